Context: an optimization exercise on an open-source flow, tuned for small area and a short achievable clock period. The choices shown serve that exercise and are no tape-out recipe.
Function was checked by simulation only, so behaviour that the tests miss may differ from the original.
The runs stand in the order in which they began. Some may have run side by side, so a run need not build on the results above it, and the first need not be the original design.
Some runs may be left out. An edit can pass the tests and still lose a function that they never use.

--- design/flow/constraint.sdc ---
create_clock -name core_clock -period 9.0 [get_ports {clk}]
set_input_delay 1.8000 -clock core_clock [delete_from_list [all_inputs] [get_ports {clk}]]
set_output_delay 1.8000 -clock core_clock [all_outputs]
set_load 0.01 [all_outputs]
--- design/flow/run.sh ---
#!/bin/bash
# synth_recipe.tcl (not shown) runs the flow's synth.tcl, then flattens the netlist and writes it again
# the make line also repeats each setting of config.mk as NAME=value (left out here)
make -C /OpenROAD-flow-scripts/flow DESIGN_CONFIG=/design/flow/config.mk WORK_HOME=/design/flow/orfs CLKGATE_MAP_FILE= SYNTH_SCRIPT=/design/flow/synth_recipe.tcl finish
--- design/flow/config.mk ---
export PLATFORM = sky130hd
export DESIGN_NAME = binary_lif_neuron
export DESIGN_NICKNAME = binary_lif_neuron
export VERILOG_FILES = /design/flow/design.v
export SDC_FILE = /design/flow/constraint.sdc
export NUM_CORES = 4
export LEC_CHECK = 0
export CAP_MARGIN = 20
export CORE_MARGIN = 2
export CORE_UTILIZATION = 40
export SLEW_MARGIN = 20
--- design/flow/design.v ---
`timescale 1ns / 1ps
module binary_lif_neuron #(
    parameter POTENTIAL_WIDTH = 16,  
    parameter FRACTION_BITS = 8      
) (
    input wire clk,
    input wire reset,
    input wire I,                    
    input wire [FRACTION_BITS-1:0] lambda_val_scaled,  
    input wire [POTENTIAL_WIDTH-1:0] theta_val_scaled,   
    input wire [POTENTIAL_WIDTH-1:0] reset_val_scaled,   
    output reg S                      
);
    reg [POTENTIAL_WIDTH-1:0] P;
    always @(posedge clk or posedge reset) begin
        if (reset) begin
            P <= 0;
            S <= 0;
        end else begin
            reg [POTENTIAL_WIDTH + FRACTION_BITS - 1:0] P_mul_result;
            reg [POTENTIAL_WIDTH-1:0] P_current_cycle_calc;  
            P_mul_result = P * lambda_val_scaled;
            P_current_cycle_calc = P_mul_result >>> FRACTION_BITS;
            P_current_cycle_calc = P_current_cycle_calc + (I ? (1 << FRACTION_BITS) : 0);
            if (P_current_cycle_calc >= theta_val_scaled) begin
                S <= 1;              
                P <= reset_val_scaled;  
            end else begin
                S <= 0;              
                P <= P_current_cycle_calc;  
            end
        end
    end
endmodule
==> results of run 1 <==
-- cell type report --
type | count | area, um^2
fillers | 1284 | 6397
clock inverters | 1 | 7.507
clock buffers | 3 | 75.07
inverters | 120 | 450.4
flip-flops and latches | 17 | 425.4
well taps | 172 | 215.2
multi-input cells | 437 | 4273
repair buffers | 97 | 827.0
-- layer usage --
| layer | global-route usage | up-vias | routed length (um) |
|---|---|---|---|
| li1 | - | 2031 | - |
| met1 | 0.2834 | 2037 | 6166 |
| met2 | 0.3302 | 76 | 6102 |
| met3 | 0.01303 | 10 | 399 |
| met4 | 0.02410 | 0 | 80 |
| met5 | 0 | - | 0 |
-- cell families (layout without fill, tap and decap cells) --
family,after synthesis,in the layout
AO/OA/AOI/OAI,65,65
XOR/XNOR,21,21
adder cells (fa/ha/maj),142,142
buffers and inverters,136,221
flip-flops,17,17
multiplexers,16,16
AND/OR/NAND/NOR,193,193
-- repair_timing --
| action | 4_1_cts | 5_1_grt |
|---|---|---|
| gates resized for setup | 7 | 15 |
| pin swaps | 0 | 1 |
| endpoints found under the setup margin | 12 | 15 |
-- worst max path at each step --
stage / cells past startpoint / end / slack [ps]
2_1_floorplan: 31 / P[10] / 350
3_3_place_gp: 32 / P[15] / -270
3_5_place_dp: 33 / P[15] / -370
4_1_cts: 33 / P[15] / 130
5_1_grt: 32 / P[11] / 30
6_report: 32 / P[11] / 430
-- synth_stat cells (2+ instances only) --
cell        n  area share
a211oi_1    3      0.0043
a21o_1     11       0.016
a21oi_1    20       0.019
a221oi_1    3      0.0050
and2_1     86        0.10
and3_1      2      0.0024
buf_6       2      0.0043
clkbuf_1   12      0.0086
dfrtp_1    17       0.081
fa_1       83        0.32
ha_1       59        0.14
inv_1     120       0.086
mux2_2     13       0.028
mux2_4      2      0.0058
nand2_1    57       0.041
nand3_1     4      0.0038
nand4_1     7      0.0084
nor2_1     14       0.010
nor2b_1     2      0.0024
nor3_1      6      0.0058
nor4_1      3      0.0036
o21a_1      3      0.0043
o21ai_0     9      0.0086
xnor2_1    12       0.020
xor2_1      9       0.015
-- sequential cells by signal, summed over array words and instances, names as in the netlist --
name	count
P	16
S	1
-- stage by stage --
step           utilization  setup TNS, ps  area (um^2)  hold WS, ps
2_1_floorplan            -              0         5223         1158
3_3_place_gp        0.4898          -2730         6206         1402
3_5_place_dp        0.4898          -4069         6206         1429
4_1_cts             0.4962              0         6287         1450
5_1_grt             0.4951              0         6274         1535
6_report            0.4951              0         6274         1430
-- critical path, delay by kind of cell --
kind	cells	cell delay [ps]
xor gates and xnor gates	2	280
muxes	2	620
buffers and inverters	5	550
and+or+nand+nor	5	730
AOI/OAI and AO/OA	10	1730
adders and majority gates	8	2970
==> impl_summary.txt, run 1 <==
----------------------------------------------------
[Run status]
  Status ... complete, no violations

[Global routing]
  Number of antenna violations at the first check in global routing ... 0
  First-pass GRT wire length ... 22,520 um
  Pin count of the biggest net entering global routing ... 18
  Vias in the first global route ... 4,650
  Total overflow reported by the global router ... 0
  Tot GR Track Use ... 0.1957

[Synthesis]
  Combinational family with the most area after synthesis ... adder cells
  Synthesized area divided by synthesized cell count ... 8.852 um^2
  Sequential fraction of the synthesis area ... 0.08146
  Simple-Gate Fraction of Synth Area ... 0.2000
  Share of async-settable or async-resettable flops after synthesis ... 1.000
  Mapped Nets ... 775
  Most used DFF post-synth ... dfrtp_1
  Fraction of the mapped netlist area in compound gates ... 0.08649
  Adder and majority cell fraction of the synthesized area ... 0.4595
  Netlist cell types ... 56
  Mux cell area share after synthesis ... 0.03570
  Synth Warn # ... 1
  Xor and xnor area share after synthesis ... 0.03522
  Cell count after synthesis ... 590
  Number of synthesized flops with an enable pin ... 0
  Flip-flop and latch count after synthesis ... 17
  Mapped cell area ... 5223 um^2

[Clock tree]
  Level count of the clock H-tree ... 1
  Maximum root-to-sink buffer count ... 2
  Later-pin clock latency in the skew report ... 250 ps
  Post-CTS setup buffer count ... 0
  CTS tree ... built
  Count of hold-fix buffers inserted at cts ... 0
  Clock Root Buffer ... clkbuf_16
  Sinks on Clock Net ... 17
  TritonCTS buffer count ... 3
  Clock edge transition at the registers on the reported setup and hold paths ... 50 ps

[Critical path]
  Worst Setup End Kind ... flip-flop
  Worst reg-to-reg setup slack ... 1600 ps
  End of the worst register-to-register path ... P[11]
  CP Data Required Time ... 9130 ps
  Max incr delay on CP ... 560 ps
  Data arrival time at the worst-slack endpoint ... 8700 ps
  Cell with the largest stage delay on the worst path ... fa_1
  Worst-path maximum fanout ... 10
  Kind of critical path ... input port to flip-flop
  Register-to-Register Path Depth ... 31
  Start of the worst register-to-register path ... P[1]
  Category of the worst setup path launch point ... input port
  Critical Path Start ... lambda_val_scaled[4]

[Timing]
  Final hold viol count ... 0
  FMAX ... 116.7 MHz
  Smallest setup slack after layout ... 431.7 ps
  Worst Tran Pin Value ... 687.0 ps
  Slew Viols, Final ... 0
  RSZ-0062 raised after global routing ... false
  Worst Skew ... 1.692 ps
  Min Tclk post-route ... 8568 ps
  Setup violation total in the final timing report ... 0
  Max-slew headroom at the worst pin ... 0.5415
  Post-route clock period utilization ... 0.9520

[Routing]
  Post-route ant nets ... 0
  Detailed-route wire length ... 12,750 um
  Number of iterations in the first detailed-routing pass ... 4
  Via count normalized by instance count ... 4.904
  DRC viols ... 0
  Routed wirelength normalized by instance count ... 15.05 um
  Total number of vias ... 4,154
  Number of design-rule violations left by the first detailed-router iteration ... 148

[Cells and area]
  Share of layout cells above drive strength 1 ... 0.1333
  Number of nets in the layout ... 861
  Most frequent standard cell in the layout excluding fill and tap cells ... inv_1
  Antenna diodes ... 0
  Top library cells by usage in the layout, fill and taps aside ... 120 x inv_1, 86 x and2_1, 83 x fa_1, 59 x ha_1, 57 x nand2_1
  Layout-stage area growth over the synthesis result ... 20.12%
  Non-filler cells in the finished layout ... 847

[Floorplan]
  Die height ... 118.3 um
  Number of top-level design ports ... 44
  Effective utilization at floorplan ... 0.4122
  Overall die area ... 13,990 um^2
  Width of the die ... 118.3 um
  Number of standard-cell rows in the floorplan ... 41
  Core box area ... 12,670 um^2

[Worst hold path]
  Hold path start ... P[15]
  Number of instances on the worst hold path ... 7
  Class of the most critical hold timing path ... flip-flop to flip-flop
  Hold-critical path endpoint ... P[15]

[Placement]
  Setup Slack @ Placement ... -370.5 ps
  Number of cells after detailed placement ... 843
  Placed wire-length estimate ... 11,240 um
  Port Buf Inserts ... 43
  Placer's final routability congestion estimate ... 0.8817

[Flow run]
  # Max-Cap Violations ... 0

----------------------------------------------------
Power of run 1 is not shown: default switching activity piles up to over one toggle a cycle in this logic, so the estimate is an artifact.
==> inputs of run 2 (changes only) <==
==> design/flow/design.v (replaced) <==
`timescale 1ns / 1ps
module binary_lif_neuron #(
    parameter POTENTIAL_WIDTH = 16,
    parameter FRACTION_BITS = 8
) (
    input wire clk,
    input wire reset,
    input wire I,
    input wire [FRACTION_BITS-1:0] lambda_val_scaled,
    input wire [POTENTIAL_WIDTH-1:0] theta_val_scaled,
    input wire [POTENTIAL_WIDTH-1:0] reset_val_scaled,
    output reg S
);
    reg [15:0] P;
    wire x1;
    wire w3;
    wire x5;
    wire w7;
    wire x9;
    wire w11;
    wire x13;
    wire w15;
    wire x17;
    wire w19;
    wire x21;
    wire w23;
    wire x25;
    wire w27;
    wire x29;
    wire w31;
    wire x33;
    wire w35;
    wire x37;
    wire w39;
    wire x41;
    wire w43;
    wire x45;
    wire w47;
    wire x49;
    wire w51;
    wire x53;
    wire w55;
    wire x57;
    wire w59;
    wire w61;
    wire w63;
    wire w65;
    wire w67;
    wire w69;
    wire w71;
    wire w73;
    wire w75;
    wire w77;
    wire w79;
    wire w81;
    wire w83;
    wire w85;
    wire w87;
    wire w89;
    wire w91;
    wire w93;
    wire w95;
    wire w97;
    wire w99;
    wire w101;
    wire w103;
    wire w105;
    wire w107;
    wire w109;
    wire w111;
    wire w113;
    wire w115;
    wire w117;
    wire w119;
    wire w121;
    wire w123;
    wire w125;
    wire w127;
    wire w129;
    wire w131;
    wire w133;
    wire w135;
    wire w137;
    wire w139;
    wire w141;
    wire w143;
    wire w145;
    wire w147;
    wire w149;
    wire w151;
    wire w153;
    wire w155;
    wire w157;
    wire x159;
    wire x161;
    wire x163;
    wire x165;
    wire x167;
    wire x169;
    wire x171;
    wire x173;
    wire x175;
    wire x177;
    wire x179;
    wire x181;
    wire x183;
    wire x185;
    wire x187;
    wire pp189;
    wire pp190;
    wire pp192;
    wire pp194;
    wire pp196;
    wire pp198;
    wire pp200;
    wire pp202;
    wire pp204;
    wire pp206;
    wire pp208;
    wire pp210;
    wire pp212;
    wire pp214;
    wire pp216;
    wire pp218;
    wire pp220;
    wire pp221;
    wire pp222;
    wire pp223;
    wire pp225;
    wire pp227;
    wire pp229;
    wire pp231;
    wire pp233;
    wire pp235;
    wire pp237;
    wire pp239;
    wire pp241;
    wire pp243;
    wire pp245;
    wire pp247;
    wire pp249;
    wire pp251;
    wire pp253;
    wire pp254;
    wire pp255;
    wire pp256;
    wire pp258;
    wire pp260;
    wire pp262;
    wire pp264;
    wire pp266;
    wire pp268;
    wire pp270;
    wire pp272;
    wire pp274;
    wire pp276;
    wire pp278;
    wire pp280;
    wire pp282;
    wire pp284;
    wire pp286;
    wire pp287;
    wire pp288;
    wire pp289;
    wire pp291;
    wire pp293;
    wire pp295;
    wire pp297;
    wire pp299;
    wire pp301;
    wire pp303;
    wire pp305;
    wire pp307;
    wire pp309;
    wire pp311;
    wire pp313;
    wire pp315;
    wire pp317;
    wire pp319;
    wire pp320;
    wire x321;
    wire w323;
    wire s325;
    wire c326;
    wire s328;
    wire c329;
    wire s331;
    wire c332;
    wire s334;
    wire c335;
    wire s337;
    wire c338;
    wire s340;
    wire c341;
    wire s343;
    wire c344;
    wire s346;
    wire c347;
    wire s349;
    wire c350;
    wire s352;
    wire c353;
    wire s355;
    wire c356;
    wire x358;
    wire w360;
    wire x362;
    wire w364;
    wire x366;
    wire w368;
    wire s370;
    wire c371;
    wire s373;
    wire c374;
    wire i376;
    wire s378;
    wire c379;
    wire s381;
    wire c382;
    wire s384;
    wire c385;
    wire s387;
    wire c388;
    wire s390;
    wire c391;
    wire s393;
    wire c394;
    wire s396;
    wire c397;
    wire s399;
    wire c400;
    wire s402;
    wire c403;
    wire s405;
    wire c406;
    wire s408;
    wire c409;
    wire s411;
    wire c412;
    wire i414;
    wire s416;
    wire c417;
    wire i419;
    wire s421;
    wire c422;
    wire x424;
    wire w426;
    wire x428;
    wire w430;
    wire x432;
    wire w434;
    wire x436;
    wire w438;
    wire x440;
    wire w442;
    wire x444;
    wire w446;
    wire x448;
    wire w450;
    wire w452;
    wire w454;
    wire w456;
    wire w458;
    wire w460;
    wire w462;
    wire w464;
    wire x466;
    wire w468;
    wire x470;
    wire w472;
    wire x474;
    wire w476;
    wire x478;
    wire w480;
    wire x482;
    wire w484;
    wire x486;
    wire w488;
    wire x490;
    wire w492;
    wire x494;
    wire w496;
    wire x498;
    wire w500;
    wire x502;
    wire w504;
    wire x506;
    wire w508;
    wire x510;
    wire w512;
    wire x514;
    wire w516;
    wire x518;
    wire w520;
    wire x522;
    wire w524;
    wire w526;
    wire w528;
    wire w530;
    wire w532;
    wire w534;
    wire w536;
    wire w538;
    wire w540;
    wire w542;
    wire w544;
    wire w546;
    wire w548;
    wire w550;
    wire w552;
    wire w554;
    wire w556;
    wire w558;
    wire w560;
    wire w562;
    wire w564;
    wire w566;
    wire w568;
    wire w570;
    wire w572;
    wire w574;
    wire w576;
    wire w578;
    wire w580;
    wire w582;
    wire w584;
    wire w586;
    wire w588;
    wire w590;
    wire w592;
    wire w594;
    wire w596;
    wire w598;
    wire w600;
    wire w602;
    wire w604;
    wire w606;
    wire w608;
    wire w610;
    wire w612;
    wire w614;
    wire w616;
    wire w618;
    wire w620;
    wire w622;
    wire w624;
    wire x626;
    wire x628;
    wire x630;
    wire x632;
    wire x634;
    wire x636;
    wire x638;
    wire x640;
    wire x642;
    wire x644;
    wire x646;
    wire x648;
    wire x650;
    wire x652;
    wire x654;
    wire x656;
    wire s658;
    wire c659;
    wire s661;
    wire c662;
    wire s664;
    wire c665;
    wire s667;
    wire c668;
    wire s670;
    wire c671;
    wire s673;
    wire c674;
    wire s676;
    wire c677;
    wire s679;
    wire c680;
    wire s682;
    wire c683;
    wire s685;
    wire c686;
    wire s688;
    wire c689;
    wire s691;
    wire c692;
    wire s694;
    wire c695;
    wire s697;
    wire c698;
    wire i700;
    wire s702;
    wire c703;
    wire x705;
    wire w707;
    wire i709;
    wire fg711;
    wire fp712;
    wire fg715;
    wire fp716;
    wire fg719;
    wire fp720;
    wire fg723;
    wire fp724;
    wire fg727;
    wire fp728;
    wire fg731;
    wire fp732;
    wire fg735;
    wire fp736;
    wire fg739;
    wire fp740;
    wire fg743;
    wire fp744;
    wire fg747;
    wire fp748;
    wire fg751;
    wire fp752;
    wire fg755;
    wire fp756;
    wire fg759;
    wire fp760;
    wire fg763;
    wire fp764;
    wire fg767;
    wire fp768;
    wire fg771;
    wire fp772;
    wire i775;
    wire i777;
    wire fz779;
    wire w781;
    wire w783;
    wire w785;
    wire w787;
    wire w789;
    wire w791;
    wire w793;
    wire w795;
    wire w797;
    wire w799;
    wire w801;
    wire w803;
    wire w805;
    wire w807;
    wire w809;
    wire w811;
    wire w813;
    wire w815;
    wire w817;
    wire w819;
    wire w821;
    wire w823;
    wire w825;
    wire w827;
    wire w829;
    wire w831;
    wire i833;
    wire i835;
    lif_xor2 u2 (.a(P[1]), .b(P[0]), .y(x1));
    lif_g0 u4 (.i0(P[1]), .i1(P[0]), .y(w3));
    lif_xor2 u6 (.a(P[2]), .b(P[1]), .y(x5));
    lif_g0 u8 (.i0(P[2]), .i1(P[1]), .y(w7));
    lif_xor2 u10 (.a(P[3]), .b(P[2]), .y(x9));
    lif_g0 u12 (.i0(P[3]), .i1(P[2]), .y(w11));
    lif_xor2 u14 (.a(P[4]), .b(P[3]), .y(x13));
    lif_g0 u16 (.i0(P[4]), .i1(P[3]), .y(w15));
    lif_xor2 u18 (.a(P[5]), .b(P[4]), .y(x17));
    lif_g0 u20 (.i0(P[5]), .i1(P[4]), .y(w19));
    lif_xor2 u22 (.a(P[6]), .b(P[5]), .y(x21));
    lif_g0 u24 (.i0(P[6]), .i1(P[5]), .y(w23));
    lif_xor2 u26 (.a(P[7]), .b(P[6]), .y(x25));
    lif_g0 u28 (.i0(P[7]), .i1(P[6]), .y(w27));
    lif_xor2 u30 (.a(P[8]), .b(P[7]), .y(x29));
    lif_g0 u32 (.i0(P[8]), .i1(P[7]), .y(w31));
    lif_xor2 u34 (.a(P[9]), .b(P[8]), .y(x33));
    lif_g0 u36 (.i0(P[9]), .i1(P[8]), .y(w35));
    lif_xor2 u38 (.a(P[10]), .b(P[9]), .y(x37));
    lif_g0 u40 (.i0(P[10]), .i1(P[9]), .y(w39));
    lif_xor2 u42 (.a(P[11]), .b(P[10]), .y(x41));
    lif_g0 u44 (.i0(P[11]), .i1(P[10]), .y(w43));
    lif_xor2 u46 (.a(P[12]), .b(P[11]), .y(x45));
    lif_g0 u48 (.i0(P[12]), .i1(P[11]), .y(w47));
    lif_xor2 u50 (.a(P[13]), .b(P[12]), .y(x49));
    lif_g0 u52 (.i0(P[13]), .i1(P[12]), .y(w51));
    lif_xor2 u54 (.a(P[14]), .b(P[13]), .y(x53));
    lif_g0 u56 (.i0(P[14]), .i1(P[13]), .y(w55));
    lif_xor2 u58 (.a(P[15]), .b(P[14]), .y(x57));
    lif_g0 u60 (.i0(P[15]), .i1(P[14]), .y(w59));
    lif_g1 u62 (.i0(w7), .i1(x5), .i2(w3), .y(w61));
    lif_g1 u64 (.i0(w15), .i1(x13), .i2(w11), .y(w63));
    lif_g0 u66 (.i0(x13), .i1(x9), .y(w65));
    lif_g1 u68 (.i0(w23), .i1(x21), .i2(w19), .y(w67));
    lif_g0 u70 (.i0(x21), .i1(x17), .y(w69));
    lif_g1 u72 (.i0(w31), .i1(x29), .i2(w27), .y(w71));
    lif_g0 u74 (.i0(x29), .i1(x25), .y(w73));
    lif_g1 u76 (.i0(w39), .i1(x37), .i2(w35), .y(w75));
    lif_g0 u78 (.i0(x37), .i1(x33), .y(w77));
    lif_g1 u80 (.i0(w47), .i1(x45), .i2(w43), .y(w79));
    lif_g0 u82 (.i0(x45), .i1(x41), .y(w81));
    lif_g1 u84 (.i0(w55), .i1(x53), .i2(w51), .y(w83));
    lif_g0 u86 (.i0(x53), .i1(x49), .y(w85));
    lif_g2 u88 (.i0(1'b0), .i1(P[15]), .i2(w59), .y(w87));
    lif_g0 u90 (.i0(P[15]), .i1(x57), .y(w89));
    lif_g3 u92 (.i0(w11), .i1(x9), .i2(w61), .y(w91));
    lif_g4 u94 (.i0(w63), .i1(w65), .i2(w61), .y(w93));
    lif_g3 u96 (.i0(w27), .i1(x25), .i2(w67), .y(w95));
    lif_g5 u98 (.i0(x25), .i1(w69), .y(w97));
    lif_g4 u100 (.i0(w71), .i1(w73), .i2(w67), .y(w99));
    lif_g6 u102 (.i0(w73), .i1(w69), .y(w101));
    lif_g3 u104 (.i0(w43), .i1(x41), .i2(w75), .y(w103));
    lif_g5 u106 (.i0(x41), .i1(w77), .y(w105));
    lif_g4 u108 (.i0(w79), .i1(w81), .i2(w75), .y(w107));
    lif_g6 u110 (.i0(w81), .i1(w77), .y(w109));
    lif_g3 u112 (.i0(w59), .i1(x57), .i2(w83), .y(w111));
    lif_g5 u114 (.i0(x57), .i1(w85), .y(w113));
    lif_g7 u116 (.i0(w87), .i1(w89), .i2(w83), .y(w115));
    lif_g6 u118 (.i0(w89), .i1(w85), .y(w117));
    lif_g1 u120 (.i0(w19), .i1(x17), .i2(w93), .y(w119));
    lif_g8 u122 (.i0(w67), .i1(w69), .i2(w93), .y(w121));
    lif_g9 u124 (.i0(w95), .i1(w97), .i2(w93), .y(w123));
    lif_g1 u126 (.i0(w99), .i1(w101), .i2(w93), .y(w125));
    lif_g1 u128 (.i0(w51), .i1(x49), .i2(w107), .y(w127));
    lif_g0 u130 (.i0(x49), .i1(w109), .y(w129));
    lif_g8 u132 (.i0(w83), .i1(w85), .i2(w107), .y(w131));
    lif_g10 u134 (.i0(w85), .i1(w109), .y(w133));
    lif_g9 u136 (.i0(w111), .i1(w113), .i2(w107), .y(w135));
    lif_g10 u138 (.i0(w113), .i1(w109), .y(w137));
    lif_g2 u140 (.i0(w115), .i1(w117), .i2(w107), .y(w139));
    lif_g0 u142 (.i0(w117), .i1(w109), .y(w141));
    lif_g3 u144 (.i0(w35), .i1(x33), .i2(w125), .y(w143));
    lif_g4 u146 (.i0(w75), .i1(w77), .i2(w125), .y(w145));
    lif_g7 u148 (.i0(w103), .i1(w105), .i2(w125), .y(w147));
    lif_g3 u150 (.i0(w107), .i1(w109), .i2(w125), .y(w149));
    lif_g4 u152 (.i0(w127), .i1(w129), .i2(w125), .y(w151));
    lif_g4 u154 (.i0(w131), .i1(w133), .i2(w125), .y(w153));
    lif_g4 u156 (.i0(w135), .i1(w137), .i2(w125), .y(w155));
    lif_g7 u158 (.i0(w139), .i1(w141), .i2(w125), .y(w157));
    lif_xnor2 u160 (.a(x5), .b(w3), .y(x159));
    lif_xor2 u162 (.a(x9), .b(w61), .y(x161));
    lif_xnor2 u164 (.a(x13), .b(w91), .y(x163));
    lif_xnor2 u166 (.a(x17), .b(w93), .y(x165));
    lif_xor2 u168 (.a(x21), .b(w119), .y(x167));
    lif_xor2 u170 (.a(x25), .b(w121), .y(x169));
    lif_xor2 u172 (.a(x29), .b(w123), .y(x171));
    lif_xor2 u174 (.a(x33), .b(w125), .y(x173));
    lif_xnor2 u176 (.a(x37), .b(w143), .y(x175));
    lif_xnor2 u178 (.a(x41), .b(w145), .y(x177));
    lif_xor2 u180 (.a(x45), .b(w147), .y(x179));
    lif_xnor2 u182 (.a(x49), .b(w149), .y(x181));
    lif_xnor2 u184 (.a(x53), .b(w151), .y(x183));
    lif_xnor2 u186 (.a(x57), .b(w153), .y(x185));
    lif_xnor2 u188 (.a(P[15]), .b(w155), .y(x187));
    wire [17:0] P3 = {w157, x187, x185, x183, x181, x179, x177, x175, x173, x171, x169, x167, x165, x163, x161, x159, x1, P[0]};
    wire [17:0] P1 = {2'b00, P};
    wire [17:0] P2 = {1'b0, P, 1'b0};
    wire s0_0 = ~lambda_val_scaled[0] & ~lambda_val_scaled[1];
    wire s1_0 =  lambda_val_scaled[0] & ~lambda_val_scaled[1];
    wire s2_0 = ~lambda_val_scaled[0] &  lambda_val_scaled[1];
    wire s3_0 =  lambda_val_scaled[0] &  lambda_val_scaled[1];
    assign pp189 = ~((P1[0] & s1_0) | (P3[0] & s3_0));
    lif_sel u191 (.a(P1[1]), .b(P2[1]), .c(P3[1]), .sa(s1_0), .sb(s2_0), .sc(s3_0), .yn(pp190));
    lif_sel u193 (.a(P1[2]), .b(P2[2]), .c(P3[2]), .sa(s1_0), .sb(s2_0), .sc(s3_0), .yn(pp192));
    lif_sel u195 (.a(P1[3]), .b(P2[3]), .c(P3[3]), .sa(s1_0), .sb(s2_0), .sc(s3_0), .yn(pp194));
    lif_sel u197 (.a(P1[4]), .b(P2[4]), .c(P3[4]), .sa(s1_0), .sb(s2_0), .sc(s3_0), .yn(pp196));
    lif_sel u199 (.a(P1[5]), .b(P2[5]), .c(P3[5]), .sa(s1_0), .sb(s2_0), .sc(s3_0), .yn(pp198));
    lif_sel u201 (.a(P1[6]), .b(P2[6]), .c(P3[6]), .sa(s1_0), .sb(s2_0), .sc(s3_0), .yn(pp200));
    lif_sel u203 (.a(P1[7]), .b(P2[7]), .c(P3[7]), .sa(s1_0), .sb(s2_0), .sc(s3_0), .yn(pp202));
    lif_sel u205 (.a(P1[8]), .b(P2[8]), .c(P3[8]), .sa(s1_0), .sb(s2_0), .sc(s3_0), .yn(pp204));
    lif_sel u207 (.a(P1[9]), .b(P2[9]), .c(P3[9]), .sa(s1_0), .sb(s2_0), .sc(s3_0), .yn(pp206));
    lif_sel u209 (.a(P1[10]), .b(P2[10]), .c(P3[10]), .sa(s1_0), .sb(s2_0), .sc(s3_0), .yn(pp208));
    lif_sel u211 (.a(P1[11]), .b(P2[11]), .c(P3[11]), .sa(s1_0), .sb(s2_0), .sc(s3_0), .yn(pp210));
    lif_sel u213 (.a(P1[12]), .b(P2[12]), .c(P3[12]), .sa(s1_0), .sb(s2_0), .sc(s3_0), .yn(pp212));
    lif_sel u215 (.a(P1[13]), .b(P2[13]), .c(P3[13]), .sa(s1_0), .sb(s2_0), .sc(s3_0), .yn(pp214));
    lif_sel u217 (.a(P1[14]), .b(P2[14]), .c(P3[14]), .sa(s1_0), .sb(s2_0), .sc(s3_0), .yn(pp216));
    lif_sel u219 (.a(P1[15]), .b(P2[15]), .c(P3[15]), .sa(s1_0), .sb(s2_0), .sc(s3_0), .yn(pp218));
    assign pp220 = ~((I & (s0_0 | s1_0)) | (s2_0 & (P2[16] ^ I)) | (s3_0 & (P3[16] ^ I)));
    assign pp221 = ~((s2_0 & (P2[16] & I)) | (s3_0 & (P3[17] ^ (P3[16] & I))));
    wire s0_1 = ~lambda_val_scaled[2] & ~lambda_val_scaled[3];
    wire s1_1 =  lambda_val_scaled[2] & ~lambda_val_scaled[3];
    wire s2_1 = ~lambda_val_scaled[2] &  lambda_val_scaled[3];
    wire s3_1 =  lambda_val_scaled[2] &  lambda_val_scaled[3];
    assign pp222 = ~((P1[0] & s1_1) | (P3[0] & s3_1));
    lif_sel u224 (.a(P1[1]), .b(P2[1]), .c(P3[1]), .sa(s1_1), .sb(s2_1), .sc(s3_1), .yn(pp223));
    lif_sel u226 (.a(P1[2]), .b(P2[2]), .c(P3[2]), .sa(s1_1), .sb(s2_1), .sc(s3_1), .yn(pp225));
    lif_sel u228 (.a(P1[3]), .b(P2[3]), .c(P3[3]), .sa(s1_1), .sb(s2_1), .sc(s3_1), .yn(pp227));
    lif_sel u230 (.a(P1[4]), .b(P2[4]), .c(P3[4]), .sa(s1_1), .sb(s2_1), .sc(s3_1), .yn(pp229));
    lif_sel u232 (.a(P1[5]), .b(P2[5]), .c(P3[5]), .sa(s1_1), .sb(s2_1), .sc(s3_1), .yn(pp231));
    lif_sel u234 (.a(P1[6]), .b(P2[6]), .c(P3[6]), .sa(s1_1), .sb(s2_1), .sc(s3_1), .yn(pp233));
    lif_sel u236 (.a(P1[7]), .b(P2[7]), .c(P3[7]), .sa(s1_1), .sb(s2_1), .sc(s3_1), .yn(pp235));
    lif_sel u238 (.a(P1[8]), .b(P2[8]), .c(P3[8]), .sa(s1_1), .sb(s2_1), .sc(s3_1), .yn(pp237));
    lif_sel u240 (.a(P1[9]), .b(P2[9]), .c(P3[9]), .sa(s1_1), .sb(s2_1), .sc(s3_1), .yn(pp239));
    lif_sel u242 (.a(P1[10]), .b(P2[10]), .c(P3[10]), .sa(s1_1), .sb(s2_1), .sc(s3_1), .yn(pp241));
    lif_sel u244 (.a(P1[11]), .b(P2[11]), .c(P3[11]), .sa(s1_1), .sb(s2_1), .sc(s3_1), .yn(pp243));
    lif_sel u246 (.a(P1[12]), .b(P2[12]), .c(P3[12]), .sa(s1_1), .sb(s2_1), .sc(s3_1), .yn(pp245));
    lif_sel u248 (.a(P1[13]), .b(P2[13]), .c(P3[13]), .sa(s1_1), .sb(s2_1), .sc(s3_1), .yn(pp247));
    lif_sel u250 (.a(P1[14]), .b(P2[14]), .c(P3[14]), .sa(s1_1), .sb(s2_1), .sc(s3_1), .yn(pp249));
    lif_sel u252 (.a(P1[15]), .b(P2[15]), .c(P3[15]), .sa(s1_1), .sb(s2_1), .sc(s3_1), .yn(pp251));
    assign pp253 = ~((P2[16] & s2_1) | (P3[16] & s3_1));
    assign pp254 = ~((P3[17] & s3_1));
    wire s0_2 = ~lambda_val_scaled[4] & ~lambda_val_scaled[5];
    wire s1_2 =  lambda_val_scaled[4] & ~lambda_val_scaled[5];
    wire s2_2 = ~lambda_val_scaled[4] &  lambda_val_scaled[5];
    wire s3_2 =  lambda_val_scaled[4] &  lambda_val_scaled[5];
    assign pp255 = ~((P1[0] & s1_2) | (P3[0] & s3_2));
    lif_sel u257 (.a(P1[1]), .b(P2[1]), .c(P3[1]), .sa(s1_2), .sb(s2_2), .sc(s3_2), .yn(pp256));
    lif_sel u259 (.a(P1[2]), .b(P2[2]), .c(P3[2]), .sa(s1_2), .sb(s2_2), .sc(s3_2), .yn(pp258));
    lif_sel u261 (.a(P1[3]), .b(P2[3]), .c(P3[3]), .sa(s1_2), .sb(s2_2), .sc(s3_2), .yn(pp260));
    lif_sel u263 (.a(P1[4]), .b(P2[4]), .c(P3[4]), .sa(s1_2), .sb(s2_2), .sc(s3_2), .yn(pp262));
    lif_sel u265 (.a(P1[5]), .b(P2[5]), .c(P3[5]), .sa(s1_2), .sb(s2_2), .sc(s3_2), .yn(pp264));
    lif_sel u267 (.a(P1[6]), .b(P2[6]), .c(P3[6]), .sa(s1_2), .sb(s2_2), .sc(s3_2), .yn(pp266));
    lif_sel u269 (.a(P1[7]), .b(P2[7]), .c(P3[7]), .sa(s1_2), .sb(s2_2), .sc(s3_2), .yn(pp268));
    lif_sel u271 (.a(P1[8]), .b(P2[8]), .c(P3[8]), .sa(s1_2), .sb(s2_2), .sc(s3_2), .yn(pp270));
    lif_sel u273 (.a(P1[9]), .b(P2[9]), .c(P3[9]), .sa(s1_2), .sb(s2_2), .sc(s3_2), .yn(pp272));
    lif_sel u275 (.a(P1[10]), .b(P2[10]), .c(P3[10]), .sa(s1_2), .sb(s2_2), .sc(s3_2), .yn(pp274));
    lif_sel u277 (.a(P1[11]), .b(P2[11]), .c(P3[11]), .sa(s1_2), .sb(s2_2), .sc(s3_2), .yn(pp276));
    lif_sel u279 (.a(P1[12]), .b(P2[12]), .c(P3[12]), .sa(s1_2), .sb(s2_2), .sc(s3_2), .yn(pp278));
    lif_sel u281 (.a(P1[13]), .b(P2[13]), .c(P3[13]), .sa(s1_2), .sb(s2_2), .sc(s3_2), .yn(pp280));
    lif_sel u283 (.a(P1[14]), .b(P2[14]), .c(P3[14]), .sa(s1_2), .sb(s2_2), .sc(s3_2), .yn(pp282));
    lif_sel u285 (.a(P1[15]), .b(P2[15]), .c(P3[15]), .sa(s1_2), .sb(s2_2), .sc(s3_2), .yn(pp284));
    assign pp286 = ~((P2[16] & s2_2) | (P3[16] & s3_2));
    assign pp287 = ~((P3[17] & s3_2));
    wire s0_3 = ~lambda_val_scaled[6] & ~lambda_val_scaled[7];
    wire s1_3 =  lambda_val_scaled[6] & ~lambda_val_scaled[7];
    wire s2_3 = ~lambda_val_scaled[6] &  lambda_val_scaled[7];
    wire s3_3 =  lambda_val_scaled[6] &  lambda_val_scaled[7];
    assign pp288 = ~((P1[0] & s1_3) | (P3[0] & s3_3));
    lif_sel u290 (.a(P1[1]), .b(P2[1]), .c(P3[1]), .sa(s1_3), .sb(s2_3), .sc(s3_3), .yn(pp289));
    lif_sel u292 (.a(P1[2]), .b(P2[2]), .c(P3[2]), .sa(s1_3), .sb(s2_3), .sc(s3_3), .yn(pp291));
    lif_sel u294 (.a(P1[3]), .b(P2[3]), .c(P3[3]), .sa(s1_3), .sb(s2_3), .sc(s3_3), .yn(pp293));
    lif_sel u296 (.a(P1[4]), .b(P2[4]), .c(P3[4]), .sa(s1_3), .sb(s2_3), .sc(s3_3), .yn(pp295));
    lif_sel u298 (.a(P1[5]), .b(P2[5]), .c(P3[5]), .sa(s1_3), .sb(s2_3), .sc(s3_3), .yn(pp297));
    lif_sel u300 (.a(P1[6]), .b(P2[6]), .c(P3[6]), .sa(s1_3), .sb(s2_3), .sc(s3_3), .yn(pp299));
    lif_sel u302 (.a(P1[7]), .b(P2[7]), .c(P3[7]), .sa(s1_3), .sb(s2_3), .sc(s3_3), .yn(pp301));
    lif_sel u304 (.a(P1[8]), .b(P2[8]), .c(P3[8]), .sa(s1_3), .sb(s2_3), .sc(s3_3), .yn(pp303));
    lif_sel u306 (.a(P1[9]), .b(P2[9]), .c(P3[9]), .sa(s1_3), .sb(s2_3), .sc(s3_3), .yn(pp305));
    lif_sel u308 (.a(P1[10]), .b(P2[10]), .c(P3[10]), .sa(s1_3), .sb(s2_3), .sc(s3_3), .yn(pp307));
    lif_sel u310 (.a(P1[11]), .b(P2[11]), .c(P3[11]), .sa(s1_3), .sb(s2_3), .sc(s3_3), .yn(pp309));
    lif_sel u312 (.a(P1[12]), .b(P2[12]), .c(P3[12]), .sa(s1_3), .sb(s2_3), .sc(s3_3), .yn(pp311));
    lif_sel u314 (.a(P1[13]), .b(P2[13]), .c(P3[13]), .sa(s1_3), .sb(s2_3), .sc(s3_3), .yn(pp313));
    lif_sel u316 (.a(P1[14]), .b(P2[14]), .c(P3[14]), .sa(s1_3), .sb(s2_3), .sc(s3_3), .yn(pp315));
    lif_sel u318 (.a(P1[15]), .b(P2[15]), .c(P3[15]), .sa(s1_3), .sb(s2_3), .sc(s3_3), .yn(pp317));
    assign pp319 = ~((P2[16] & s2_3) | (P3[16] & s3_3));
    assign pp320 = ~((P3[17] & s3_3));
    lif_xnor2 u322 (.a(pp200), .b(pp229), .y(x321));
    lif_g6 u324 (.i0(pp200), .i1(pp229), .y(w323));
    lif_fa u327 (.a(pp202), .b(pp231), .c(pp260), .s(s325), .co(c326));
    lif_fa u330 (.a(pp204), .b(pp233), .c(pp262), .s(s328), .co(c329));
    lif_fa u333 (.a(pp206), .b(pp235), .c(pp264), .s(s331), .co(c332));
    lif_fa u336 (.a(pp208), .b(pp237), .c(pp266), .s(s334), .co(c335));
    lif_fa u339 (.a(pp210), .b(pp239), .c(pp268), .s(s337), .co(c338));
    lif_fa u342 (.a(pp212), .b(pp241), .c(pp270), .s(s340), .co(c341));
    lif_fa u345 (.a(pp214), .b(pp243), .c(pp272), .s(s343), .co(c344));
    lif_fa u348 (.a(pp216), .b(pp245), .c(pp274), .s(s346), .co(c347));
    lif_fa u351 (.a(pp218), .b(pp247), .c(pp276), .s(s349), .co(c350));
    lif_fa u354 (.a(pp220), .b(pp249), .c(pp278), .s(s352), .co(c353));
    lif_fa u357 (.a(pp221), .b(pp251), .c(pp280), .s(s355), .co(c356));
    lif_xnor2 u359 (.a(pp253), .b(pp282), .y(x358));
    lif_g6 u361 (.i0(pp253), .i1(pp282), .y(w360));
    lif_xnor2 u363 (.a(pp254), .b(pp284), .y(x362));
    lif_g6 u365 (.i0(pp254), .i1(pp284), .y(w364));
    lif_xnor2 u367 (.a(pp196), .b(pp225), .y(x366));
    lif_g6 u369 (.i0(pp196), .i1(pp225), .y(w368));
    lif_fa u372 (.a(pp198), .b(pp227), .c(pp256), .s(s370), .co(c371));
    lif_fa u375 (.a(pp258), .b(pp288), .c(x321), .s(s373), .co(c374));
    lif_inv u377 (.a(w323), .y(i376));
    lif_fa u380 (.a(pp289), .b(s325), .c(i376), .s(s378), .co(c379));
    lif_fa u383 (.a(pp291), .b(s328), .c(c326), .s(s381), .co(c382));
    lif_fa u386 (.a(pp293), .b(s331), .c(c329), .s(s384), .co(c385));
    lif_fa u389 (.a(pp295), .b(s334), .c(c332), .s(s387), .co(c388));
    lif_fa u392 (.a(pp297), .b(s337), .c(c335), .s(s390), .co(c391));
    lif_fa u395 (.a(pp299), .b(s340), .c(c338), .s(s393), .co(c394));
    lif_fa u398 (.a(pp301), .b(s343), .c(c341), .s(s396), .co(c397));
    lif_fa u401 (.a(pp303), .b(s346), .c(c344), .s(s399), .co(c400));
    lif_fa u404 (.a(pp305), .b(s349), .c(c347), .s(s402), .co(c403));
    lif_fa u407 (.a(pp307), .b(s352), .c(c350), .s(s405), .co(c406));
    lif_fa u410 (.a(pp309), .b(s355), .c(c353), .s(s408), .co(c409));
    lif_fa u413 (.a(pp311), .b(x358), .c(c356), .s(s411), .co(c412));
    lif_inv u415 (.a(w360), .y(i414));
    lif_fa u418 (.a(pp313), .b(x362), .c(i414), .s(s416), .co(c417));
    lif_inv u420 (.a(w364), .y(i419));
    lif_fa u423 (.a(pp286), .b(pp315), .c(i419), .s(s421), .co(c422));
    lif_xnor2 u425 (.a(pp287), .b(pp317), .y(x424));
    lif_g6 u427 (.i0(pp287), .i1(pp317), .y(w426));
    lif_xor2 u429 (.a(pp192), .b(pp222), .y(x428));
    lif_g6 u431 (.i0(pp192), .i1(pp222), .y(w430));
    lif_xor2 u433 (.a(pp194), .b(pp223), .y(x432));
    lif_g6 u435 (.i0(pp194), .i1(pp223), .y(w434));
    lif_xor2 u437 (.a(pp255), .b(x366), .y(x436));
    lif_g6 u439 (.i0(pp255), .i1(x366), .y(w438));
    lif_xnor2 u441 (.a(s370), .b(w368), .y(x440));
    lif_g10 u443 (.i0(s370), .i1(w368), .y(w442));
    lif_xor2 u445 (.a(s373), .b(c371), .y(x444));
    lif_g6 u447 (.i0(s373), .i1(c371), .y(w446));
    lif_xor2 u449 (.a(s378), .b(c374), .y(x448));
    lif_g6 u451 (.i0(s378), .i1(c374), .y(w450));
    lif_g11 u453 (.i0(w434), .i1(x432), .i2(w430), .y(w452));
    lif_g3 u455 (.i0(w442), .i1(x440), .i2(w438), .y(w454));
    lif_g0 u457 (.i0(x440), .i1(x436), .y(w456));
    lif_g11 u459 (.i0(w450), .i1(x448), .i2(w446), .y(w458));
    lif_g0 u461 (.i0(x448), .i1(x444), .y(w460));
    lif_g9 u463 (.i0(w454), .i1(w456), .i2(w452), .y(w462));
    lif_g7 u465 (.i0(w458), .i1(w460), .i2(w462), .y(w464));
    lif_xor2 u467 (.a(s381), .b(c379), .y(x466));
    lif_g6 u469 (.i0(s381), .i1(c379), .y(w468));
    lif_xor2 u471 (.a(s384), .b(c382), .y(x470));
    lif_g6 u473 (.i0(s384), .i1(c382), .y(w472));
    lif_xor2 u475 (.a(s387), .b(c385), .y(x474));
    lif_g6 u477 (.i0(s387), .i1(c385), .y(w476));
    lif_xor2 u479 (.a(s390), .b(c388), .y(x478));
    lif_g6 u481 (.i0(s390), .i1(c388), .y(w480));
    lif_xor2 u483 (.a(s393), .b(c391), .y(x482));
    lif_g6 u485 (.i0(s393), .i1(c391), .y(w484));
    lif_xor2 u487 (.a(s396), .b(c394), .y(x486));
    lif_g6 u489 (.i0(s396), .i1(c394), .y(w488));
    lif_xor2 u491 (.a(s399), .b(c397), .y(x490));
    lif_g6 u493 (.i0(s399), .i1(c397), .y(w492));
    lif_xor2 u495 (.a(s402), .b(c400), .y(x494));
    lif_g6 u497 (.i0(s402), .i1(c400), .y(w496));
    lif_xor2 u499 (.a(s405), .b(c403), .y(x498));
    lif_g6 u501 (.i0(s405), .i1(c403), .y(w500));
    lif_xor2 u503 (.a(s408), .b(c406), .y(x502));
    lif_g6 u505 (.i0(s408), .i1(c406), .y(w504));
    lif_xor2 u507 (.a(s411), .b(c409), .y(x506));
    lif_g6 u509 (.i0(s411), .i1(c409), .y(w508));
    lif_xor2 u511 (.a(s416), .b(c412), .y(x510));
    lif_g6 u513 (.i0(s416), .i1(c412), .y(w512));
    lif_xor2 u515 (.a(s421), .b(c417), .y(x514));
    lif_g6 u517 (.i0(s421), .i1(c417), .y(w516));
    lif_xor2 u519 (.a(x424), .b(c422), .y(x518));
    lif_g6 u521 (.i0(x424), .i1(c422), .y(w520));
    lif_xnor2 u523 (.a(pp319), .b(w426), .y(x522));
    lif_g10 u525 (.i0(pp319), .i1(w426), .y(w524));
    lif_g11 u527 (.i0(w468), .i1(x466), .i2(w464), .y(w526));
    lif_g2 u529 (.i0(w472), .i1(x470), .i2(w526), .y(w528));
    lif_g11 u531 (.i0(w480), .i1(x478), .i2(w476), .y(w530));
    lif_g0 u533 (.i0(x478), .i1(x474), .y(w532));
    lif_g11 u535 (.i0(w488), .i1(x486), .i2(w484), .y(w534));
    lif_g0 u537 (.i0(x486), .i1(x482), .y(w536));
    lif_g11 u539 (.i0(w496), .i1(x494), .i2(w492), .y(w538));
    lif_g0 u541 (.i0(x494), .i1(x490), .y(w540));
    lif_g11 u543 (.i0(w504), .i1(x502), .i2(w500), .y(w542));
    lif_g0 u545 (.i0(x502), .i1(x498), .y(w544));
    lif_g11 u547 (.i0(w512), .i1(x510), .i2(w508), .y(w546));
    lif_g0 u549 (.i0(x510), .i1(x506), .y(w548));
    lif_g11 u551 (.i0(w520), .i1(x518), .i2(w516), .y(w550));
    lif_g0 u553 (.i0(x518), .i1(x514), .y(w552));
    lif_g8 u555 (.i0(1'b0), .i1(pp320), .i2(w524), .y(w554));
    lif_g10 u557 (.i0(pp320), .i1(x522), .y(w556));
    lif_g2 u559 (.i0(w476), .i1(x474), .i2(w528), .y(w558));
    lif_g9 u561 (.i0(w530), .i1(w532), .i2(w528), .y(w560));
    lif_g2 u563 (.i0(w492), .i1(x490), .i2(w534), .y(w562));
    lif_g5 u565 (.i0(x490), .i1(w536), .y(w564));
    lif_g9 u567 (.i0(w538), .i1(w540), .i2(w534), .y(w566));
    lif_g6 u569 (.i0(w540), .i1(w536), .y(w568));
    lif_g2 u571 (.i0(w508), .i1(x506), .i2(w542), .y(w570));
    lif_g5 u573 (.i0(x506), .i1(w544), .y(w572));
    lif_g9 u575 (.i0(w546), .i1(w548), .i2(w542), .y(w574));
    lif_g6 u577 (.i0(w548), .i1(w544), .y(w576));
    lif_g1 u579 (.i0(w524), .i1(x522), .i2(w550), .y(w578));
    lif_g5 u581 (.i0(x522), .i1(w552), .y(w580));
    lif_g8 u583 (.i0(w554), .i1(w556), .i2(w550), .y(w582));
    lif_g6 u585 (.i0(w556), .i1(w552), .y(w584));
    lif_g11 u587 (.i0(w484), .i1(x482), .i2(w560), .y(w586));
    lif_g7 u589 (.i0(w534), .i1(w536), .i2(w560), .y(w588));
    lif_g7 u591 (.i0(w562), .i1(w564), .i2(w560), .y(w590));
    lif_g11 u593 (.i0(w566), .i1(w568), .i2(w560), .y(w592));
    lif_g11 u595 (.i0(w516), .i1(x514), .i2(w574), .y(w594));
    lif_g0 u597 (.i0(x514), .i1(w576), .y(w596));
    lif_g7 u599 (.i0(w550), .i1(w552), .i2(w574), .y(w598));
    lif_g10 u601 (.i0(w552), .i1(w576), .y(w600));
    lif_g4 u603 (.i0(w578), .i1(w580), .i2(w574), .y(w602));
    lif_g10 u605 (.i0(w580), .i1(w576), .y(w604));
    lif_g11 u607 (.i0(w582), .i1(w584), .i2(w574), .y(w606));
    lif_g0 u609 (.i0(w584), .i1(w576), .y(w608));
    lif_g2 u611 (.i0(w500), .i1(x498), .i2(w592), .y(w610));
    lif_g9 u613 (.i0(w542), .i1(w544), .i2(w592), .y(w612));
    lif_g9 u615 (.i0(w570), .i1(w572), .i2(w592), .y(w614));
    lif_g2 u617 (.i0(w574), .i1(w576), .i2(w592), .y(w616));
    lif_g9 u619 (.i0(w594), .i1(w596), .i2(w592), .y(w618));
    lif_g8 u621 (.i0(w598), .i1(w600), .i2(w592), .y(w620));
    lif_g9 u623 (.i0(w602), .i1(w604), .i2(w592), .y(w622));
    lif_g9 u625 (.i0(w606), .i1(w608), .i2(w592), .y(w624));
    lif_xor2 u627 (.a(x466), .b(w464), .y(x626));
    lif_xnor2 u629 (.a(x470), .b(w526), .y(x628));
    lif_xnor2 u631 (.a(x474), .b(w528), .y(x630));
    lif_xnor2 u633 (.a(x478), .b(w558), .y(x632));
    lif_xor2 u635 (.a(x482), .b(w560), .y(x634));
    lif_xnor2 u637 (.a(x486), .b(w586), .y(x636));
    lif_xor2 u639 (.a(x490), .b(w588), .y(x638));
    lif_xor2 u641 (.a(x494), .b(w590), .y(x640));
    lif_xnor2 u643 (.a(x498), .b(w592), .y(x642));
    lif_xnor2 u645 (.a(x502), .b(w610), .y(x644));
    lif_xor2 u647 (.a(x506), .b(w612), .y(x646));
    lif_xor2 u649 (.a(x510), .b(w614), .y(x648));
    lif_xnor2 u651 (.a(x514), .b(w616), .y(x650));
    lif_xor2 u653 (.a(x518), .b(w618), .y(x652));
    lif_xor2 u655 (.a(x522), .b(w620), .y(x654));
    lif_xnor2 u657 (.a(pp320), .b(w622), .y(x656));
    wire [15:0] Pc = {x656, x654, x652, x650, x648, x646, x644, x642, x640, x638, x636, x634, x632, x630, x628, x626};
    lif_fa u660 (.a(s381), .b(c379), .c(theta_val_scaled[0]), .s(s658), .co(c659));
    lif_fa u663 (.a(s384), .b(c382), .c(theta_val_scaled[1]), .s(s661), .co(c662));
    lif_fa u666 (.a(s387), .b(c385), .c(theta_val_scaled[2]), .s(s664), .co(c665));
    lif_fa u669 (.a(s390), .b(c388), .c(theta_val_scaled[3]), .s(s667), .co(c668));
    lif_fa u672 (.a(s393), .b(c391), .c(theta_val_scaled[4]), .s(s670), .co(c671));
    lif_fa u675 (.a(s396), .b(c394), .c(theta_val_scaled[5]), .s(s673), .co(c674));
    lif_fa u678 (.a(s399), .b(c397), .c(theta_val_scaled[6]), .s(s676), .co(c677));
    lif_fa u681 (.a(s402), .b(c400), .c(theta_val_scaled[7]), .s(s679), .co(c680));
    lif_fa u684 (.a(s405), .b(c403), .c(theta_val_scaled[8]), .s(s682), .co(c683));
    lif_fa u687 (.a(s408), .b(c406), .c(theta_val_scaled[9]), .s(s685), .co(c686));
    lif_fa u690 (.a(s411), .b(c409), .c(theta_val_scaled[10]), .s(s688), .co(c689));
    lif_fa u693 (.a(s416), .b(c412), .c(theta_val_scaled[11]), .s(s691), .co(c692));
    lif_fa u696 (.a(s421), .b(c417), .c(theta_val_scaled[12]), .s(s694), .co(c695));
    lif_fa u699 (.a(x424), .b(c422), .c(theta_val_scaled[13]), .s(s697), .co(c698));
    lif_inv u701 (.a(w426), .y(i700));
    lif_fa u704 (.a(pp319), .b(i700), .c(theta_val_scaled[14]), .s(s702), .co(c703));
    lif_xnor2 u706 (.a(pp320), .b(theta_val_scaled[15]), .y(x705));
    lif_g6 u708 (.i0(pp320), .i1(theta_val_scaled[15]), .y(w707));
    lif_inv u710 (.a(w464), .y(i709));
    lif_nor2 u713 (.a(s658), .b(i709), .y(fg711));
    lif_nand2 u714 (.a(s658), .b(i709), .y(fp712));
    lif_nor2 u717 (.a(s661), .b(c659), .y(fg715));
    lif_nand2 u718 (.a(s661), .b(c659), .y(fp716));
    lif_nor2 u721 (.a(s664), .b(c662), .y(fg719));
    lif_nand2 u722 (.a(s664), .b(c662), .y(fp720));
    lif_nor2 u725 (.a(s667), .b(c665), .y(fg723));
    lif_nand2 u726 (.a(s667), .b(c665), .y(fp724));
    lif_nor2 u729 (.a(s670), .b(c668), .y(fg727));
    lif_nand2 u730 (.a(s670), .b(c668), .y(fp728));
    lif_nor2 u733 (.a(s673), .b(c671), .y(fg731));
    lif_nand2 u734 (.a(s673), .b(c671), .y(fp732));
    lif_nor2 u737 (.a(s676), .b(c674), .y(fg735));
    lif_nand2 u738 (.a(s676), .b(c674), .y(fp736));
    lif_nor2 u741 (.a(s679), .b(c677), .y(fg739));
    lif_nand2 u742 (.a(s679), .b(c677), .y(fp740));
    lif_nor2 u745 (.a(s682), .b(c680), .y(fg743));
    lif_nand2 u746 (.a(s682), .b(c680), .y(fp744));
    lif_nor2 u749 (.a(s685), .b(c683), .y(fg747));
    lif_nand2 u750 (.a(s685), .b(c683), .y(fp748));
    lif_nor2 u753 (.a(s688), .b(c686), .y(fg751));
    lif_nand2 u754 (.a(s688), .b(c686), .y(fp752));
    lif_nor2 u757 (.a(s691), .b(c689), .y(fg755));
    lif_nand2 u758 (.a(s691), .b(c689), .y(fp756));
    lif_nor2 u761 (.a(s694), .b(c692), .y(fg759));
    lif_nand2 u762 (.a(s694), .b(c692), .y(fp760));
    lif_nor2 u765 (.a(s697), .b(c695), .y(fg763));
    lif_nand2 u766 (.a(s697), .b(c695), .y(fp764));
    lif_nor2 u769 (.a(s702), .b(c698), .y(fg767));
    lif_nand2 u770 (.a(s702), .b(c698), .y(fp768));
    lif_nor2 u773 (.a(x705), .b(c703), .y(fg771));
    lif_nand2 u774 (.a(x705), .b(c703), .y(fp772));
    lif_inv u776 (.a(fg711), .y(i775));
    lif_inv u778 (.a(fp712), .y(i777));
    lif_nand2 u780 (.a(i775), .b(i777), .y(fz779));
    lif_g11 u782 (.i0(fg715), .i1(fp716), .i2(fz779), .y(w781));
    lif_g11 u784 (.i0(fg723), .i1(fp724), .i2(fg719), .y(w783));
    lif_g0 u786 (.i0(fp724), .i1(fp720), .y(w785));
    lif_g11 u788 (.i0(fg731), .i1(fp732), .i2(fg727), .y(w787));
    lif_g0 u790 (.i0(fp732), .i1(fp728), .y(w789));
    lif_g11 u792 (.i0(fg739), .i1(fp740), .i2(fg735), .y(w791));
    lif_g0 u794 (.i0(fp740), .i1(fp736), .y(w793));
    lif_g11 u796 (.i0(fg747), .i1(fp748), .i2(fg743), .y(w795));
    lif_g0 u798 (.i0(fp748), .i1(fp744), .y(w797));
    lif_g11 u800 (.i0(fg755), .i1(fp756), .i2(fg751), .y(w799));
    lif_g0 u802 (.i0(fp756), .i1(fp752), .y(w801));
    lif_g11 u804 (.i0(fg763), .i1(fp764), .i2(fg759), .y(w803));
    lif_g0 u806 (.i0(fp764), .i1(fp760), .y(w805));
    lif_g11 u808 (.i0(fg771), .i1(fp772), .i2(fg767), .y(w807));
    lif_g0 u810 (.i0(fp772), .i1(fp768), .y(w809));
    lif_g9 u812 (.i0(w783), .i1(w785), .i2(w781), .y(w811));
    lif_g9 u814 (.i0(w791), .i1(w793), .i2(w787), .y(w813));
    lif_g6 u816 (.i0(w793), .i1(w789), .y(w815));
    lif_g9 u818 (.i0(w799), .i1(w801), .i2(w795), .y(w817));
    lif_g6 u820 (.i0(w801), .i1(w797), .y(w819));
    lif_g9 u822 (.i0(w807), .i1(w809), .i2(w803), .y(w821));
    lif_g6 u824 (.i0(w809), .i1(w805), .y(w823));
    lif_g11 u826 (.i0(w813), .i1(w815), .i2(w811), .y(w825));
    lif_g11 u828 (.i0(w821), .i1(w823), .i2(w817), .y(w827));
    lif_g0 u830 (.i0(w823), .i1(w819), .y(w829));
    lif_g9 u832 (.i0(w827), .i1(w829), .i2(w825), .y(w831));
    lif_inv u834 (.a(w831), .y(i833));
    lif_inv u836 (.a(w707), .y(i835));
    wire spike = ~(i833 & i835);
    always @(posedge clk or posedge reset) begin
        if (reset) begin
            P <= 16'd0;
            S <= 1'b0;
        end else begin
            S <= spike;
            P <= spike ? reset_val_scaled : Pc;
        end
    end
endmodule
module lif_fa (input wire a, input wire b, input wire c, output wire s, output wire co);
    assign s = a ^ b ^ c;
    assign co = (a & b) | (a & c) | (b & c);
endmodule
module lif_ha (input wire a, input wire b, output wire s, output wire co);
    assign s = a ^ b;
    assign co = a & b;
endmodule
module lif_inv (input wire a, output wire y);
    assign y = ~a;
endmodule
module lif_aoi21 (input wire a, input wire b, input wire c, output wire y);
    assign y = ~(a | (b & c));
endmodule
module lif_oai21 (input wire a, input wire b, input wire c, output wire y);
    assign y = ~(a & (b | c));
endmodule
module lif_nand2 (input wire a, input wire b, output wire y);
    assign y = ~(a & b);
endmodule
module lif_nor2 (input wire a, input wire b, output wire y);
    assign y = ~(a | b);
endmodule
module lif_or2 (input wire a, input wire b, output wire y);
    assign y = a | b;
endmodule
module lif_xor2 (input wire a, input wire b, output wire y);
    assign y = a ^ b;
endmodule
module lif_xnor2 (input wire a, input wire b, output wire y);
    assign y = ~(a ^ b);
endmodule
module lif_geq (input wire a, input wire b, output wire g, output wire p);
    assign g = a & ~b;
    assign p = a | ~b;
endmodule
module lif_sel (input wire a, input wire b, input wire c, input wire sa, input wire sb,
                input wire sc, output wire yn);
    assign yn = ~((a & sa) | (b & sb) | (c & sc));
endmodule
module lif_g0 (input wire i0, input wire i1, output wire y);
    assign y = ~((i0 & i1));
endmodule
module lif_g1 (input wire i0, input wire i1, input wire i2, output wire y);
    assign y = (~i0 | (i1 & ~i2));
endmodule
module lif_g2 (input wire i0, input wire i1, input wire i2, output wire y);
    assign y = ~((i0 | (i1 & ~i2)));
endmodule
module lif_g3 (input wire i0, input wire i1, input wire i2, output wire y);
    assign y = ~((~i0 | (i1 & i2)));
endmodule
module lif_g4 (input wire i0, input wire i1, input wire i2, output wire y);
    assign y = ~((i0 | (~i1 & i2)));
endmodule
module lif_g5 (input wire i0, input wire i1, output wire y);
    assign y = ~((i0 & ~i1));
endmodule
module lif_g6 (input wire i0, input wire i1, output wire y);
    assign y = (~i0 & ~i1);
endmodule
module lif_g7 (input wire i0, input wire i1, input wire i2, output wire y);
    assign y = (~i0 | (~i1 & i2));
endmodule
module lif_g8 (input wire i0, input wire i1, input wire i2, output wire y);
    assign y = (i0 | (~i1 & ~i2));
endmodule
module lif_g9 (input wire i0, input wire i1, input wire i2, output wire y);
    assign y = (~i0 | (~i1 & ~i2));
endmodule
module lif_g10 (input wire i0, input wire i1, output wire y);
    assign y = ~((~i0 & i1));
endmodule
module lif_g11 (input wire i0, input wire i1, input wire i2, output wire y);
    assign y = ~((i0 | (i1 & i2)));
endmodule
--- a/design/flow/config.mk
+++ b/design/flow/config.mk
@@ -9,3 +9,4 @@
 export CORE_MARGIN = 2
 export CORE_UTILIZATION = 40
 export SLEW_MARGIN = 20
+export SYNTH_HIERARCHICAL = 1
==> impl_summary.txt, run 2 <==
----------------------------------------------------
[Synthesis]
  Cell count after synthesis ... 484
  Largest area contributor in the netlist ... fa_1
  Flip-flop and latch count after synthesis ... 17
  Number of synthesized flops with an enable pin ... 0
  Most used DFF post-synth ... dfrtp_1
  Mapped cell area ... 4255 um^2
  Synthesized area divided by synthesized cell count ... 8.792 um^2
  Netlist cell types ... 25
  Top post-synthesis cells by count ... 67 x nand2_1, 59 x a222oi_1, 49 x nor2_1, 47 x xor2_1, 44 x inv_1
  Mapped Nets ... 571
  Share of the synthesized area in the top cell type ... 0.1976
  Ranking of synthesized cells by area ... fa_1 20%, a222oi_1 14%, dfrtp_1 10%
  Synth Warn # ... 7
  Cell with the most instances after synthesis ... nand2_1
  Sequential fraction of the synthesis area ... 0.09997
  Share of async-settable or async-resettable flops after synthesis ... 1.000

[Cells and area]
  Layout-stage area growth over the synthesis result ... 14.97%
  Largest regs ... P x16, S x1
  Antenna diodes ... 0
  Register bank with the most flops ... P
  Filler Cell Count ... 1,011
  Most frequent standard cell in the layout excluding fill and tap cells ... nand2_1
  Max FFs per register ... 16
  Share of layout cells above drive strength 1 ... 0.1736
  Number of nets in the layout ... 618
  Top library cells by usage in the layout, fill and taps aside ... 67 x nand2_1, 59 x a222oi_1, 49 x nor2_1, 47 x xor2_1, 44 x inv_1

[Flow run]
  # Max-Cap Violations ... 0

[Routing]
  Number of iterations in the first detailed-routing pass ... 14
  Via count normalized by instance count ... 5.839
  DRC viols ... 0
  Routed wirelength normalized by instance count ... 17.20 um
  Detailed-route wire length ... 11,460 um
  Number of design-rule violations left by the first detailed-router iteration ... 525
  Total number of vias ... 3,889
  Post-route ant nets ... 0

[Clock tree]
  Clock Root Buffer ... clkbuf_8
  Clock edge transition at the registers on the reported setup and hold paths ... 90 ps
  Number of gates resized after CTS ... 0
  Sinks on Clock Net ... 17
  Count of hold-fix buffers inserted at cts ... 0
  Later-pin clock latency in the skew report ... 270 ps
  Maximum root-to-sink buffer count ... 2
  CTS tree ... built
  Post-CTS setup buffer count ... 0
  Level count of the clock H-tree ... 1
  TritonCTS buffer count ... 3

[Critical path]
  Kind of critical path ... input port to flip-flop
  Cell with the largest stage delay on the worst path ... nor2b_1
  Endpoint of the worst setup timing path ... P[15]
  End of the worst register-to-register path ... P[15]
  Worst-path maximum fanout ... 17
  Critical Path Start ... lambda_val_scaled[2]
  Cell-by-cell listing of the critical path ... clkdlybuf4s50_1 -> nor2b_1 -> a222oi_1 -> fa_1 -> fa_1 -> xor2_1 -> nand2_1 -> o21ai_2 -> inv_1 -> nor2_1 -> inv_1 -> nand2_1 -> a21oi_2 -> o21ai_1 -> a21oi_2 -> o21ai_1 -> inv_1 -> nand2_4 -> mux2_2
  Start of the worst register-to-register path ... P[2]
  Category of the worst setup path launch point ... input port
  Dominant delay contributor by cell family on the critical path ... simple AND/OR/NAND/NOR gates
  Worst reg-to-reg setup slack ... 2860 ps
  Data arrival time at the worst-slack endpoint ... 6900 ps
  CP Data Required Time ... 9150 ps
  Worst path buffer plus inverter count ... 4
  Cell seen most often among critical-path stages ... inv_1
  Max incr delay on CP ... 900 ps
  Register-to-Register Path Depth ... 21
  Worst path depth ... 19
  Worst Setup End Kind ... flip-flop

[Global routing]
  Global-route met2 utilization ... 0.3463
  Vias in the first global route ... 3,965
  Number of antenna violations at the first check in global routing ... 0
  Met3 Use GR ... 0.02006
  Total overflow reported by the global router ... 0
  Fraction of met1 tracks used by global routing ... 0.2987
  Pin count of the biggest net entering global routing ... 18
  First-pass GRT wire length ... 19,620 um
  GRT Max-Usage Layer ... met2
  Tot GR Track Use ... 0.2109

[Timing]
  Post-route clock period utilization ... 0.7499
  Worst Tran Pin Value ... 1134 ps
  Slew Viols, Final ... 0
  Min Tclk post-route ... 6749 ps
  Setup TNS ... 0 ps
  Max-slew headroom at the worst pin ... 0.2422
  Worst Skew ... 10.76 ps
  FMAX ... 148.2 MHz
  Final hold viol count ... 0
  Smallest setup slack after layout ... 2251 ps
  Setup violation total in the final timing report ... 0
  RSZ-0062 raised after global routing ... false

[Placement]
  Port Buf Inserts ... 43
  Placer's final routability congestion estimate ... 0.8245
  Placed wire-length estimate ... 8812 um
  Setup Slack @ Placement ... 2026 ps

[Floorplan]
  Effective utilization at floorplan ... 0.4122
  Number of standard-cell rows in the floorplan ... 37
  Number of top-level design ports ... 44
  Overall die area ... 11,480 um^2
  Die height ... 107.1 um
  Core box area ... 10,320 um^2
  Width of the die ... 107.1 um

[Worst hold path]
  Class of the most critical hold timing path ... flip-flop to flip-flop

[Run status]
  Status ... complete, no violations

----------------------------------------------------
run 2: worst min path at each step:
| stage | startpoint | end | slack, ps | cells after the start |
|---|---|---|---|---|
| after detailed placement | P[0] | P[0] | 1310 | 8 |
| after global placement | P[0] | P[0] | 1290 | 8 |
| after floorplan | P[0] | P[0] | 1120 | 8 |
| final | P[0] | P[0] | 1360 | 8 |
| after CTS | P[0] | P[0] | 1340 | 8 |
| after global routing | P[0] | P[0] | 1430 | 8 |
run 2: layout make-up:
| cell class | instances | area (um^2) | share of cell area |
|---|---|---|---|
| multi-input combinational | 422 | 3655 | 0.7471 |
| timing repair buffer | 43 | 430.4 | 0.08798 |
| sequential | 17 | 425.4 | 0.08696 |
| tap | 136 | 170.2 | 0.03478 |
| inverter | 44 | 165.2 | 0.03376 |
| clock buffer | 3 | 41.29 | 0.008440 |
| clock inverter | 1 | 5.005 | 0.001023 |
run 2: routing by layer:
metal	vias up	wire length (um)
met2	145	5587
met1	1879	5018
met3	17	667
li1	1848	-
met4	0	183
met5	-	0
run 2: tightest hold or removal path: stages, from the launching register on:
cell	delay (ps)
dfrtp_1	500
nand2_1	150
xor2_1	70
nand2_1	50
o21ai_1	60
inv_1	70
o21ai_2	90
xor2_1	170
mux2_2	160
run 2: kinds of logic after synthesis:
logic type               after synthesis  share of synthesized area
AO/OA/AOI/OAI                        142                     0.2984
XOR/XNOR                              73                     0.1502
adder cells (fa/ha/maj)               44                     0.2035
buffers and inverters                 45                    0.04352
flip-flops                            17                    0.09997
multiplexers                          21                    0.06322
other                                  1                  0.0008812
AND/OR/NAND/NOR                      141                     0.1403
run 2: modules after synthesis (local to each module, per instance), excerpt:
module     cells  flops+latches  times used
lif_g8         1              0           3
lif_inv        1              0           9
lif_sel        1              0          59
lif_g5         1              0           6
lif_g7         2              0           7
lif_g6         1              0          33
lif_g4         2              0           8
lif_g1         2              0          11
lif_g2         2              0           8
lif_nand2      1              0          17
lif_g0         1              0          41
lif_xor2       1              0          47
run 2: through the flow:
stage,cells,area (um^2),hold slack (ps),utilization
after floorplan,484,4255,1119,-
after global placement,662,4836,1294,0.4684
after detailed placement,662,4838,1311,0.4687
after CTS,666,4885,1343,0.4732
after global routing,666,4892,1432,0.4739
final,666,4892,1362,0.4739
Power of run 2 is left out for the same reason.
==> inputs of run 3 (changes only) <==
--- a/design/flow/config.mk
+++ b/design/flow/config.mk
@@ -7,6 +7,7 @@
 export LEC_CHECK = 0
 export CAP_MARGIN = 20
 export CORE_MARGIN = 2
-export CORE_UTILIZATION = 40
+export CORE_UTILIZATION = 30
+export SETUP_SLACK_MARGIN = 2.5
 export SLEW_MARGIN = 20
 export SYNTH_HIERARCHICAL = 1
==> impl_summary.txt, run 3 <==
----------------------------------------------------
[Run status]
  Status ... complete, no violations

[Floorplan]
  Number of standard-cell rows in the floorplan ... 43
  Effective utilization at floorplan ... 0.3066
  Overall die area ... 15,150 um^2
  Number of top-level design ports ... 44
  Width of the die ... 123.1 um
  Core box area ... 13,880 um^2
  Die height ... 123.1 um

[Timing]
  Max-slew headroom at the worst pin ... 0.4956
  Worst Tran Pin Value ... 753.2 ps
  Final hold viol count ... 0
  RSZ-0062 raised after global routing ... false
  Setup violation total in the final timing report ... 0
  Post-route clock period utilization ... 0.6910
  Worst Skew ... 7.422 ps
  FMAX ... 160.8 MHz
  Setup TNS ... 0 ps
  Min Tclk post-route ... 6219 ps
  Slew Viols, Final ... 0

[Synthesis]
  Mapped cell area ... 4255 um^2
  Top post-synthesis cells by count ... 67 x nand2_1, 59 x a222oi_1, 49 x nor2_1, 47 x xor2_1, 44 x inv_1
  Sequential fraction of the synthesis area ... 0.09997
  Most used DFF post-synth ... dfrtp_1
  Flip-flop and latch count after synthesis ... 17
  Share of the synthesized area in the top cell type ... 0.1976
  Cell with the most instances after synthesis ... nand2_1
  Number of synthesized flops with an enable pin ... 0
  Largest area contributor in the netlist ... fa_1
  Netlist cell types ... 25
  Share of async-settable or async-resettable flops after synthesis ... 1.000
  Mapped Nets ... 571
  Synthesized area divided by synthesized cell count ... 8.792 um^2
  Cell count after synthesis ... 484
  Synth Warn # ... 7
  Ranking of synthesized cells by area ... fa_1 20%, a222oi_1 14%, dfrtp_1 10%

[Clock tree]
  Clock edge transition at the registers on the reported setup and hold paths ... 60 ps
  Post-CTS setup buffer count ... 0
  Maximum root-to-sink buffer count ... 2
  Level count of the clock H-tree ... 1
  CTS tree ... built
  TritonCTS buffer count ... 3
  Later-pin clock latency in the skew report ... 260 ps
  Sinks on Clock Net ... 17
  Clock Root Buffer ... clkbuf_16

[Flow run]
  # Max-Cap Violations ... 0

[Routing]
  Number of design-rule violations left by the first detailed-router iteration ... 564
  Total number of vias ... 3,979
  Number of iterations in the first detailed-routing pass ... 9
  Post-route ant nets ... 0
  Via count normalized by instance count ... 5.604
  Detailed-route wire length ... 12,310 um
  DRC viols ... 0
  Routed wirelength normalized by instance count ... 17.34 um

[Critical path]
  Kind of critical path ... input port to flip-flop
  Worst Setup End Kind ... flip-flop
  CP Data Required Time ... 9140 ps
  Worst-path maximum fanout ... 17
  Data arrival time at the worst-slack endpoint ... 6360 ps
  Category of the worst setup path launch point ... input port

[Cells and area]
  Most frequent standard cell in the layout excluding fill and tap cells ... nand2_1
  Filler Cell Count ... 1,421
  Top library cells by usage in the layout, fill and taps aside ... 67 x nand2_1, 59 x a222oi_1, 49 x nor2_1, 47 x xor2_1, 44 x inv_1
  Core Util, Final ... 0.3617
  Non-filler cells in the finished layout ... 710
  Layout-stage area growth over the synthesis result ... 17.99%
  Number of nets in the layout ... 618
  Antenna diodes ... 0
  Share of layout cells above drive strength 1 ... 0.1849
  Largest regs ... P x16, S x1
  Max FFs per register ... 16
  Register bank with the most flops ... P

[Placement]
  Port Buf Inserts ... 43
  Placed wire-length estimate ... 9531 um
  Placer's final routability congestion estimate ... 0.8518
  Number of cells after detailed placement ... 706

[Global routing]
  Vias in the first global route ... 4,095
  Tot GR Track Use ... 0.1677
  Number of antenna violations at the first check in global routing ... 0
  Total overflow reported by the global router ... 0
  First-pass GRT wire length ... 20,350 um
  Pin count of the biggest net entering global routing ... 18

[Worst hold path]
  Class of the most critical hold timing path ... flip-flop to flip-flop

----------------------------------------------------
==> run 3: path summary, 6_finish.rpt <==
path	from	end	slack, ps	cells past startpoint
max in group asynchronous	reset	P[15]	6600	2
min reg2reg	P[0]	P[0]	1360	8
min in group asynchronous	reset	P[5]	1950	2
max	lambda_val_scaled[4]	P[0]	2780	19
max reg2reg	P[6]	P[0]	3040	21
min	P[0]	P[0]	1360	8
==> run 3: cell families (layout without fill, tap and decap cells) <==
group,after synthesis,in the layout,synth area share
DFF,17,17,0.09997
muxes,21,21,0.06322
other,1,1,0.0008812
adders and majority gates,44,44,0.2035
buffers and inverters,45,91,0.04352
xor gates and xnor gates,73,73,0.1502
AOI/OAI and AO/OA,142,142,0.2984
and+or+nand+nor,141,141,0.1403
==> run 3: critical path, stage by stage <==
cell	delay, ps
clkdlybuf4s50_1	550
nor2b_2	630
a222oi_1	260
fa_1	510
fa_1	560
xor2_1	240
nand2_1	110
o21ai_2	220
inv_1	90
nor2_1	100
inv_1	40
nand2_1	70
a21oi_2	50
o21ai_1	210
a21oi_2	100
o21ai_1	130
inv_1	80
nand2_4	240
mux2_2	380
==> run 3: metal layers <==
metal / routed length (um) / track usage / share of wire / vias to the layer above
met5: 0 / 0 / 0 / -
met4: 224 / 0.04759 / 0.018 / 0
met3: 776 / 0.01661 / 0.063 / 25
met2: 6026 / 0.2907 / 0.49 / 169
met1: 5283 / 0.2218 / 0.43 / 1937
li1: - / - / - / 1848
==> run 3: Yosys stat by module (local to each module, per instance), excerpt <==
module | copies in the design | flip-flops and latches | cell area [um^2]
lif_inv | 9 | 0 | 3.754
lif_g4 | 8 | 0 | 12.51
lif_g3 | 7 | 0 | 11.26
lif_fa | 42 | 0 | 20.02
lif_g8 | 3 | 0 | 7.507
lif_sel | 59 | 0 | 10.01
lif_nand2 | 17 | 0 | 3.754
lif_g7 | 7 | 0 | 12.51
lif_g2 | 8 | 0 | 12.51
lif_g1 | 11 | 0 | 12.51
lif_xor2 | 47 | 0 | 8.758
lif_xnor2 | 25 | 0 | 8.758
==> run 3: what timing repair did <==
item | in CTS | in global routing
endpoints found under the setup margin | 12 | 16
pin swaps | 0 | 1
resized for setup | 3 | 9
hold buffers | 0 | 0
==> run 3: layout make-up <==
cell class / count / area [um^2] / share of cell area
Clock buffer: 3 / 75.07 / 0.01495
Clock inverter: 1 / 5.005 / 0.0009968
Inverter: 44 / 165.2 / 0.03289
Multi-Input combinational cell: 422 / 3695 / 0.7359
Sequential cell: 17 / 425.4 / 0.08472
Tap cell: 180 / 225.2 / 0.04485
Timing Repair Buffer: 43 / 430.4 / 0.08572
==> run 3: stage by stage <==
stage | hold slack (ps) | cell area, um^2 | setup slack, ps
finish | 1361 | 5021 | 2781
detailed placement | 1325 | 4893 | 2175
CTS | 1350 | 4981 | 2515
floorplan | 1119 | 4255 | 3484
global placement | 1319 | 4891 | 2286
global route | 1429 | 5021 | 2511
Power of run 3 is left out for the same reason.
==> inputs of run 4 (changes only) <==
--- a/design/flow/config.mk
+++ b/design/flow/config.mk
@@ -7,7 +7,7 @@
 export LEC_CHECK = 0
 export CAP_MARGIN = 20
 export CORE_MARGIN = 2
-export CORE_UTILIZATION = 30
-export SETUP_SLACK_MARGIN = 2.5
+export CORE_UTILIZATION = 40
+export SETUP_SLACK_MARGIN = 3.0
 export SLEW_MARGIN = 20
 export SYNTH_HIERARCHICAL = 1
==> impl_summary.txt, run 4 <==
----------------------------------------------------
[Synthesis]
  Share of async-settable or async-resettable flops after synthesis ... 1.000
  Share of the synthesized area in the top cell type ... 0.1976
  Synth Warn # ... 7
  Most used DFF post-synth ... dfrtp_1
  Fraction of the mapped netlist area in compound gates ... 0.2984
  Adder and majority cell fraction of the synthesized area ... 0.2035
  Mapped cell area ... 4255 um^2
  Ranking of synthesized cells by area ... fa_1 20%, a222oi_1 14%, dfrtp_1 10%
  Synthesized area divided by synthesized cell count ... 8.792 um^2
  Largest area contributor in the netlist ... fa_1
  Xor and xnor area share after synthesis ... 0.1502
  Simple-Gate Fraction of Synth Area ... 0.1403
  Sequential fraction of the synthesis area ... 0.09997
  Mapped Nets ... 571
  Flip-flop and latch count after synthesis ... 17
  Combinational family with the most area after synthesis ... compound AO/OA/AOI/OAI gates
  Number of synthesized flops with an enable pin ... 0
  Top post-synthesis cells by count ... 67 x nand2_1, 59 x a222oi_1, 49 x nor2_1, 47 x xor2_1, 44 x inv_1
  Cell count after synthesis ... 484
  Mux cell area share after synthesis ... 0.06322
  Cell with the most instances after synthesis ... nand2_1
  Netlist cell types ... 25

[Critical path]
  Register-to-Register Path Depth ... 21
  Worst reg-to-reg setup slack ... 3280 ps
  Data arrival time at the worst-slack endpoint ... 5930 ps
  Critical Path Start ... I
  Worst-path maximum fanout ... 8
  Category of the worst setup path launch point ... input port
  Start of the worst register-to-register path ... P[2]
  CP Data Required Time ... 9150 ps
  Kind of critical path ... input port to flip-flop
  Endpoint of the worst setup timing path ... P[10]
  Worst Setup End Kind ... flip-flop
  End of the worst register-to-register path ... P[10]

[Timing]
  Worst Skew ... 9.706 ps
  Max-slew headroom at the worst pin ... 0.4942
  Setup TNS ... 0 ps
  Post-route clock period utilization ... 0.6420
  RSZ-0062 raised after global routing ... true
  Min Tclk post-route ... 5778 ps
  FMAX ... 173.1 MHz
  Final hold viol count ... 0
  Slew Viols, Final ... 0
  Worst Tran Pin Value ... 757.8 ps
  Setup violation total in the final timing report ... 0

[Worst hold path]
  Class of the most critical hold timing path ... flip-flop to flip-flop

[Cells and area]
  Top library cells by usage in the layout, fill and taps aside ... 67 x nand2_1, 59 x a222oi_1, 49 x nor2_1, 45 x xor2_1, 43 x inv_1
  Max FFs per register ... 16
  Register bank with the most flops ... P
  Most frequent standard cell in the layout excluding fill and tap cells ... nand2_1
  Layout-stage area growth over the synthesis result ... 21.93%
  Largest regs ... P x16, S x1
  Share of layout cells above drive strength 1 ... 0.2482
  Antenna diodes ... 0
  Number of nets in the layout ... 640
  Core Util, Final ... 0.5026
  Non-filler cells in the finished layout ... 688
  Filler Cell Count ... 993

[Clock tree]
  Maximum root-to-sink buffer count ... 2
  Later-pin clock latency in the skew report ... 270 ps
  Clock Root Buffer ... clkbuf_8
  TritonCTS buffer count ... 3
  Clock edge transition at the registers on the reported setup and hold paths ... 90 ps
  CTS tree ... built
  Count of hold-fix buffers inserted at cts ... 0
  Level count of the clock H-tree ... 1
  Sinks on Clock Net ... 17

[Placement]
  Port Buf Inserts ... 43
  Number of cells after detailed placement ... 662
  Placer's final routability congestion estimate ... 0.8245
  Placed wire-length estimate ... 8812 um

[Global routing]
  First-pass GRT wire length ... 20,270 um
  Total overflow reported by the global router ... 0
  Tot GR Track Use ... 0.2185
  Pin count of the biggest net entering global routing ... 18
  Vias in the first global route ... 4,032
  Number of antenna violations at the first check in global routing ... 0

[Routing]
  DRC viols ... 0
  Number of iterations in the first detailed-routing pass ... 12
  Total number of vias ... 4,002
  Via count normalized by instance count ... 5.817
  Detailed-route wire length ... 12,080 um
  Post-route ant nets ... 0
  Number of design-rule violations left by the first detailed-router iteration ... 691
  Routed wirelength normalized by instance count ... 17.55 um

[Floorplan]
  Number of standard-cell rows in the floorplan ... 37
  Number of top-level design ports ... 44
  Effective utilization at floorplan ... 0.4122
  Core box area ... 10,320 um^2
  Width of the die ... 107.1 um
  Die height ... 107.1 um
  Overall die area ... 11,480 um^2

[Run status]
  Status ... complete, no violations

[Flow run]
  # Max-Cap Violations ... 0

----------------------------------------------------
[run 4: what timing repair did]
item / CTS / global route
setup endpoints to repair: 17 / 16
cloned: 1 / 0
resized for setup: 26 / 20
setup buffers: 12 / 9
pin swaps: 6 / 7
[run 4: worst max-delay path: stages]
cell and delay [ps]:
clkdlybuf4s50_1 470, ha_1 320, mux2_2 260, mux2i_1 320
fa_1 500, fa_1 580, fa_1 590, nor2_1 50
a21oi_2 120, o21ai_1 90, a21oi_2 110, o21ai_1 80
inv_2 150, nand2_4 150, mux2_4 330
[run 4: area by class of cell]
| type | instances | area, um^2 | area share |
|---|---|---|---|
| sequential | 17 | 437.9 | 0.08440 |
| clock buffer | 3 | 41.29 | 0.007958 |
| clock inverter | 1 | 5.005 | 0.0009646 |
| timing repair buffer | 64 | 591.8 | 0.1141 |
| tap | 136 | 170.2 | 0.03279 |
| inverter | 44 | 165.2 | 0.03183 |
| multi-input combinational | 423 | 3777 | 0.7280 |
[run 4: worst min path at each step]
stage | from | end | slack [ps] | cells after the start
after floorplan | P[0] | P[0] | 1120 | 8
after global placement | P[0] | P[0] | 1290 | 8
after detailed placement | P[0] | P[0] | 1310 | 8
after CTS | P[0] | P[0] | 1350 | 8
after global routing | P[0] | P[0] | 1450 | 8
final | P[0] | P[0] | 1380 | 8
[run 4: metrics by stage]
step | setup WS (ps) | hold slack, ps | cell area [um^2]
detailed placement | 2026 | 1311 | 4838
global placement | 2191 | 1294 | 4836
floorplan | 3484 | 1119 | 4255
finish | 3222 | 1376 | 5189
CTS | 3002 | 1346 | 5061
global route | 2975 | 1448 | 5189
[run 4: cell families (layout without fill, tap and decap cells)]
family          Yosys count  count (layout)
xor+xnor                 73              73
simple gates            141             142
other cells               1               1
mux                      21              21
compound gates          142             142
buf+inv                  45             112
fa+ha+maj                44              44
flops                    17              17
[run 4: per-module statistics from Yosys (local to each module, per instance), a selection]
module,cell area [um^2],flops+latches
lif_fa,20.02,0
lif_g1,12.51,0
lif_g11,8.758,0
lif_g2,12.51,0
lif_g3,11.26,0
lif_g4,12.51,0
lif_g5,6.256,0
lif_g6,3.754,0
lif_g7,12.51,0
lif_g9,5.005,0
lif_inv,3.754,0
lif_xnor2,8.758,0
[run 4: routing by layer]
metal	track usage	wire length, um	vias up
li1	-	-	1894
met1	0.3109	5273	1931
met2	0.3590	5890	163
met3	0.01702	746	14
met4	0.05473	165	0
met5	0	0	-
Power of run 4 is left out for the same reason.
==> inputs of run 5 (changes only) <==
==> design/flow/design.v (replaced) <==
`timescale 1ns / 1ps
module binary_lif_neuron #(
    parameter POTENTIAL_WIDTH = 16,
    parameter FRACTION_BITS = 8
) (
    input wire clk,
    input wire reset,
    input wire I,
    input wire [FRACTION_BITS-1:0] lambda_val_scaled,
    input wire [POTENTIAL_WIDTH-1:0] theta_val_scaled,
    input wire [POTENTIAL_WIDTH-1:0] reset_val_scaled,
    output reg S
);
    reg [15:0] P;
    wire x1;
    wire w3;
    wire x5;
    wire w7;
    wire x9;
    wire w11;
    wire x13;
    wire w15;
    wire x17;
    wire w19;
    wire x21;
    wire w23;
    wire x25;
    wire w27;
    wire x29;
    wire w31;
    wire x33;
    wire w35;
    wire x37;
    wire w39;
    wire x41;
    wire w43;
    wire x45;
    wire w47;
    wire x49;
    wire w51;
    wire x53;
    wire w55;
    wire x57;
    wire w59;
    wire i61;
    wire w63;
    wire i65;
    wire w67;
    wire w69;
    wire i71;
    wire w73;
    wire w75;
    wire i77;
    wire w79;
    wire w81;
    wire i83;
    wire w85;
    wire w87;
    wire i89;
    wire w91;
    wire w93;
    wire i95;
    wire w97;
    wire w99;
    wire i101;
    wire w103;
    wire w105;
    wire i107;
    wire w109;
    wire w111;
    wire i113;
    wire w115;
    wire w117;
    wire w119;
    wire w121;
    wire i123;
    wire w125;
    wire w127;
    wire w129;
    wire w131;
    wire i133;
    wire w135;
    wire w137;
    wire w139;
    wire w141;
    wire w143;
    wire i145;
    wire w147;
    wire w149;
    wire w151;
    wire w153;
    wire w155;
    wire i157;
    wire w159;
    wire w161;
    wire w163;
    wire w165;
    wire w167;
    wire w169;
    wire i171;
    wire w173;
    wire w175;
    wire w177;
    wire w179;
    wire w181;
    wire w183;
    wire w185;
    wire w187;
    wire x189;
    wire x191;
    wire x193;
    wire x195;
    wire x197;
    wire x199;
    wire x201;
    wire x203;
    wire x205;
    wire x207;
    wire x209;
    wire x211;
    wire x213;
    wire x215;
    wire x217;
    wire pp219;
    wire pp220;
    wire pp222;
    wire pp224;
    wire pp226;
    wire pp228;
    wire pp230;
    wire pp232;
    wire pp234;
    wire pp236;
    wire pp238;
    wire pp240;
    wire pp242;
    wire pp244;
    wire pp246;
    wire pp248;
    wire pp250;
    wire pp251;
    wire pp252;
    wire pp253;
    wire pp255;
    wire pp257;
    wire pp259;
    wire pp261;
    wire pp263;
    wire pp265;
    wire pp267;
    wire pp269;
    wire pp271;
    wire pp273;
    wire pp275;
    wire pp277;
    wire pp279;
    wire pp281;
    wire pp283;
    wire pp284;
    wire pp285;
    wire pp286;
    wire pp288;
    wire pp290;
    wire pp292;
    wire pp294;
    wire pp296;
    wire pp298;
    wire pp300;
    wire pp302;
    wire pp304;
    wire pp306;
    wire pp308;
    wire pp310;
    wire pp312;
    wire pp314;
    wire pp316;
    wire pp317;
    wire pp318;
    wire pp319;
    wire pp321;
    wire pp323;
    wire pp325;
    wire pp327;
    wire pp329;
    wire pp331;
    wire pp333;
    wire pp335;
    wire pp337;
    wire pp339;
    wire pp341;
    wire pp343;
    wire pp345;
    wire pp347;
    wire pp349;
    wire pp350;
    wire x351;
    wire w353;
    wire s355;
    wire c356;
    wire s358;
    wire c359;
    wire s361;
    wire c362;
    wire s364;
    wire c365;
    wire s367;
    wire c368;
    wire s370;
    wire c371;
    wire s373;
    wire c374;
    wire s376;
    wire c377;
    wire s379;
    wire c380;
    wire s382;
    wire c383;
    wire s385;
    wire c386;
    wire x388;
    wire w390;
    wire x392;
    wire w394;
    wire x396;
    wire w398;
    wire s400;
    wire c401;
    wire s403;
    wire c404;
    wire i406;
    wire s408;
    wire c409;
    wire s411;
    wire c412;
    wire s414;
    wire c415;
    wire s417;
    wire c418;
    wire s420;
    wire c421;
    wire s423;
    wire c424;
    wire s426;
    wire c427;
    wire s429;
    wire c430;
    wire s432;
    wire c433;
    wire s435;
    wire c436;
    wire s438;
    wire c439;
    wire s441;
    wire c442;
    wire i444;
    wire s446;
    wire c447;
    wire i449;
    wire s451;
    wire c452;
    wire x454;
    wire w456;
    wire x458;
    wire w460;
    wire x462;
    wire w464;
    wire x466;
    wire w468;
    wire x470;
    wire w472;
    wire x474;
    wire w476;
    wire x478;
    wire w480;
    wire w482;
    wire w484;
    wire w486;
    wire w488;
    wire w490;
    wire w492;
    wire i494;
    wire w496;
    wire x498;
    wire w500;
    wire x502;
    wire w504;
    wire x506;
    wire w508;
    wire x510;
    wire w512;
    wire x514;
    wire w516;
    wire x518;
    wire w520;
    wire x522;
    wire w524;
    wire x526;
    wire w528;
    wire x530;
    wire w532;
    wire x534;
    wire w536;
    wire x538;
    wire w540;
    wire x542;
    wire w544;
    wire x546;
    wire w548;
    wire x550;
    wire w552;
    wire x554;
    wire w556;
    wire w558;
    wire i560;
    wire w562;
    wire w564;
    wire w566;
    wire w568;
    wire w570;
    wire w572;
    wire w574;
    wire w576;
    wire w578;
    wire w580;
    wire w582;
    wire w584;
    wire w586;
    wire w588;
    wire w590;
    wire i592;
    wire w594;
    wire w596;
    wire i598;
    wire w600;
    wire w602;
    wire w604;
    wire w606;
    wire i608;
    wire w610;
    wire w612;
    wire w614;
    wire w616;
    wire i618;
    wire w620;
    wire w622;
    wire w624;
    wire w626;
    wire w628;
    wire i630;
    wire w632;
    wire w634;
    wire w636;
    wire w638;
    wire w640;
    wire i642;
    wire w644;
    wire w646;
    wire w648;
    wire w650;
    wire w652;
    wire w654;
    wire i656;
    wire w658;
    wire w660;
    wire w662;
    wire w664;
    wire w666;
    wire w668;
    wire w670;
    wire w672;
    wire x674;
    wire x676;
    wire x678;
    wire x680;
    wire x682;
    wire x684;
    wire x686;
    wire x688;
    wire x690;
    wire x692;
    wire x694;
    wire x696;
    wire x698;
    wire x700;
    wire x702;
    wire x704;
    wire s706;
    wire c707;
    wire s709;
    wire c710;
    wire s712;
    wire c713;
    wire s715;
    wire c716;
    wire s718;
    wire c719;
    wire s721;
    wire c722;
    wire s724;
    wire c725;
    wire s727;
    wire c728;
    wire s730;
    wire c731;
    wire s733;
    wire c734;
    wire s736;
    wire c737;
    wire s739;
    wire c740;
    wire s742;
    wire c743;
    wire s745;
    wire c746;
    wire i748;
    wire s750;
    wire c751;
    wire x753;
    wire w755;
    wire i757;
    wire fg759;
    wire fp760;
    wire fg763;
    wire fp764;
    wire fg767;
    wire fp768;
    wire fg771;
    wire fp772;
    wire fg775;
    wire fp776;
    wire fg779;
    wire fp780;
    wire fg783;
    wire fp784;
    wire fg787;
    wire fp788;
    wire fg791;
    wire fp792;
    wire fg795;
    wire fp796;
    wire fg799;
    wire fp800;
    wire fg803;
    wire fp804;
    wire fg807;
    wire fp808;
    wire fg811;
    wire fp812;
    wire fg815;
    wire fp816;
    wire fg819;
    wire fp820;
    wire i823;
    wire i825;
    wire fz827;
    wire w829;
    wire w831;
    wire w833;
    wire w835;
    wire w837;
    wire w839;
    wire w841;
    wire w843;
    wire w845;
    wire w847;
    wire w849;
    wire w851;
    wire w853;
    wire w855;
    wire w857;
    wire w859;
    wire w861;
    wire w863;
    wire w865;
    wire w867;
    wire w869;
    wire w871;
    wire w873;
    wire w875;
    wire w877;
    wire w879;
    wire i881;
    wire i883;
    lif_xor2 u2 (.a(P[1]), .b(P[0]), .y(x1));
    lif_g0 u4 (.i0(P[1]), .i1(P[0]), .y(w3));
    lif_xor2 u6 (.a(P[2]), .b(P[1]), .y(x5));
    lif_g0 u8 (.i0(P[2]), .i1(P[1]), .y(w7));
    lif_xor2 u10 (.a(P[3]), .b(P[2]), .y(x9));
    lif_g0 u12 (.i0(P[3]), .i1(P[2]), .y(w11));
    lif_xor2 u14 (.a(P[4]), .b(P[3]), .y(x13));
    lif_g0 u16 (.i0(P[4]), .i1(P[3]), .y(w15));
    lif_xor2 u18 (.a(P[5]), .b(P[4]), .y(x17));
    lif_g0 u20 (.i0(P[5]), .i1(P[4]), .y(w19));
    lif_xor2 u22 (.a(P[6]), .b(P[5]), .y(x21));
    lif_g0 u24 (.i0(P[6]), .i1(P[5]), .y(w23));
    lif_xor2 u26 (.a(P[7]), .b(P[6]), .y(x25));
    lif_g0 u28 (.i0(P[7]), .i1(P[6]), .y(w27));
    lif_xor2 u30 (.a(P[8]), .b(P[7]), .y(x29));
    lif_g0 u32 (.i0(P[8]), .i1(P[7]), .y(w31));
    lif_xor2 u34 (.a(P[9]), .b(P[8]), .y(x33));
    lif_g0 u36 (.i0(P[9]), .i1(P[8]), .y(w35));
    lif_xor2 u38 (.a(P[10]), .b(P[9]), .y(x37));
    lif_g0 u40 (.i0(P[10]), .i1(P[9]), .y(w39));
    lif_xor2 u42 (.a(P[11]), .b(P[10]), .y(x41));
    lif_g0 u44 (.i0(P[11]), .i1(P[10]), .y(w43));
    lif_xor2 u46 (.a(P[12]), .b(P[11]), .y(x45));
    lif_g0 u48 (.i0(P[12]), .i1(P[11]), .y(w47));
    lif_xor2 u50 (.a(P[13]), .b(P[12]), .y(x49));
    lif_g0 u52 (.i0(P[13]), .i1(P[12]), .y(w51));
    lif_xor2 u54 (.a(P[14]), .b(P[13]), .y(x53));
    lif_g0 u56 (.i0(P[14]), .i1(P[13]), .y(w55));
    lif_xor2 u58 (.a(P[15]), .b(P[14]), .y(x57));
    lif_g0 u60 (.i0(P[15]), .i1(P[14]), .y(w59));
    lif_inv u62 (.a(w3), .y(i61));
    lif_g1 u64 (.i0(w7), .i1(x5), .i2(i61), .y(w63));
    lif_inv u66 (.a(w11), .y(i65));
    lif_g1 u68 (.i0(w15), .i1(x13), .i2(i65), .y(w67));
    lif_g0 u70 (.i0(x13), .i1(x9), .y(w69));
    lif_inv u72 (.a(w19), .y(i71));
    lif_g1 u74 (.i0(w23), .i1(x21), .i2(i71), .y(w73));
    lif_g0 u76 (.i0(x21), .i1(x17), .y(w75));
    lif_inv u78 (.a(w27), .y(i77));
    lif_g1 u80 (.i0(w31), .i1(x29), .i2(i77), .y(w79));
    lif_g0 u82 (.i0(x29), .i1(x25), .y(w81));
    lif_inv u84 (.a(w35), .y(i83));
    lif_g1 u86 (.i0(w39), .i1(x37), .i2(i83), .y(w85));
    lif_g0 u88 (.i0(x37), .i1(x33), .y(w87));
    lif_inv u90 (.a(w43), .y(i89));
    lif_g1 u92 (.i0(w47), .i1(x45), .i2(i89), .y(w91));
    lif_g0 u94 (.i0(x45), .i1(x41), .y(w93));
    lif_inv u96 (.a(w51), .y(i95));
    lif_g1 u98 (.i0(w55), .i1(x53), .i2(i95), .y(w97));
    lif_g0 u100 (.i0(x53), .i1(x49), .y(w99));
    lif_inv u102 (.a(w59), .y(i101));
    lif_g2 u104 (.i0(1'b0), .i1(P[15]), .i2(i101), .y(w103));
    lif_g0 u106 (.i0(P[15]), .i1(x57), .y(w105));
    lif_inv u108 (.a(w63), .y(i107));
    lif_g1 u110 (.i0(w11), .i1(x9), .i2(i107), .y(w109));
    lif_g3 u112 (.i0(w67), .i1(w69), .i2(w63), .y(w111));
    lif_inv u114 (.a(w73), .y(i113));
    lif_g1 u116 (.i0(w27), .i1(x25), .i2(i113), .y(w115));
    lif_g4 u118 (.i0(x25), .i1(w75), .y(w117));
    lif_g3 u120 (.i0(w79), .i1(w81), .i2(w73), .y(w119));
    lif_g5 u122 (.i0(w81), .i1(w75), .y(w121));
    lif_inv u124 (.a(w85), .y(i123));
    lif_g1 u126 (.i0(w43), .i1(x41), .i2(i123), .y(w125));
    lif_g4 u128 (.i0(x41), .i1(w87), .y(w127));
    lif_g3 u130 (.i0(w91), .i1(w93), .i2(w85), .y(w129));
    lif_g5 u132 (.i0(w93), .i1(w87), .y(w131));
    lif_inv u134 (.a(w97), .y(i133));
    lif_g1 u136 (.i0(w59), .i1(x57), .i2(i133), .y(w135));
    lif_g4 u138 (.i0(x57), .i1(w99), .y(w137));
    lif_g3 u140 (.i0(w103), .i1(w105), .i2(w97), .y(w139));
    lif_g5 u142 (.i0(w105), .i1(w99), .y(w141));
    lif_g1 u144 (.i0(w19), .i1(x17), .i2(w111), .y(w143));
    lif_inv u146 (.a(w111), .y(i145));
    lif_g3 u148 (.i0(w73), .i1(w75), .i2(i145), .y(w147));
    lif_g3 u150 (.i0(w115), .i1(w117), .i2(i145), .y(w149));
    lif_g2 u152 (.i0(w119), .i1(w121), .i2(w111), .y(w151));
    lif_g1 u154 (.i0(w51), .i1(x49), .i2(w129), .y(w153));
    lif_g0 u156 (.i0(x49), .i1(w131), .y(w155));
    lif_inv u158 (.a(w129), .y(i157));
    lif_g3 u160 (.i0(w97), .i1(w99), .i2(i157), .y(w159));
    lif_g6 u162 (.i0(w99), .i1(w131), .y(w161));
    lif_g3 u164 (.i0(w135), .i1(w137), .i2(i157), .y(w163));
    lif_g6 u166 (.i0(w137), .i1(w131), .y(w165));
    lif_g2 u168 (.i0(w139), .i1(w141), .i2(w129), .y(w167));
    lif_g0 u170 (.i0(w141), .i1(w131), .y(w169));
    lif_inv u172 (.a(w151), .y(i171));
    lif_g1 u174 (.i0(w35), .i1(x33), .i2(i171), .y(w173));
    lif_g3 u176 (.i0(w85), .i1(w87), .i2(w151), .y(w175));
    lif_g3 u178 (.i0(w125), .i1(w127), .i2(w151), .y(w177));
    lif_g2 u180 (.i0(w129), .i1(w131), .i2(i171), .y(w179));
    lif_g3 u182 (.i0(w153), .i1(w155), .i2(w151), .y(w181));
    lif_g7 u184 (.i0(w159), .i1(w161), .i2(w151), .y(w183));
    lif_g7 u186 (.i0(w163), .i1(w165), .i2(w151), .y(w185));
    lif_g3 u188 (.i0(w167), .i1(w169), .i2(w151), .y(w187));
    lif_xnor2 u190 (.a(x5), .b(w3), .y(x189));
    lif_xnor2 u192 (.a(x9), .b(w63), .y(x191));
    lif_xnor2 u194 (.a(x13), .b(w109), .y(x193));
    lif_xor2 u196 (.a(x17), .b(w111), .y(x195));
    lif_xnor2 u198 (.a(x21), .b(w143), .y(x197));
    lif_xor2 u200 (.a(x25), .b(w147), .y(x199));
    lif_xor2 u202 (.a(x29), .b(w149), .y(x201));
    lif_xnor2 u204 (.a(x33), .b(w151), .y(x203));
    lif_xnor2 u206 (.a(x37), .b(w173), .y(x205));
    lif_xor2 u208 (.a(x41), .b(w175), .y(x207));
    lif_xor2 u210 (.a(x45), .b(w177), .y(x209));
    lif_xnor2 u212 (.a(x49), .b(w179), .y(x211));
    lif_xor2 u214 (.a(x53), .b(w181), .y(x213));
    lif_xor2 u216 (.a(x57), .b(w183), .y(x215));
    lif_xor2 u218 (.a(P[15]), .b(w185), .y(x217));
    wire [17:0] P3 = {w187, x217, x215, x213, x211, x209, x207, x205, x203, x201, x199, x197, x195, x193, x191, x189, x1, P[0]};
    wire [17:0] P1 = {2'b00, P};
    wire [17:0] P2 = {1'b0, P, 1'b0};
    wire s0_0 = ~lambda_val_scaled[0] & ~lambda_val_scaled[1];
    wire s1_0 =  lambda_val_scaled[0] & ~lambda_val_scaled[1];
    wire s2_0 = ~lambda_val_scaled[0] &  lambda_val_scaled[1];
    wire s3_0 =  lambda_val_scaled[0] &  lambda_val_scaled[1];
    assign pp219 = ~((P1[0] & s1_0) | (P3[0] & s3_0));
    lif_sel u221 (.a(P1[1]), .b(P2[1]), .c(P3[1]), .sa(s1_0), .sb(s2_0), .sc(s3_0), .yn(pp220));
    lif_sel u223 (.a(P1[2]), .b(P2[2]), .c(P3[2]), .sa(s1_0), .sb(s2_0), .sc(s3_0), .yn(pp222));
    lif_sel u225 (.a(P1[3]), .b(P2[3]), .c(P3[3]), .sa(s1_0), .sb(s2_0), .sc(s3_0), .yn(pp224));
    lif_sel u227 (.a(P1[4]), .b(P2[4]), .c(P3[4]), .sa(s1_0), .sb(s2_0), .sc(s3_0), .yn(pp226));
    lif_sel u229 (.a(P1[5]), .b(P2[5]), .c(P3[5]), .sa(s1_0), .sb(s2_0), .sc(s3_0), .yn(pp228));
    lif_sel u231 (.a(P1[6]), .b(P2[6]), .c(P3[6]), .sa(s1_0), .sb(s2_0), .sc(s3_0), .yn(pp230));
    lif_sel u233 (.a(P1[7]), .b(P2[7]), .c(P3[7]), .sa(s1_0), .sb(s2_0), .sc(s3_0), .yn(pp232));
    lif_sel u235 (.a(P1[8]), .b(P2[8]), .c(P3[8]), .sa(s1_0), .sb(s2_0), .sc(s3_0), .yn(pp234));
    lif_sel u237 (.a(P1[9]), .b(P2[9]), .c(P3[9]), .sa(s1_0), .sb(s2_0), .sc(s3_0), .yn(pp236));
    lif_sel u239 (.a(P1[10]), .b(P2[10]), .c(P3[10]), .sa(s1_0), .sb(s2_0), .sc(s3_0), .yn(pp238));
    lif_sel u241 (.a(P1[11]), .b(P2[11]), .c(P3[11]), .sa(s1_0), .sb(s2_0), .sc(s3_0), .yn(pp240));
    lif_sel u243 (.a(P1[12]), .b(P2[12]), .c(P3[12]), .sa(s1_0), .sb(s2_0), .sc(s3_0), .yn(pp242));
    lif_sel u245 (.a(P1[13]), .b(P2[13]), .c(P3[13]), .sa(s1_0), .sb(s2_0), .sc(s3_0), .yn(pp244));
    lif_sel u247 (.a(P1[14]), .b(P2[14]), .c(P3[14]), .sa(s1_0), .sb(s2_0), .sc(s3_0), .yn(pp246));
    lif_sel u249 (.a(P1[15]), .b(P2[15]), .c(P3[15]), .sa(s1_0), .sb(s2_0), .sc(s3_0), .yn(pp248));
    assign pp250 = ~((I & (s0_0 | s1_0)) | (s2_0 & (P2[16] ^ I)) | (s3_0 & (P3[16] ^ I)));
    assign pp251 = ~((s2_0 & (P2[16] & I)) | (s3_0 & (P3[17] ^ (P3[16] & I))));
    wire s0_1 = ~lambda_val_scaled[2] & ~lambda_val_scaled[3];
    wire s1_1 =  lambda_val_scaled[2] & ~lambda_val_scaled[3];
    wire s2_1 = ~lambda_val_scaled[2] &  lambda_val_scaled[3];
    wire s3_1 =  lambda_val_scaled[2] &  lambda_val_scaled[3];
    assign pp252 = ~((P1[0] & s1_1) | (P3[0] & s3_1));
    lif_sel u254 (.a(P1[1]), .b(P2[1]), .c(P3[1]), .sa(s1_1), .sb(s2_1), .sc(s3_1), .yn(pp253));
    lif_sel u256 (.a(P1[2]), .b(P2[2]), .c(P3[2]), .sa(s1_1), .sb(s2_1), .sc(s3_1), .yn(pp255));
    lif_sel u258 (.a(P1[3]), .b(P2[3]), .c(P3[3]), .sa(s1_1), .sb(s2_1), .sc(s3_1), .yn(pp257));
    lif_sel u260 (.a(P1[4]), .b(P2[4]), .c(P3[4]), .sa(s1_1), .sb(s2_1), .sc(s3_1), .yn(pp259));
    lif_sel u262 (.a(P1[5]), .b(P2[5]), .c(P3[5]), .sa(s1_1), .sb(s2_1), .sc(s3_1), .yn(pp261));
    lif_sel u264 (.a(P1[6]), .b(P2[6]), .c(P3[6]), .sa(s1_1), .sb(s2_1), .sc(s3_1), .yn(pp263));
    lif_sel u266 (.a(P1[7]), .b(P2[7]), .c(P3[7]), .sa(s1_1), .sb(s2_1), .sc(s3_1), .yn(pp265));
    lif_sel u268 (.a(P1[8]), .b(P2[8]), .c(P3[8]), .sa(s1_1), .sb(s2_1), .sc(s3_1), .yn(pp267));
    lif_sel u270 (.a(P1[9]), .b(P2[9]), .c(P3[9]), .sa(s1_1), .sb(s2_1), .sc(s3_1), .yn(pp269));
    lif_sel u272 (.a(P1[10]), .b(P2[10]), .c(P3[10]), .sa(s1_1), .sb(s2_1), .sc(s3_1), .yn(pp271));
    lif_sel u274 (.a(P1[11]), .b(P2[11]), .c(P3[11]), .sa(s1_1), .sb(s2_1), .sc(s3_1), .yn(pp273));
    lif_sel u276 (.a(P1[12]), .b(P2[12]), .c(P3[12]), .sa(s1_1), .sb(s2_1), .sc(s3_1), .yn(pp275));
    lif_sel u278 (.a(P1[13]), .b(P2[13]), .c(P3[13]), .sa(s1_1), .sb(s2_1), .sc(s3_1), .yn(pp277));
    lif_sel u280 (.a(P1[14]), .b(P2[14]), .c(P3[14]), .sa(s1_1), .sb(s2_1), .sc(s3_1), .yn(pp279));
    lif_sel u282 (.a(P1[15]), .b(P2[15]), .c(P3[15]), .sa(s1_1), .sb(s2_1), .sc(s3_1), .yn(pp281));
    assign pp283 = ~((P2[16] & s2_1) | (P3[16] & s3_1));
    assign pp284 = ~((P3[17] & s3_1));
    wire s0_2 = ~lambda_val_scaled[4] & ~lambda_val_scaled[5];
    wire s1_2 =  lambda_val_scaled[4] & ~lambda_val_scaled[5];
    wire s2_2 = ~lambda_val_scaled[4] &  lambda_val_scaled[5];
    wire s3_2 =  lambda_val_scaled[4] &  lambda_val_scaled[5];
    assign pp285 = ~((P1[0] & s1_2) | (P3[0] & s3_2));
    lif_sel u287 (.a(P1[1]), .b(P2[1]), .c(P3[1]), .sa(s1_2), .sb(s2_2), .sc(s3_2), .yn(pp286));
    lif_sel u289 (.a(P1[2]), .b(P2[2]), .c(P3[2]), .sa(s1_2), .sb(s2_2), .sc(s3_2), .yn(pp288));
    lif_sel u291 (.a(P1[3]), .b(P2[3]), .c(P3[3]), .sa(s1_2), .sb(s2_2), .sc(s3_2), .yn(pp290));
    lif_sel u293 (.a(P1[4]), .b(P2[4]), .c(P3[4]), .sa(s1_2), .sb(s2_2), .sc(s3_2), .yn(pp292));
    lif_sel u295 (.a(P1[5]), .b(P2[5]), .c(P3[5]), .sa(s1_2), .sb(s2_2), .sc(s3_2), .yn(pp294));
    lif_sel u297 (.a(P1[6]), .b(P2[6]), .c(P3[6]), .sa(s1_2), .sb(s2_2), .sc(s3_2), .yn(pp296));
    lif_sel u299 (.a(P1[7]), .b(P2[7]), .c(P3[7]), .sa(s1_2), .sb(s2_2), .sc(s3_2), .yn(pp298));
    lif_sel u301 (.a(P1[8]), .b(P2[8]), .c(P3[8]), .sa(s1_2), .sb(s2_2), .sc(s3_2), .yn(pp300));
    lif_sel u303 (.a(P1[9]), .b(P2[9]), .c(P3[9]), .sa(s1_2), .sb(s2_2), .sc(s3_2), .yn(pp302));
    lif_sel u305 (.a(P1[10]), .b(P2[10]), .c(P3[10]), .sa(s1_2), .sb(s2_2), .sc(s3_2), .yn(pp304));
    lif_sel u307 (.a(P1[11]), .b(P2[11]), .c(P3[11]), .sa(s1_2), .sb(s2_2), .sc(s3_2), .yn(pp306));
    lif_sel u309 (.a(P1[12]), .b(P2[12]), .c(P3[12]), .sa(s1_2), .sb(s2_2), .sc(s3_2), .yn(pp308));
    lif_sel u311 (.a(P1[13]), .b(P2[13]), .c(P3[13]), .sa(s1_2), .sb(s2_2), .sc(s3_2), .yn(pp310));
    lif_sel u313 (.a(P1[14]), .b(P2[14]), .c(P3[14]), .sa(s1_2), .sb(s2_2), .sc(s3_2), .yn(pp312));
    lif_sel u315 (.a(P1[15]), .b(P2[15]), .c(P3[15]), .sa(s1_2), .sb(s2_2), .sc(s3_2), .yn(pp314));
    assign pp316 = ~((P2[16] & s2_2) | (P3[16] & s3_2));
    assign pp317 = ~((P3[17] & s3_2));
    wire s0_3 = ~lambda_val_scaled[6] & ~lambda_val_scaled[7];
    wire s1_3 =  lambda_val_scaled[6] & ~lambda_val_scaled[7];
    wire s2_3 = ~lambda_val_scaled[6] &  lambda_val_scaled[7];
    wire s3_3 =  lambda_val_scaled[6] &  lambda_val_scaled[7];
    assign pp318 = ~((P1[0] & s1_3) | (P3[0] & s3_3));
    lif_sel u320 (.a(P1[1]), .b(P2[1]), .c(P3[1]), .sa(s1_3), .sb(s2_3), .sc(s3_3), .yn(pp319));
    lif_sel u322 (.a(P1[2]), .b(P2[2]), .c(P3[2]), .sa(s1_3), .sb(s2_3), .sc(s3_3), .yn(pp321));
    lif_sel u324 (.a(P1[3]), .b(P2[3]), .c(P3[3]), .sa(s1_3), .sb(s2_3), .sc(s3_3), .yn(pp323));
    lif_sel u326 (.a(P1[4]), .b(P2[4]), .c(P3[4]), .sa(s1_3), .sb(s2_3), .sc(s3_3), .yn(pp325));
    lif_sel u328 (.a(P1[5]), .b(P2[5]), .c(P3[5]), .sa(s1_3), .sb(s2_3), .sc(s3_3), .yn(pp327));
    lif_sel u330 (.a(P1[6]), .b(P2[6]), .c(P3[6]), .sa(s1_3), .sb(s2_3), .sc(s3_3), .yn(pp329));
    lif_sel u332 (.a(P1[7]), .b(P2[7]), .c(P3[7]), .sa(s1_3), .sb(s2_3), .sc(s3_3), .yn(pp331));
    lif_sel u334 (.a(P1[8]), .b(P2[8]), .c(P3[8]), .sa(s1_3), .sb(s2_3), .sc(s3_3), .yn(pp333));
    lif_sel u336 (.a(P1[9]), .b(P2[9]), .c(P3[9]), .sa(s1_3), .sb(s2_3), .sc(s3_3), .yn(pp335));
    lif_sel u338 (.a(P1[10]), .b(P2[10]), .c(P3[10]), .sa(s1_3), .sb(s2_3), .sc(s3_3), .yn(pp337));
    lif_sel u340 (.a(P1[11]), .b(P2[11]), .c(P3[11]), .sa(s1_3), .sb(s2_3), .sc(s3_3), .yn(pp339));
    lif_sel u342 (.a(P1[12]), .b(P2[12]), .c(P3[12]), .sa(s1_3), .sb(s2_3), .sc(s3_3), .yn(pp341));
    lif_sel u344 (.a(P1[13]), .b(P2[13]), .c(P3[13]), .sa(s1_3), .sb(s2_3), .sc(s3_3), .yn(pp343));
    lif_sel u346 (.a(P1[14]), .b(P2[14]), .c(P3[14]), .sa(s1_3), .sb(s2_3), .sc(s3_3), .yn(pp345));
    lif_sel u348 (.a(P1[15]), .b(P2[15]), .c(P3[15]), .sa(s1_3), .sb(s2_3), .sc(s3_3), .yn(pp347));
    assign pp349 = ~((P2[16] & s2_3) | (P3[16] & s3_3));
    assign pp350 = ~((P3[17] & s3_3));
    lif_xnor2 u352 (.a(pp230), .b(pp259), .y(x351));
    lif_g5 u354 (.i0(pp230), .i1(pp259), .y(w353));
    lif_fa u357 (.a(pp232), .b(pp261), .c(pp290), .s(s355), .co(c356));
    lif_fa u360 (.a(pp234), .b(pp263), .c(pp292), .s(s358), .co(c359));
    lif_fa u363 (.a(pp236), .b(pp265), .c(pp294), .s(s361), .co(c362));
    lif_fa u366 (.a(pp238), .b(pp267), .c(pp296), .s(s364), .co(c365));
    lif_fa u369 (.a(pp240), .b(pp269), .c(pp298), .s(s367), .co(c368));
    lif_fa u372 (.a(pp242), .b(pp271), .c(pp300), .s(s370), .co(c371));
    lif_fa u375 (.a(pp244), .b(pp273), .c(pp302), .s(s373), .co(c374));
    lif_fa u378 (.a(pp246), .b(pp275), .c(pp304), .s(s376), .co(c377));
    lif_fa u381 (.a(pp248), .b(pp277), .c(pp306), .s(s379), .co(c380));
    lif_fa u384 (.a(pp250), .b(pp279), .c(pp308), .s(s382), .co(c383));
    lif_fa u387 (.a(pp251), .b(pp281), .c(pp310), .s(s385), .co(c386));
    lif_xnor2 u389 (.a(pp283), .b(pp312), .y(x388));
    lif_g5 u391 (.i0(pp283), .i1(pp312), .y(w390));
    lif_xnor2 u393 (.a(pp284), .b(pp314), .y(x392));
    lif_g5 u395 (.i0(pp284), .i1(pp314), .y(w394));
    lif_xnor2 u397 (.a(pp226), .b(pp255), .y(x396));
    lif_g5 u399 (.i0(pp226), .i1(pp255), .y(w398));
    lif_fa u402 (.a(pp228), .b(pp257), .c(pp286), .s(s400), .co(c401));
    lif_fa u405 (.a(pp288), .b(pp318), .c(x351), .s(s403), .co(c404));
    lif_inv u407 (.a(w353), .y(i406));
    lif_fa u410 (.a(pp319), .b(s355), .c(i406), .s(s408), .co(c409));
    lif_fa u413 (.a(pp321), .b(s358), .c(c356), .s(s411), .co(c412));
    lif_fa u416 (.a(pp323), .b(s361), .c(c359), .s(s414), .co(c415));
    lif_fa u419 (.a(pp325), .b(s364), .c(c362), .s(s417), .co(c418));
    lif_fa u422 (.a(pp327), .b(s367), .c(c365), .s(s420), .co(c421));
    lif_fa u425 (.a(pp329), .b(s370), .c(c368), .s(s423), .co(c424));
    lif_fa u428 (.a(pp331), .b(s373), .c(c371), .s(s426), .co(c427));
    lif_fa u431 (.a(pp333), .b(s376), .c(c374), .s(s429), .co(c430));
    lif_fa u434 (.a(pp335), .b(s379), .c(c377), .s(s432), .co(c433));
    lif_fa u437 (.a(pp337), .b(s382), .c(c380), .s(s435), .co(c436));
    lif_fa u440 (.a(pp339), .b(s385), .c(c383), .s(s438), .co(c439));
    lif_fa u443 (.a(pp341), .b(x388), .c(c386), .s(s441), .co(c442));
    lif_inv u445 (.a(w390), .y(i444));
    lif_fa u448 (.a(pp343), .b(x392), .c(i444), .s(s446), .co(c447));
    lif_inv u450 (.a(w394), .y(i449));
    lif_fa u453 (.a(pp316), .b(pp345), .c(i449), .s(s451), .co(c452));
    lif_xnor2 u455 (.a(pp317), .b(pp347), .y(x454));
    lif_g5 u457 (.i0(pp317), .i1(pp347), .y(w456));
    lif_xor2 u459 (.a(pp222), .b(pp252), .y(x458));
    lif_g5 u461 (.i0(pp222), .i1(pp252), .y(w460));
    lif_xor2 u463 (.a(pp224), .b(pp253), .y(x462));
    lif_g5 u465 (.i0(pp224), .i1(pp253), .y(w464));
    lif_xor2 u467 (.a(pp285), .b(x396), .y(x466));
    lif_g5 u469 (.i0(pp285), .i1(x396), .y(w468));
    lif_xnor2 u471 (.a(s400), .b(w398), .y(x470));
    lif_g6 u473 (.i0(s400), .i1(w398), .y(w472));
    lif_xor2 u475 (.a(s403), .b(c401), .y(x474));
    lif_g5 u477 (.i0(s403), .i1(c401), .y(w476));
    lif_xor2 u479 (.a(s408), .b(c404), .y(x478));
    lif_g5 u481 (.i0(s408), .i1(c404), .y(w480));
    lif_g2 u483 (.i0(w464), .i1(x462), .i2(w460), .y(w482));
    lif_g1 u485 (.i0(w472), .i1(x470), .i2(w468), .y(w484));
    lif_g0 u487 (.i0(x470), .i1(x466), .y(w486));
    lif_g2 u489 (.i0(w480), .i1(x478), .i2(w476), .y(w488));
    lif_g0 u491 (.i0(x478), .i1(x474), .y(w490));
    lif_g3 u493 (.i0(w484), .i1(w486), .i2(w482), .y(w492));
    lif_inv u495 (.a(w492), .y(i494));
    lif_g3 u497 (.i0(w488), .i1(w490), .i2(i494), .y(w496));
    lif_xor2 u499 (.a(s411), .b(c409), .y(x498));
    lif_g5 u501 (.i0(s411), .i1(c409), .y(w500));
    lif_xor2 u503 (.a(s414), .b(c412), .y(x502));
    lif_g5 u505 (.i0(s414), .i1(c412), .y(w504));
    lif_xor2 u507 (.a(s417), .b(c415), .y(x506));
    lif_g5 u509 (.i0(s417), .i1(c415), .y(w508));
    lif_xor2 u511 (.a(s420), .b(c418), .y(x510));
    lif_g5 u513 (.i0(s420), .i1(c418), .y(w512));
    lif_xor2 u515 (.a(s423), .b(c421), .y(x514));
    lif_g5 u517 (.i0(s423), .i1(c421), .y(w516));
    lif_xor2 u519 (.a(s426), .b(c424), .y(x518));
    lif_g5 u521 (.i0(s426), .i1(c424), .y(w520));
    lif_xor2 u523 (.a(s429), .b(c427), .y(x522));
    lif_g5 u525 (.i0(s429), .i1(c427), .y(w524));
    lif_xor2 u527 (.a(s432), .b(c430), .y(x526));
    lif_g5 u529 (.i0(s432), .i1(c430), .y(w528));
    lif_xor2 u531 (.a(s435), .b(c433), .y(x530));
    lif_g5 u533 (.i0(s435), .i1(c433), .y(w532));
    lif_xor2 u535 (.a(s438), .b(c436), .y(x534));
    lif_g5 u537 (.i0(s438), .i1(c436), .y(w536));
    lif_xor2 u539 (.a(s441), .b(c439), .y(x538));
    lif_g5 u541 (.i0(s441), .i1(c439), .y(w540));
    lif_xor2 u543 (.a(s446), .b(c442), .y(x542));
    lif_g5 u545 (.i0(s446), .i1(c442), .y(w544));
    lif_xor2 u547 (.a(s451), .b(c447), .y(x546));
    lif_g5 u549 (.i0(s451), .i1(c447), .y(w548));
    lif_xor2 u551 (.a(x454), .b(c452), .y(x550));
    lif_g5 u553 (.i0(x454), .i1(c452), .y(w552));
    lif_xnor2 u555 (.a(pp349), .b(w456), .y(x554));
    lif_g6 u557 (.i0(pp349), .i1(w456), .y(w556));
    lif_g2 u559 (.i0(w500), .i1(x498), .i2(w496), .y(w558));
    lif_inv u561 (.a(w558), .y(i560));
    lif_g2 u563 (.i0(w504), .i1(x502), .i2(i560), .y(w562));
    lif_g2 u565 (.i0(w512), .i1(x510), .i2(w508), .y(w564));
    lif_g0 u567 (.i0(x510), .i1(x506), .y(w566));
    lif_g2 u569 (.i0(w520), .i1(x518), .i2(w516), .y(w568));
    lif_g0 u571 (.i0(x518), .i1(x514), .y(w570));
    lif_g2 u573 (.i0(w528), .i1(x526), .i2(w524), .y(w572));
    lif_g0 u575 (.i0(x526), .i1(x522), .y(w574));
    lif_g2 u577 (.i0(w536), .i1(x534), .i2(w532), .y(w576));
    lif_g0 u579 (.i0(x534), .i1(x530), .y(w578));
    lif_g2 u581 (.i0(w544), .i1(x542), .i2(w540), .y(w580));
    lif_g0 u583 (.i0(x542), .i1(x538), .y(w582));
    lif_g2 u585 (.i0(w552), .i1(x550), .i2(w548), .y(w584));
    lif_g0 u587 (.i0(x550), .i1(x546), .y(w586));
    lif_g7 u589 (.i0(1'b0), .i1(pp350), .i2(w556), .y(w588));
    lif_g6 u591 (.i0(pp350), .i1(x554), .y(w590));
    lif_inv u593 (.a(w562), .y(i592));
    lif_g2 u595 (.i0(w508), .i1(x506), .i2(i592), .y(w594));
    lif_g3 u597 (.i0(w564), .i1(w566), .i2(w562), .y(w596));
    lif_inv u599 (.a(w568), .y(i598));
    lif_g2 u601 (.i0(w524), .i1(x522), .i2(i598), .y(w600));
    lif_g4 u603 (.i0(x522), .i1(w570), .y(w602));
    lif_g3 u605 (.i0(w572), .i1(w574), .i2(w568), .y(w604));
    lif_g5 u607 (.i0(w574), .i1(w570), .y(w606));
    lif_inv u609 (.a(w576), .y(i608));
    lif_g2 u611 (.i0(w540), .i1(x538), .i2(i608), .y(w610));
    lif_g4 u613 (.i0(x538), .i1(w578), .y(w612));
    lif_g3 u615 (.i0(w580), .i1(w582), .i2(w576), .y(w614));
    lif_g5 u617 (.i0(w582), .i1(w578), .y(w616));
    lif_inv u619 (.a(w584), .y(i618));
    lif_g1 u621 (.i0(w556), .i1(x554), .i2(i618), .y(w620));
    lif_g4 u623 (.i0(x554), .i1(w586), .y(w622));
    lif_g7 u625 (.i0(w588), .i1(w590), .i2(w584), .y(w624));
    lif_g5 u627 (.i0(w590), .i1(w586), .y(w626));
    lif_g2 u629 (.i0(w516), .i1(x514), .i2(w596), .y(w628));
    lif_inv u631 (.a(w596), .y(i630));
    lif_g3 u633 (.i0(w568), .i1(w570), .i2(i630), .y(w632));
    lif_g3 u635 (.i0(w600), .i1(w602), .i2(i630), .y(w634));
    lif_g2 u637 (.i0(w604), .i1(w606), .i2(w596), .y(w636));
    lif_g2 u639 (.i0(w548), .i1(x546), .i2(w614), .y(w638));
    lif_g0 u641 (.i0(x546), .i1(w616), .y(w640));
    lif_inv u643 (.a(w614), .y(i642));
    lif_g3 u645 (.i0(w584), .i1(w586), .i2(i642), .y(w644));
    lif_g6 u647 (.i0(w586), .i1(w616), .y(w646));
    lif_g3 u649 (.i0(w620), .i1(w622), .i2(i642), .y(w648));
    lif_g6 u651 (.i0(w622), .i1(w616), .y(w650));
    lif_g2 u653 (.i0(w624), .i1(w626), .i2(w614), .y(w652));
    lif_g0 u655 (.i0(w626), .i1(w616), .y(w654));
    lif_inv u657 (.a(w636), .y(i656));
    lif_g2 u659 (.i0(w532), .i1(x530), .i2(i656), .y(w658));
    lif_g3 u661 (.i0(w576), .i1(w578), .i2(w636), .y(w660));
    lif_g3 u663 (.i0(w610), .i1(w612), .i2(w636), .y(w662));
    lif_g2 u665 (.i0(w614), .i1(w616), .i2(i656), .y(w664));
    lif_g3 u667 (.i0(w638), .i1(w640), .i2(w636), .y(w666));
    lif_g7 u669 (.i0(w644), .i1(w646), .i2(w636), .y(w668));
    lif_g7 u671 (.i0(w648), .i1(w650), .i2(w636), .y(w670));
    lif_g3 u673 (.i0(w652), .i1(w654), .i2(w636), .y(w672));
    lif_xor2 u675 (.a(x498), .b(w496), .y(x674));
    lif_xnor2 u677 (.a(x502), .b(w558), .y(x676));
    lif_xnor2 u679 (.a(x506), .b(w562), .y(x678));
    lif_xnor2 u681 (.a(x510), .b(w594), .y(x680));
    lif_xor2 u683 (.a(x514), .b(w596), .y(x682));
    lif_xnor2 u685 (.a(x518), .b(w628), .y(x684));
    lif_xor2 u687 (.a(x522), .b(w632), .y(x686));
    lif_xor2 u689 (.a(x526), .b(w634), .y(x688));
    lif_xnor2 u691 (.a(x530), .b(w636), .y(x690));
    lif_xnor2 u693 (.a(x534), .b(w658), .y(x692));
    lif_xor2 u695 (.a(x538), .b(w660), .y(x694));
    lif_xor2 u697 (.a(x542), .b(w662), .y(x696));
    lif_xnor2 u699 (.a(x546), .b(w664), .y(x698));
    lif_xor2 u701 (.a(x550), .b(w666), .y(x700));
    lif_xor2 u703 (.a(x554), .b(w668), .y(x702));
    lif_xnor2 u705 (.a(pp350), .b(w670), .y(x704));
    wire [15:0] Pc = {x704, x702, x700, x698, x696, x694, x692, x690, x688, x686, x684, x682, x680, x678, x676, x674};
    lif_fa u708 (.a(s411), .b(c409), .c(theta_val_scaled[0]), .s(s706), .co(c707));
    lif_fa u711 (.a(s414), .b(c412), .c(theta_val_scaled[1]), .s(s709), .co(c710));
    lif_fa u714 (.a(s417), .b(c415), .c(theta_val_scaled[2]), .s(s712), .co(c713));
    lif_fa u717 (.a(s420), .b(c418), .c(theta_val_scaled[3]), .s(s715), .co(c716));
    lif_fa u720 (.a(s423), .b(c421), .c(theta_val_scaled[4]), .s(s718), .co(c719));
    lif_fa u723 (.a(s426), .b(c424), .c(theta_val_scaled[5]), .s(s721), .co(c722));
    lif_fa u726 (.a(s429), .b(c427), .c(theta_val_scaled[6]), .s(s724), .co(c725));
    lif_fa u729 (.a(s432), .b(c430), .c(theta_val_scaled[7]), .s(s727), .co(c728));
    lif_fa u732 (.a(s435), .b(c433), .c(theta_val_scaled[8]), .s(s730), .co(c731));
    lif_fa u735 (.a(s438), .b(c436), .c(theta_val_scaled[9]), .s(s733), .co(c734));
    lif_fa u738 (.a(s441), .b(c439), .c(theta_val_scaled[10]), .s(s736), .co(c737));
    lif_fa u741 (.a(s446), .b(c442), .c(theta_val_scaled[11]), .s(s739), .co(c740));
    lif_fa u744 (.a(s451), .b(c447), .c(theta_val_scaled[12]), .s(s742), .co(c743));
    lif_fa u747 (.a(x454), .b(c452), .c(theta_val_scaled[13]), .s(s745), .co(c746));
    lif_inv u749 (.a(w456), .y(i748));
    lif_fa u752 (.a(pp349), .b(i748), .c(theta_val_scaled[14]), .s(s750), .co(c751));
    lif_xnor2 u754 (.a(pp350), .b(theta_val_scaled[15]), .y(x753));
    lif_g5 u756 (.i0(pp350), .i1(theta_val_scaled[15]), .y(w755));
    lif_inv u758 (.a(w496), .y(i757));
    lif_nor2 u761 (.a(s706), .b(i757), .y(fg759));
    lif_nand2 u762 (.a(s706), .b(i757), .y(fp760));
    lif_nor2 u765 (.a(s709), .b(c707), .y(fg763));
    lif_nand2 u766 (.a(s709), .b(c707), .y(fp764));
    lif_nor2 u769 (.a(s712), .b(c710), .y(fg767));
    lif_nand2 u770 (.a(s712), .b(c710), .y(fp768));
    lif_nor2 u773 (.a(s715), .b(c713), .y(fg771));
    lif_nand2 u774 (.a(s715), .b(c713), .y(fp772));
    lif_nor2 u777 (.a(s718), .b(c716), .y(fg775));
    lif_nand2 u778 (.a(s718), .b(c716), .y(fp776));
    lif_nor2 u781 (.a(s721), .b(c719), .y(fg779));
    lif_nand2 u782 (.a(s721), .b(c719), .y(fp780));
    lif_nor2 u785 (.a(s724), .b(c722), .y(fg783));
    lif_nand2 u786 (.a(s724), .b(c722), .y(fp784));
    lif_nor2 u789 (.a(s727), .b(c725), .y(fg787));
    lif_nand2 u790 (.a(s727), .b(c725), .y(fp788));
    lif_nor2 u793 (.a(s730), .b(c728), .y(fg791));
    lif_nand2 u794 (.a(s730), .b(c728), .y(fp792));
    lif_nor2 u797 (.a(s733), .b(c731), .y(fg795));
    lif_nand2 u798 (.a(s733), .b(c731), .y(fp796));
    lif_nor2 u801 (.a(s736), .b(c734), .y(fg799));
    lif_nand2 u802 (.a(s736), .b(c734), .y(fp800));
    lif_nor2 u805 (.a(s739), .b(c737), .y(fg803));
    lif_nand2 u806 (.a(s739), .b(c737), .y(fp804));
    lif_nor2 u809 (.a(s742), .b(c740), .y(fg807));
    lif_nand2 u810 (.a(s742), .b(c740), .y(fp808));
    lif_nor2 u813 (.a(s745), .b(c743), .y(fg811));
    lif_nand2 u814 (.a(s745), .b(c743), .y(fp812));
    lif_nor2 u817 (.a(s750), .b(c746), .y(fg815));
    lif_nand2 u818 (.a(s750), .b(c746), .y(fp816));
    lif_nor2 u821 (.a(x753), .b(c751), .y(fg819));
    lif_nand2 u822 (.a(x753), .b(c751), .y(fp820));
    lif_inv u824 (.a(fg759), .y(i823));
    lif_inv u826 (.a(fp760), .y(i825));
    lif_nand2 u828 (.a(i823), .b(i825), .y(fz827));
    lif_g2 u830 (.i0(fg763), .i1(fp764), .i2(fz827), .y(w829));
    lif_g2 u832 (.i0(fg771), .i1(fp772), .i2(fg767), .y(w831));
    lif_g0 u834 (.i0(fp772), .i1(fp768), .y(w833));
    lif_g2 u836 (.i0(fg779), .i1(fp780), .i2(fg775), .y(w835));
    lif_g0 u838 (.i0(fp780), .i1(fp776), .y(w837));
    lif_g2 u840 (.i0(fg787), .i1(fp788), .i2(fg783), .y(w839));
    lif_g0 u842 (.i0(fp788), .i1(fp784), .y(w841));
    lif_g2 u844 (.i0(fg795), .i1(fp796), .i2(fg791), .y(w843));
    lif_g0 u846 (.i0(fp796), .i1(fp792), .y(w845));
    lif_g2 u848 (.i0(fg803), .i1(fp804), .i2(fg799), .y(w847));
    lif_g0 u850 (.i0(fp804), .i1(fp800), .y(w849));
    lif_g2 u852 (.i0(fg811), .i1(fp812), .i2(fg807), .y(w851));
    lif_g0 u854 (.i0(fp812), .i1(fp808), .y(w853));
    lif_g2 u856 (.i0(fg819), .i1(fp820), .i2(fg815), .y(w855));
    lif_g0 u858 (.i0(fp820), .i1(fp816), .y(w857));
    lif_g3 u860 (.i0(w831), .i1(w833), .i2(w829), .y(w859));
    lif_g3 u862 (.i0(w839), .i1(w841), .i2(w835), .y(w861));
    lif_g5 u864 (.i0(w841), .i1(w837), .y(w863));
    lif_g3 u866 (.i0(w847), .i1(w849), .i2(w843), .y(w865));
    lif_g5 u868 (.i0(w849), .i1(w845), .y(w867));
    lif_g3 u870 (.i0(w855), .i1(w857), .i2(w851), .y(w869));
    lif_g5 u872 (.i0(w857), .i1(w853), .y(w871));
    lif_g2 u874 (.i0(w861), .i1(w863), .i2(w859), .y(w873));
    lif_g2 u876 (.i0(w869), .i1(w871), .i2(w865), .y(w875));
    lif_g0 u878 (.i0(w871), .i1(w867), .y(w877));
    lif_g3 u880 (.i0(w875), .i1(w877), .i2(w873), .y(w879));
    lif_inv u882 (.a(w879), .y(i881));
    lif_inv u884 (.a(w755), .y(i883));
    wire spike = ~(i881 & i883);
    always @(posedge clk or posedge reset) begin
        if (reset) begin
            P <= 16'd0;
            S <= 1'b0;
        end else begin
            S <= spike;
            P <= spike ? reset_val_scaled : Pc;
        end
    end
endmodule
module lif_fa (input wire a, input wire b, input wire c, output wire s, output wire co);
    assign s = a ^ b ^ c;
    assign co = (a & b) | (a & c) | (b & c);
endmodule
module lif_ha (input wire a, input wire b, output wire s, output wire co);
    assign s = a ^ b;
    assign co = a & b;
endmodule
module lif_inv (input wire a, output wire y);
    assign y = ~a;
endmodule
module lif_aoi21 (input wire a, input wire b, input wire c, output wire y);
    assign y = ~(a | (b & c));
endmodule
module lif_oai21 (input wire a, input wire b, input wire c, output wire y);
    assign y = ~(a & (b | c));
endmodule
module lif_nand2 (input wire a, input wire b, output wire y);
    assign y = ~(a & b);
endmodule
module lif_nor2 (input wire a, input wire b, output wire y);
    assign y = ~(a | b);
endmodule
module lif_or2 (input wire a, input wire b, output wire y);
    assign y = a | b;
endmodule
module lif_xor2 (input wire a, input wire b, output wire y);
    assign y = a ^ b;
endmodule
module lif_xnor2 (input wire a, input wire b, output wire y);
    assign y = ~(a ^ b);
endmodule
module lif_geq (input wire a, input wire b, output wire g, output wire p);
    assign g = a & ~b;
    assign p = a | ~b;
endmodule
module lif_sel (input wire a, input wire b, input wire c, input wire sa, input wire sb,
                input wire sc, output wire yn);
    assign yn = ~((a & sa) | (b & sb) | (c & sc));
endmodule
module lif_g0 (input wire i0, input wire i1, output wire y);
    assign y = ~((i0 & i1));
endmodule
module lif_g1 (input wire i0, input wire i1, input wire i2, output wire y);
    assign y = ~((~i0 | (i1 & i2)));
endmodule
module lif_g2 (input wire i0, input wire i1, input wire i2, output wire y);
    assign y = ~((i0 | (i1 & i2)));
endmodule
module lif_g3 (input wire i0, input wire i1, input wire i2, output wire y);
    assign y = (~i0 | (~i1 & ~i2));
endmodule
module lif_g4 (input wire i0, input wire i1, output wire y);
    assign y = ~((i0 & ~i1));
endmodule
module lif_g5 (input wire i0, input wire i1, output wire y);
    assign y = (~i0 & ~i1);
endmodule
module lif_g6 (input wire i0, input wire i1, output wire y);
    assign y = ~((~i0 & i1));
endmodule
module lif_g7 (input wire i0, input wire i1, input wire i2, output wire y);
    assign y = (i0 | (~i1 & ~i2));
endmodule
==> design/flow/flow/run.sh (new file) <==
#!/bin/bash
# Own layout flow: the standard flow (standard.sh) with three changes:
#  * port buffers are buf_1 (the resizer still upsizes them where timing needs it),
#  * after the standard synthesis, every combinational cell is set to its smallest drive
#    strength, so that the resizer grows only the cells whose timing needs it,
#  * repair_timing aims at the setup slack margin in config.mk as usual.
# Each step's full output goes to a log file in the folder this runs in.
set -euo pipefail
export BUFFER_PORTS_ARGS="-buffer_cell sky130_fd_sc_hd__buf_1"
bash standard.sh synth > run_synth.log 2>&1
R=orfs/results/${FLOW_PLATFORM}/binary_lif_neuron/base
cp $R/1_2_yosys.v run_synth_netlist_orig.v
sed -E -i 's/\b(sky130_fd_sc_hd__(a21oi|a21o|a21boi|a21bo|o21ai|o21a|o21bai|o21ba|mux2|mux2i|nand2|nand2b|nor2|nor2b|and2|and2b|or2|or2b|xor2|xnor2|inv|buf|clkbuf|a222oi|a22oi|a22o|nand3|nor3|and3|or3|a211oi|o211ai|a31oi|o31ai))_[0-9]+\b/\1_1/g' $R/1_2_yosys.v
touch $R/1_2_yosys.v
bash standard.sh > run_layout.log 2>&1
==> design/flow/standard.sh (new file) <==
#!/bin/bash
# synth_recipe.tcl (not shown) runs the flow's synth.tcl, then flattens the netlist and writes it again
# the make line also repeats each setting of config.mk as NAME=value (left out here)
make -C /OpenROAD-flow-scripts/flow DESIGN_CONFIG=/design/flow/config.mk WORK_HOME=/design/flow/orfs CLKGATE_MAP_FILE= SYNTH_SCRIPT=/design/flow/synth_recipe.tcl "${@:-finish}"
removed: design/flow/run.sh
==> impl_summary.txt, run 5 <==
----------------------------------------------------
[Critical path]
  Critical Path Start ... lambda_val_scaled[1]
  End of the worst register-to-register path ... P[11]
  Cell-by-cell listing of the critical path ... buf_1 -> and2_2 -> a222oi_1 -> fa_1 -> fa_1 -> xor2_1 -> a21oi_1 -> o21ai_1 -> a21oi_2 -> inv_1 -> a21oi_2 -> o21ai_2 -> a21oi_4 -> inv_1 -> a21oi_1 -> xnor2_1 -> mux2_1
  Cell with the largest stage delay on the worst path ... fa_1
  Max incr delay on CP ... 510 ps
  Dominant delay contributor by cell family on the critical path ... compound AO/OA/AOI/OAI gates
  Worst Setup End Kind ... flip-flop
  Worst path buffer plus inverter count ... 3
  Category of the worst setup path launch point ... input port
  CP Data Required Time ... 9150 ps
  Worst path depth ... 17
  Worst reg-to-reg setup slack ... 3350 ps
  Kind of critical path ... input port to flip-flop
  Start of the worst register-to-register path ... P[11]
  Register-to-Register Path Depth ... 21
  Data arrival time at the worst-slack endpoint ... 5880 ps
  Worst-path maximum fanout ... 14

[Timing]
  Min Tclk post-route ... 5723 ps
  Slew Viols, Final ... 0
  Worst Tran Pin Value ... 727.4 ps
  Final hold viol count ... 0
  Worst Skew ... 2.639 ps
  FMAX ... 174.7 MHz
  Setup violation total in the final timing report ... 0
  Max-slew headroom at the worst pin ... 0.5129
  RSZ-0062 raised after global routing ... false
  Setup TNS ... 0 ps
  Post-route clock period utilization ... 0.6359

[Flow run]
  # Max-Cap Violations ... 0

[Floorplan]
  Width of the die ... 103.4 um
  Number of top-level design ports ... 44
  Die height ... 103.4 um
  Core box area ... 9684 um^2
  Overall die area ... 10,680 um^2
  Number of standard-cell rows in the floorplan ... 36
  Effective utilization at floorplan ... 0.4078

[Clock tree]
  Maximum root-to-sink buffer count ... 2
  Count of hold-fix buffers inserted at cts ... 0
  TritonCTS buffer count ... 3
  Later-pin clock latency in the skew report ... 270 ps
  Sinks on Clock Net ... 17
  Clock Root Buffer ... clkbuf_8
  Clock edge transition at the registers on the reported setup and hold paths ... 80 ps
  Level count of the clock H-tree ... 1
  CTS tree ... built

[Global routing]
  Pin count of the biggest net entering global routing ... 18
  Total overflow reported by the global router ... 0
  Tot GR Track Use ... 0.2224
  First-pass GRT wire length ... 18,570 um
  Number of antenna violations at the first check in global routing ... 0
  Vias in the first global route ... 3,826

[Placement]
  Placed wire-length estimate ... 8691 um
  Port Buf Inserts ... 43
  Placer's final routability congestion estimate ... 0.8145

[Routing]
  Via count normalized by instance count ... 5.979
  Number of design-rule violations left by the first detailed-router iteration ... 595
  Post-route ant nets ... 0
  Routed wirelength normalized by instance count ... 17.23 um
  Total number of vias ... 3,928
  Number of iterations in the first detailed-routing pass ... 12
  DRC viols ... 0
  Detailed-route wire length ... 11,320 um

[Cells and area]
  Number of nets in the layout ... 612
  Largest regs ... P x16, S x1
  Top library cells by usage in the layout, fill and taps aside ... 67 x nand2_1, 59 x a222oi_1, 48 x nor2_1, 46 x xor2_1, 43 x buf_1
  Core Util, Final ... 0.4656
  Max FFs per register ... 16
  Share of layout cells above drive strength 1 ... 0.08779
  Antenna diodes ... 0
  Layout-stage area growth over the synthesis result ... 14.20%
  Most frequent standard cell in the layout excluding fill and tap cells ... nand2_1
  Register bank with the most flops ... P

[Synthesis]
  Synth Warn # ... 7
  Cell count after synthesis ... 474
  Mapped Nets ... 561
  Synthesized area divided by synthesized cell count ... 8.331 um^2
  Mapped cell area ... 3949 um^2

[Run status]
  Status ... complete, no violations

[Worst hold path]
  Hold-critical path endpoint ... P[0]
  Hold path start ... P[0]
  Number of instances on the worst hold path ... 8
  Class of the most critical hold timing path ... flip-flop to flip-flop

----------------------------------------------------
[run 5: layer usage]
layer	vias to the layer above	global-route usage	part of all wire
met3	26	0.02890	0.070
met1	1894	0.2758	0.40
li1	1833	-	-
met4	0	0.06174	0.024
met2	175	0.4040	0.50
met5	-	0	0
[run 5: layout make-up]
type,instances,area [um^2]
inverter,34,127.6
clock buffer,3,41.29
sequential,17,442.9
multi-input combinational,422,3532
tap,133,166.4
timing repair buffer,47,191.4
clock inverter,1,7.507
fill,977,5175
[run 5: worst reg2reg max path: cells and delay by family, from the launching register on]
kind	cells	cell delay [ps]
buffers and inverters	2	200
AO/OA/AOI/OAI	7	1150
multiplexers	3	920
adder cells (fa/ha/maj)	4	1910
XOR/XNOR	2	490
AND/OR/NAND/NOR	3	370
flip-flops	1	500
[run 5: repair_timing]
action                     in CTS  in global routing
gates cloned                    0                  0
buffers inserted                1                  2
gates resized for setup        29                 18
setup endpoints to repair      17                 17
pin swaps                       1                  2
[run 5: worst max-delay path by stage]
stage                     slack (ps)     to
final                           3280   P[9]
after floorplan                 3230  P[10]
after detailed placement        2060   P[9]
after global placement          2100  P[12]
after CTS                       3070   P[9]
after global routing            2970   P[8]
[run 5: stage by stage]
step           instances  setup WS [ps]  hold slack (ps)  area (um^2)
3_5_place_dp         650           2055             1278         4283
2_1_floorplan        474           3234             1111         3949
6_report             657           3277             1321         4509
5_1_grt              657           2969             1408         4509
4_1_cts              655           3072             1306         4433
3_3_place_gp         650           2098             1277         4280
Power of run 5 is left out for the same reason.
==> inputs of run 6 (changes only) <==
==> design/flow/design.v (replaced) <==
`timescale 1ns / 1ps
module binary_lif_neuron #(
    parameter POTENTIAL_WIDTH = 16,
    parameter FRACTION_BITS = 8
) (
    input wire clk,
    input wire reset,
    input wire I,
    input wire [FRACTION_BITS-1:0] lambda_val_scaled,
    input wire [POTENTIAL_WIDTH-1:0] theta_val_scaled,
    input wire [POTENTIAL_WIDTH-1:0] reset_val_scaled,
    output reg S
);
    reg [15:0] P;
    wire x1;
    wire w3;
    wire x5;
    wire w7;
    wire x9;
    wire w11;
    wire x13;
    wire w15;
    wire x17;
    wire w19;
    wire x21;
    wire w23;
    wire x25;
    wire w27;
    wire x29;
    wire w31;
    wire x33;
    wire w35;
    wire x37;
    wire w39;
    wire x41;
    wire w43;
    wire x45;
    wire w47;
    wire x49;
    wire w51;
    wire x53;
    wire w55;
    wire x57;
    wire w59;
    wire i61;
    wire w63;
    wire i65;
    wire w67;
    wire w69;
    wire i71;
    wire w73;
    wire w75;
    wire i77;
    wire w79;
    wire w81;
    wire i83;
    wire w85;
    wire w87;
    wire i89;
    wire w91;
    wire w93;
    wire i95;
    wire w97;
    wire w99;
    wire i101;
    wire w103;
    wire w105;
    wire w107;
    wire w109;
    wire w111;
    wire w113;
    wire w115;
    wire w117;
    wire w119;
    wire w121;
    wire w123;
    wire w125;
    wire w127;
    wire i129;
    wire w131;
    wire i133;
    wire w135;
    wire w137;
    wire w139;
    wire i141;
    wire w143;
    wire w145;
    wire w147;
    wire w149;
    wire w151;
    wire i153;
    wire w155;
    wire w157;
    wire x159;
    wire x161;
    wire x163;
    wire x165;
    wire x167;
    wire x169;
    wire x171;
    wire x173;
    wire x175;
    wire x177;
    wire x179;
    wire x181;
    wire x183;
    wire x185;
    wire x187;
    wire pp189;
    wire pp190;
    wire pp192;
    wire pp194;
    wire pp196;
    wire pp198;
    wire pp200;
    wire pp202;
    wire pp204;
    wire pp206;
    wire pp208;
    wire pp210;
    wire pp212;
    wire pp214;
    wire pp216;
    wire pp218;
    wire pp220;
    wire w221;
    wire x223;
    wire w225;
    wire pp227;
    wire pp228;
    wire pp229;
    wire pp231;
    wire pp233;
    wire pp235;
    wire pp237;
    wire pp239;
    wire pp241;
    wire pp243;
    wire pp245;
    wire pp247;
    wire pp249;
    wire pp251;
    wire pp253;
    wire pp255;
    wire pp257;
    wire pp259;
    wire pp260;
    wire pp261;
    wire pp262;
    wire pp264;
    wire pp266;
    wire pp268;
    wire pp270;
    wire pp272;
    wire pp274;
    wire pp276;
    wire pp278;
    wire pp280;
    wire pp282;
    wire pp284;
    wire pp286;
    wire pp288;
    wire pp290;
    wire pp292;
    wire pp293;
    wire pp294;
    wire pp295;
    wire pp297;
    wire pp299;
    wire pp301;
    wire pp303;
    wire pp305;
    wire pp307;
    wire pp309;
    wire pp311;
    wire pp313;
    wire pp315;
    wire pp317;
    wire pp319;
    wire pp321;
    wire pp323;
    wire pp325;
    wire pp326;
    wire x327;
    wire w329;
    wire s331;
    wire c332;
    wire s334;
    wire c335;
    wire s337;
    wire c338;
    wire s340;
    wire c341;
    wire s343;
    wire c344;
    wire s346;
    wire c347;
    wire s349;
    wire c350;
    wire s352;
    wire c353;
    wire s355;
    wire c356;
    wire s358;
    wire c359;
    wire s361;
    wire c362;
    wire x364;
    wire w366;
    wire x368;
    wire w370;
    wire x372;
    wire w374;
    wire s376;
    wire c377;
    wire s379;
    wire c380;
    wire i382;
    wire s384;
    wire c385;
    wire s387;
    wire c388;
    wire s390;
    wire c391;
    wire s393;
    wire c394;
    wire s396;
    wire c397;
    wire s399;
    wire c400;
    wire s402;
    wire c403;
    wire s405;
    wire c406;
    wire s408;
    wire c409;
    wire s411;
    wire c412;
    wire s414;
    wire c415;
    wire s417;
    wire c418;
    wire i420;
    wire s422;
    wire c423;
    wire i425;
    wire s427;
    wire c428;
    wire x430;
    wire w432;
    wire w434;
    wire w436;
    wire w438;
    wire w440;
    wire w442;
    wire w444;
    wire w446;
    wire w448;
    wire w450;
    wire w452;
    wire w454;
    wire w456;
    wire i458;
    wire w460;
    wire w462;
    wire w464;
    wire w466;
    wire w468;
    wire i470;
    wire w472;
    wire x474;
    wire w476;
    wire x478;
    wire w480;
    wire x482;
    wire w484;
    wire x486;
    wire w488;
    wire x490;
    wire w492;
    wire x494;
    wire w496;
    wire x498;
    wire w500;
    wire x502;
    wire w504;
    wire x506;
    wire w508;
    wire x510;
    wire w512;
    wire x514;
    wire w516;
    wire x518;
    wire w520;
    wire x522;
    wire w524;
    wire x526;
    wire w528;
    wire x530;
    wire w532;
    wire w534;
    wire i536;
    wire w538;
    wire w540;
    wire w542;
    wire w544;
    wire w546;
    wire w548;
    wire w550;
    wire w552;
    wire w554;
    wire w556;
    wire w558;
    wire w560;
    wire w562;
    wire w564;
    wire w566;
    wire i568;
    wire w570;
    wire w572;
    wire i574;
    wire w576;
    wire w578;
    wire w580;
    wire w582;
    wire i584;
    wire w586;
    wire w588;
    wire w590;
    wire w592;
    wire i594;
    wire w596;
    wire w598;
    wire w600;
    wire w602;
    wire w604;
    wire i606;
    wire w608;
    wire w610;
    wire w612;
    wire w614;
    wire w616;
    wire i618;
    wire w620;
    wire w622;
    wire w624;
    wire w626;
    wire w628;
    wire w630;
    wire i632;
    wire w634;
    wire w636;
    wire w638;
    wire w640;
    wire w642;
    wire w644;
    wire w646;
    wire w648;
    wire x650;
    wire x652;
    wire x654;
    wire x656;
    wire x658;
    wire x660;
    wire x662;
    wire x664;
    wire x666;
    wire x668;
    wire x670;
    wire x672;
    wire x674;
    wire x676;
    wire x678;
    wire x680;
    wire s682;
    wire c683;
    wire s685;
    wire c686;
    wire s688;
    wire c689;
    wire s691;
    wire c692;
    wire s694;
    wire c695;
    wire s697;
    wire c698;
    wire s700;
    wire c701;
    wire s703;
    wire c704;
    wire s706;
    wire c707;
    wire s709;
    wire c710;
    wire s712;
    wire c713;
    wire s715;
    wire c716;
    wire s718;
    wire c719;
    wire s721;
    wire c722;
    wire i724;
    wire s726;
    wire c727;
    wire x729;
    wire w731;
    wire i733;
    wire fg735;
    wire fp736;
    wire fg739;
    wire fp740;
    wire fg743;
    wire fp744;
    wire fg747;
    wire fp748;
    wire fg751;
    wire fp752;
    wire fg755;
    wire fp756;
    wire fg759;
    wire fp760;
    wire fg763;
    wire fp764;
    wire fg767;
    wire fp768;
    wire fg771;
    wire fp772;
    wire fg775;
    wire fp776;
    wire fg779;
    wire fp780;
    wire fg783;
    wire fp784;
    wire fg787;
    wire fp788;
    wire fg791;
    wire fp792;
    wire fg795;
    wire fp796;
    wire i799;
    wire i801;
    wire fz803;
    wire w805;
    wire w807;
    wire w809;
    wire w811;
    wire w813;
    wire w815;
    wire w817;
    wire w819;
    wire w821;
    wire w823;
    wire w825;
    wire w827;
    wire w829;
    wire w831;
    wire w833;
    wire w835;
    wire w837;
    wire w839;
    wire w841;
    wire w843;
    wire w845;
    wire w847;
    wire w849;
    wire w851;
    wire w853;
    wire w855;
    wire i857;
    wire i859;
    lif_xor2 u2 (.a(P[1]), .b(P[0]), .y(x1));
    lif_g0 u4 (.i0(P[1]), .i1(P[0]), .y(w3));
    lif_xor2 u6 (.a(P[2]), .b(P[1]), .y(x5));
    lif_g0 u8 (.i0(P[2]), .i1(P[1]), .y(w7));
    lif_xor2 u10 (.a(P[3]), .b(P[2]), .y(x9));
    lif_g0 u12 (.i0(P[3]), .i1(P[2]), .y(w11));
    lif_xor2 u14 (.a(P[4]), .b(P[3]), .y(x13));
    lif_g0 u16 (.i0(P[4]), .i1(P[3]), .y(w15));
    lif_xor2 u18 (.a(P[5]), .b(P[4]), .y(x17));
    lif_g0 u20 (.i0(P[5]), .i1(P[4]), .y(w19));
    lif_xor2 u22 (.a(P[6]), .b(P[5]), .y(x21));
    lif_g0 u24 (.i0(P[6]), .i1(P[5]), .y(w23));
    lif_xor2 u26 (.a(P[7]), .b(P[6]), .y(x25));
    lif_g0 u28 (.i0(P[7]), .i1(P[6]), .y(w27));
    lif_xor2 u30 (.a(P[8]), .b(P[7]), .y(x29));
    lif_g0 u32 (.i0(P[8]), .i1(P[7]), .y(w31));
    lif_xor2 u34 (.a(P[9]), .b(P[8]), .y(x33));
    lif_g0 u36 (.i0(P[9]), .i1(P[8]), .y(w35));
    lif_xor2 u38 (.a(P[10]), .b(P[9]), .y(x37));
    lif_g0 u40 (.i0(P[10]), .i1(P[9]), .y(w39));
    lif_xor2 u42 (.a(P[11]), .b(P[10]), .y(x41));
    lif_g0 u44 (.i0(P[11]), .i1(P[10]), .y(w43));
    lif_xor2 u46 (.a(P[12]), .b(P[11]), .y(x45));
    lif_g0 u48 (.i0(P[12]), .i1(P[11]), .y(w47));
    lif_xor2 u50 (.a(P[13]), .b(P[12]), .y(x49));
    lif_g0 u52 (.i0(P[13]), .i1(P[12]), .y(w51));
    lif_xor2 u54 (.a(P[14]), .b(P[13]), .y(x53));
    lif_g0 u56 (.i0(P[14]), .i1(P[13]), .y(w55));
    lif_xor2 u58 (.a(P[15]), .b(P[14]), .y(x57));
    lif_g0 u60 (.i0(P[15]), .i1(P[14]), .y(w59));
    lif_inv u62 (.a(w3), .y(i61));
    lif_g1 u64 (.i0(w7), .i1(x5), .i2(i61), .y(w63));
    lif_inv u66 (.a(w11), .y(i65));
    lif_g1 u68 (.i0(w15), .i1(x13), .i2(i65), .y(w67));
    lif_g0 u70 (.i0(x13), .i1(x9), .y(w69));
    lif_inv u72 (.a(w19), .y(i71));
    lif_g1 u74 (.i0(w23), .i1(x21), .i2(i71), .y(w73));
    lif_g0 u76 (.i0(x21), .i1(x17), .y(w75));
    lif_inv u78 (.a(w27), .y(i77));
    lif_g1 u80 (.i0(w31), .i1(x29), .i2(i77), .y(w79));
    lif_g0 u82 (.i0(x29), .i1(x25), .y(w81));
    lif_inv u84 (.a(w35), .y(i83));
    lif_g1 u86 (.i0(w39), .i1(x37), .i2(i83), .y(w85));
    lif_g0 u88 (.i0(x37), .i1(x33), .y(w87));
    lif_inv u90 (.a(w43), .y(i89));
    lif_g1 u92 (.i0(w47), .i1(x45), .i2(i89), .y(w91));
    lif_g0 u94 (.i0(x45), .i1(x41), .y(w93));
    lif_inv u96 (.a(w51), .y(i95));
    lif_g1 u98 (.i0(w55), .i1(x53), .i2(i95), .y(w97));
    lif_g0 u100 (.i0(x53), .i1(x49), .y(w99));
    lif_inv u102 (.a(w59), .y(i101));
    lif_g2 u104 (.i0(1'b0), .i1(P[15]), .i2(i101), .y(w103));
    lif_g0 u106 (.i0(P[15]), .i1(x57), .y(w105));
    lif_g3 u108 (.i0(w67), .i1(w69), .i2(w63), .y(w107));
    lif_g3 u110 (.i0(w79), .i1(w81), .i2(w73), .y(w109));
    lif_g4 u112 (.i0(w81), .i1(w75), .y(w111));
    lif_g3 u114 (.i0(w91), .i1(w93), .i2(w85), .y(w113));
    lif_g4 u116 (.i0(w93), .i1(w87), .y(w115));
    lif_g3 u118 (.i0(w103), .i1(w105), .i2(w97), .y(w117));
    lif_g4 u120 (.i0(w105), .i1(w99), .y(w119));
    lif_g2 u122 (.i0(w109), .i1(w111), .i2(w107), .y(w121));
    lif_g2 u124 (.i0(w117), .i1(w119), .i2(w113), .y(w123));
    lif_g0 u126 (.i0(w119), .i1(w115), .y(w125));
    lif_g3 u128 (.i0(w123), .i1(w125), .i2(w121), .y(w127));
    lif_inv u130 (.a(w121), .y(i129));
    lif_g2 u132 (.i0(w113), .i1(w115), .i2(i129), .y(w131));
    lif_inv u134 (.a(w107), .y(i133));
    lif_g3 u136 (.i0(w73), .i1(w75), .i2(i133), .y(w135));
    lif_g3 u138 (.i0(w85), .i1(w87), .i2(w121), .y(w137));
    lif_g3 u140 (.i0(w97), .i1(w99), .i2(w131), .y(w139));
    lif_inv u142 (.a(w63), .y(i141));
    lif_g1 u144 (.i0(w11), .i1(x9), .i2(i141), .y(w143));
    lif_g1 u146 (.i0(w19), .i1(x17), .i2(w107), .y(w145));
    lif_g1 u148 (.i0(w27), .i1(x25), .i2(w135), .y(w147));
    lif_g1 u150 (.i0(w35), .i1(x33), .i2(i129), .y(w149));
    lif_g1 u152 (.i0(w43), .i1(x41), .i2(w137), .y(w151));
    lif_inv u154 (.a(w131), .y(i153));
    lif_g1 u156 (.i0(w51), .i1(x49), .i2(i153), .y(w155));
    lif_g1 u158 (.i0(w59), .i1(x57), .i2(w139), .y(w157));
    lif_xnor2 u160 (.a(x5), .b(w3), .y(x159));
    lif_xnor2 u162 (.a(x9), .b(w63), .y(x161));
    lif_xnor2 u164 (.a(x13), .b(w143), .y(x163));
    lif_xor2 u166 (.a(x17), .b(w107), .y(x165));
    lif_xnor2 u168 (.a(x21), .b(w145), .y(x167));
    lif_xor2 u170 (.a(x25), .b(w135), .y(x169));
    lif_xnor2 u172 (.a(x29), .b(w147), .y(x171));
    lif_xnor2 u174 (.a(x33), .b(w121), .y(x173));
    lif_xnor2 u176 (.a(x37), .b(w149), .y(x175));
    lif_xor2 u178 (.a(x41), .b(w137), .y(x177));
    lif_xnor2 u180 (.a(x45), .b(w151), .y(x179));
    lif_xnor2 u182 (.a(x49), .b(w131), .y(x181));
    lif_xnor2 u184 (.a(x53), .b(w155), .y(x183));
    lif_xor2 u186 (.a(x57), .b(w139), .y(x185));
    lif_xnor2 u188 (.a(P[15]), .b(w157), .y(x187));
    wire [17:0] P3 = {w127, x187, x185, x183, x181, x179, x177, x175, x173, x171, x169, x167, x165, x163, x161, x159, x1, P[0]};
    wire [17:0] P1 = {2'b00, P};
    wire [17:0] P2 = {1'b0, P, 1'b0};
    wire s0_0 = ~lambda_val_scaled[0] & ~lambda_val_scaled[1];
    wire s1_0 =  lambda_val_scaled[0] & ~lambda_val_scaled[1];
    wire s2_0 = ~lambda_val_scaled[0] &  lambda_val_scaled[1];
    wire s3_0 =  lambda_val_scaled[0] &  lambda_val_scaled[1];
    assign pp189 = ~((P1[0] & s1_0) | (P3[0] & s3_0));
    lif_sel u191 (.a(P1[1]), .b(P2[1]), .c(P3[1]), .sa(s1_0), .sb(s2_0), .sc(s3_0), .yn(pp190));
    lif_sel u193 (.a(P1[2]), .b(P2[2]), .c(P3[2]), .sa(s1_0), .sb(s2_0), .sc(s3_0), .yn(pp192));
    lif_sel u195 (.a(P1[3]), .b(P2[3]), .c(P3[3]), .sa(s1_0), .sb(s2_0), .sc(s3_0), .yn(pp194));
    lif_sel u197 (.a(P1[4]), .b(P2[4]), .c(P3[4]), .sa(s1_0), .sb(s2_0), .sc(s3_0), .yn(pp196));
    lif_sel u199 (.a(P1[5]), .b(P2[5]), .c(P3[5]), .sa(s1_0), .sb(s2_0), .sc(s3_0), .yn(pp198));
    lif_sel u201 (.a(P1[6]), .b(P2[6]), .c(P3[6]), .sa(s1_0), .sb(s2_0), .sc(s3_0), .yn(pp200));
    lif_sel u203 (.a(P1[7]), .b(P2[7]), .c(P3[7]), .sa(s1_0), .sb(s2_0), .sc(s3_0), .yn(pp202));
    lif_sel u205 (.a(P1[8]), .b(P2[8]), .c(P3[8]), .sa(s1_0), .sb(s2_0), .sc(s3_0), .yn(pp204));
    lif_sel u207 (.a(P1[9]), .b(P2[9]), .c(P3[9]), .sa(s1_0), .sb(s2_0), .sc(s3_0), .yn(pp206));
    lif_sel u209 (.a(P1[10]), .b(P2[10]), .c(P3[10]), .sa(s1_0), .sb(s2_0), .sc(s3_0), .yn(pp208));
    lif_sel u211 (.a(P1[11]), .b(P2[11]), .c(P3[11]), .sa(s1_0), .sb(s2_0), .sc(s3_0), .yn(pp210));
    lif_sel u213 (.a(P1[12]), .b(P2[12]), .c(P3[12]), .sa(s1_0), .sb(s2_0), .sc(s3_0), .yn(pp212));
    lif_sel u215 (.a(P1[13]), .b(P2[13]), .c(P3[13]), .sa(s1_0), .sb(s2_0), .sc(s3_0), .yn(pp214));
    lif_sel u217 (.a(P1[14]), .b(P2[14]), .c(P3[14]), .sa(s1_0), .sb(s2_0), .sc(s3_0), .yn(pp216));
    lif_sel u219 (.a(P1[15]), .b(P2[15]), .c(P3[15]), .sa(s1_0), .sb(s2_0), .sc(s3_0), .yn(pp218));
    lif_g5 u222 (.i0(s2_0), .i1(P2[16]), .i2(s3_0), .i3(P3[16]), .y(w221));
    lif_xor2 u224 (.a(w221), .b(I), .y(x223));
    lif_g6 u226 (.i0(s3_0), .i1(P3[17]), .i2(w221), .i3(I), .y(w225));
    wire s0_1 = ~lambda_val_scaled[2] & ~lambda_val_scaled[3];
    wire s1_1 =  lambda_val_scaled[2] & ~lambda_val_scaled[3];
    wire s2_1 = ~lambda_val_scaled[2] &  lambda_val_scaled[3];
    wire s3_1 =  lambda_val_scaled[2] &  lambda_val_scaled[3];
    assign pp228 = ~((P1[0] & s1_1) | (P3[0] & s3_1));
    lif_sel u230 (.a(P1[1]), .b(P2[1]), .c(P3[1]), .sa(s1_1), .sb(s2_1), .sc(s3_1), .yn(pp229));
    lif_sel u232 (.a(P1[2]), .b(P2[2]), .c(P3[2]), .sa(s1_1), .sb(s2_1), .sc(s3_1), .yn(pp231));
    lif_sel u234 (.a(P1[3]), .b(P2[3]), .c(P3[3]), .sa(s1_1), .sb(s2_1), .sc(s3_1), .yn(pp233));
    lif_sel u236 (.a(P1[4]), .b(P2[4]), .c(P3[4]), .sa(s1_1), .sb(s2_1), .sc(s3_1), .yn(pp235));
    lif_sel u238 (.a(P1[5]), .b(P2[5]), .c(P3[5]), .sa(s1_1), .sb(s2_1), .sc(s3_1), .yn(pp237));
    lif_sel u240 (.a(P1[6]), .b(P2[6]), .c(P3[6]), .sa(s1_1), .sb(s2_1), .sc(s3_1), .yn(pp239));
    lif_sel u242 (.a(P1[7]), .b(P2[7]), .c(P3[7]), .sa(s1_1), .sb(s2_1), .sc(s3_1), .yn(pp241));
    lif_sel u244 (.a(P1[8]), .b(P2[8]), .c(P3[8]), .sa(s1_1), .sb(s2_1), .sc(s3_1), .yn(pp243));
    lif_sel u246 (.a(P1[9]), .b(P2[9]), .c(P3[9]), .sa(s1_1), .sb(s2_1), .sc(s3_1), .yn(pp245));
    lif_sel u248 (.a(P1[10]), .b(P2[10]), .c(P3[10]), .sa(s1_1), .sb(s2_1), .sc(s3_1), .yn(pp247));
    lif_sel u250 (.a(P1[11]), .b(P2[11]), .c(P3[11]), .sa(s1_1), .sb(s2_1), .sc(s3_1), .yn(pp249));
    lif_sel u252 (.a(P1[12]), .b(P2[12]), .c(P3[12]), .sa(s1_1), .sb(s2_1), .sc(s3_1), .yn(pp251));
    lif_sel u254 (.a(P1[13]), .b(P2[13]), .c(P3[13]), .sa(s1_1), .sb(s2_1), .sc(s3_1), .yn(pp253));
    lif_sel u256 (.a(P1[14]), .b(P2[14]), .c(P3[14]), .sa(s1_1), .sb(s2_1), .sc(s3_1), .yn(pp255));
    lif_sel u258 (.a(P1[15]), .b(P2[15]), .c(P3[15]), .sa(s1_1), .sb(s2_1), .sc(s3_1), .yn(pp257));
    assign pp259 = ~((P2[16] & s2_1) | (P3[16] & s3_1));
    assign pp260 = ~((P3[17] & s3_1));
    wire s0_2 = ~lambda_val_scaled[4] & ~lambda_val_scaled[5];
    wire s1_2 =  lambda_val_scaled[4] & ~lambda_val_scaled[5];
    wire s2_2 = ~lambda_val_scaled[4] &  lambda_val_scaled[5];
    wire s3_2 =  lambda_val_scaled[4] &  lambda_val_scaled[5];
    assign pp261 = ~((P1[0] & s1_2) | (P3[0] & s3_2));
    lif_sel u263 (.a(P1[1]), .b(P2[1]), .c(P3[1]), .sa(s1_2), .sb(s2_2), .sc(s3_2), .yn(pp262));
    lif_sel u265 (.a(P1[2]), .b(P2[2]), .c(P3[2]), .sa(s1_2), .sb(s2_2), .sc(s3_2), .yn(pp264));
    lif_sel u267 (.a(P1[3]), .b(P2[3]), .c(P3[3]), .sa(s1_2), .sb(s2_2), .sc(s3_2), .yn(pp266));
    lif_sel u269 (.a(P1[4]), .b(P2[4]), .c(P3[4]), .sa(s1_2), .sb(s2_2), .sc(s3_2), .yn(pp268));
    lif_sel u271 (.a(P1[5]), .b(P2[5]), .c(P3[5]), .sa(s1_2), .sb(s2_2), .sc(s3_2), .yn(pp270));
    lif_sel u273 (.a(P1[6]), .b(P2[6]), .c(P3[6]), .sa(s1_2), .sb(s2_2), .sc(s3_2), .yn(pp272));
    lif_sel u275 (.a(P1[7]), .b(P2[7]), .c(P3[7]), .sa(s1_2), .sb(s2_2), .sc(s3_2), .yn(pp274));
    lif_sel u277 (.a(P1[8]), .b(P2[8]), .c(P3[8]), .sa(s1_2), .sb(s2_2), .sc(s3_2), .yn(pp276));
    lif_sel u279 (.a(P1[9]), .b(P2[9]), .c(P3[9]), .sa(s1_2), .sb(s2_2), .sc(s3_2), .yn(pp278));
    lif_sel u281 (.a(P1[10]), .b(P2[10]), .c(P3[10]), .sa(s1_2), .sb(s2_2), .sc(s3_2), .yn(pp280));
    lif_sel u283 (.a(P1[11]), .b(P2[11]), .c(P3[11]), .sa(s1_2), .sb(s2_2), .sc(s3_2), .yn(pp282));
    lif_sel u285 (.a(P1[12]), .b(P2[12]), .c(P3[12]), .sa(s1_2), .sb(s2_2), .sc(s3_2), .yn(pp284));
    lif_sel u287 (.a(P1[13]), .b(P2[13]), .c(P3[13]), .sa(s1_2), .sb(s2_2), .sc(s3_2), .yn(pp286));
    lif_sel u289 (.a(P1[14]), .b(P2[14]), .c(P3[14]), .sa(s1_2), .sb(s2_2), .sc(s3_2), .yn(pp288));
    lif_sel u291 (.a(P1[15]), .b(P2[15]), .c(P3[15]), .sa(s1_2), .sb(s2_2), .sc(s3_2), .yn(pp290));
    assign pp292 = ~((P2[16] & s2_2) | (P3[16] & s3_2));
    assign pp293 = ~((P3[17] & s3_2));
    wire s0_3 = ~lambda_val_scaled[6] & ~lambda_val_scaled[7];
    wire s1_3 =  lambda_val_scaled[6] & ~lambda_val_scaled[7];
    wire s2_3 = ~lambda_val_scaled[6] &  lambda_val_scaled[7];
    wire s3_3 =  lambda_val_scaled[6] &  lambda_val_scaled[7];
    assign pp294 = ~((P1[0] & s1_3) | (P3[0] & s3_3));
    lif_sel u296 (.a(P1[1]), .b(P2[1]), .c(P3[1]), .sa(s1_3), .sb(s2_3), .sc(s3_3), .yn(pp295));
    lif_sel u298 (.a(P1[2]), .b(P2[2]), .c(P3[2]), .sa(s1_3), .sb(s2_3), .sc(s3_3), .yn(pp297));
    lif_sel u300 (.a(P1[3]), .b(P2[3]), .c(P3[3]), .sa(s1_3), .sb(s2_3), .sc(s3_3), .yn(pp299));
    lif_sel u302 (.a(P1[4]), .b(P2[4]), .c(P3[4]), .sa(s1_3), .sb(s2_3), .sc(s3_3), .yn(pp301));
    lif_sel u304 (.a(P1[5]), .b(P2[5]), .c(P3[5]), .sa(s1_3), .sb(s2_3), .sc(s3_3), .yn(pp303));
    lif_sel u306 (.a(P1[6]), .b(P2[6]), .c(P3[6]), .sa(s1_3), .sb(s2_3), .sc(s3_3), .yn(pp305));
    lif_sel u308 (.a(P1[7]), .b(P2[7]), .c(P3[7]), .sa(s1_3), .sb(s2_3), .sc(s3_3), .yn(pp307));
    lif_sel u310 (.a(P1[8]), .b(P2[8]), .c(P3[8]), .sa(s1_3), .sb(s2_3), .sc(s3_3), .yn(pp309));
    lif_sel u312 (.a(P1[9]), .b(P2[9]), .c(P3[9]), .sa(s1_3), .sb(s2_3), .sc(s3_3), .yn(pp311));
    lif_sel u314 (.a(P1[10]), .b(P2[10]), .c(P3[10]), .sa(s1_3), .sb(s2_3), .sc(s3_3), .yn(pp313));
    lif_sel u316 (.a(P1[11]), .b(P2[11]), .c(P3[11]), .sa(s1_3), .sb(s2_3), .sc(s3_3), .yn(pp315));
    lif_sel u318 (.a(P1[12]), .b(P2[12]), .c(P3[12]), .sa(s1_3), .sb(s2_3), .sc(s3_3), .yn(pp317));
    lif_sel u320 (.a(P1[13]), .b(P2[13]), .c(P3[13]), .sa(s1_3), .sb(s2_3), .sc(s3_3), .yn(pp319));
    lif_sel u322 (.a(P1[14]), .b(P2[14]), .c(P3[14]), .sa(s1_3), .sb(s2_3), .sc(s3_3), .yn(pp321));
    lif_sel u324 (.a(P1[15]), .b(P2[15]), .c(P3[15]), .sa(s1_3), .sb(s2_3), .sc(s3_3), .yn(pp323));
    assign pp325 = ~((P2[16] & s2_3) | (P3[16] & s3_3));
    assign pp326 = ~((P3[17] & s3_3));
    lif_xnor2 u328 (.a(pp200), .b(pp235), .y(x327));
    lif_g4 u330 (.i0(pp200), .i1(pp235), .y(w329));
    lif_fa u333 (.a(pp202), .b(pp237), .c(pp266), .s(s331), .co(c332));
    lif_fa u336 (.a(pp204), .b(pp239), .c(pp268), .s(s334), .co(c335));
    lif_fa u339 (.a(pp206), .b(pp241), .c(pp270), .s(s337), .co(c338));
    lif_fa u342 (.a(pp208), .b(pp243), .c(pp272), .s(s340), .co(c341));
    lif_fa u345 (.a(pp210), .b(pp245), .c(pp274), .s(s343), .co(c344));
    lif_fa u348 (.a(pp212), .b(pp247), .c(pp276), .s(s346), .co(c347));
    lif_fa u351 (.a(pp214), .b(pp249), .c(pp278), .s(s349), .co(c350));
    lif_fa u354 (.a(pp216), .b(pp251), .c(pp280), .s(s352), .co(c353));
    lif_fa u357 (.a(pp218), .b(pp253), .c(pp282), .s(s355), .co(c356));
    lif_fa u360 (.a(pp255), .b(pp284), .c(pp313), .s(s358), .co(c359));
    lif_fa u363 (.a(pp257), .b(pp286), .c(pp315), .s(s361), .co(c362));
    lif_xnor2 u365 (.a(pp259), .b(pp288), .y(x364));
    lif_g4 u367 (.i0(pp259), .i1(pp288), .y(w366));
    lif_xnor2 u369 (.a(pp260), .b(pp290), .y(x368));
    lif_g4 u371 (.i0(pp260), .i1(pp290), .y(w370));
    lif_xnor2 u373 (.a(pp196), .b(pp231), .y(x372));
    lif_g4 u375 (.i0(pp196), .i1(pp231), .y(w374));
    lif_fa u378 (.a(pp198), .b(pp233), .c(pp262), .s(s376), .co(c377));
    lif_fa u381 (.a(pp264), .b(pp294), .c(x327), .s(s379), .co(c380));
    lif_inv u383 (.a(w329), .y(i382));
    lif_fa u386 (.a(pp295), .b(i382), .c(s331), .s(s384), .co(c385));
    lif_fa u389 (.a(pp297), .b(c332), .c(s334), .s(s387), .co(c388));
    lif_fa u392 (.a(pp299), .b(c335), .c(s337), .s(s390), .co(c391));
    lif_fa u395 (.a(pp301), .b(c338), .c(s340), .s(s393), .co(c394));
    lif_fa u398 (.a(pp303), .b(c341), .c(s343), .s(s396), .co(c397));
    lif_fa u401 (.a(pp305), .b(c344), .c(s346), .s(s399), .co(c400));
    lif_fa u404 (.a(pp307), .b(c347), .c(s349), .s(s402), .co(c403));
    lif_fa u407 (.a(pp309), .b(c350), .c(s352), .s(s405), .co(c406));
    lif_fa u410 (.a(pp311), .b(c353), .c(s355), .s(s408), .co(c409));
    lif_fa u413 (.a(x223), .b(c356), .c(s358), .s(s411), .co(c412));
    lif_fa u416 (.a(w225), .b(c359), .c(s361), .s(s414), .co(c415));
    lif_fa u419 (.a(pp317), .b(x364), .c(c362), .s(s417), .co(c418));
    lif_inv u421 (.a(w366), .y(i420));
    lif_fa u424 (.a(pp319), .b(i420), .c(x368), .s(s422), .co(c423));
    lif_inv u426 (.a(w370), .y(i425));
    lif_fa u429 (.a(pp292), .b(pp321), .c(i425), .s(s427), .co(c428));
    lif_xnor2 u431 (.a(pp293), .b(pp323), .y(x430));
    lif_g4 u433 (.i0(pp293), .i1(pp323), .y(w432));
    lif_g4 u435 (.i0(pp192), .i1(pp228), .y(w434));
    lif_g4 u437 (.i0(pp194), .i1(pp229), .y(w436));
    lif_g7 u439 (.i0(pp194), .i1(pp229), .y(w438));
    lif_g4 u441 (.i0(pp261), .i1(x372), .y(w440));
    lif_g7 u443 (.i0(pp261), .i1(x372), .y(w442));
    lif_g8 u445 (.i0(s376), .i1(w374), .y(w444));
    lif_g9 u447 (.i0(s376), .i1(w374), .y(w446));
    lif_g4 u449 (.i0(s379), .i1(c377), .y(w448));
    lif_g7 u451 (.i0(s379), .i1(c377), .y(w450));
    lif_g4 u453 (.i0(s384), .i1(c380), .y(w452));
    lif_g7 u455 (.i0(s384), .i1(c380), .y(w454));
    lif_g2 u457 (.i0(w436), .i1(w438), .i2(w434), .y(w456));
    lif_inv u459 (.a(w440), .y(i458));
    lif_g3 u461 (.i0(w444), .i1(w446), .i2(i458), .y(w460));
    lif_g8 u463 (.i0(w446), .i1(w442), .y(w462));
    lif_g2 u465 (.i0(w452), .i1(w454), .i2(w448), .y(w464));
    lif_g0 u467 (.i0(w454), .i1(w450), .y(w466));
    lif_g10 u469 (.i0(w460), .i1(w462), .i2(w456), .y(w468));
    lif_inv u471 (.a(w468), .y(i470));
    lif_g3 u473 (.i0(w464), .i1(w466), .i2(i470), .y(w472));
    lif_xor2 u475 (.a(s387), .b(c385), .y(x474));
    lif_g4 u477 (.i0(s387), .i1(c385), .y(w476));
    lif_xor2 u479 (.a(s390), .b(c388), .y(x478));
    lif_g4 u481 (.i0(s390), .i1(c388), .y(w480));
    lif_xor2 u483 (.a(s393), .b(c391), .y(x482));
    lif_g4 u485 (.i0(s393), .i1(c391), .y(w484));
    lif_xor2 u487 (.a(s396), .b(c394), .y(x486));
    lif_g4 u489 (.i0(s396), .i1(c394), .y(w488));
    lif_xor2 u491 (.a(s399), .b(c397), .y(x490));
    lif_g4 u493 (.i0(s399), .i1(c397), .y(w492));
    lif_xor2 u495 (.a(s402), .b(c400), .y(x494));
    lif_g4 u497 (.i0(s402), .i1(c400), .y(w496));
    lif_xor2 u499 (.a(s405), .b(c403), .y(x498));
    lif_g4 u501 (.i0(s405), .i1(c403), .y(w500));
    lif_xor2 u503 (.a(s408), .b(c406), .y(x502));
    lif_g4 u505 (.i0(s408), .i1(c406), .y(w504));
    lif_xor2 u507 (.a(s411), .b(c409), .y(x506));
    lif_g4 u509 (.i0(s411), .i1(c409), .y(w508));
    lif_xor2 u511 (.a(s414), .b(c412), .y(x510));
    lif_g4 u513 (.i0(s414), .i1(c412), .y(w512));
    lif_xor2 u515 (.a(s417), .b(c415), .y(x514));
    lif_g4 u517 (.i0(s417), .i1(c415), .y(w516));
    lif_xor2 u519 (.a(s422), .b(c418), .y(x518));
    lif_g4 u521 (.i0(s422), .i1(c418), .y(w520));
    lif_xor2 u523 (.a(s427), .b(c423), .y(x522));
    lif_g4 u525 (.i0(s427), .i1(c423), .y(w524));
    lif_xor2 u527 (.a(x430), .b(c428), .y(x526));
    lif_g4 u529 (.i0(x430), .i1(c428), .y(w528));
    lif_xnor2 u531 (.a(pp325), .b(w432), .y(x530));
    lif_g8 u533 (.i0(pp325), .i1(w432), .y(w532));
    lif_g2 u535 (.i0(w476), .i1(x474), .i2(w472), .y(w534));
    lif_inv u537 (.a(w534), .y(i536));
    lif_g2 u539 (.i0(w480), .i1(x478), .i2(i536), .y(w538));
    lif_g2 u541 (.i0(w488), .i1(x486), .i2(w484), .y(w540));
    lif_g0 u543 (.i0(x486), .i1(x482), .y(w542));
    lif_g2 u545 (.i0(w496), .i1(x494), .i2(w492), .y(w544));
    lif_g0 u547 (.i0(x494), .i1(x490), .y(w546));
    lif_g2 u549 (.i0(w504), .i1(x502), .i2(w500), .y(w548));
    lif_g0 u551 (.i0(x502), .i1(x498), .y(w550));
    lif_g2 u553 (.i0(w512), .i1(x510), .i2(w508), .y(w552));
    lif_g0 u555 (.i0(x510), .i1(x506), .y(w554));
    lif_g2 u557 (.i0(w520), .i1(x518), .i2(w516), .y(w556));
    lif_g0 u559 (.i0(x518), .i1(x514), .y(w558));
    lif_g2 u561 (.i0(w528), .i1(x526), .i2(w524), .y(w560));
    lif_g0 u563 (.i0(x526), .i1(x522), .y(w562));
    lif_g10 u565 (.i0(1'b0), .i1(pp326), .i2(w532), .y(w564));
    lif_g8 u567 (.i0(pp326), .i1(x530), .y(w566));
    lif_inv u569 (.a(w538), .y(i568));
    lif_g2 u571 (.i0(w484), .i1(x482), .i2(i568), .y(w570));
    lif_g3 u573 (.i0(w540), .i1(w542), .i2(w538), .y(w572));
    lif_inv u575 (.a(w544), .y(i574));
    lif_g2 u577 (.i0(w500), .i1(x498), .i2(i574), .y(w576));
    lif_g11 u579 (.i0(x498), .i1(w546), .y(w578));
    lif_g3 u581 (.i0(w548), .i1(w550), .i2(w544), .y(w580));
    lif_g4 u583 (.i0(w550), .i1(w546), .y(w582));
    lif_inv u585 (.a(w552), .y(i584));
    lif_g2 u587 (.i0(w516), .i1(x514), .i2(i584), .y(w586));
    lif_g11 u589 (.i0(x514), .i1(w554), .y(w588));
    lif_g3 u591 (.i0(w556), .i1(w558), .i2(w552), .y(w590));
    lif_g4 u593 (.i0(w558), .i1(w554), .y(w592));
    lif_inv u595 (.a(w560), .y(i594));
    lif_g1 u597 (.i0(w532), .i1(x530), .i2(i594), .y(w596));
    lif_g11 u599 (.i0(x530), .i1(w562), .y(w598));
    lif_g10 u601 (.i0(w564), .i1(w566), .i2(w560), .y(w600));
    lif_g4 u603 (.i0(w566), .i1(w562), .y(w602));
    lif_g2 u605 (.i0(w492), .i1(x490), .i2(w572), .y(w604));
    lif_inv u607 (.a(w572), .y(i606));
    lif_g3 u609 (.i0(w544), .i1(w546), .i2(i606), .y(w608));
    lif_g3 u611 (.i0(w576), .i1(w578), .i2(i606), .y(w610));
    lif_g2 u613 (.i0(w580), .i1(w582), .i2(w572), .y(w612));
    lif_g2 u615 (.i0(w524), .i1(x522), .i2(w590), .y(w614));
    lif_g0 u617 (.i0(x522), .i1(w592), .y(w616));
    lif_inv u619 (.a(w590), .y(i618));
    lif_g3 u621 (.i0(w560), .i1(w562), .i2(i618), .y(w620));
    lif_g8 u623 (.i0(w562), .i1(w592), .y(w622));
    lif_g3 u625 (.i0(w596), .i1(w598), .i2(i618), .y(w624));
    lif_g8 u627 (.i0(w598), .i1(w592), .y(w626));
    lif_g2 u629 (.i0(w600), .i1(w602), .i2(w590), .y(w628));
    lif_g0 u631 (.i0(w602), .i1(w592), .y(w630));
    lif_inv u633 (.a(w612), .y(i632));
    lif_g2 u635 (.i0(w508), .i1(x506), .i2(i632), .y(w634));
    lif_g3 u637 (.i0(w552), .i1(w554), .i2(w612), .y(w636));
    lif_g3 u639 (.i0(w586), .i1(w588), .i2(w612), .y(w638));
    lif_g2 u641 (.i0(w590), .i1(w592), .i2(i632), .y(w640));
    lif_g3 u643 (.i0(w614), .i1(w616), .i2(w612), .y(w642));
    lif_g10 u645 (.i0(w620), .i1(w622), .i2(w612), .y(w644));
    lif_g10 u647 (.i0(w624), .i1(w626), .i2(w612), .y(w646));
    lif_g3 u649 (.i0(w628), .i1(w630), .i2(w612), .y(w648));
    lif_xor2 u651 (.a(x474), .b(w472), .y(x650));
    lif_xnor2 u653 (.a(x478), .b(w534), .y(x652));
    lif_xnor2 u655 (.a(x482), .b(w538), .y(x654));
    lif_xnor2 u657 (.a(x486), .b(w570), .y(x656));
    lif_xor2 u659 (.a(x490), .b(w572), .y(x658));
    lif_xnor2 u661 (.a(x494), .b(w604), .y(x660));
    lif_xor2 u663 (.a(x498), .b(w608), .y(x662));
    lif_xor2 u665 (.a(x502), .b(w610), .y(x664));
    lif_xnor2 u667 (.a(x506), .b(w612), .y(x666));
    lif_xnor2 u669 (.a(x510), .b(w634), .y(x668));
    lif_xor2 u671 (.a(x514), .b(w636), .y(x670));
    lif_xor2 u673 (.a(x518), .b(w638), .y(x672));
    lif_xnor2 u675 (.a(x522), .b(w640), .y(x674));
    lif_xor2 u677 (.a(x526), .b(w642), .y(x676));
    lif_xor2 u679 (.a(x530), .b(w644), .y(x678));
    lif_xnor2 u681 (.a(pp326), .b(w646), .y(x680));
    wire [15:0] Pc = {x680, x678, x676, x674, x672, x670, x668, x666, x664, x662, x660, x658, x656, x654, x652, x650};
    lif_fa u684 (.a(s387), .b(c385), .c(theta_val_scaled[0]), .s(s682), .co(c683));
    lif_fa u687 (.a(s390), .b(c388), .c(theta_val_scaled[1]), .s(s685), .co(c686));
    lif_fa u690 (.a(s393), .b(c391), .c(theta_val_scaled[2]), .s(s688), .co(c689));
    lif_fa u693 (.a(s396), .b(c394), .c(theta_val_scaled[3]), .s(s691), .co(c692));
    lif_fa u696 (.a(s399), .b(c397), .c(theta_val_scaled[4]), .s(s694), .co(c695));
    lif_fa u699 (.a(s402), .b(c400), .c(theta_val_scaled[5]), .s(s697), .co(c698));
    lif_fa u702 (.a(s405), .b(c403), .c(theta_val_scaled[6]), .s(s700), .co(c701));
    lif_fa u705 (.a(s408), .b(c406), .c(theta_val_scaled[7]), .s(s703), .co(c704));
    lif_fa u708 (.a(s411), .b(c409), .c(theta_val_scaled[8]), .s(s706), .co(c707));
    lif_fa u711 (.a(s414), .b(c412), .c(theta_val_scaled[9]), .s(s709), .co(c710));
    lif_fa u714 (.a(s417), .b(c415), .c(theta_val_scaled[10]), .s(s712), .co(c713));
    lif_fa u717 (.a(s422), .b(c418), .c(theta_val_scaled[11]), .s(s715), .co(c716));
    lif_fa u720 (.a(s427), .b(c423), .c(theta_val_scaled[12]), .s(s718), .co(c719));
    lif_fa u723 (.a(x430), .b(c428), .c(theta_val_scaled[13]), .s(s721), .co(c722));
    lif_inv u725 (.a(w432), .y(i724));
    lif_fa u728 (.a(pp325), .b(i724), .c(theta_val_scaled[14]), .s(s726), .co(c727));
    lif_xnor2 u730 (.a(pp326), .b(theta_val_scaled[15]), .y(x729));
    lif_g4 u732 (.i0(pp326), .i1(theta_val_scaled[15]), .y(w731));
    lif_inv u734 (.a(w472), .y(i733));
    lif_nor2 u737 (.a(s682), .b(i733), .y(fg735));
    lif_nand2 u738 (.a(s682), .b(i733), .y(fp736));
    lif_nor2 u741 (.a(s685), .b(c683), .y(fg739));
    lif_nand2 u742 (.a(s685), .b(c683), .y(fp740));
    lif_nor2 u745 (.a(s688), .b(c686), .y(fg743));
    lif_nand2 u746 (.a(s688), .b(c686), .y(fp744));
    lif_nor2 u749 (.a(s691), .b(c689), .y(fg747));
    lif_nand2 u750 (.a(s691), .b(c689), .y(fp748));
    lif_nor2 u753 (.a(s694), .b(c692), .y(fg751));
    lif_nand2 u754 (.a(s694), .b(c692), .y(fp752));
    lif_nor2 u757 (.a(s697), .b(c695), .y(fg755));
    lif_nand2 u758 (.a(s697), .b(c695), .y(fp756));
    lif_nor2 u761 (.a(s700), .b(c698), .y(fg759));
    lif_nand2 u762 (.a(s700), .b(c698), .y(fp760));
    lif_nor2 u765 (.a(s703), .b(c701), .y(fg763));
    lif_nand2 u766 (.a(s703), .b(c701), .y(fp764));
    lif_nor2 u769 (.a(s706), .b(c704), .y(fg767));
    lif_nand2 u770 (.a(s706), .b(c704), .y(fp768));
    lif_nor2 u773 (.a(s709), .b(c707), .y(fg771));
    lif_nand2 u774 (.a(s709), .b(c707), .y(fp772));
    lif_nor2 u777 (.a(s712), .b(c710), .y(fg775));
    lif_nand2 u778 (.a(s712), .b(c710), .y(fp776));
    lif_nor2 u781 (.a(s715), .b(c713), .y(fg779));
    lif_nand2 u782 (.a(s715), .b(c713), .y(fp780));
    lif_nor2 u785 (.a(s718), .b(c716), .y(fg783));
    lif_nand2 u786 (.a(s718), .b(c716), .y(fp784));
    lif_nor2 u789 (.a(s721), .b(c719), .y(fg787));
    lif_nand2 u790 (.a(s721), .b(c719), .y(fp788));
    lif_nor2 u793 (.a(s726), .b(c722), .y(fg791));
    lif_nand2 u794 (.a(s726), .b(c722), .y(fp792));
    lif_nor2 u797 (.a(x729), .b(c727), .y(fg795));
    lif_nand2 u798 (.a(x729), .b(c727), .y(fp796));
    lif_inv u800 (.a(fg735), .y(i799));
    lif_inv u802 (.a(fp736), .y(i801));
    lif_nand2 u804 (.a(i799), .b(i801), .y(fz803));
    lif_g2 u806 (.i0(fg739), .i1(fp740), .i2(fz803), .y(w805));
    lif_g2 u808 (.i0(fg747), .i1(fp748), .i2(fg743), .y(w807));
    lif_g0 u810 (.i0(fp748), .i1(fp744), .y(w809));
    lif_g2 u812 (.i0(fg755), .i1(fp756), .i2(fg751), .y(w811));
    lif_g0 u814 (.i0(fp756), .i1(fp752), .y(w813));
    lif_g2 u816 (.i0(fg763), .i1(fp764), .i2(fg759), .y(w815));
    lif_g0 u818 (.i0(fp764), .i1(fp760), .y(w817));
    lif_g2 u820 (.i0(fg771), .i1(fp772), .i2(fg767), .y(w819));
    lif_g0 u822 (.i0(fp772), .i1(fp768), .y(w821));
    lif_g2 u824 (.i0(fg779), .i1(fp780), .i2(fg775), .y(w823));
    lif_g0 u826 (.i0(fp780), .i1(fp776), .y(w825));
    lif_g2 u828 (.i0(fg787), .i1(fp788), .i2(fg783), .y(w827));
    lif_g0 u830 (.i0(fp788), .i1(fp784), .y(w829));
    lif_g2 u832 (.i0(fg795), .i1(fp796), .i2(fg791), .y(w831));
    lif_g0 u834 (.i0(fp796), .i1(fp792), .y(w833));
    lif_g3 u836 (.i0(w807), .i1(w809), .i2(w805), .y(w835));
    lif_g3 u838 (.i0(w815), .i1(w817), .i2(w811), .y(w837));
    lif_g4 u840 (.i0(w817), .i1(w813), .y(w839));
    lif_g3 u842 (.i0(w823), .i1(w825), .i2(w819), .y(w841));
    lif_g4 u844 (.i0(w825), .i1(w821), .y(w843));
    lif_g3 u846 (.i0(w831), .i1(w833), .i2(w827), .y(w845));
    lif_g4 u848 (.i0(w833), .i1(w829), .y(w847));
    lif_g2 u850 (.i0(w837), .i1(w839), .i2(w835), .y(w849));
    lif_g2 u852 (.i0(w845), .i1(w847), .i2(w841), .y(w851));
    lif_g0 u854 (.i0(w847), .i1(w843), .y(w853));
    lif_g3 u856 (.i0(w851), .i1(w853), .i2(w849), .y(w855));
    lif_inv u858 (.a(w855), .y(i857));
    lif_inv u860 (.a(w731), .y(i859));
    wire spike = ~(i857 & i859);
    always @(posedge clk or posedge reset) begin
        if (reset) begin
            P <= 16'd0;
            S <= 1'b0;
        end else begin
            S <= spike;
            P <= spike ? reset_val_scaled : Pc;
        end
    end
endmodule
module lif_fa (input wire a, input wire b, input wire c, output wire s, output wire co);
    assign s = a ^ b ^ c;
    assign co = (a & b) | (a & c) | (b & c);
endmodule
module lif_ha (input wire a, input wire b, output wire s, output wire co);
    assign s = a ^ b;
    assign co = a & b;
endmodule
module lif_inv (input wire a, output wire y);
    assign y = ~a;
endmodule
module lif_aoi21 (input wire a, input wire b, input wire c, output wire y);
    assign y = ~(a | (b & c));
endmodule
module lif_oai21 (input wire a, input wire b, input wire c, output wire y);
    assign y = ~(a & (b | c));
endmodule
module lif_nand2 (input wire a, input wire b, output wire y);
    assign y = ~(a & b);
endmodule
module lif_nor2 (input wire a, input wire b, output wire y);
    assign y = ~(a | b);
endmodule
module lif_or2 (input wire a, input wire b, output wire y);
    assign y = a | b;
endmodule
module lif_xor2 (input wire a, input wire b, output wire y);
    assign y = a ^ b;
endmodule
module lif_xnor2 (input wire a, input wire b, output wire y);
    assign y = ~(a ^ b);
endmodule
module lif_geq (input wire a, input wire b, output wire g, output wire p);
    assign g = a & ~b;
    assign p = a | ~b;
endmodule
module lif_sel (input wire a, input wire b, input wire c, input wire sa, input wire sb,
                input wire sc, output wire yn);
    assign yn = ~((a & sa) | (b & sb) | (c & sc));
endmodule
module lif_g0 (input wire i0, input wire i1, output wire y);
    assign y = ~((i0 & i1));
endmodule
module lif_g1 (input wire i0, input wire i1, input wire i2, output wire y);
    assign y = ~((~i0 | (i1 & i2)));
endmodule
module lif_g2 (input wire i0, input wire i1, input wire i2, output wire y);
    assign y = ~((i0 | (i1 & i2)));
endmodule
module lif_g3 (input wire i0, input wire i1, input wire i2, output wire y);
    assign y = (~i0 | (~i1 & ~i2));
endmodule
module lif_g4 (input wire i0, input wire i1, output wire y);
    assign y = (~i0 & ~i1);
endmodule
module lif_g5 (input wire i0, input wire i1, input wire i2, input wire i3, output wire y);
    assign y = ~(((i0 & i1) | (i2 & i3)));
endmodule
module lif_g6 (input wire i0, input wire i1, input wire i2, input wire i3, output wire y);
    assign y = ~(((i0 & i1) | (~i2 & i3)));
endmodule
module lif_g7 (input wire i0, input wire i1, output wire y);
    assign y = (~i0 | ~i1);
endmodule
module lif_g8 (input wire i0, input wire i1, output wire y);
    assign y = ~((~i0 & i1));
endmodule
module lif_g9 (input wire i0, input wire i1, output wire y);
    assign y = ~((~i0 | i1));
endmodule
module lif_g10 (input wire i0, input wire i1, input wire i2, output wire y);
    assign y = (i0 | (~i1 & ~i2));
endmodule
module lif_g11 (input wire i0, input wire i1, output wire y);
    assign y = ~((i0 & ~i1));
endmodule
--- a/design/flow/config.mk
+++ b/design/flow/config.mk
@@ -8,6 +8,6 @@
 export CAP_MARGIN = 20
 export CORE_MARGIN = 2
 export CORE_UTILIZATION = 40
-export SETUP_SLACK_MARGIN = 3.0
+export SETUP_SLACK_MARGIN = 3.4
 export SLEW_MARGIN = 20
 export SYNTH_HIERARCHICAL = 1
==> impl_summary.txt, run 6 <==
----------------------------------------------------
[Global routing]
  First-pass GRT wire length ... 18,670 um
  Number of antenna violations at the first check in global routing ... 0
  Tot GR Track Use ... 0.2282
  Total overflow reported by the global router ... 0
  Pin count of the biggest net entering global routing ... 18
  Vias in the first global route ... 3,877

[Floorplan]
  Overall die area ... 10,320 um^2
  Number of standard-cell rows in the floorplan ... 35
  Core box area ... 9240 um^2
  Effective utilization at floorplan ... 0.4125
  Number of top-level design ports ... 44
  Die height ... 101.6 um
  Width of the die ... 101.6 um

[Placement]
  Number of cells after detailed placement ... 628
  Placed wire-length estimate ... 8510 um
  Port Buf Inserts ... 43
  Placer's final routability congestion estimate ... 0.9312

[Routing]
  Total number of vias ... 3,948
  Via count normalized by instance count ... 6.000
  DRC viols ... 0
  Detailed-route wire length ... 11,600 um
  Number of iterations in the first detailed-routing pass ... 8
  Number of design-rule violations left by the first detailed-router iteration ... 650
  Post-route ant nets ... 0
  Routed wirelength normalized by instance count ... 17.63 um

[Critical path]
  Kind of critical path ... input port to flip-flop
  Data arrival time at the worst-slack endpoint ... 5570 ps
  Worst-path maximum fanout ... 17
  Category of the worst setup path launch point ... input port
  Worst Setup End Kind ... flip-flop
  CP Data Required Time ... 9160 ps

[Cells and area]
  Antenna diodes ... 0
  Largest regs ... P x16, S x1
  Max FFs per register ... 16
  Share of layout cells above drive strength 1 ... 0.1285
  Layout-stage area growth over the synthesis result ... 19.63%
  Top library cells by usage in the layout, fill and taps aside ... 69 x nand2_1, 59 x a222oi_1, 49 x nor2_1, 43 x buf_1, 42 x xor2_1
  Register bank with the most flops ... P
  Most frequent standard cell in the layout excluding fill and tap cells ... nand2_1
  Non-filler cells in the finished layout ... 658
  Number of nets in the layout ... 615

[Clock tree]
  Later-pin clock latency in the skew report ... 280 ps
  Count of hold-fix buffers inserted at cts ... 0
  Clock edge transition at the registers on the reported setup and hold paths ... 90 ps
  CTS tree ... built
  Sinks on Clock Net ... 17
  Clock Root Buffer ... clkbuf_8
  TritonCTS buffer count ... 3
  Level count of the clock H-tree ... 1
  Maximum root-to-sink buffer count ... 2

[Timing]
  Worst Skew ... 1.394 ps
  Setup TNS ... 0 ps
  Worst hold-check slack ... 1341 ps
  Slew Viols, Final ... 0
  Post-route clock period utilization ... 0.6001
  FMAX ... 185.1 MHz
  RSZ-0062 raised after global routing ... false
  Worst Tran Pin Value ... 773.2 ps
  Final hold viol count ... 0
  Max-slew headroom at the worst pin ... 0.4840
  Min Tclk post-route ... 5401 ps
  Setup violation total in the final timing report ... 0

[Synthesis]
  Synthesized area divided by synthesized cell count ... 8.340 um^2
  Mapped cell area ... 3811 um^2
  Synth Warn # ... 7
  Mapped Nets ... 542
  Cell count after synthesis ... 457

[Run status]
  Status ... complete, no violations

[Worst hold path]
  Class of the most critical hold timing path ... flip-flop to flip-flop

[Flow run]
  # Max-Cap Violations ... 0

----------------------------------------------------
## run 6: metal layers
| metal | GRT usage | vias to the layer above | wire (um) | share of wire |
|---|---|---|---|---|
| li1 | - | 1823 | - | - |
| met1 | 0.2909 | 1890 | 4720 | 0.41 |
| met2 | 0.3957 | 208 | 5763 | 0.50 |
| met3 | 0.03175 | 27 | 825 | 0.071 |
| met4 | 0.07796 | 0 | 291 | 0.025 |
| met5 | 0 | - | 0 | 0 |
## run 6: critical path, cell delays in order
cell and delay, ps:
buf_1 170, nor2b_4 190, buf_4 150, a222oi_1 400, fa_1 500, fa_2 590
fa_1 410, nor2_1 100, inv_1 40, nand2_1 70, a21oi_2 70, o21ai_2 200
a21oi_1 100, o21ai_1 170, inv_2 80, nand2_8 170, mux2_1 340
## run 6: area by class of cell
type	count	area, um^2
Sequential cell	17	435.4
Timing Repair Buffer	69	369.1
Clock buffer	3	41.29
Tap cell	129	161.4
Inverter	33	123.9
Clock inverter	1	7.507
Fill cell	930	4681
Multi-Input combinational cell	406	3421
## run 6: per-stage QoR
step / setup slack, ps / utilization / cell area [um^2]
final: 3599 / 0.4934 / 4559
after global routing: 3393 / 0.4934 / 4559
after CTS: 3407 / 0.4636 / 4284
after detailed placement: 2467 / 0.4492 / 4150
after global placement: 2200 / 0.4486 / 4145
after floorplan: 3445 / - / 3826
## run 6: what timing repair did
item	CTS	global route
setup endpoints to repair	17	17
buffers inserted	0	26
pin swaps	5	21
gates resized for setup	25	22
## run 6: worst paths after layout
kind,slack [ps],cells after the start,start,end
worst min-delay path,1340,8,P[0],P[0]
worst min register to register,1340,8,P[0],P[0]
min in group asynchronous,1620,2,reset,P[10]
worst max register to register,3660,21,P[1],P[2]
worst max-delay path,3600,17,lambda_val_scaled[2],P[2]
max in group asynchronous,6850,2,reset,P[2]
Power of run 6 is left out for the same reason.
==> inputs of run 7 (changes only) <==
--- a/design/flow/config.mk
+++ b/design/flow/config.mk
@@ -8,6 +8,6 @@
 export CAP_MARGIN = 20
 export CORE_MARGIN = 2
 export CORE_UTILIZATION = 40
-export SETUP_SLACK_MARGIN = 3.4
+export SETUP_SLACK_MARGIN = 3.0
 export SLEW_MARGIN = 20
 export SYNTH_HIERARCHICAL = 1
==> impl_summary.txt, run 7 <==
----------------------------------------------------
[Critical path]
  Cell-by-cell listing of the critical path ... buf_1 -> and2_2 -> a222oi_1 -> fa_1 -> fa_1 -> nand2_1 -> a21oi_1 -> o21ai_1 -> a21oi_1 -> inv_1 -> a21oi_1 -> o21ai_2 -> a21oi_4 -> inv_1 -> a21oi_1 -> xnor2_1 -> mux2_1
  End of the worst register-to-register path ... P[11]
  Critical Path Start ... lambda_val_scaled[2]
  Category of the worst setup path launch point ... input port
  Dominant delay contributor by cell family on the critical path ... compound AO/OA/AOI/OAI gates
  Register-to-Register Path Depth ... 21
  Data arrival time at the worst-slack endpoint ... 5870 ps
  Worst path buffer plus inverter count ... 3
  Kind of critical path ... input port to flip-flop
  Max incr delay on CP ... 520 ps
  Worst reg-to-reg setup slack ... 3420 ps
  CP Data Required Time ... 9150 ps
  Cell seen most often among critical-path stages ... a21oi_1
  Worst Setup End Kind ... flip-flop
  Start of the worst register-to-register path ... P[2]
  Worst path depth ... 17
  Worst-path maximum fanout ... 16
  Endpoint of the worst setup timing path ... P[12]
  Cell with the largest stage delay on the worst path ... fa_1

[Routing]
  Number of iterations in the first detailed-routing pass ... 14
  DRC viols ... 0
  Detailed-route wire length ... 10,910 um
  Total number of vias ... 3,733
  Post-route ant nets ... 0
  Routed wirelength normalized by instance count ... 17.12 um
  Via count normalized by instance count ... 5.860
  Number of design-rule violations left by the first detailed-router iteration ... 562

[Placement]
  Placer's final routability congestion estimate ... 0.8463
  Placed wire-length estimate ... 8349 um
  Port Buf Inserts ... 43

[Cells and area]
  Most frequent standard cell in the layout excluding fill and tap cells ... nand2_1
  Max FFs per register ... 16
  Number of nets in the layout ... 594
  Share of layout cells above drive strength 1 ... 0.05709
  Antenna diodes ... 0
  Top library cells by usage in the layout, fill and taps aside ... 69 x nand2_1, 59 x a222oi_1, 49 x nor2_1, 43 x buf_1
  Register bank with the most flops ... P
  Layout-stage area growth over the synthesis result ... 12.97%
  Largest regs ... P x16, S x1
  Filler Cell Count ... 931

[Synthesis]
  Cell count after synthesis ... 457
  Synthesized area divided by synthesized cell count ... 8.340 um^2
  Mapped cell area ... 3811 um^2
  Synth Warn # ... 7
  Mapped Nets ... 542

[Global routing]
  Total overflow reported by the global router ... 0
  First-pass GRT wire length ... 18,220 um
  Number of antenna violations at the first check in global routing ... 0
  Pin count of the biggest net entering global routing ... 18
  Vias in the first global route ... 3,759
  Tot GR Track Use ... 0.2206

[Clock tree]
  Clock Root Buffer ... clkbuf_8
  Later-pin clock latency in the skew report ... 270 ps
  TritonCTS buffer count ... 3
  Clock edge transition at the registers on the reported setup and hold paths ... 90 ps
  Sinks on Clock Net ... 17
  CTS tree ... built
  Level count of the clock H-tree ... 1
  Maximum root-to-sink buffer count ... 2

[Floorplan]
  Width of the die ... 101.6 um
  Overall die area ... 10,320 um^2
  Effective utilization at floorplan ... 0.4125
  Die height ... 101.6 um
  Number of standard-cell rows in the floorplan ... 35
  Number of top-level design ports ... 44
  Core box area ... 9240 um^2

[Timing]
  Worst Skew ... 6.590 ps
  Worst hold-check slack ... 1310 ps
  FMAX ... 174.8 MHz
  RSZ-0062 raised after global routing ... false
  Final hold viol count ... 0
  Max-slew headroom at the worst pin ... 0.5121
  Slew Viols, Final ... 0
  Setup violation total in the final timing report ... 0
  Setup TNS ... 0 ps
  Post-route clock period utilization ... 0.6356
  Worst Tran Pin Value ... 731.0 ps
  Min Tclk post-route ... 5720 ps

[Run status]
  Status ... complete, no violations

[Flow run]
  # Max-Cap Violations ... 0

[Worst hold path]
  Class of the most critical hold timing path ... flip-flop to flip-flop

----------------------------------------------------
-- run 7: cell count changes in the layout (fill, tap and decap cells not counted), sizes merged --
cell	change
buf	-21
clkinv	+1
clkinvlp	-1
-- run 7: cell type report --
cell class	instances	area, um^2	area share
Tap cell	129	161.4	0.03749
Clock buffer	3	41.29	0.009590
Sequential cell	17	430.4	0.09997
Multi-Input combinational cell	406	3344	0.7768
Inverter	33	123.9	0.02877
Timing Repair Buffer	48	198.9	0.04621
Clock inverter	1	5.005	0.001162
-- run 7: how the worst min path moves through the flow --
stage               from  endpoint  slack, ps  cells past startpoint
floorplan           P[0]      P[0]       1100                      8
global placement    P[0]      P[0]       1300                      8
detailed placement  P[0]      P[0]       1280                      8
CTS                 P[0]      P[0]       1310                      8
global route        P[0]      P[0]       1420                      8
finish              P[0]      P[0]       1310                      8
-- run 7: stage by stage --
stage	worst slack, ps	area [um^2]	utilization	instances
after floorplan	3282	3811	-	457
after global placement	2216	4145	0.4486	630
after detailed placement	2132	4145	0.4486	630
after CTS	3009	4233	0.4581	634
after global routing	2998	4305	0.4659	637
final	3280	4305	0.4659	637
-- run 7: tightest hold or removal path, delay by kind of cell (launching register included) --
kind                   cells  cell delay [ps]
AO/OA/AOI/OAI              2              200
XOR/XNOR                   1              160
flip-flops                 1              490
multiplexers               1              130
AND/OR/NAND/NOR            3              240
buffers and inverters      1               50
-- run 7: repair_timing --
item / in CTS / in global routing
buffers inserted: 0 / 3
setup endpoints to repair: 17 / 16
pin swaps: 1 / 3
hold buffers: 0 / 0
resized for setup: 13 / 15
-- run 7: layer usage --
layer	vias to the layer above	share of wire	track usage
met1	1768	0.43	0.2855
li1	1787	-	-
met4	0	0.018	0.06133
met3	22	0.064	0.02899
met5	-	0	0
met2	156	0.49	0.3856
Power of run 7 is left out for the same reason.
==> inputs of run 8 (changes only) <==
--- a/design/flow/config.mk
+++ b/design/flow/config.mk
@@ -6,8 +6,10 @@
 export NUM_CORES = 4
 export LEC_CHECK = 0
 export CAP_MARGIN = 20
+export CELL_PAD_IN_SITES_DETAIL_PLACEMENT = 1
 export CORE_MARGIN = 2
 export CORE_UTILIZATION = 40
+export PLACE_DENSITY = 0.5
 export SETUP_SLACK_MARGIN = 3.0
 export SLEW_MARGIN = 20
 export SYNTH_HIERARCHICAL = 1
==> impl_summary.txt, run 8 <==
----------------------------------------------------
[Run status]
  Status ... complete, no violations

[Floorplan]
  Die height ... 101.6 um
  Width of the die ... 101.6 um
  Core box area ... 9240 um^2
  Effective utilization at floorplan ... 0.4125
  Overall die area ... 10,320 um^2
  Number of standard-cell rows in the floorplan ... 35
  Number of top-level design ports ... 44

[Timing]
  Post-route clock period utilization ... 0.6383
  Worst Tran Pin Value ... 802.7 ps
  Min Tclk post-route ... 5745 ps
  Final hold viol count ... 0
  Setup TNS ... 0 ps
  Max-slew headroom at the worst pin ... 0.4648
  FMAX ... 174.1 MHz
  Slew Viols, Final ... 0
  Worst hold-check slack ... 1406 ps
  Worst Skew ... 2.917 ps
  Setup violation total in the final timing report ... 0
  RSZ-0062 raised after global routing ... false

[Synthesis]
  Synth Warn # ... 7
  Cell count after synthesis ... 457
  Mapped Nets ... 542
  Mapped cell area ... 3811 um^2
  Synthesized area divided by synthesized cell count ... 8.340 um^2

[Critical path]
  Worst-path maximum fanout ... 16
  Start of the worst register-to-register path ... P[1]
  Worst Setup End Kind ... flip-flop
  Data arrival time at the worst-slack endpoint ... 5900 ps
  Kind of critical path ... input port to flip-flop
  Register-to-Register Path Depth ... 21
  Category of the worst setup path launch point ... input port
  End of the worst register-to-register path ... P[14]
  CP Data Required Time ... 9160 ps
  Cell with the largest stage delay on the worst path ... fa_1
  Max incr delay on CP ... 520 ps
  Worst reg-to-reg setup slack ... 3400 ps
  Cell-by-cell listing of the critical path ... buf_1 -> and2_2 -> a222oi_1 -> fa_1 -> fa_1 -> nand2_1 -> a21oi_1 -> o21ai_1 -> a21oi_2 -> inv_1 -> a21oi_2 -> o21ai_1 -> a21oi_4 -> inv_1 -> a21oi_1 -> xnor2_1 -> mux2_1

[Cells and area]
  Most frequent standard cell in the layout excluding fill and tap cells ... nand2_1
  Max FFs per register ... 16
  Sequential cell area ... 432.9 um^2
  Core Util, Final ... 0.4678
  Largest regs ... P x16, S x1
  Multi-input logic area ... 3329 um^2
  Register bank with the most flops ... P
  Share of layout cells above drive strength 1 ... 0.06641
  Antenna diodes ... 0
  Top library cells by usage in the layout, fill and taps aside ... 69 x nand2_1, 59 x a222oi_1, 49 x nor2_1, 43 x buf_1
  Finished Cell Area ... 4323 um^2
  Number of nets in the layout ... 598
  Layout-stage area growth over the synthesis result ... 13.43%
  Filler Cell Count ... 1,153

[Clock tree]
  Later-pin clock latency in the skew report ... 270 ps
  TritonCTS buffer count ... 3
  Sinks on Clock Net ... 17
  Count of hold-fix buffers inserted at cts ... 0
  Clock edge transition at the registers on the reported setup and hold paths ... 80 ps
  Clock Root Buffer ... clkbuf_8
  CTS tree ... built
  Level count of the clock H-tree ... 1
  Maximum root-to-sink buffer count ... 2

[Worst hold path]
  Number of instances on the worst hold path ... 8
  Class of the most critical hold timing path ... flip-flop to flip-flop
  Hold path start ... P[0]
  Hold-critical path endpoint ... P[0]

[Flow run]
  # Max-Cap Violations ... 0

[Global routing]
  Total overflow reported by the global router ... 0
  Number of antenna violations at the first check in global routing ... 0
  Pin count of the biggest net entering global routing ... 18
  Vias in the first global route ... 3,998
  Tot GR Track Use ... 0.2564
  First-pass GRT wire length ... 20,800 um

[Routing]
  Detailed-route wire length ... 12,680 um
  Routed wirelength normalized by instance count ... 19.78 um
  Via count normalized by instance count ... 6.000
  Total number of vias ... 3,846
  Number of design-rule violations left by the first detailed-router iteration ... 545
  DRC viols ... 0
  Post-route ant nets ... 0
  Number of iterations in the first detailed-routing pass ... 9

[Placement]
  Placer's final routability congestion estimate ... 0.7993
  Placed wire-length estimate ... 9753 um
  Port Buf Inserts ... 43
  Cell Area, Placed ... 4168 um^2

----------------------------------------------------
run 8: how the worst max path moves through the flow:
stage / startpoint / to / cells after the start
after floorplan: lambda_val_scaled[1] / P[10] / 16
after global placement: lambda_val_scaled[2] / P[3] / 16
after detailed placement: lambda_val_scaled[2] / P[9] / 17
after CTS: P[1] / P[14] / 21
after global routing: P[1] / P[14] / 20
final: lambda_val_scaled[2] / P[9] / 17
run 8: per-layer routing:
layer / track usage / vias to the layer above / wire length, um
li1: - / 1789 / -
met1: 0.3629 / 1904 / 5707
met2: 0.4200 / 139 / 6134
met3: 0.02277 / 14 / 655
met4: 0.07069 / 0 / 180
met5: 0 / - / 0
run 8: layout make-up:
type	instances	area share
clock inverter	1	0.001158
clock buffer	3	0.009551
inverter	33	0.02865
sequential	17	0.1001
multi-input combinational	406	0.7702
timing repair buffer	52	0.05297
tap	129	0.03734
run 8: stage by stage:
stage / setup WS (ps) / instances
floorplan: 3282 / 457
global placement: 2190 / 633
detailed placement: 2054 / 633
CTS: 2995 / 637
global route: 3004 / 641
finish: 3255 / 641
run 8: worst max-delay path: cells and delay by family:
kind,cells,cell delay (ps)
adder cells (fa/ha/maj),2,1030
AO/OA/AOI/OAI,8,1920
XOR/XNOR,1,120
buffers and inverters,3,340
multiplexers,1,290
AND/OR/NAND/NOR,2,400
run 8: timing repair:
item | CTS | global route
pin swaps | 1 | 5
setup endpoints to repair | 17 | 17
resized for setup | 16 | 10
cloned | 0 | 0
setup buffers | 0 | 4
Power of run 8 is left out for the same reason.
==> inputs of run 9 (changes only) <==
--- a/design/flow/design.v
+++ b/design/flow/design.v
@@ -903,16 +903,38 @@
     lif_inv u858 (.a(w855), .y(i857));
     lif_inv u860 (.a(w731), .y(i859));
     wire spike = ~(i857 & i859);
+    wire [15:0] Pn;
+    wire spike_n = i857 & i859;
+    lif_ao22 u861 (.a(spike), .b(reset_val_scaled[0]), .c(spike_n), .d(Pc[0]), .y(Pn[0]));
+    lif_ao22 u862 (.a(spike), .b(reset_val_scaled[1]), .c(spike_n), .d(Pc[1]), .y(Pn[1]));
+    lif_ao22 u863 (.a(spike), .b(reset_val_scaled[2]), .c(spike_n), .d(Pc[2]), .y(Pn[2]));
+    lif_ao22 u864 (.a(spike), .b(reset_val_scaled[3]), .c(spike_n), .d(Pc[3]), .y(Pn[3]));
+    lif_ao22 u865 (.a(spike), .b(reset_val_scaled[4]), .c(spike_n), .d(Pc[4]), .y(Pn[4]));
+    lif_ao22 u866 (.a(spike), .b(reset_val_scaled[5]), .c(spike_n), .d(Pc[5]), .y(Pn[5]));
+    lif_ao22 u867 (.a(spike), .b(reset_val_scaled[6]), .c(spike_n), .d(Pc[6]), .y(Pn[6]));
+    lif_ao22 u868 (.a(spike), .b(reset_val_scaled[7]), .c(spike_n), .d(Pc[7]), .y(Pn[7]));
+    lif_ao22 u869 (.a(spike), .b(reset_val_scaled[8]), .c(spike_n), .d(Pc[8]), .y(Pn[8]));
+    lif_ao22 u870 (.a(spike), .b(reset_val_scaled[9]), .c(spike_n), .d(Pc[9]), .y(Pn[9]));
+    lif_ao22 u871 (.a(spike), .b(reset_val_scaled[10]), .c(spike_n), .d(Pc[10]), .y(Pn[10]));
+    lif_ao22 u872 (.a(spike), .b(reset_val_scaled[11]), .c(spike_n), .d(Pc[11]), .y(Pn[11]));
+    lif_ao22 u873 (.a(spike), .b(reset_val_scaled[12]), .c(spike_n), .d(Pc[12]), .y(Pn[12]));
+    lif_ao22 u874 (.a(spike), .b(reset_val_scaled[13]), .c(spike_n), .d(Pc[13]), .y(Pn[13]));
+    lif_ao22 u875 (.a(spike), .b(reset_val_scaled[14]), .c(spike_n), .d(Pc[14]), .y(Pn[14]));
+    lif_ao22 u876 (.a(spike), .b(reset_val_scaled[15]), .c(spike_n), .d(Pc[15]), .y(Pn[15]));
+    wire [15:0] PNEXT = Pn;
     always @(posedge clk or posedge reset) begin
         if (reset) begin
             P <= 16'd0;
             S <= 1'b0;
         end else begin
             S <= spike;
-            P <= spike ? reset_val_scaled : Pc;
+            P <= PNEXT;
         end
     end
 endmodule
+module lif_ao22 (input wire a, input wire b, input wire c, input wire d, output wire y);
+    assign y = (a & b) | (c & d);
+endmodule
 module lif_fa (input wire a, input wire b, input wire c, output wire s, output wire co);
     assign s = a ^ b ^ c;
     assign co = (a & b) | (a & c) | (b & c);
@@ -936,6 +958,9 @@
 module lif_nor2 (input wire a, input wire b, output wire y);
     assign y = ~(a | b);
 endmodule
+module lif_and2 (input wire a, input wire b, output wire y);
+    assign y = a & b;
+endmodule
 module lif_or2 (input wire a, input wire b, output wire y);
     assign y = a | b;
 endmodule
@@ -957,35 +982,35 @@
     assign y = ~((i0 & i1));
 endmodule
 module lif_g1 (input wire i0, input wire i1, input wire i2, output wire y);
-    assign y = ~((~i0 | (i1 & i2)));
+    assign y = ~(((~i0) | (i1 & i2)));
 endmodule
 module lif_g2 (input wire i0, input wire i1, input wire i2, output wire y);
     assign y = ~((i0 | (i1 & i2)));
 endmodule
 module lif_g3 (input wire i0, input wire i1, input wire i2, output wire y);
-    assign y = (~i0 | (~i1 & ~i2));
+    assign y = ((~i0) | ((~i1) & (~i2)));
 endmodule
 module lif_g4 (input wire i0, input wire i1, output wire y);
-    assign y = (~i0 & ~i1);
+    assign y = ((~i0) & (~i1));
 endmodule
 module lif_g5 (input wire i0, input wire i1, input wire i2, input wire i3, output wire y);
     assign y = ~(((i0 & i1) | (i2 & i3)));
 endmodule
 module lif_g6 (input wire i0, input wire i1, input wire i2, input wire i3, output wire y);
-    assign y = ~(((i0 & i1) | (~i2 & i3)));
+    assign y = ~(((i0 & i1) | ((~i2) & i3)));
 endmodule
 module lif_g7 (input wire i0, input wire i1, output wire y);
-    assign y = (~i0 | ~i1);
+    assign y = ((~i0) | (~i1));
 endmodule
 module lif_g8 (input wire i0, input wire i1, output wire y);
-    assign y = ~((~i0 & i1));
+    assign y = ~(((~i0) & i1));
 endmodule
 module lif_g9 (input wire i0, input wire i1, output wire y);
-    assign y = ~((~i0 | i1));
+    assign y = ~(((~i0) | i1));
 endmodule
 module lif_g10 (input wire i0, input wire i1, input wire i2, output wire y);
-    assign y = (i0 | (~i1 & ~i2));
+    assign y = (i0 | ((~i1) & (~i2)));
 endmodule
 module lif_g11 (input wire i0, input wire i1, output wire y);
-    assign y = ~((i0 & ~i1));
+    assign y = ~((i0 & (~i1)));
 endmodule
--- a/design/flow/config.mk
+++ b/design/flow/config.mk
@@ -6,10 +6,8 @@
 export NUM_CORES = 4
 export LEC_CHECK = 0
 export CAP_MARGIN = 20
-export CELL_PAD_IN_SITES_DETAIL_PLACEMENT = 1
 export CORE_MARGIN = 2
 export CORE_UTILIZATION = 40
-export PLACE_DENSITY = 0.5
-export SETUP_SLACK_MARGIN = 3.0
+export SETUP_SLACK_MARGIN = 3.2
 export SLEW_MARGIN = 20
 export SYNTH_HIERARCHICAL = 1
==> impl_summary.txt, run 9 <==
----------------------------------------------------
[Run status]
  Status ... complete, no violations

[Global routing]
  First-pass GRT wire length ... 18,540 um
  Tot GR Track Use ... 0.2255
  Vias in the first global route ... 3,640
  Number of antenna violations at the first check in global routing ... 0
  Total overflow reported by the global router ... 0
  Pin count of the biggest net entering global routing ... 19

[Timing]
  FMAX ... 179.5 MHz
  Max-slew headroom at the worst pin ... 0.5932
  Setup violation total in the final timing report ... 0
  Slew Viols, Final ... 0
  Final hold viol count ... 0
  Worst Tran Pin Value ... 609.5 ps
  Setup TNS ... 0 ps
  Min Tclk post-route ... 5570 ps
  Post-route clock period utilization ... 0.6188
  Worst Skew ... 2.169 ps
  RSZ-0062 raised after global routing ... false

[Cells and area]
  Non-filler cells in the finished layout ... 623
  Antenna diodes ... 0
  Filler Cell Count ... 957
  Most frequent standard cell in the layout excluding fill and tap cells ... nand2_1
  Core Util, Final ... 0.4657
  Max FFs per register ... 16
  Share of layout cells above drive strength 1 ... 0.07422
  Largest regs ... P x16, S x1
  Sequential cell area ... 434.2 um^2
  Register bank with the most flops ... P
  Layout-stage area growth over the synthesis result ... 13.46%
  Top library cells by usage in the layout, fill and taps aside ... 69 x nand2_1, 59 x a222oi_1, 49 x nor2_1, 43 x buf_1
  Multi-input logic area ... 3312 um^2
  Number of nets in the layout ... 598

[Clock tree]
  Clock Root Buffer ... clkbuf_8
  TritonCTS buffer count ... 3
  Count of hold-fix buffers inserted at cts ... 0
  CTS tree ... built
  Maximum root-to-sink buffer count ... 2
  Later-pin clock latency in the skew report ... 240 ps
  Sinks on Clock Net ... 17
  Level count of the clock H-tree ... 1
  Clock edge transition at the registers on the reported setup and hold paths ... 60 ps

[Critical path]
  Worst-path maximum fanout ... 16
  Category of the worst setup path launch point ... input port
  Data arrival time at the worst-slack endpoint ... 5700 ps
  End of the worst register-to-register path ... P[15]
  Kind of critical path ... input port to flip-flop
  CP Data Required Time ... 9130 ps
  Worst Setup End Kind ... flip-flop
  Start of the worst register-to-register path ... P[1]
  Register-to-Register Path Depth ... 23
  Worst reg-to-reg setup slack ... 3550 ps

[Synthesis]
  Synth Warn # ... 7
  Mapped cell area ... 3775 um^2
  Cell count after synthesis ... 457
  Synthesized area divided by synthesized cell count ... 8.260 um^2
  Mapped Nets ... 542

[Placement]
  Port Buf Inserts ... 43
  Placed wire-length estimate ... 8806 um
  Number of cells after detailed placement ... 611
  Placer's final routability congestion estimate ... 0.9656

[Worst hold path]
  Hold path start ... P[0]
  Class of the most critical hold timing path ... flip-flop to flip-flop
  Hold-critical path endpoint ... P[0]
  Number of instances on the worst hold path ... 8

[Routing]
  Total number of vias ... 3,855
  DRT met1 WL ... 5003 um
  Routed wirelength normalized by instance count ... 18.00 um
  Met2 Routed Length ... 5118 um
  Number of iterations in the first detailed-routing pass ... 14
  Topmost layer with routed signal wires ... met4
  Post-route ant nets ... 0
  Met3 Wirelength ... 954 um
  Via count normalized by instance count ... 6.188
  Detailed-route wire length ... 11,210 um
  Number of design-rule violations left by the first detailed-router iteration ... 721
  DRC viols ... 0

[Floorplan]
  Effective utilization at floorplan ... 0.4105
  Width of the die ... 101.1 um
  Core box area ... 9196 um^2
  Overall die area ... 10,230 um^2
  Number of top-level design ports ... 44
  Number of standard-cell rows in the floorplan ... 35
  Die height ... 101.1 um

[Flow run]
  # Max-Cap Violations ... 0

----------------------------------------------------
==> run 9: layout make-up <==
type	count	share of cell area
well taps	111	0.03243
multi-input cells	406	0.7733
clock buffers	4	0.01052
repair buffers	51	0.05171
flip-flops and latches	17	0.1014
inverters	34	0.03067
==> run 9: worst max path at each step <==
stage | from | end | slack, ps | depth (start not counted)
2_1_floorplan | lambda_val_scaled[1] | P[0] | 3380 | 16
3_3_place_gp | lambda_val_scaled[4] | P[11] | 2150 | 20
3_5_place_dp | lambda_val_scaled[2] | P[11] | 2080 | 20
4_1_cts | lambda_val_scaled[1] | P[9] | 3230 | 17
5_1_grt | lambda_val_scaled[2] | P[12] | 3220 | 17
6_report | lambda_val_scaled[2] | P[15] | 3430 | 18
==> run 9: worst max-delay path: stages <==
cell and delay [ps]:
buf_1 180, nor2b_4 440, a222oi_1 210, fa_1 550
fa_1 490, fa_1 520, nor2_1 100, inv_1 40
nand2_1 50, a21oi_1 70, o21ai_1 210, a21oi_1 150
o21ai_1 150, inv_1 80, nand2_4 140, clkinvlp_4 100
buf_4 190, a22o_1 210
==> run 9: timing repair <==
| item | CTS | global route |
|---|---|---|
| gates resized for setup | 21 | 17 |
| endpoints found under the setup margin | 17 | 16 |
| hold endpoints to repair | 0 | 0 |
| setup buffers | 2 | 6 |
| pin swaps | 1 | 7 |
==> run 9: metal layers <==
layer	up-vias	track usage
li1	1804	-
met1	1831	0.3439
met2	206	0.3469
met3	14	0.02761
met4	0	0.04158
met5	-	0
==> run 9: per-stage QoR <==
| stage | setup slack, ps | hold WS (ps) | cell area [um^2] |
|---|---|---|---|
| after global routing | 3223 | 1488 | 4283 |
| final | 3430 | 1347 | 4283 |
| after detailed placement | 2081 | 1369 | 4075 |
| after CTS | 3231 | 1392 | 4198 |
| after floorplan | 3378 | 1114 | 3775 |
| after global placement | 2154 | 1383 | 4075 |
Power of run 9 is left out for the same reason.
==> inputs of run 10 (changes only) <==
--- a/design/flow/config.mk
+++ b/design/flow/config.mk
@@ -8,6 +8,6 @@
 export CAP_MARGIN = 20
 export CORE_MARGIN = 2
 export CORE_UTILIZATION = 40
-export SETUP_SLACK_MARGIN = 3.2
+export SETUP_SLACK_MARGIN = 3.5
 export SLEW_MARGIN = 20
 export SYNTH_HIERARCHICAL = 1
==> impl_summary.txt, run 10 <==
----------------------------------------------------
[Critical path]
  Worst Setup End Kind ... flip-flop
  Kind of critical path ... input port to flip-flop
  Worst-path maximum fanout ... 13
  Start of the worst register-to-register path ... P[1]
  Worst reg-to-reg setup slack ... 3780 ps
  Register-to-Register Path Depth ... 22
  Data arrival time at the worst-slack endpoint ... 5450 ps
  End of the worst register-to-register path ... P[14]
  CP Data Required Time ... 9140 ps
  Category of the worst setup path launch point ... input port

[Synthesis]
  Cell count after synthesis ... 457
  Synthesized area divided by synthesized cell count ... 8.260 um^2
  Synth Warn # ... 7
  Mapped Nets ... 542
  Mapped cell area ... 3775 um^2

[Routing]
  DRC viols ... 0
  Routed wirelength normalized by instance count ... 18.50 um
  Number of iterations in the first detailed-routing pass ... 8
  Total number of vias ... 3,932
  Post-route ant nets ... 0
  Detailed-route wire length ... 11,860 um
  Number of design-rule violations left by the first detailed-router iteration ... 800
  Via count normalized by instance count ... 6.134

[Timing]
  Setup violation total in the final timing report ... 0
  Worst Tran Pin Value ... 641.7 ps
  Smallest setup slack after layout ... 3686 ps
  RSZ-0062 raised after global routing ... false
  Worst Skew ... 2.191 ps
  Min Tclk post-route ... 5314 ps
  Post-route clock period utilization ... 0.5905
  Max-slew headroom at the worst pin ... 0.5717
  Setup TNS ... 0 ps
  Final hold viol count ... 0
  Slew Viols, Final ... 0
  FMAX ... 188.2 MHz

[Floorplan]
  Overall die area ... 10,230 um^2
  Die height ... 101.1 um
  Width of the die ... 101.1 um
  Number of top-level design ports ... 44
  Effective utilization at floorplan ... 0.4105
  Core box area ... 9196 um^2
  Number of standard-cell rows in the floorplan ... 35

[Placement]
  Setup Slack @ Placement ... 2241 ps
  Placed wire-length estimate ... 8787 um
  Port Buf Inserts ... 43
  Placer's final routability congestion estimate ... 0.9141
  Number of cells after detailed placement ... 611

[Worst hold path]
  Hold-critical path endpoint ... P[0]
  Number of instances on the worst hold path ... 8
  Class of the most critical hold timing path ... flip-flop to flip-flop
  Hold path start ... P[0]

[Flow run]
  # Max-Cap Violations ... 0

[Cells and area]
  Most frequent standard cell in the layout excluding fill and tap cells ... nand2_1
  Top library cells by usage in the layout, fill and taps aside ... 68 x nand2_1, 59 x a222oi_1, 49 x nor2_1, 41 x buf_1, 37 x fa_1
  Antenna diodes ... 0
  Core Util, Final ... 0.4948
  Share of layout cells above drive strength 1 ... 0.1585
  Number of nets in the layout ... 616
  Non-filler cells in the finished layout ... 641
  Layout-stage area growth over the synthesis result ... 20.55%
  Max FFs per register ... 16
  Largest regs ... P x16, S x1
  Register bank with the most flops ... P

[Run status]
  Status ... complete, no violations

[Global routing]
  Tot GR Track Use ... 0.2346
  Number of antenna violations at the first check in global routing ... 0
  Pin count of the biggest net entering global routing ... 19
  Vias in the first global route ... 3,793
  Total overflow reported by the global router ... 0
  First-pass GRT wire length ... 19,130 um

[Clock tree]
  TritonCTS buffer count ... 3
  CTS tree ... built
  Clock edge transition at the registers on the reported setup and hold paths ... 70 ps
  Later-pin clock latency in the skew report ... 250 ps
  Sinks on Clock Net ... 17
  Maximum root-to-sink buffer count ... 2
  Clock Root Buffer ... clkbuf_8
  Level count of the clock H-tree ... 1

----------------------------------------------------
run 10: worst max-delay path, stage by stage:
cell      delay [ps]
buf_1            130
nor2b_4          150
buf_12           140
a222oi_1         460
fa_1             500
fa_1             530
fa_1             590
nand2_1           60
a21oi_1          170
o21ai_1           90
a21oi_1          140
o21ai_1           90
inv_1             90
nand2_4           70
buf_4            180
a22o_1           240
run 10: final cells by class:
cell class,instances,area [um^2]
fillers,895,4646
multi-input cells,406,3423
flip-flops and latches,17,436.7
repair buffers,69,374.1
well taps,111,138.9
inverters,34,131.4
clock buffers,3,41.29
clock inverters,1,5.005
run 10: metal layers:
layer	GRT usage	wire length, um	vias to the layer above
li1	-	-	1838
met1	0.3645	5344	1862
met2	0.3505	5297	212
met3	0.02277	1063	20
met4	0.05717	155	0
met5	0	0	-
run 10: worst max path at each step:
stage	from	end	slack, ps	cells past startpoint
finish	lambda_val_scaled[0]	P[14]	3690	16
global route	lambda_val_scaled[0]	P[12]	3480	19
CTS	lambda_val_scaled[6]	P[5]	3500	16
detailed placement	lambda_val_scaled[6]	P[5]	2240	15
global placement	lambda_val_scaled[6]	P[2]	2350	15
floorplan	lambda_val_scaled[3]	P[0]	3540	16
run 10: metrics by stage:
stage	hold WS [ps]	cell area (um^2)
6_report	1359	4551
5_1_grt	1451	4551
4_1_cts	1427	4262
3_5_place_dp	1403	4085
3_3_place_gp	1416	4085
2_1_floorplan	1114	3785
run 10: repair_timing:
action                     4_1_cts  5_1_grt
setup buffers                    5       21
hold buffers                     0        0
pin swaps                        6       34
resized for setup               33       34
setup endpoints to repair       17       17
Power of run 10 is left out for the same reason.
==> inputs of run 11 (changes only) <==
--- a/design/flow/config.mk
+++ b/design/flow/config.mk
@@ -8,6 +8,6 @@
 export CAP_MARGIN = 20
 export CORE_MARGIN = 2
 export CORE_UTILIZATION = 40
-export SETUP_SLACK_MARGIN = 3.5
+export SETUP_SLACK_MARGIN = 2.8
 export SLEW_MARGIN = 20
 export SYNTH_HIERARCHICAL = 1
==> impl_summary.txt, run 11 <==
----------------------------------------------------
[Timing]
  Smallest setup slack after layout ... 3063 ps
  Setup violation total in the final timing report ... 0
  Worst hold-check slack ... 1400 ps
  FMAX ... 168.4 MHz
  Worst Skew ... 0.8191 ps
  Setup TNS ... 0 ps
  Worst Tran Pin Value ... 1051 ps
  Slew Viols, Final ... 0
  Post-route clock period utilization ... 0.6597
  Min Tclk post-route ... 5937 ps
  Max-slew headroom at the worst pin ... 0.2979
  RSZ-0062 raised after global routing ... false
  Final hold viol count ... 0

[Global routing]
  Number of antenna violations at the first check in global routing ... 0
  Pin count of the biggest net entering global routing ... 19
  First-pass GRT wire length ... 18,350 um
  Tot GR Track Use ... 0.2232
  Total overflow reported by the global router ... 0
  Vias in the first global route ... 3,639

[Cells and area]
  Most frequent standard cell in the layout excluding fill and tap cells ... nand2_1
  Max FFs per register ... 16
  Layout-stage area growth over the synthesis result ... 10.54%
  Share of layout cells above drive strength 1 ... 0.02970
  Antenna diodes ... 0
  Number of nets in the layout ... 591
  Register bank with the most flops ... P
  Largest regs ... P x16, S x1
  Finished Cell Area ... 4173 um^2
  Filler Cell Count ... 948
  Top library cells by usage in the layout, fill and taps aside ... 69 x nand2_1, 59 x a222oi_1, 49 x nor2_1, 43 x buf_1

[Run status]
  Status ... complete, no violations

[Synthesis]
  Mapped Nets ... 542
  Synth Warn # ... 7
  Cell count after synthesis ... 457
  Synthesized area divided by synthesized cell count ... 8.260 um^2
  Mapped cell area ... 3775 um^2

[Critical path]
  Kind of critical path ... input port to flip-flop
  Cell-by-cell listing of the critical path ... buf_1 -> nor2b_1 -> a222oi_1 -> fa_1 -> fa_1 -> fa_1 -> nor2_1 -> a21oi_1 -> o21ai_1 -> a21oi_1 -> o21ai_1 -> inv_1 -> nand2_4 -> clkinvlp_4 -> buf_4 -> a22o_1
  Data arrival time at the worst-slack endpoint ... 6070 ps
  Max incr delay on CP ... 860 ps
  Category of the worst setup path launch point ... input port
  Cell seen most often among critical-path stages ... fa_1
  Worst-path maximum fanout ... 18
  End of the worst register-to-register path ... P[15]
  CP Data Required Time ... 9130 ps
  Worst path buffer plus inverter count ... 4
  Worst Setup End Kind ... flip-flop
  Dominant delay contributor by cell family on the critical path ... adder cells
  Worst reg-to-reg setup slack ... 3150 ps
  Start of the worst register-to-register path ... P[2]
  Cell with the largest stage delay on the worst path ... nor2b_1
  Register-to-Register Path Depth ... 22

[Placement]
  Setup Slack @ Placement ... 2081 ps
  Placed wire-length estimate ... 8806 um
  Cell Area, Placed ... 4075 um^2
  Port Buf Inserts ... 43
  Placer's final routability congestion estimate ... 0.9656

[Routing]
  Via count normalized by instance count ... 6.201
  Routed wirelength normalized by instance count ... 18.10 um
  Detailed-route wire length ... 11,150 um
  Number of design-rule violations left by the first detailed-router iteration ... 821
  Post-route ant nets ... 0
  Number of iterations in the first detailed-routing pass ... 13
  Total number of vias ... 3,820
  DRC viols ... 0

[Worst hold path]
  Hold path start ... P[0]
  Hold-critical path endpoint ... P[0]
  Number of instances on the worst hold path ... 8
  Class of the most critical hold timing path ... flip-flop to flip-flop

[Floorplan]
  Core box area ... 9196 um^2
  Number of standard-cell rows in the floorplan ... 35
  Width of the die ... 101.1 um
  Overall die area ... 10,230 um^2
  Number of top-level design ports ... 44
  Effective utilization at floorplan ... 0.4105
  Die height ... 101.1 um

[Clock tree]
  CTS tree ... built
  Count of hold-fix buffers inserted at cts ... 0
  TritonCTS buffer count ... 3
  Level count of the clock H-tree ... 1
  Clock edge transition at the registers on the reported setup and hold paths ... 60 ps
  Clock Root Buffer ... clkbuf_8
  Sinks on Clock Net ... 17
  Maximum root-to-sink buffer count ... 2
  Later-pin clock latency in the skew report ... 240 ps

[Flow run]
  # Max-Cap Violations ... 0

----------------------------------------------------
run 11: area by class of cell:
class	count	area [um^2]	share of cell area
Sequential cell	17	427.9	0.1025
Tap cell	111	138.9	0.03328
Inverter	34	131.4	0.03148
Multi-Input combinational cell	406	3261	0.7814
Timing Repair Buffer	44	168.9	0.04048
Clock buffer	4	45.04	0.01079
run 11: worst register-to-register path, delay by kind of cell, from the launching register on:
kind | cells | cell delay [ps]
buf+inv | 4 | 500
fa+ha+maj | 3 | 1780
simple gates | 2 | 210
xor+xnor | 2 | 590
compound gates | 11 | 2170
flops | 1 | 510
run 11: what timing repair did:
action / CTS / global route
resized for setup: 7 / 7
setup buffers: 0 / 1
endpoints found under the setup margin: 16 / 16
pin swaps: 0 / 1
run 11: how the worst max path moves through the flow:
stage	from	end	cells past startpoint
3_5_place_dp	lambda_val_scaled[2]	P[11]	20
3_3_place_gp	lambda_val_scaled[4]	P[11]	20
4_1_cts	lambda_val_scaled[2]	P[11]	20
2_1_floorplan	lambda_val_scaled[1]	P[0]	16
6_report	lambda_val_scaled[6]	P[15]	16
5_1_grt	P[2]	P[3]	23
run 11: stage by stage:
| step | cells | util |
|---|---|---|
| after floorplan | 457 | - |
| after global placement | 611 | 0.4431 |
| after detailed placement | 611 | 0.4431 |
| after CTS | 615 | 0.4502 |
| after global routing | 616 | 0.4537 |
| final | 616 | 0.4537 |
run 11: per-layer routing:
layer | global-route usage | up-vias | wire [um]
li1 | - | 1790 | -
met1 | 0.3393 | 1813 | 4971
met2 | 0.3439 | 207 | 5071
met3 | 0.02899 | 10 | 1005
met4 | 0.04054 | 0 | 103
met5 | 0 | - | 0
Power of run 11 is left out for the same reason.

==> afterwards: timing with drivers on the ports <==
No port has a modelled driver above. Below, the same layouts with a new extraction and two added sets of constraints.
Step 1 (the two cells are an assumption about what drives the block):
set clk [get_ports {clk}]
set_driving_cell -lib_cell sky130_fd_sc_hd__clkbuf_16 $clk
set_driving_cell -lib_cell sky130_fd_sc_hd__buf_2 [delete_from_list [all_inputs] $clk]
Step 2, shift: input delay + t, output delay - t, t = (earliest + latest rising clock arrival at the registers) / 2. This alone moves slack from input paths to output paths.
Slacks: ideal / step 1 / step 2; pairs: ideal / step 1.
run	shift t [ns]	setup WS [ns]	worst data-port slew with drivers (ns)
run 1	0.275	0.432 / 0.433 / 0.158	0.05
run 2	0.293	2.251 / 2.258 / 1.964	0.03
run 3	0.291	2.781 / 2.785 / 2.494	0.04
run 4	0.293	3.222 / 3.230 / 2.937	0.03
run 5	0.296	3.277 / 3.290 / 2.994	0.04
run 6	0.311	3.599 / 3.612 / 3.301	0.03
run 7	0.297	3.280 / 3.292 / 2.995	0.04
run 8	0.299	3.255 / 3.263 / 2.963	0.03
run 9	0.266	3.430 / 3.431 / 3.165	0.03
run 10	0.275	3.686 / 3.688 / 3.413	0.03
run 11	0.266	3.063 / 3.062 / 2.797	0.03
After both steps setup and hold are still met in every run listed. The setup slack of run 6, which loses most, moves by +0.013 ns with the drivers and by -0.298 ns with both steps.
